This design comes from an exercise in tuning for small area, a short achievable clock period and few clock cycles on the open sky130 flow, not from production work. Only simulation tests tie the RTL to the original design; equivalence was not proved. Order is by start time. A run may have started before the one above it ended, and the first run may already hold edits. Not every run is shown, and edits may drop behaviour that the tests do not exercise. Power figures rest on the tool's default switching activity, not on a simulated workload.

## flow/design.v

```verilog
`timescale 1ns / 1 ps
module Registers(
input clk, wr,
input [3:0] rno0, rno1, rno2,
input [31:0] din,
output [31:0] dout0, dout1, dout2);
reg [31:0] R [0:15];
assign dout0 = R[rno0];
assign dout1 = R[rno1];
assign dout2 = R[rno2];
always @ (posedge clk) begin
  if (wr) R[rno0] <= din;
end
endmodule
`timescale 1ns / 1 ps
module Multiplier(    
input clk, run, u,
output stall,
input [31:0] x, y,
output [63:0] z);
reg [5:0] S;
reg [63:0] P;
wire [31:0] w0;
wire [32:0] w1;
assign stall = (run & (S != 33));
assign z = P;
assign w0 = (P[0] ? y : 0);
assign w1 = (((S == 32) & u) ? ({P[63], P[63:32]} - {w0[31], w0}) : ({P[63], P[63:32]} + {w0[31], w0}));
always @ (posedge clk) begin S <= (run ? (S + 1) : 0);
P <= ((S == 0) ? {32'h0, x} : {w1[32:0], P[31:1]});
end
endmodule
`timescale 1ns / 1 ps
module Divider(    
input clk, run, u,
output stall,
input [31:0] x, y,
output [31:0] quot, rem);
reg [5:0] S;
reg [63:0] RQ;
wire sign;
wire [31:0] x0, w0, w1;
assign stall = (run & (S != 33));
assign quot = (~sign ? RQ[31:0] : ((RQ[63:32] == 0) ? ( - RQ[31:0]) : (( - RQ[31:0]) - 1)));
assign rem = (~sign ? RQ[63:32] : ((RQ[63:32] == 0) ? 0 : (y - RQ[63:32])));
assign sign = (x[31] & u);
assign x0 = (sign ? ( - x) : x);
assign w0 = RQ[62:31];
assign w1 = (w0 - y);
always @ (posedge clk) begin S <= (run ? (S + 1) : 0);
RQ <= ((S == 0) ? {32'h0, x0} : {(w1[31] ? w0 : w1), RQ[30:0], ~w1[31]});
end
endmodule
`timescale 1ns / 1 ps
module LeftShifter(    
input [31:0] x,
input [4:0] sc,
output [31:0] y);
wire [1:0] sc0, sc1;
wire [31:0] t1, t2;
assign y = (sc[4] ? {t2[15:0], 16'h0} : t2);
assign sc0 = sc[1:0];
assign sc1 = sc[3:2];
assign t1 = ((sc0 == 3) ? {x[28:0], 3'h0} : ((sc0 == 2) ? {x[29:0], 2'h0} : ((sc0 == 1) ? {x[30:0], 1'h0} : x)));
assign t2 = ((sc1 == 3) ? {t1[19:0], 12'h0} : ((sc1 == 2) ? {t1[23:0], 8'h0} : ((sc1 == 1) ? {t1[27:0], 4'h0} : t1)));
endmodule
`timescale 1ns / 1 ps
module RightShifter(    
input [31:0] x,
input [4:0] sc,
input md,
output [31:0] y);
wire [1:0] sc0, sc1;
wire [31:0] s1, s2;
assign y = (sc[4] ? {(md ? s2[15:0] : {16{s2[31]}}), s2[31:16]} : s2);
assign sc0 = sc[1:0];
assign sc1 = sc[3:2];
assign s1 = ((sc0 == 3) ? {(md ? x[2:0] : {3{x[31]}}), x[31:3]} : ((sc0 == 2) ? {(md ? x[1:0] : {2{x[31]}}), x[31:2]} : ((sc0 == 1) ? {(md ? x[0] : x[31]), x[31:1]} : x)));
assign s2 = ((sc1 == 3) ? {(md ? s1[11:0] : {12{x[31]}}), s1[31:12]} : ((sc1 == 2) ? {(md ? s1[7:0] : {8{x[31]}}), s1[31:8]} : ((sc1 == 1) ? {(md ? s1[3:0] : {4{x[31]}}), s1[31:4]} : s1)));
endmodule
`timescale 1ns / 1 ps
module FPAdder(    
input clk, run, u, v,
input [31:0] x, y,
output stall,
output [31:0] z);
reg [1:0] State;
reg [24:0] x3, y3, t3;
reg [26:0] Sum;
wire xs, ys, xn, yn;
wire [8:0] xe, ye;
wire [24:0] xm, ym;
wire [8:0] dx, dy, e0, e1;
wire [8:0] sx, sy;
wire [1:0] sx0, sx1, sy0, sy1;
wire sxh, syh;
wire [24:0] x0, x1, x2, y0, y1, y2;
wire [26:0] s;
wire z24, z22, z20, z18, z16, z14, z12, z10, z8, z6, z4, z2;
wire [4:0] sc;
wire [1:0] sc0, sc1;
wire [24:0] t1, t2;
assign stall = (run & (State != 3));
assign z = (v ? {{7{Sum[26]}}, Sum[25:1]} : (xn ? ((u | yn) ? 0 : y) : (yn ? x : (((t3 == 0) | e1[8]) ? 0 : {Sum[26], e1[7:0], t3[23:1]}))));
assign xs = x[31];
assign ys = y[31];
assign xn = (x[30:0] == 0);
assign yn = (y[30:0] == 0);
assign xe = (u ? 9'h96 : {1'h0, x[30:23]});
assign ye = {1'h0, y[30:23]};
assign xm = {(~u | x[23]), x[22:0], 1'h0};
assign ym = {(~u & ~v), y[22:0], 1'h0};
assign dx = (xe - ye);
assign dy = (ye - xe);
assign e0 = (dx[8] ? ye : xe);
assign e1 = ((e0 - {4'h0, sc}) + 1);
assign sx = (dy[8] ? 0 : dy);
assign sy = (dx[8] ? 0 : dx);
assign sx0 = sx[1:0];
assign sx1 = sx[3:2];
assign sy0 = sy[1:0];
assign sy1 = sy[3:2];
assign sxh = ((sx[7] | sx[6]) | sx[5]);
assign syh = ((sy[7] | sy[6]) | sy[5]);
assign x0 = ((xs & ~u) ? ( - xm) : xm);
assign x1 = ((sx0 == 3) ? {{3{xs}}, x0[24:3]} : ((sx0 == 2) ? {{2{xs}}, x0[24:2]} : ((sx0 == 1) ? {xs, x0[24:1]} : x0)));
assign x2 = ((sx1 == 3) ? {{12{xs}}, x1[24:12]} : ((sx1 == 2) ? {{8{xs}}, x1[24:8]} : ((sx1 == 1) ? {{4{xs}}, x1[24:4]} : x1)));
assign y0 = ((ys & ~u) ? ( - ym) : ym);
assign y1 = ((sy0 == 3) ? {{3{ys}}, y0[24:3]} : ((sy0 == 2) ? {{2{ys}}, y0[24:2]} : ((sy0 == 1) ? {ys, y0[24:1]} : y0)));
assign y2 = ((sy1 == 3) ? {{12{ys}}, y1[24:12]} : ((sy1 == 2) ? {{8{ys}}, y1[24:8]} : ((sy1 == 1) ? {{4{ys}}, y1[24:4]} : y1)));
assign s = ((Sum[26] ? ( - Sum) : Sum) + 1);
assign z24 = (~s[25] & ~s[24]);
assign z22 = ((z24 & ~s[23]) & ~s[22]);
assign z20 = ((z22 & ~s[21]) & ~s[20]);
assign z18 = ((z20 & ~s[19]) & ~s[18]);
assign z16 = ((z18 & ~s[17]) & ~s[16]);
assign z14 = ((z16 & ~s[15]) & ~s[14]);
assign z12 = ((z14 & ~s[13]) & ~s[12]);
assign z10 = ((z12 & ~s[11]) & ~s[10]);
assign z8 = ((z10 & ~s[9]) & ~s[8]);
assign z6 = ((z8 & ~s[7]) & ~s[6]);
assign z4 = ((z6 & ~s[5]) & ~s[4]);
assign z2 = ((z4 & ~s[3]) & ~s[2]);
assign sc = {z10, ((z18 & (((((((s[17] | s[16]) | s[15]) | s[14]) | s[13]) | s[12]) | s[11]) | s[10])) | z2), (((z22 & (((s[21] | s[20]) | s[19]) | s[18])) | (z14 & (((s[13] | s[12]) | s[11]) | s[10]))) | (z6 & (((s[5] | s[4]) | s[3]) | s[2]))), ((((((z24 & (s[23] | s[22])) | (z20 & (s[19] | s[18]))) | (z16 & (s[15] | s[14]))) | (z12 & (s[11] | s[10]))) | (z8 & (s[7] | s[6]))) | (z4 & (s[3] | s[2]))), (((((((((((((~s[25] & s[24]) | ((z24 & ~s[23]) & s[22])) | ((z24 & ~s[23]) & s[22])) | ((z22 & ~s[21]) & s[20])) | ((z20 & ~s[19]) & s[18])) | ((z18 & ~s[17]) & s[16])) | ((z16 & ~s[15]) & s[14])) | ((z14 & ~s[13]) & s[12])) | ((z12 & ~s[11]) & s[10])) | ((z10 & ~s[9]) & s[8])) | ((z8 & ~s[7]) & s[6])) | ((z6 & ~s[5]) & s[4])) | ((z4 & ~s[3]) & s[2]))};
assign sc0 = sc[1:0];
assign sc1 = sc[3:2];
assign t1 = ((sc0 == 3) ? {s[22:1], 3'h0} : ((sc0 == 2) ? {s[23:1], 2'h0} : ((sc0 == 1) ? {s[24:1], 1'h0} : s[25:1])));
assign t2 = ((sc1 == 3) ? {t1[12:0], 12'h0} : ((sc1 == 2) ? {t1[16:0], 8'h0} : ((sc1 == 1) ? {t1[20:0], 4'h0} : t1)));
always @ (posedge clk) begin State <= (run ? (State + 1) : 0);
x3 <= (sxh ? {25{xs}} : (sx[4] ? {{16{xs}}, x2[24:16]} : x2));
y3 <= (syh ? {25{ys}} : (sy[4] ? {{16{ys}}, y2[24:16]} : y2));
t3 <= (sc[4] ? {t2[8:0], 16'h0} : t2);
Sum <= ({xs, xs, x3} + {ys, ys, y3});
end
endmodule
`timescale 1ns / 1 ps
module FPMultiplier(    
input clk, run,
input [31:0] x, y,
output stall,
output [31:0] z);
reg [4:0] S;
reg [47:0] P;
wire sign;
wire [7:0] xe, ye;
wire [8:0] e0, e1;
wire [23:0] w0;
wire [24:0] w1, z0;
assign stall = (run & (S != 25));
assign z = (((xe == 0) | (ye == 0)) ? 0 : (~e1[8] ? {sign, e1[7:0], z0[23:1]} : (~e1[7] ? {sign, 8'hFF, z0[23:1]} : 0)));
assign sign = (x[31] ^ y[31]);
assign xe = x[30:23];
assign ye = y[30:23];
assign e0 = ({1'h0, xe} + {1'h0, ye});
assign e1 = ((e0 - 127) + {8'h0, P[47]});
assign w0 = (P[0] ? {1'h1, y[22:0]} : 0);
assign w1 = ({1'h0, P[47:24]} + {1'h0, w0});
assign z0 = (P[47] ? (P[47:23] + 1) : (P[46:22] + 1));
always @ (posedge clk) begin S <= (run ? (S + 1) : 0);
P <= ((S == 0) ? {24'h0, 1'h1, x[22:0]} : {w1, P[23:1]});
end
endmodule
`timescale 1ns / 1 ps
module FPDivider(    
input clk, run,
input [31:0] x, y,
output stall,
output [31:0] z);
reg [4:0] S;
reg [23:0] R;
reg [25:0] Q;
wire sign;
wire [7:0] xe, ye;
wire [8:0] e0, e1;
wire [24:0] r0, r1, d;
wire [25:0] q0;
wire [24:0] z0, z1;
assign stall = (run & (S != 26));
assign z = ((xe == 0) ? 0 : ((ye == 0) ? {sign, 8'hFF, 23'h0} : (~e1[8] ? {sign, e1[7:0], z1[23:1]} : (~e1[7] ? {sign, 8'hFF, z0[23:1]} : 0))));
assign sign = (x[31] ^ y[31]);
assign xe = x[30:23];
assign ye = y[30:23];
assign e0 = ({1'h0, xe} - {1'h0, ye});
assign e1 = ((e0 + 126) + {8'h0, Q[25]});
assign r0 = ((S == 0) ? {2'h1, x[22:0]} : {R, 1'h0});
assign r1 = (d[24] ? r0 : d);
assign d = (r0 - {2'h1, y[22:0]});
assign q0 = ((S == 0) ? 0 : Q);
assign z0 = (Q[25] ? Q[25:1] : Q[24:0]);
assign z1 = (z0 + 1);
always @ (posedge clk) begin S <= (run ? (S + 1) : 0);
R <= r1[23:0];
Q <= {q0[24:0], ~d[24]};
end
endmodule
`timescale 1ns / 1 ps
module RISC5(    
input clk, rst, irq, stallX,
input [31:0] inbus, codebus,
output [23:0] adr,
output rd, wr, ben,
output [31:0] outbus);
reg [21:0] PC;
reg [31:0] IR;
reg N, Z, C, OV, stallL1;
reg [31:0] H;
reg irq1, intEnb, intPnd, intMd;
reg [25:0] SPC;
wire [21:0] pcmux, pcmux0, nxpc;
wire cond, S, sa, sb, sc, p, q, u, v;
wire [3:0] op, ira, ira0, irb, irc;
wire [2:0] cc;
wire [15:0] imm;
wire [19:0] off;
wire [21:0] disp;
wire regwr, stall, stallL0, stallM, stallD, stallFA, stallFM, stallFD, intAck, nn, zz, cx, vv;
wire [31:0] A, B, C0, C1, aluRes, regmux, inbus1, lshout, rshout, quotient, remainder;
wire [63:0] product;
wire [31:0] fsum, fprod, fquot;
wire Add, Sub, Mul, Div, Fadd, Fsub, Fmul, Fdiv, Ldr, Str, Br, RTI;
assign adr = (stallL0 ? (B[23:0] + {{4{off[19]}}, off}) : {pcmux, 2'h0});
assign rd = ((Ldr & ~stallX) & ~stallL1);
assign wr = ((Str & ~stallX) & ~stallL1);
assign ben = ((((p & ~q) & v) & ~stallX) & ~stallL1);
assign outbus = (~ben ? A : (adr[1] ? (adr[0] ? {A[7:0], 24'h0} : {8'h0, A[7:0], 16'h0}) : (adr[0] ? {16'h0, A[7:0], 8'h0} : {24'h0, A[7:0]})));
Registers regs(.clk(clk), .wr(regwr), .rno0(ira0), .rno1(irb), .rno2(irc), .din(regmux), .dout0(A), .dout1(B), .dout2(C0));
Multiplier mulUnit(.clk(clk), .run(Mul), .u(~u), .stall(stallM), .x(B), .y(C1), .z(product));
Divider divUnit(.clk(clk), .run(Div), .u(~u), .stall(stallD), .x(B), .y(C1), .quot(quotient), .rem(remainder));
LeftShifter LshUnit(.x(B), .sc(C1[4:0]), .y(lshout));
RightShifter RshUnit(.x(B), .sc(C1[4:0]), .md(IR[16]), .y(rshout));
FPAdder faddUnit(.clk(clk), .run((Fadd | Fsub)), .u(u), .v(v), .stall(stallFA), .x(B), .y({(Fsub ^ C0[31]), C0[30:0]}), .z(fsum));
FPMultiplier fmulUnit(.clk(clk), .run(Fmul), .stall(stallFM), .x(B), .y(C0), .z(fprod));
FPDivider fdivUnit(.clk(clk), .run(Fdiv), .stall(stallFD), .x(B), .y(C0), .z(fquot));
assign pcmux = (~rst ? 22'h3FF800 : (intAck ? 1 : pcmux0));
assign pcmux0 = (stall ? PC : (RTI ? SPC[21:0] : ((Br & cond) ? (u ? (disp + nxpc) : C0[23:2]) : nxpc)));
assign nxpc = (PC + 1);
assign cond = (IR[27] ^ (((((((((cc == 0) & N) | ((cc == 1) & Z)) | ((cc == 2) & C)) | ((cc == 3) & OV)) | ((cc == 4) & (C | Z))) | ((cc == 5) & S)) | ((cc == 6) & (S | Z))) | (cc == 7)));
assign S = (N ^ OV);
assign sa = aluRes[31];
assign sb = B[31];
assign sc = C1[31];
assign p = IR[31];
assign q = IR[30];
assign u = IR[29];
assign v = IR[28];
assign op = IR[19:16];
assign ira = IR[27:24];
assign ira0 = (Br ? 4'hF : ira);
assign irb = IR[23:20];
assign irc = IR[3:0];
assign cc = IR[26:24];
assign imm = IR[15:0];
assign off = IR[19:0];
assign disp = IR[21:0];
assign regwr = (((~p & ~stall) | ((Ldr & ~stallX) & ~stallL1)) | (((Br & cond) & v) & ~stallX));
assign stall = ((((((stallL0 | stallM) | stallD) | stallFA) | stallFM) | stallFD) | stallX);
assign stallL0 = ((Ldr | Str) & ~stallL1);
assign intAck = (((intPnd & intEnb) & ~intMd) & ~stall);
assign nn = (RTI ? SPC[25] : (regwr ? regmux[31] : N));
assign zz = (RTI ? SPC[24] : (regwr ? (regmux == 0) : Z));
assign cx = (RTI ? SPC[23] : (Add ? (((sb & sc) | ((~sa & ~sb) & sc)) | (((~sa & sb) & ~sc) & sa)) : (Sub ? (((~sb & sc) | ((sa & ~sb) & ~sc)) | ((sa & sb) & sc)) : C)));
assign vv = (RTI ? SPC[22] : (Add ? (((sa & ~sb) & ~sc) | ((~sa & sb) & sc)) : (Sub ? (((sa & ~sb) & sc) | ((~sa & sb) & ~sc)) : OV)));
assign C1 = (q ? {{16{v}}, imm} : C0);
assign aluRes = (~op[3] ? (~op[2] ? (~op[1] ? (~op[0] ? (q ? (~u ? {{16{v}}, imm} : {imm, 16'h0}) : (~u ? C0 : (~v ? H : {N, Z, C, OV, 20'h0, 8'h5B}))) : lshout) : rshout) : (~op[1] ? (~op[0] ? (B & C1) : (B & ~C1)) : (~op[0] ? (B | C1) : (B ^ C1)))) : (~op[2] ? (~op[1] ? (~op[0] ? ((B + C1) + {31'h0, (u & C)}) : ((B - C1) - {31'h0, (u & C)})) : (~op[0] ? product[31:0] : quotient)) : (~op[1] ? fsum : (~op[0] ? fprod : fquot))));
assign regmux = (Ldr ? inbus1 : ((Br & v) ? {8'h0, nxpc, 2'h0} : aluRes));
assign inbus1 = (~ben ? inbus : {24'h0, (adr[1] ? (adr[0] ? inbus[31:24] : inbus[23:16]) : (adr[0] ? inbus[15:8] : inbus[7:0]))});
assign Add = (~p & (op == 8));
assign Sub = (~p & (op == 9));
assign Mul = (~p & (op == 10));
assign Div = (~p & (op == 11));
assign Fadd = (~p & (op == 12));
assign Fsub = (~p & (op == 13));
assign Fmul = (~p & (op == 14));
assign Fdiv = (~p & (op == 15));
assign Ldr = ((p & ~q) & ~u);
assign Str = ((p & ~q) & u);
assign Br = (p & q);
assign RTI = (((Br & ~u) & ~v) & IR[4]);
always @ (posedge clk) begin PC <= pcmux;
IR <= (stall ? IR : codebus);
N <= nn;
Z <= zz;
C <= (stallX ? C : cx);
OV <= (stallX ? OV : vv);
stallL1 <= (stallX ? stallL1 : stallL0);
H <= (Mul ? product[63:32] : (Div ? remainder : H));
irq1 <= irq;
intEnb <= (~rst ? 0 : ((((Br & ~u) & ~v) & IR[5]) ? IR[0] : intEnb));
intPnd <= ((rst & ~intAck) & ((~irq1 & irq) | intPnd));
intMd <= ((rst & ~RTI) & (intAck | intMd));
SPC <= (intAck ? {nn, zz, cx, vv, pcmux0} : SPC);
end
endmodule
```

## flow/run.sh

```bash
#!/bin/bash
# synth_recipe.tcl (not shown) runs the flow's synth.tcl, then flattens the netlist and writes it again
# the make line also repeats each setting of config.mk as NAME=value (left out here)
make -C /OpenROAD-flow-scripts/flow DESIGN_CONFIG=/design/flow/config.mk WORK_HOME=/design/flow/orfs CLKGATE_MAP_FILE= SYNTH_SCRIPT=/design/flow/synth_recipe.tcl finish
```

## flow/config.mk

```make
export PLATFORM = sky130hd
export DESIGN_NAME = RISC5
export DESIGN_NICKNAME = RISC5
export VERILOG_FILES = /design/flow/design.v
export SDC_FILE = /design/flow/constraint.sdc
export NUM_CORES = 4
export LEC_CHECK = 0
export CAP_MARGIN = 30
export CORE_MARGIN = 2
export CORE_UTILIZATION = 35
export PLACE_DENSITY = 0.55
export SLEW_MARGIN = 30
```

## flow/constraint.sdc

```tcl
create_clock -name core_clock -period 13.0 [get_ports {clk}]
set_input_delay 2.6000 -clock core_clock [delete_from_list [all_inputs] [get_ports {clk}]]
set_output_delay 2.6000 -clock core_clock [all_outputs]
set_load 0.01 [all_outputs]
```

==> results of run 1 <==
-- metrics by stage --
step           total power, uW  setup slack (ns)  std cells  hold slack (ns)  instance area (um2)
5_1_grt                  21100              1.56      12700            0.456                92900
6_report                 20500              1.89      12700            0.425                93000
3_5_place_dp             16300              2.76      12400            0.418                88700
2_1_floorplan            11300              3.82       9363            0.401                82000
3_3_place_gp             16400              2.80      12400            0.410                88500
4_1_cts                  20000              1.84      12700            0.420                92800
-- flip-flops by register name, summed over array words and instances (netlist names), 2 cells and up, named ones only --
signal,count
divUnit.S,6
divUnit.RQ,64
fmulUnit.S,5
mulUnit.P,64
IR,32
fmulUnit.P,48
faddUnit.Sum,27
fdivUnit.R,24
H,32
PC,22
regs.R,512
SPC,26
fdivUnit.S,5
faddUnit.x3,25
faddUnit.State,2
faddUnit.t3,25
fdivUnit.Q,26
mulUnit.S,6
faddUnit.y3,25
-- final cells by class --
cell class | count | share of cell area
diodes | 70 | 0.00188
inverters | 363 | 0.0147
multi-input cells | 7417 | 0.570
clock inverters | 87 | 0.0101
well taps | 3132 | 0.0421
repair buffers | 541 | 0.0478
flip-flops and latches | 993 | 0.279
clock buffers | 143 | 0.0344
-- final timing paths --
path	endpoint	from	slack [ns]	cells past startpoint
worst max-delay path	adr[22]	flop	1.89	24
worst min-delay path	fmulUnit.P[1]	fmulUnit.P[2]	0.42	2
worst max register to register	SPC[24]	flop	2.35	33
worst min register to register	fmulUnit.P[1]	fmulUnit.P[2]	0.42	2
-- tightest hold or removal path, stage by stage, from the launching register on --
cell	delay, ns
dfxtp_1	0.31
nand2_1	0.05
o21ai_0	0.06
-- layer usage --
layer	track usage	up-vias	part of all wire
met5	0.00674	-	0.0015
met4	0.310	50	0.086
met3	0.155	1579	0.13
met2	0.592	6772	0.41
met1	0.523	43000	0.38
li1	-	35500	-
-- power groups by stage --
stage | logic, uW | clock network [uW] | registers (uW)
floorplan | 7120 | 0 | 4130
detailed placement | 11900 | 0 | 4480
CTS | 11900 | 3650 | 4420
finish | 12500 | 3620 | 4450
global route | 12900 | 3760 | 4460
global placement | 11900 | 0 | 4480
-- Yosys cell counts (82+ instances only) --
| cell | number | share of area |
|---|---|---|
| xnor2_1 | 334 | 0.036 |
| a31oi_1 | 113 | 0.0086 |
| ha_1 | 415 | 0.063 |
| o211ai_1 | 139 | 0.013 |
| a221oi_1 | 116 | 0.012 |
| nand2_1 | 908 | 0.042 |
| xor2_1 | 143 | 0.015 |
| or3_1 | 82 | 0.0063 |
| o21ai_0 | 782 | 0.048 |
| nor2b_1 | 83 | 0.0063 |
| clkbuf_1 | 440 | 0.020 |
| a21o_1 | 91 | 0.0083 |
| o22ai_1 | 138 | 0.011 |
| a211oi_1 | 146 | 0.013 |
| nor2_1 | 916 | 0.042 |
| o31ai_1 | 82 | 0.0075 |
| nand3_1 | 226 | 0.014 |
| a21oi_1 | 684 | 0.042 |
| mux2i_1 | 241 | 0.029 |
| dfxtp_1 | 388 | 0.095 |
| mux2_2 | 144 | 0.020 |
| edfxtp_1 | 605 | 0.22 |
| inv_1 | 340 | 0.016 |
| nor3_1 | 234 | 0.014 |
| buf_1 | 108 | 0.0049 |
| mux4_2 | 294 | 0.081 |
-- kinds of logic (layout without fill, tap and decap cells) --
family / count (synthesis) / count (layout) / share of synthesized area
AOI/OAI and AO/OA: 2926 / 2926 / 0.229
xor gates and xnor gates: 477 / 477 / 0.0509
adders and majority gates: 432 / 432 / 0.0675
buffers and inverters: 953 / 1134 / 0.0447
DFF: 993 / 993 / 0.316
muxes: 679 / 679 / 0.130
other: 0 / 70 / 0
and+or+nand+nor: 2903 / 2903 / 0.161
==> impl_metrics.tcl, run 1 <==
set metrics [dict create \
    status "finished clean" \
    clk-insertion-delay-late_ns 0.88 \
    drt_wl_total_mm 518 \
    hold_viol 0 \
    syn_area_um2 82000 \
    grt_pass1_vias 79000 \
    synthDistinctLibCells 99 \
    multi_input_area_um2 53000 \
    ios 127 \
    ir_drop_uv 229 \
    hold_buffers 0 \
    grt_max_degree 83 \
    initial_core_util 0.352 \
    antenna_found_initial 92 \
    slowest_stage "inv_1" \
    tightest_slew_ns 1.26 \
    slew_viol_final 0 \
    synth_cells 9363 \
    arrival_ns 8.51 \
    cts_made_buffers 121 \
    fin_util 0.400 \
    drc 0 \
    crit_type "flop to primary output" \
    rsz0062_at_grt "no" \
    grt_pass1_wl_mm 689 \
    drt_first_pass_iters 8 \
    die_area_um2 238000 \
    max_cap_violations 0 \
    layout_common_cells "nand2_1, nor2_1, o21ai_0" \
    yosysWarningCount 7 \
    synth_edf_count 605 \
    path_common_cell "o21ai_0" \
    slowest_delay_ns 0.71 \
    ys_seq_area_frac 0.316 \
    synth_ff_type "edfxtp_1" \
    final_common_cell "nand2_1" \
    cts.sinks 993 \
    worst_hold_path_type "flop to flop" \
    power_switching_uw 10700 \
    cp_top_family "compound AO/OA/AOI/OAI gates" \
    switching_share 0.523 \
    detail-route-antenna-nets 0 \
    p_per_area_nw_per_um2 221 \
    ys_seq_elements 993 \
    core_area_um2 233000 \
    p_clk_frac 0.176 \
    clock_path_buffers 3 \
    dr_total_vias 87000 \
    path_cells "buf_6 -> mux4_2 -> a22oi_1 -> nand2_1 -> buf_4 -> inv_1 -> fa_1 -> nor2b_1 -> o21ai_0 -> a21boi_0 -> o21ai_0 -> a21boi_0 -> o21ai_0 -> a21oi_1 -> o21a_1 -> o2111a_1 -> o31a_1 -> o41ai_1 -> o21ai_0 -> nor4_1 -> nor3_1 -> xor2_1 -> mux2_2 -> clkdlybuf4s50_1" \
    grt_util_all_layers 0.421 \
    nets 9937 \
    cp-start-kind "flop" \
    grt-ovfl-total 0 \
    maxSlewHeadroom 0.152 \
    routedWlPerCell_um 40.6 \
    rows 177 \
    htreeDepth 3 \
    syn_nets 9863 \
    layout-area-overhead-vs-synth_pct 13.5 \
    first_iter_violations 13700 \
    seqCellArea_um2 26000 \
    required_ns 10.40 \
    numPortBuffers 126 \
    place_congestion 1.11 \
    path_clk_slew_ns 0.07 \
    skew_ns 0.0796 \
    p_leak_uw 0.0337 \
    avgSynthCellArea_um2 8.76 \
    setup_viol_count_final 0 \
    finalCritPeriodShare 0.854 \
    power_frac_seq 0.217 \
    cp-end-kind "primary output" \
    intPower_uw 9790 \
    setup_tns_ns 0 \
    cts_root_buffer "clkbuf_16" \
    fmax_mhz 90.0 \
    post_cts_buffers 0 \
    drive_gt1_frac 0.135 \
    cts_tree "built" \
    async_flop_share 0 \
    routed_via_density 6.82 \
    cts_resized 0 \
    fill_cells 23400 \
    crit_fanout 48 \
    die_w_um 488 \
    power_frac_comb 0.607 \
    dpl.hpwl_mm 389 \
    die_y_um 488 \
    finalCriticalPeriod_ns 11.11 \
    crit_buf_inv 4 \
]
Testbench counts, summed over its fixed seeds: cycles 180,239.
==> run 2, diff against run 1 <==
==> flow/design.v (replaced) <==
`timescale 1ns / 1 ps
module Registers(
input clk, wr,
input [3:0] wno,
input [15:0] sel1, sel2,
input [31:0] din,
output [31:0] dout1, dout2);
reg [31:0] R [0:15];
reg [31:0] d1, d2;
integer i;
always @* begin
  d1 = 32'h0; d2 = 32'h0;
  for (i = 0; i < 16; i = i + 1) begin
    d1 = d1 | (R[i] & {32{sel1[i]}});
    d2 = d2 | (R[i] & {32{sel2[i]}});
  end
end
assign dout1 = d1;
assign dout2 = d2;
always @ (posedge clk) begin
  if (wr) R[wno] <= din;
end
endmodule
`timescale 1ns / 1 ps
module MulDiv(
input clk, rst, stallX,
input mul, div, fml, fdv, u,
input [31:0] x, yi, yf,
output stall,
output [31:0] z, hz);
reg [4:0] S;
reg [63:0] P;
wire run = mul | div | fml | fdv;
wire [4:0] last = mul ? 5'd8 : (fml ? 5'd6 : (div ? 5'd17 : 5'd14));
wire done = (S == last);
assign stall = run & ~done;
wire first = (S == 0);
wire msgn = mul & ~u;                       
wire [31:0] ym = fml ? {8'h0, 1'b1, yf[22:0]} : yi;
wire [63:0] mi = first ? {32'h0, (fml ? {8'h0, 1'b1, x[22:0]} : x)} : P;
wire [3:0] nib = mi[3:0];
wire neg3 = msgn & (S == 7);
wire [36:0] Y = {{5{ym[31]}}, ym};
wire [36:0] a0 = nib[0] ? Y : 37'h0;
wire [36:0] a1 = nib[1] ? {Y[35:0], 1'b0} : 37'h0;
wire [36:0] a2 = nib[2] ? {Y[34:0], 2'b0} : 37'h0;
wire [36:0] a3 = nib[3] ? {Y[33:0], 3'b0} : 37'h0;
wire [36:0] macc = {{5{mi[63]}}, mi[63:32]} + a0 + a1 + a2 + (neg3 ? ~a3 : a3) + {36'h0, neg3};
wire [63:0] mnext = {macc[35:0], mi[31:4]};
wire dsgn = div & ~u & x[31];
wire [31:0] yd = fdv ? {8'h0, 1'b1, yf[22:0]} : yi;
wire [31:0] xneg = dsgn ? (32'h0 - x) : x;
wire [63:0] di = P;
wire [31:0] w0a = di[62:31];
wire [31:0] w1a = w0a - yd;
wire [63:0] da = {(w1a[31] ? w0a : w1a), di[30:0], ~w1a[31]};
wire [31:0] w0b = da[62:31];
wire [31:0] w1b = w0b - yd;
wire [63:0] db = {(w1b[31] ? w0b : w1b), da[30:0], ~w1b[31]};
always @ (posedge clk) begin
  S <= (~rst | ~run | (done & ~stallX)) ? 5'd0 : (done ? S : S + 5'd1);
  if (~done) P <= (mul | fml) ? mnext : (~first ? db : (fdv ? {9'h0, 1'b1, x[22:0], 31'h0} : {32'h0, xneg}));
end
wire [31:0] R = P[63:32], Q = P[31:0];
wire rz = (R == 0);
wire [31:0] quot = ~dsgn ? Q : (rz ? (32'h0 - Q) : ~Q);
wire [31:0] rem = ~dsgn ? R : (rz ? 32'h0 : (yi - R));
wire sign = x[31] ^ yf[31];
wire [7:0] xe = x[30:23], ye = yf[30:23];
wire [47:0] fp = P[55:8];
wire hb = fml ? fp[47] : P[25];
wire [8:0] e1 = fml ? ({1'b0, xe} + {1'b0, ye} - 9'd127 + {8'h0, hb})
                    : ({1'b0, xe} - {1'b0, ye} + 9'd126 + {8'h0, hb});
wire [24:0] m0 = fml ? (fp[47] ? fp[47:23] : fp[46:22]) : (P[25] ? P[25:1] : P[24:0]);
wire [24:0] m1 = m0 + 25'd1;
wire [31:0] fmz = ((xe == 0) | (ye == 0)) ? 32'h0 : (~e1[8] ? {sign, e1[7:0], m1[23:1]} : (~e1[7] ? {sign, 8'hFF, m1[23:1]} : 32'h0));
wire [31:0] fdz = (xe == 0) ? 32'h0 : ((ye == 0) ? {sign, 8'hFF, 23'h0} : (~e1[8] ? {sign, e1[7:0], m1[23:1]} : (~e1[7] ? {sign, 8'hFF, m0[23:1]} : 32'h0)));
assign z = mul ? Q : (div ? quot : (fml ? fmz : fdz));
assign hz = mul ? R : rem;
endmodule
`timescale 1ns / 1 ps
`timescale 1ns / 1 ps
module LeftShifter(
input [31:0] x,
input [4:0] sc,
input rt, ar,
output [31:0] y);
wire [4:0] n = rt ? sc : (5'd0 - sc);
wire [31:0] r0 = n[0] ? {x[0], x[31:1]} : x;
wire [31:0] r1 = n[1] ? {r0[1:0], r0[31:2]} : r0;
wire [31:0] r2 = n[2] ? {r1[3:0], r1[31:4]} : r1;
wire [31:0] r3 = n[3] ? {r2[7:0], r2[31:8]} : r2;
wire [31:0] r4 = n[4] ? {r3[15:0], r3[31:16]} : r3;
wire [31:0] lm;
genvar i;
generate for (i = 0; i < 32; i = i + 1) begin : g
  assign lm[i] = (i < sc);
  assign y[i] = rt ? (ar & lm[31 - i] ? x[31] : r4[i]) : (~lm[i] & r4[i]);
end endgenerate
endmodule
`timescale 1ns / 1 ps
`timescale 1ns / 1 ps
module FPAdder(
input clk, rst, stallX, run, u, v,
input [31:0] x, y,
output stall,
output [31:0] z);
reg [1:0] State;
reg [24:0] a3, b3;
reg as3, bs3;
reg [26:0] Sum;
wire xs = x[31], ys = y[31];
wire xn = (x[30:0] == 0), yn = (y[30:0] == 0);
wire [8:0] xe = (u ? 9'h96 : {1'h0, x[30:23]});
wire [8:0] ye = {1'h0, y[30:23]};
wire [24:0] xm = {(~u | x[23]), x[22:0], 1'h0};
wire [24:0] ym = {(~u & ~v), y[22:0], 1'h0};
wire [8:0] dx = (xe - ye);
wire [8:0] dy = (ye - xe);
wire [8:0] e0 = (dx[8] ? ye : xe);
wire [24:0] x0 = ((xs & ~u) ? ( - xm) : xm);
wire [24:0] y0 = ((ys & ~u) ? ( - ym) : ym);
wire sw = dy[8];                      
wire [24:0] h0 = sw ? y0 : x0;
wire hs = sw ? ys : xs;
wire [7:0] sa = sw ? dx[7:0] : dy[7:0];
wire [24:0] h1 = (sa[1:0] == 3) ? {{3{hs}}, h0[24:3]} : ((sa[1:0] == 2) ? {{2{hs}}, h0[24:2]} : ((sa[1:0] == 1) ? {hs, h0[24:1]} : h0));
wire [24:0] h2 = (sa[3:2] == 3) ? {{12{hs}}, h1[24:12]} : ((sa[3:2] == 2) ? {{8{hs}}, h1[24:8]} : ((sa[3:2] == 1) ? {{4{hs}}, h1[24:4]} : h1));
wire [24:0] h3 = (sa[7] | sa[6] | sa[5]) ? {25{hs}} : (sa[4] ? {{16{hs}}, h2[24:16]} : h2);
wire [26:0] s = ((Sum[26] ? ( - Sum) : Sum) + 1);
wire z24, z22, z20, z18, z16, z14, z12, z10, z8, z6, z4, z2;
wire [4:0] sc;
wire [24:0] t1, t2, t3;
wire [8:0] e1 = ((e0 - {4'h0, sc}) + 1);
assign stall = (run & (State != 2));
assign z = (v ? {{7{Sum[26]}}, Sum[25:1]} : (xn ? ((u | yn) ? 0 : y) : (yn ? x : (((t3 == 0) | e1[8]) ? 0 : {Sum[26], e1[7:0], t3[23:1]}))));
assign z24 = (~s[25] & ~s[24]);
assign z22 = ((z24 & ~s[23]) & ~s[22]);
assign z20 = ((z22 & ~s[21]) & ~s[20]);
assign z18 = ((z20 & ~s[19]) & ~s[18]);
assign z16 = ((z18 & ~s[17]) & ~s[16]);
assign z14 = ((z16 & ~s[15]) & ~s[14]);
assign z12 = ((z14 & ~s[13]) & ~s[12]);
assign z10 = ((z12 & ~s[11]) & ~s[10]);
assign z8 = ((z10 & ~s[9]) & ~s[8]);
assign z6 = ((z8 & ~s[7]) & ~s[6]);
assign z4 = ((z6 & ~s[5]) & ~s[4]);
assign z2 = ((z4 & ~s[3]) & ~s[2]);
assign sc = {z10, ((z18 & (((((((s[17] | s[16]) | s[15]) | s[14]) | s[13]) | s[12]) | s[11]) | s[10])) | z2), (((z22 & (((s[21] | s[20]) | s[19]) | s[18])) | (z14 & (((s[13] | s[12]) | s[11]) | s[10]))) | (z6 & (((s[5] | s[4]) | s[3]) | s[2]))), ((((((z24 & (s[23] | s[22])) | (z20 & (s[19] | s[18]))) | (z16 & (s[15] | s[14]))) | (z12 & (s[11] | s[10]))) | (z8 & (s[7] | s[6]))) | (z4 & (s[3] | s[2]))), (((((((((((((~s[25] & s[24]) | ((z24 & ~s[23]) & s[22])) | ((z24 & ~s[23]) & s[22])) | ((z22 & ~s[21]) & s[20])) | ((z20 & ~s[19]) & s[18])) | ((z18 & ~s[17]) & s[16])) | ((z16 & ~s[15]) & s[14])) | ((z14 & ~s[13]) & s[12])) | ((z12 & ~s[11]) & s[10])) | ((z10 & ~s[9]) & s[8])) | ((z8 & ~s[7]) & s[6])) | ((z6 & ~s[5]) & s[4])) | ((z4 & ~s[3]) & s[2]))};
assign t1 = ((sc[1:0] == 3) ? {s[22:1], 3'h0} : ((sc[1:0] == 2) ? {s[23:1], 2'h0} : ((sc[1:0] == 1) ? {s[24:1], 1'h0} : s[25:1])));
assign t2 = ((sc[3:2] == 3) ? {t1[12:0], 12'h0} : ((sc[3:2] == 2) ? {t1[16:0], 8'h0} : ((sc[3:2] == 1) ? {t1[20:0], 4'h0} : t1)));
assign t3 = (sc[4] ? {t2[8:0], 16'h0} : t2);
always @ (posedge clk) begin
  State <= (~rst | ~run | (~stall & ~stallX)) ? 2'd0 : (stall ? State + 2'd1 : State);
  a3 <= sw ? x0 : y0;
  as3 <= sw ? xs : ys;
  b3 <= h3;
  bs3 <= hs;
  Sum <= ({as3, as3, a3} + {bs3, bs3, b3});
end
endmodule
`timescale 1ns / 1 ps
`timescale 1ns / 1 ps
`timescale 1ns / 1 ps
module RISC5(    
input clk, rst, irq, stallX,
input [31:0] inbus, codebus,
output [23:0] adr,
output rd, wr, ben,
output [31:0] outbus);
reg [21:0] PC;
reg [31:0] IR;
reg N, Z, C, OV, stallL1;
reg [31:0] H;
reg irq1, intEnb, intPnd, intMd;
reg [25:0] SPC;
wire [21:0] pcmux, pcmux0, nxpc;
wire cond, S, sa, sb, sc, p, q, u, v;
wire [3:0] op, ira, ira0, irb, irc;
wire [2:0] cc;
wire [15:0] imm;
wire [19:0] off;
wire [21:0] disp;
wire regwr, stall, stallU, stallL0, stallMD, stallFA, intAck, intAckU, nn, zz, cx, vv;
wire [31:0] B, C0, C1, aluRes, regmux, inbus1, shout, mdres, mdh;
wire [31:0] fsum;
wire Add, Sub, Mul, Div, Fadd, Fsub, Fmul, Fdiv, Ldr, Str, Br, RTI;
wire ldst = stallL0 & rst;
assign adr = (ldst ? (B[23:0] + {{4{off[19]}}, off}) : {pcmux, 2'h0});
assign rd = (Ldr & ~stallL1);
assign wr = (Str & ~stallL1);
assign ben = (((p & ~q) & v) & ~stallL1);
assign outbus = (~v ? C0 : {C0[7:0], C0[7:0], C0[7:0], C0[7:0]});
reg [15:0] selB, selC;
wire [3:0] nrb = codebus[23:20];
wire [3:0] nrc = (codebus[31] & ~codebus[30]) ? codebus[27:24] : codebus[3:0];
Registers regs(.clk(clk), .wr(regwr), .wno(ira0), .sel1(selB), .sel2(selC), .din(regmux), .dout1(B), .dout2(C0));
MulDiv mdUnit(.clk(clk), .rst(rst), .stallX(stallX), .mul(Mul), .div(Div), .fml(Fmul), .fdv(Fdiv), .u(u), .x(B), .yi(C1), .yf(C0), .stall(stallMD), .z(mdres), .hz(mdh));
LeftShifter shUnit(.x(B), .sc(C1[4:0]), .rt(op[1]), .ar(~IR[16]), .y(shout));
FPAdder faddUnit(.clk(clk), .rst(rst), .stallX(stallX), .run((Fadd | Fsub)), .u(u), .v(v), .stall(stallFA), .x(B), .y({(Fsub ^ C0[31]), C0[30:0]}), .z(fsum));
assign pcmux = (~rst ? 22'h3FF800 : (intAckU ? 1 : pcmux0));
assign pcmux0 = (stallU ? PC : (RTI ? SPC[21:0] : ((Br & cond) ? (u ? (disp + nxpc) : C0[23:2]) : nxpc)));
assign nxpc = (PC + 1);
assign cond = (IR[27] ^ (((((((((cc == 0) & N) | ((cc == 1) & Z)) | ((cc == 2) & C)) | ((cc == 3) & OV)) | ((cc == 4) & (C | Z))) | ((cc == 5) & S)) | ((cc == 6) & (S | Z))) | (cc == 7)));
assign S = (N ^ OV);
assign sa = aluRes[31];
assign sb = B[31];
assign sc = C1[31];
assign p = IR[31];
assign q = IR[30];
assign u = IR[29];
assign v = IR[28];
assign op = IR[19:16];
assign ira = IR[27:24];
assign ira0 = (Br ? 4'hF : ira);
assign irb = IR[23:20];
assign irc = IR[3:0];
assign cc = IR[26:24];
assign imm = IR[15:0];
assign off = IR[19:0];
assign disp = IR[21:0];
assign regwr = (((~p & ~stall) | ((Ldr & ~stallX) & ~stallL1)) | (((Br & cond) & v) & ~stallX));
assign stallU = ((stallL0 | stallMD) | stallFA);
assign stall = stallU | stallX;
assign stallL0 = ((Ldr | Str) & ~stallL1);
assign intAckU = (((intPnd & intEnb) & ~intMd) & ~stallU);
assign intAck = intAckU & ~stallX;
assign nn = (RTI ? SPC[25] : (regwr ? regmux[31] : N));
assign zz = (RTI ? SPC[24] : (regwr ? (regmux == 0) : Z));
assign cx = (RTI ? SPC[23] : (Add ? (((sb & sc) | ((~sa & ~sb) & sc)) | (((~sa & sb) & ~sc) & sa)) : (Sub ? (((~sb & sc) | ((sa & ~sb) & ~sc)) | ((sa & sb) & sc)) : C)));
assign vv = (RTI ? SPC[22] : (Add ? (((sa & ~sb) & ~sc) | ((~sa & sb) & sc)) : (Sub ? (((sa & ~sb) & sc) | ((~sa & sb) & ~sc)) : OV)));
assign C1 = (q ? {{16{v}}, imm} : C0);
assign aluRes = (~op[3] ? (~op[2] ? (~op[1] ? (~op[0] ? (q ? (~u ? {{16{v}}, imm} : {imm, 16'h0}) : (~u ? C0 : (~v ? H : {N, Z, C, OV, 20'h0, 8'h5B}))) : shout) : shout) : (~op[1] ? (~op[0] ? (B & C1) : (B & ~C1)) : (~op[0] ? (B | C1) : (B ^ C1)))) : (~op[2] ? (~op[1] ? (~op[0] ? ((B + C1) + {31'h0, (u & C)}) : ((B - C1) - {31'h0, (u & C)})) : mdres) : (~op[1] ? fsum : mdres)));
assign regmux = (Ldr ? inbus1 : ((Br & v) ? {8'h0, nxpc, 2'h0} : aluRes));
assign inbus1 = (~v ? inbus : {24'h0, (adr[1] ? (adr[0] ? inbus[31:24] : inbus[23:16]) : (adr[0] ? inbus[15:8] : inbus[7:0]))});
assign Add = (~p & (op == 8));
assign Sub = (~p & (op == 9));
assign Mul = (~p & (op == 10));
assign Div = (~p & (op == 11));
assign Fadd = (~p & (op == 12));
assign Fsub = (~p & (op == 13));
assign Fmul = (~p & (op == 14));
assign Fdiv = (~p & (op == 15));
assign Ldr = ((p & ~q) & ~u);
assign Str = ((p & ~q) & u);
assign Br = (p & q);
assign RTI = (((Br & ~u) & ~v) & IR[4]);
always @ (posedge clk) begin
PC <= (~rst | ~stallX) ? pcmux : PC;
if (~rst | ~stall) begin
  IR <= codebus;
  selB <= 16'h1 << nrb;
  selC <= 16'h1 << nrc;
end
N <= nn;
Z <= zz;
C <= (stallX ? C : cx);
OV <= (stallX ? OV : vv);
stallL1 <= (~rst ? 1'b0 : (stallX ? stallL1 : stallL0));
H <= ((Mul | Div) & ~stallMD) ? mdh : H;
irq1 <= irq;
intEnb <= (~rst ? 0 : ((((Br & ~u) & ~v) & IR[5]) ? IR[0] : intEnb));
intPnd <= ((rst & ~intAck) & ((~irq1 & irq) | intPnd));
intMd <= ((rst & ~RTI) & (intAck | intMd));
SPC <= (intAck ? {nn, zz, cx, vv, pcmux0} : SPC);
end
endmodule
==> run 2 against run 1 <==
Global-route usage shrank 2.9 points. Critical path depth grew 20. Area after synthesis shrank 13%. Non-clock buffer count shrank 43. Clock skew shrank 0.0039 ns. Die area shrank 13%. Register-to-register slack lost 1.4 ns. Via count shrank 15%. Count of clock-buffer cells in the layout shrank 24. First-iteration DRC count shrank 16%. Cell count shrank 14%. Total power shrank 13%. Critical path type is now flop to flop.
==> impl_metrics.tcl, run 2 <==
set metrics [dict create \
    dr_total_vias 73600 \
    syn_nets 8734 \
    ys_top_cells_by_area "edfxtp_1, ha_1, nand2_1, xnor2_1, a21oi_1" \
    path_clk_slew_ns 0.06 \
    regMostFlops "regs.R" \
    whs_ns 0.338 \
    fin_area_um2 80100 \
    synth_commonest_cells "nand2_1, nor2_1, edfxtp_1" \
    hold_viol 0 \
    setup_viol_count_final 0 \
    slew_viol_final 0 \
    crit_fanout 36 \
    grt-ovfl-total 0 \
    reg2reg_setup_slack_ns 0.91 \
    drc 0 \
    cts_made_buffers 92 \
    detail-route-antenna-nets 0 \
    routedWlPerCell_um 38.0 \
    cts.sinks 812 \
    rsz0062_at_grt "no" \
    largest_register_ffs 512 \
    finalCriticalPeriod_ns 12.09 \
    cts_root_buffer "clkbuf_16" \
    required_ns 13.50 \
    reg2reg_depth 44 \
    antenna_found_initial 51 \
    finalCritPeriodShare 0.930 \
    synth_edf_count 720 \
    grt_util_all_layers 0.392 \
    ys_seq_elements 812 \
    synth_ff_type "edfxtp_1" \
    p_per_area_nw_per_um2 224 \
    top_regs "regs.R: 512 flops, mdUnit.P: 64 flops, H: 32 flops" \
    drt_wl_total_mm 418 \
    tightest_slew_ns 1.16 \
    ios 127 \
    synth_cells 8158 \
    placed_cells_incl_taps 10800 \
    hold_buffers 0 \
    layout-area-overhead-vs-synth_pct 12.8 \
    yosysWarningCount 4 \
    crit_path_end "mdUnit.P[37]" \
    clk-insertion-delay-late_ns 0.82 \
    arrival_ns 12.59 \
    yosys.area.top_type "edfxtp_1" \
    timing.rr.end "mdUnit.P[37]" \
    r2r-start "selC[14]" \
    layout_common_cells "nand2_1, nor2_1, edfxtp_1" \
    die_area_um2 206000 \
    routed_via_density 6.69 \
    async_flop_share 0 \
    crit_type "flop to flop" \
    drive_gt1_frac 0.0887 \
    status "finished clean" \
    ys_seq_area_frac 0.331 \
    crit_cells 44 \
    crit_buf_inv 3 \
    avgSynthCellArea_um2 8.70 \
    first_iter_violations 11400 \
    fin_util 0.397 \
    final_common_cell "nand2_1" \
    die_y_um 454 \
    drt_first_pass_iters 7 \
    slowest_delay_ns 0.77 \
    htreeDepth 3 \
    post_cts_buffers 0 \
    rows 165 \
    cp-start-kind "flop" \
    worst_hold_path_type "flop to flop" \
    syn_area_um2 71000 \
    max_cap_violations 0 \
    slowest_stage "edfxtp_1" \
    grt_pass1_vias 67800 \
    placed_area_um2 76900 \
    nets 8807 \
    grt_max_degree 75 \
    dpl.hpwl_mm 312 \
    cp-end-kind "flop" \
    path_common_cell "o21ai_0" \
    synthDistinctLibCells 104 \
    stdcell_count 11000 \
    cp_top_family "compound AO/OA/AOI/OAI gates" \
    place_congestion 1.12 \
    p_leak_uw 0.0301 \
    netlist.area_leader.share 0.305 \
    cts_resized 0 \
    core_area_um2 202000 \
    initial_core_util 0.352 \
    cts_tree "built" \
    skew_ns 0.0756 \
    fmax_mhz 82.7 \
    startpoint "selC[14]" \
    clock_path_buffers 3 \
    die_w_um 454 \
    setup_tns_ns 0 \
    maxSlewHeadroom 0.216 \
    yosysMostFrequentCell "nand2_1" \
    numPortBuffers 126 \
    ir_drop_uv 192 \
    grt_pass1_wl_mm 564 \
]
==> run 2: cell count changes after synthesis, sizes merged, moves of 109 or more <==
cell	delta
dfxtp	-296
o21ai	-270
edfxtp	+115
a22oi	+159
a22o	+146
mux4	-265
nor2	-157
mux2	-109
==> run 2: power breakdown <==
group / leakage [uW] / internal [uW] / switching, uW
Clock: 0.00145 / 1480 / 1210
Sequential: 0.00748 / 3320 / 400
Combinational: 0.0212 / 3960 / 7540
Total: 0.0301 / 8760 / 9150
==> run 2: final cells by class <==
type / instances / area [um2]
Timing Repair Buffer: 498 / 4100
Multi-Input combinational cell: 6401 / 44500
Fill cell: 20300 / 122000
Antenna cell: 21 / 52.6
Clock inverter: 49 / 617
Inverter: 426 / 1600
Clock buffer: 119 / 2430
Tap cell: 2672 / 3340
Sequential cell: 812 / 23500
==> run 2: through the flow <==
step                total power, uW  worst slack [ns]
floorplan                     11000              2.77
global placement              14800              1.19
detailed placement            14900              1.13
CTS                           17600              1.06
global route                  18800             0.344
finish                        17900             0.913
==> run 2: kinds of logic (layout without fill, tap and decap cells) <==
logic type	count (synthesis)	count (layout)	share of synthesized area
xor+xnor	461	461	0.0570
fa+ha+maj	509	509	0.102
flops	812	812	0.331
compound gates	2640	2640	0.252
other cells	0	21	0
mux	276	276	0.0447
buf+inv	945	1092	0.0507
simple gates	2515	2515	0.163
==> run 2: how the worst min path moves through the flow <==
stage          slack [ns]         endpoint      startpoint  cells past startpoint
3_3_place_gp         0.33  faddUnit.Sum[0]  faddUnit.b3[0]                      0
2_1_floorplan        0.31  faddUnit.Sum[0]  faddUnit.b3[0]                      0
3_5_place_dp         0.33  faddUnit.Sum[0]  faddUnit.b3[0]                      0
6_report             0.34  faddUnit.Sum[0]  faddUnit.b3[0]                      0
5_1_grt              0.34  faddUnit.Sum[0]  faddUnit.b3[0]                      0
4_1_cts              0.34  faddUnit.Sum[0]  faddUnit.b3[0]                      0
==> run 2: worst register-to-register path, delay by kind of cell (launching register included) <==
kind            cells  cell delay, ns
compound gates     24            6.51
simple gates       11            1.63
flops               1            0.77
mux                 2            0.55
xor+xnor            2            0.77
buf+inv             3            0.98
fa+ha+maj           2            0.55
==> run 2: per-layer routing <==
layer,global-route usage,vias up,wire [um],share of wire
li1,-,30700,-,-
met1,0.480,36100,156000,0.37
met2,0.579,5327,175000,0.42
met3,0.117,1393,48400,0.12
met4,0.294,34,38500,0.092
met5,0,-,216,0.00052
Testbench counts for the RTL of run 2, summed over its fixed seeds: cycles 96,917.
==> run 3, diff against run 2 <==
==> flow/design.v (replaced) <==
`timescale 1ns / 1 ps
module Registers(
input clk, wr,
input [3:0] wno,
input [15:0] sel1, sel2,
input [31:0] din,
output [31:0] dout1, dout2);
reg [31:0] R [0:15];
reg [31:0] d1, d2;
integer i;
always @* begin
  d1 = 32'h0; d2 = 32'h0;
  for (i = 0; i < 16; i = i + 1) begin
    d1 = d1 | (R[i] & {32{sel1[i]}});
    d2 = d2 | (R[i] & {32{sel2[i]}});
  end
end
assign dout1 = d1;
assign dout2 = d2;
always @ (posedge clk) begin
  if (wr) R[wno] <= din;
end
endmodule
`timescale 1ns / 1 ps
module Div2(
input [63:0] P,
input [31:0] Y, Y3,
output [63:0] Pn);
wire [31:0] w0a = P[62:31];
wire [31:0] u2 = P[61:30];
wire [31:0] t1, t2r, t2s;
PAdd #(32) sub1(.a(w0a), .b(~Y), .ci(1'b1), .s(t1));
PAdd #(32) sub2(.a(u2), .b(~Y), .ci(1'b1), .s(t2r));
PAdd #(32) sub3(.a(u2), .b(~Y3), .ci(1'b1), .s(t2s));
wire q1 = ~t1[31];
wire [31:0] w0b = q1 ? {t1[30:0], P[30]} : u2;
wire [31:0] t2 = q1 ? t2s : t2r;
wire q2 = ~t2[31];
assign Pn = {(q2 ? t2 : w0b), P[29:0], q1, q2};
endmodule
module MulDiv(
input clk, rst, stallX,
input mul, div, fml, fdv, u,
input [31:0] x, yi, yf,
output stall,
output [31:0] z, hz);
reg [3:0] S;
reg [63:0] P;
reg [31:0] Y, Y3;
reg [8:0] E;
wire run = mul | div | fml | fdv;
wire [3:0] last = mul ? 4'd5 : (fml ? 4'd4 : (div ? 4'd9 : 4'd8));
wire done = (S == last);
assign stall = run & ~done;
wire first = (S == 0);
wire dsgn = div & ~u & x[31];
wire fp = fml | fdv;
wire [31:0] yo = fp ? {8'h0, 1'b1, yf[22:0]} : yi;
wire [31:0] xneg, y3;
PAdd #(32) nadd(.a(x ^ {32{dsgn}}), .b(32'h0), .ci(dsgn), .s(xneg));
PAdd #(32) y3add(.a(yo), .b({yo[30:0], 1'b0}), .ci(1'b0), .s(y3));
wire [7:0] xe = x[30:23], ye = yf[30:23];
wire [8:0] eb = fml ? ({1'b0, xe} + {1'b0, ye} - 9'd127) : ({1'b0, xe} - {1'b0, ye} + 9'd126);
wire [63:0] P0 = fml ? {32'h0, 8'h0, 1'b1, x[22:0]} : (fdv ? {9'h0, 1'b1, x[22:0], 31'h0} : {32'h0, xneg});
wire neg = mul & ~u & (S == 4);            
wire [7:0] b = P[7:0];
wire [40:0] YM = {{9{Y[31]}}, Y};
wire [40:0] h0 = {{9{P[63]}}, P[63:32]};
wire [40:0] a0 = b[0] ? YM : 41'h0;
wire [40:0] a1 = b[1] ? {YM[39:0], 1'b0} : 41'h0;
wire [40:0] a2 = b[2] ? {YM[38:0], 2'b0} : 41'h0;
wire [40:0] a3 = b[3] ? {YM[37:0], 3'b0} : 41'h0;
wire [40:0] a4 = b[4] ? {YM[36:0], 4'b0} : 41'h0;
wire [40:0] a5 = b[5] ? {YM[35:0], 5'b0} : 41'h0;
wire [40:0] a6 = b[6] ? {YM[34:0], 6'b0} : 41'h0;
wire [40:0] a7 = (b[7] ? {YM[33:0], 7'b0} : 41'h0) ^ {41{neg}};
wire [40:0] s1 = h0 ^ a0 ^ a1, c1 = {((h0 & a0) | (h0 & a1) | (a0 & a1)), 1'b0};
wire [40:0] s2 = a2 ^ a3 ^ a4, c2 = {((a2 & a3) | (a2 & a4) | (a3 & a4)), 1'b0};
wire [40:0] s3 = a5 ^ a6 ^ a7, c3 = {((a5 & a6) | (a5 & a7) | (a6 & a7)), 1'b0};
wire [40:0] s4 = s1 ^ c1 ^ s2, c4 = {((s1 & c1) | (s1 & s2) | (c1 & s2)), 1'b0};
wire [40:0] s5 = c2 ^ s3 ^ c3, c5 = {((c2 & s3) | (c2 & c3) | (s3 & c3)), 1'b0};
wire [40:0] s6 = s4 ^ c4 ^ s5, c6 = {((s4 & c4) | (s4 & s5) | (c4 & s5)), 1'b0};
wire [40:0] s7 = s6 ^ c6 ^ c5, c7 = {((s6 & c6) | (s6 & c5) | (c6 & c5)), 1'b0};
wire [40:0] macc;
PAdd #(41) maddr(.a(s7), .b(c7), .ci(neg), .s(macc));
wire [63:0] mnext = {macc[39:0], P[31:8]};
wire [63:0] d1, d2;
Div2 dv1(.P(P), .Y(Y), .Y3(Y3), .Pn(d1));
Div2 dv2(.P(d1), .Y(Y), .Y3(Y3), .Pn(d2));
always @ (posedge clk) begin
  S <= (~rst | ~run | (done & ~stallX)) ? 4'd0 : (done ? S : S + 4'd1);
  if (first) begin
    P <= P0;
    Y <= yo;
    Y3 <= y3;
    E <= eb;
  end else if (~done)
    P <= (mul | fml) ? mnext : ((fdv & (S == 7)) ? d1 : d2);
end
wire [31:0] R = P[63:32], Q = P[31:0];
wire rz = (R == 0);
wire [31:0] qneg, rneg;
PAdd #(32) qadd(.a(~Q), .b(32'h0), .ci(rz), .s(qneg));      
PAdd #(32) radd(.a(Y), .b(~R), .ci(1'b1), .s(rneg));        
wire [31:0] quot = ~dsgn ? Q : qneg;
wire [31:0] rem = ~dsgn ? R : (rz ? 32'h0 : rneg);
wire sign = x[31] ^ yf[31];
wire [47:0] fpp = P[55:8];
wire hb = fml ? fpp[47] : P[25];
wire [8:0] e1 = E + {8'h0, hb};
wire [24:0] m0 = fml ? (fpp[47] ? fpp[47:23] : fpp[46:22]) : (P[25] ? P[25:1] : P[24:0]);
wire [24:0] m1;
PAdd #(25) madd(.a(m0), .b(25'h0), .ci(1'b1), .s(m1));
wire [31:0] fmz = ((xe == 0) | (ye == 0)) ? 32'h0 : (~e1[8] ? {sign, e1[7:0], m1[23:1]} : (~e1[7] ? {sign, 8'hFF, m1[23:1]} : 32'h0));
wire [31:0] fdz = (xe == 0) ? 32'h0 : ((ye == 0) ? {sign, 8'hFF, 23'h0} : (~e1[8] ? {sign, e1[7:0], m1[23:1]} : (~e1[7] ? {sign, 8'hFF, m0[23:1]} : 32'h0)));
assign z = mul ? Q : (div ? quot : (fml ? fmz : fdz));
assign hz = mul ? R : rem;
endmodule
`timescale 1ns / 1 ps
`timescale 1ns / 1 ps
module LeftShifter(
input [31:0] x,
input [4:0] sc,
input rt, ar,
output [31:0] y);
wire [4:0] n = rt ? sc : (5'd0 - sc);
wire [31:0] r0 = n[0] ? {x[0], x[31:1]} : x;
wire [31:0] r1 = n[1] ? {r0[1:0], r0[31:2]} : r0;
wire [31:0] r2 = n[2] ? {r1[3:0], r1[31:4]} : r1;
wire [31:0] r3 = n[3] ? {r2[7:0], r2[31:8]} : r2;
wire [31:0] r4 = n[4] ? {r3[15:0], r3[31:16]} : r3;
wire [31:0] lm;
genvar i;
generate for (i = 0; i < 32; i = i + 1) begin : g
  assign lm[i] = (i < sc);
  assign y[i] = rt ? (ar & lm[31 - i] ? x[31] : r4[i]) : (~lm[i] & r4[i]);
end endgenerate
endmodule
`timescale 1ns / 1 ps
module PAdd #(parameter N = 32) (
input [N-1:0] a, b,
input ci,
output [N-1:0] s);
localparam L = (N <= 2) ? 1 : (N <= 4) ? 2 : (N <= 8) ? 3 : (N <= 16) ? 4 : (N <= 32) ? 5 : 6;
wire [(L+1)*N-1:0] G, P;
genvar l, i;
generate
  for (i = 0; i < N; i = i + 1) begin : g0
    if (i == 0) begin : b0
      assign G[0] = (a[0] & b[0]) | ((a[0] ^ b[0]) & ci);
      assign P[0] = 1'b0;
    end else begin : bi
      assign G[i] = a[i] & b[i];
      assign P[i] = a[i] ^ b[i];
    end
  end
  for (l = 0; l < L; l = l + 1) begin : lv
    for (i = 0; i < N; i = i + 1) begin : bt
      if ((i >> l) & 1) begin : cmb
        localparam integer J = ((i >> (l + 1)) << (l + 1)) + (1 << l) - 1;
        assign G[(l+1)*N + i] = G[l*N + i] | (P[l*N + i] & G[l*N + J]);
        assign P[(l+1)*N + i] = P[l*N + i] & P[l*N + J];
      end else begin : pass
        assign G[(l+1)*N + i] = G[l*N + i];
        assign P[(l+1)*N + i] = P[l*N + i];
      end
    end
  end
  for (i = 0; i < N; i = i + 1) begin : sm
    if (i == 0) begin : s0
      assign s[0] = a[0] ^ b[0] ^ ci;
    end else begin : si
      assign s[i] = a[i] ^ b[i] ^ G[L*N + i - 1];
    end
  end
endgenerate
endmodule
`timescale 1ns / 1 ps
module FPAdder(
input clk, rst, stallX, run, u, v,
input [31:0] x, y,
output stall,
output [31:0] z);
reg [1:0] State;
reg [24:0] a3, b3;
reg as3, bs3;
reg [26:0] r;      
reg rs;            
wire xs = x[31], ys = y[31];
wire xn = (x[30:0] == 0), yn = (y[30:0] == 0);
wire [8:0] xe = (u ? 9'h96 : {1'h0, x[30:23]});
wire [8:0] ye = {1'h0, y[30:23]};
wire [24:0] xm = {(~u | x[23]), x[22:0], 1'h0};
wire [24:0] ym = {(~u & ~v), y[22:0], 1'h0};
wire [8:0] dx = (xe - ye);
wire [8:0] dy = (ye - xe);
wire [8:0] e0 = (dx[8] ? ye : xe);
wire [24:0] x0, y0;
PAdd #(25) xneg(.a(xm ^ {25{xs & ~u}}), .b(25'h0), .ci(xs & ~u), .s(x0));
PAdd #(25) yneg(.a(ym ^ {25{ys & ~u}}), .b(25'h0), .ci(ys & ~u), .s(y0));
wire sw = dy[8];                      
wire [24:0] h0 = sw ? y0 : x0;
wire hs = sw ? ys : xs;
wire [7:0] sa = sw ? dx[7:0] : dy[7:0];
wire [24:0] h1 = (sa[1:0] == 3) ? {{3{hs}}, h0[24:3]} : ((sa[1:0] == 2) ? {{2{hs}}, h0[24:2]} : ((sa[1:0] == 1) ? {hs, h0[24:1]} : h0));
wire [24:0] h2 = (sa[3:2] == 3) ? {{12{hs}}, h1[24:12]} : ((sa[3:2] == 2) ? {{8{hs}}, h1[24:8]} : ((sa[3:2] == 1) ? {{4{hs}}, h1[24:4]} : h1));
wire [24:0] h3 = (sa[7] | sa[6] | sa[5]) ? {25{hs}} : (sa[4] ? {{16{hs}}, h2[24:16]} : h2);
wire [26:0] Sum, s1;
PAdd #(27) sadd(.a({as3, as3, a3}), .b({bs3, bs3, b3}), .ci(1'b0), .s(Sum));
PAdd #(27) aadd(.a(Sum ^ {27{Sum[26]}}), .b({26'h0, Sum[26]}), .ci(1'b1), .s(s1));    
wire [26:0] s = r;
wire z24, z22, z20, z18, z16, z14, z12, z10, z8, z6, z4, z2;
wire [4:0] sc;
wire [24:0] t1, t2, t3;
wire [8:0] e1 = ((e0 - {4'h0, sc}) + 1);
assign stall = (run & (State != 2));
assign z = (v ? {{7{rs}}, r[25:1]} : (xn ? ((u | yn) ? 0 : y) : (yn ? x : (((t3 == 0) | e1[8]) ? 0 : {rs, e1[7:0], t3[23:1]}))));
assign z24 = (~s[25] & ~s[24]);
assign z22 = ((z24 & ~s[23]) & ~s[22]);
assign z20 = ((z22 & ~s[21]) & ~s[20]);
assign z18 = ((z20 & ~s[19]) & ~s[18]);
assign z16 = ((z18 & ~s[17]) & ~s[16]);
assign z14 = ((z16 & ~s[15]) & ~s[14]);
assign z12 = ((z14 & ~s[13]) & ~s[12]);
assign z10 = ((z12 & ~s[11]) & ~s[10]);
assign z8 = ((z10 & ~s[9]) & ~s[8]);
assign z6 = ((z8 & ~s[7]) & ~s[6]);
assign z4 = ((z6 & ~s[5]) & ~s[4]);
assign z2 = ((z4 & ~s[3]) & ~s[2]);
assign sc = {z10, ((z18 & (((((((s[17] | s[16]) | s[15]) | s[14]) | s[13]) | s[12]) | s[11]) | s[10])) | z2), (((z22 & (((s[21] | s[20]) | s[19]) | s[18])) | (z14 & (((s[13] | s[12]) | s[11]) | s[10]))) | (z6 & (((s[5] | s[4]) | s[3]) | s[2]))), ((((((z24 & (s[23] | s[22])) | (z20 & (s[19] | s[18]))) | (z16 & (s[15] | s[14]))) | (z12 & (s[11] | s[10]))) | (z8 & (s[7] | s[6]))) | (z4 & (s[3] | s[2]))), (((((((((((((~s[25] & s[24]) | ((z24 & ~s[23]) & s[22])) | ((z24 & ~s[23]) & s[22])) | ((z22 & ~s[21]) & s[20])) | ((z20 & ~s[19]) & s[18])) | ((z18 & ~s[17]) & s[16])) | ((z16 & ~s[15]) & s[14])) | ((z14 & ~s[13]) & s[12])) | ((z12 & ~s[11]) & s[10])) | ((z10 & ~s[9]) & s[8])) | ((z8 & ~s[7]) & s[6])) | ((z6 & ~s[5]) & s[4])) | ((z4 & ~s[3]) & s[2]))};
assign t1 = ((sc[1:0] == 3) ? {s[22:1], 3'h0} : ((sc[1:0] == 2) ? {s[23:1], 2'h0} : ((sc[1:0] == 1) ? {s[24:1], 1'h0} : s[25:1])));
assign t2 = ((sc[3:2] == 3) ? {t1[12:0], 12'h0} : ((sc[3:2] == 2) ? {t1[16:0], 8'h0} : ((sc[3:2] == 1) ? {t1[20:0], 4'h0} : t1)));
assign t3 = (sc[4] ? {t2[8:0], 16'h0} : t2);
always @ (posedge clk) begin
  State <= (~rst | ~run | (~stall & ~stallX)) ? 2'd0 : (stall ? State + 2'd1 : State);
  a3 <= sw ? x0 : y0;
  as3 <= sw ? xs : ys;
  b3 <= h3;
  bs3 <= hs;
  r <= v ? Sum : s1;
  rs <= Sum[26];
end
endmodule
`timescale 1ns / 1 ps
`timescale 1ns / 1 ps
`timescale 1ns / 1 ps
module RISC5(
input clk, rst, irq, stallX,
input [31:0] inbus, codebus,
output [23:0] adr,
output rd, wr, ben,
output [31:0] outbus);
reg [21:0] PC;          
reg [31:0] IR;
reg [15:0] selB, selC;  
reg [21:0] BT;          
reg ival;               
reg mem2;               
reg ldL, ldB;           
reg [3:0] ldR;          
reg [23:0] DA;          
reg [31:0] SD;          
reg N, Z, C, OV;
reg [31:0] H;
reg irq1, intEnb, intPnd, intMd;
reg [25:0] SPC;
wire p = IR[31], q = IR[30], u = IR[29], v = IR[28];
wire [3:0] op = IR[19:16];
wire [3:0] ira = IR[27:24];
wire [2:0] cc = IR[26:24];
wire [15:0] imm = IR[15:0];
wire [19:0] off = IR[19:0];
wire ex = ival & ~mem2;             
wire Rg = ex & ~p;
wire Add = Rg & (op == 8);
wire Sub = Rg & (op == 9);
wire Mul = Rg & (op == 10);
wire Div = Rg & (op == 11);
wire Fadd = Rg & (op == 12);
wire Fsub = Rg & (op == 13);
wire Fmul = Rg & (op == 14);
wire Fdiv = Rg & (op == 15);
wire LdSt = ex & p & ~q;
wire Br = ex & p & q;
wire RTI = Br & ~u & ~v & IR[4];
wire [31:0] B, C0, C1, aluRes, regmux, inbus1, shout, mdres, mdh, fsum, sum;
wire stallMD, stallFA;
wire busy = stallMD | stallFA;
wire S = N ^ OV;
wire cond = (IR[27] ^ (((((((((cc == 0) & N) | ((cc == 1) & Z)) | ((cc == 2) & C)) | ((cc == 3) & OV)) | ((cc == 4) & (C | Z))) | ((cc == 5) & S)) | ((cc == 6) & (S | Z))) | (cc == 7)));
wire [21:0] nxpc;
PAdd #(22) incpc(.a(PC), .b(22'h0), .ci(1'b1), .s(nxpc));
wire [21:0] pcmux0 = busy ? PC : (RTI ? SPC[21:0] : ((Br & cond) ? (u ? BT : C0[23:2]) : nxpc));
wire intAckU = intPnd & intEnb & ~intMd & ex & ~busy & ~LdSt;
wire intAck = intAckU & ~stallX;
wire [21:0] pcmux = ~ival ? PC : (intAckU ? 22'h1 : pcmux0);
wire fetch = ~mem2 & (~ival | ~busy);
wire [21:0] bt;
PAdd #(22) btadd(.a(pcmux), .b(codebus[21:0]), .ci(1'b1), .s(bt));
assign adr = mem2 ? DA : {pcmux, 2'h0};
assign rd = mem2 & ldL;
assign wr = mem2 & ~ldL;
assign ben = ldB;
assign outbus = ldB ? {SD[7:0], SD[7:0], SD[7:0], SD[7:0]} : SD;
wire regwr = (((Rg & ~busy) | (Br & cond & v)) & ~stallX) | (mem2 & ldL & ~stallX);
wire [3:0] wno = mem2 ? ldR : (Br ? 4'hF : ira);
wire [3:0] nrb = codebus[23:20];
wire [3:0] nrc = (codebus[31] & ~codebus[30]) ? codebus[27:24] : codebus[3:0];
Registers regs(.clk(clk), .wr(regwr), .wno(wno), .sel1(selB), .sel2(selC), .din(regmux), .dout1(B), .dout2(C0));
MulDiv mdUnit(.clk(clk), .rst(rst), .stallX(stallX), .mul(Mul), .div(Div), .fml(Fmul), .fdv(Fdiv), .u(u), .x(B), .yi(C1), .yf(C0), .stall(stallMD), .z(mdres), .hz(mdh));
LeftShifter shUnit(.x(B), .sc(C1[4:0]), .rt(op[1]), .ar(~IR[16]), .y(shout));
FPAdder faddUnit(.clk(clk), .rst(rst), .stallX(stallX), .run((Fadd | Fsub)), .u(u), .v(v), .stall(stallFA), .x(B), .y({(Fsub ^ C0[31]), C0[30:0]}), .z(fsum));
assign C1 = (q ? {{16{v}}, imm} : C0);
wire sb_ = op[0];
wire cin = sb_ ? ~(u & C) : (u & C);
PAdd #(32) alu(.a(B), .b(C1 ^ {32{sb_}}), .ci(cin), .s(sum));
wire sa = sum[31];
wire sb = B[31];
wire sc = C1[31];
wire o3 = op[3], o2 = op[2], o1 = op[1], o0 = op[0];
wire rMov = Rg & ~o3 & ~o2 & ~o1 & ~o0;
wire rSh = Rg & ~o3 & ~o2 & (o1 | o0);
wire rAnd = Rg & ~o3 & o2 & ~o1 & ~o0;
wire rAnn = Rg & ~o3 & o2 & ~o1 & o0;
wire rIor = Rg & ~o3 & o2 & o1 & ~o0;
wire rXor = Rg & ~o3 & o2 & o1 & o0;
wire rSum = Rg & o3 & ~o2 & ~o1;
wire rMD = Rg & o3 & o1;
wire rFA = Rg & o3 & o2 & ~o1;
wire rLink = Br & v;
assign aluRes = ({32{rMov & q & ~u}} & {{16{v}}, imm}) | ({32{rMov & q & u}} & {imm, 16'h0})
  | ({32{rMov & ~q & ~u}} & C0) | ({32{rMov & ~q & u & ~v}} & H) | ({32{rMov & ~q & u & v}} & {N, Z, C, OV, 20'h0, 8'h5B})
  | ({32{rSh}} & shout) | ({32{rAnd}} & (B & C1)) | ({32{rAnn}} & (B & ~C1)) | ({32{rIor}} & (B | C1)) | ({32{rXor}} & (B ^ C1))
  | ({32{rSum}} & sum) | ({32{rMD}} & mdres) | ({32{rFA}} & fsum);
assign regmux = ({32{mem2}} & inbus1) | ({32{rLink}} & {8'h0, nxpc, 2'h0}) | aluRes;
assign inbus1 = (~ldB ? inbus : {24'h0, (DA[1] ? (DA[0] ? inbus[31:24] : inbus[23:16]) : (DA[0] ? inbus[15:8] : inbus[7:0]))});
wire nn = (RTI ? SPC[25] : (regwr ? regmux[31] : N));
wire zz = (RTI ? SPC[24] : (regwr ? (regmux == 0) : Z));
wire cx = (RTI ? SPC[23] : (Add ? (((sb & sc) | ((~sa & ~sb) & sc)) | (((~sa & sb) & ~sc) & sa)) : (Sub ? (((~sb & sc) | ((sa & ~sb) & ~sc)) | ((sa & sb) & sc)) : C)));
wire vv = (RTI ? SPC[22] : (Add ? (((sa & ~sb) & ~sc) | ((~sa & sb) & sc)) : (Sub ? (((sa & ~sb) & sc) | ((~sa & sb) & ~sc)) : OV)));
wire [23:0] da;
PAdd #(24) dadd(.a(B[23:0]), .b({{4{off[19]}}, off}), .ci(1'b0), .s(da));
always @ (posedge clk) begin
  if (~rst) begin
    PC <= 22'h3FF800;
    ival <= 1'b0;
    mem2 <= 1'b0;
  end else if (~stallX) begin
    if (fetch) begin
      PC <= pcmux;
      IR <= codebus;
      selB <= 16'h1 << nrb;
      selC <= 16'h1 << nrc;
      BT <= bt;
      ival <= 1'b1;
    end
    mem2 <= LdSt;
  end
  if (LdSt) begin
    DA <= da;
    SD <= C0;
    ldL <= ~u;
    ldB <= v;
    ldR <= ira;
  end
  N <= nn;
  Z <= zz;
  C <= (stallX ? C : cx);
  OV <= (stallX ? OV : vv);
  H <= ((Mul | Div) & ~stallMD) ? mdh : H;
  irq1 <= irq;
  intEnb <= (~rst ? 0 : ((((Br & ~u) & ~v) & IR[5]) ? IR[0] : intEnb));
  intPnd <= ((rst & ~intAck) & ((~irq1 & irq) | intPnd));
  intMd <= ((rst & ~RTI) & (intAck | intMd));
  SPC <= (intAck ? {nn, zz, cx, vv, pcmux0} : SPC);
end
endmodule
--- a/flow/config.mk
+++ b/flow/config.mk
@@ -9,4 +9,6 @@
 export CORE_MARGIN = 2
 export CORE_UTILIZATION = 35
 export PLACE_DENSITY = 0.55
+export SETUP_SLACK_MARGIN = 5
 export SLEW_MARGIN = 30
+export TNS_END_PERCENT = 100
==> run 3 against run 2 <==
Critical path depth is 5 lower. Via count is 12% higher. Highest routed layer unchanged. Non-clock buffer count is 246 higher. Critical path type unchanged. Fmax is 43% higher. Clock skew is 0.051 ns higher. Largest cell class unchanged. Clock power is 24% higher. Register-to-register slack better by 3.6 ns. Worst hold slack better by 0.13 ns. Critical endpoint is now mdUnit.P[35]. Global-route usage is 4.4 points lower.
==> impl_metrics.tcl, run 3 <==
set metrics [dict create \
    status "finished clean" \
    die_w_um 495 \
    setup_tns_ns 0 \
    worst_hold_path_type "flop to flop" \
    cts_root_buffer "clkbuf_16" \
    cts.sinks 965 \
    synth_commonest_cells "edfxtp_1, nand2_1, inv_1" \
    initial_core_util 0.352 \
    cts_made_buffers 106 \
    ios 127 \
    hold_viol 0 \
    synth_ff_type "edfxtp_1" \
    layout-area-overhead-vs-synth_pct 17.4 \
    skew_ns 0.127 \
    p_leak_uw 0.0403 \
    largest_register_ffs 512 \
    final_common_cell "edfxtp_1" \
    htreeDepth 3 \
    core_area_um2 240000 \
    timing.rr.end "mdUnit.P[35]" \
    required_ns 13.54 \
    fin_util 0.413 \
    ys_seq_area_frac 0.329 \
    rows 180 \
    arrival_ns 9.01 \
    regMostFlops "regs.R" \
    layout_common_cells "edfxtp_1, nand2_1, inv_1" \
    ir_drop_uv 266 \
    avgSynthCellArea_um2 9.31 \
    yosysMostFrequentCell "edfxtp_1" \
    maxSlewHeadroom 0.201 \
    slowest_stage "o41a_1" \
    netlist.area_leader.share 0.303 \
    numPortBuffers 126 \
    p_per_area_nw_per_um2 173 \
    whs_path_depth 1 \
    drive_gt1_frac 0.140 \
    async_flop_share 0 \
    ys_seq_elements 965 \
    reg2reg_depth 39 \
    syn_area_um2 84500 \
    yosys.area.top_type "edfxtp_1" \
    antenna_found_initial 36 \
    grt_pass1_vias 77500 \
    nets 10400 \
    grt_util_all_layers 0.347 \
    finalCriticalPeriod_ns 8.47 \
    clk-insertion-delay-late_ns 0.88 \
    cp-start-kind "flop" \
    hold_buffers 0 \
    finalCritPeriodShare 0.651 \
    place_congestion 1.06 \
    slowest_delay_ns 0.44 \
    ys_top_cells_by_area "edfxtp_1, ha_1, fa_1, nand2_1, xnor2_1" \
    tightest_slew_ns 1.20 \
    top_regs "regs.R: 512 flops, mdUnit.P: 64 flops" \
    grt-ovfl-total 0 \
    drt_first_pass_iters 9 \
    cp-end-kind "flop" \
    yosysWarningCount 4 \
    syn_nets 10000 \
    rsz0062_at_grt "yes" \
    first_iter_violations 13000 \
    drt_wl_total_mm 442 \
    drc 0 \
    clock_path_buffers 3 \
    die_y_um 495 \
    fmax_mhz 118 \
    routedWlPerCell_um 34.8 \
    grt_max_degree 65 \
    dpl.hpwl_mm 311 \
    crit_type "flop to flop" \
    grt_pass1_wl_mm 605 \
    crit_fanout 23 \
    detail-route-antenna-nets 0 \
    synth_edf_count 852 \
    r2r-start "mdUnit.Y3[0]" \
    min-delay-start "SPC[25]" \
    path_clk_slew_ns 0.06 \
    die_area_um2 245000 \
    setup_viol_count_final 0 \
    cts_tree "built" \
    synthDistinctLibCells 111 \
    dr_total_vias 82700 \
    synth_cells 9084 \
    routed_via_density 6.51 \
    reg2reg_setup_slack_ns 4.53 \
    hold_end "N" \
    slew_viol_final 0 \
    max_cap_violations 0 \
]
==> run 3: timing repair <==
item                       4_1_cts  5_1_grt
pin swaps                      100       91
cloned                           7        6
resized for setup              283      163
setup endpoints to repair      288      110
buffers inserted               180       81
==> run 3: cell families (layout without fill, tap and decap cells) <==
kind of cell | after synthesis | in the layout | synth area share
adder cells (fa/ha/maj) | 885 | 885 | 0.158
flip-flops | 965 | 965 | 0.329
XOR/XNOR | 542 | 543 | 0.0566
buffers and inverters | 1360 | 1759 | 0.0637
AO/OA/AOI/OAI | 2582 | 2583 | 0.208
other | 0 | 33 | 0
multiplexers | 362 | 363 | 0.0539
AND/OR/NAND/NOR | 2388 | 2389 | 0.131
==> run 3: per-layer routing <==
metal | wire length, um | part of all wire | track usage
met1 | 170000 | 0.38 | 0.448
met2 | 179000 | 0.41 | 0.494
met3 | 57100 | 0.13 | 0.115
met4 | 35200 | 0.080 | 0.228
met5 | 286 | 0.00065 | 0.00568
==> run 3: report_power, final <==
group	switching, uW	internal, uW
Combinational	6250	3770
Clock	1460	1870
Sequential	244	3570
==> run 3: critical path, delay by kind of cell (launching register included) <==
family	cells	cell delay (ns)
fa+ha+maj	3	0.73
xor+xnor	1	0.16
mux	1	0.18
compound gates	18	4.08
buf+inv	10	1.38
flops	1	0.39
simple gates	6	1.22
==> run 3: worst max-delay path by stage <==
stage,start,end,slack (ns),cells after the start
final,mdUnit.Y3[0],mdUnit.P[35],4.53,39
after global routing,mdUnit.P[31],mdUnit.P[49],4.27,39
after CTS,mdUnit.P[31],mdUnit.P[62],4.36,37
after detailed placement,mdUnit.Y3[0],mdUnit.P[59],2.26,33
after global placement,mdUnit.P[30],mdUnit.P[59],2.33,36
after floorplan,mdUnit.P[31],mdUnit.P[42],4.89,34
==> run 3: layout make-up <==
type	count	area, um2
Inverter	817	3120
Sequential cell	965	27900
Fill cell	23400	141000
Antenna cell	33	82.6
Multi-Input combinational cell	6763	53500
Tap cell	3185	3990
Clock buffer	119	2720
Clock inverter	79	1040
Timing Repair Buffer	744	6890
==> run 3: per-stage QoR <==
stage	setup slack (ns)	hold slack, ns	total power [uW]	cells	area [um2]
6_report	4.53	0.467	17200	12700	99200
5_1_grt	4.27	0.485	18000	12700	99200
4_1_cts	4.36	0.471	16600	12600	97500
3_5_place_dp	2.26	0.456	12700	12200	90800
3_3_place_gp	2.33	0.447	12600	12200	90700
2_1_floorplan	4.89	0.424	9550	9084	84800
Testbench counts for the RTL of run 3, summed over its fixed seeds: cycles 78,827.
==> run 4, diff against run 3 <==
--- a/flow/design.v
+++ b/flow/design.v
@@ -40,19 +40,17 @@
 endmodule
 module MulDiv(
 input clk, rst, stallX,
-input mul, div, fml, fdv, u,
+input run, mul, div, fml, fdv, u,
 input [31:0] x, yi, yf,
 output stall,
 output [31:0] z, hz);
-reg [3:0] S;
+reg [4:0] S;
 reg [63:0] P;
 reg [31:0] Y, Y3;
 reg [8:0] E;
-wire run = mul | div | fml | fdv;
-wire [3:0] last = mul ? 4'd5 : (fml ? 4'd4 : (div ? 4'd9 : 4'd8));
-wire done = (S == last);
+reg done, first, neg;
+wire [4:0] last = mul ? 5'd5 : (fml ? 5'd4 : (div ? 5'd17 : 5'd14));
 assign stall = run & ~done;
-wire first = (S == 0);
 wire dsgn = div & ~u & x[31];
 wire fp = fml | fdv;
 wire [31:0] yo = fp ? {8'h0, 1'b1, yf[22:0]} : yi;
@@ -62,7 +60,6 @@
 wire [7:0] xe = x[30:23], ye = yf[30:23];
 wire [8:0] eb = fml ? ({1'b0, xe} + {1'b0, ye} - 9'd127) : ({1'b0, xe} - {1'b0, ye} + 9'd126);
 wire [63:0] P0 = fml ? {32'h0, 8'h0, 1'b1, x[22:0]} : (fdv ? {9'h0, 1'b1, x[22:0], 31'h0} : {32'h0, xneg});
-wire neg = mul & ~u & (S == 4);            
 wire [7:0] b = P[7:0];
 wire [40:0] YM = {{9{Y[31]}}, Y};
 wire [40:0] h0 = {{9{P[63]}}, P[63:32]};
@@ -84,18 +81,27 @@
 wire [40:0] macc;
 PAdd #(41) maddr(.a(s7), .b(c7), .ci(neg), .s(macc));
 wire [63:0] mnext = {macc[39:0], P[31:8]};
-wire [63:0] d1, d2;
+wire [63:0] d1;
 Div2 dv1(.P(P), .Y(Y), .Y3(Y3), .Pn(d1));
-Div2 dv2(.P(d1), .Y(Y), .Y3(Y3), .Pn(d2));
 always @ (posedge clk) begin
-  S <= (~rst | ~run | (done & ~stallX)) ? 4'd0 : (done ? S : S + 4'd1);
+  if (~rst | ~run | (done & ~stallX)) begin
+    S <= 5'd0;
+    done <= 1'b0;
+    first <= 1'b1;
+    neg <= 1'b0;
+  end else if (~done) begin
+    S <= S + 5'd1;
+    done <= (S + 5'd1 == last);
+    first <= 1'b0;
+    neg <= mul & ~u & (S + 5'd1 == 5'd4);     
+  end
   if (first) begin
     P <= P0;
     Y <= yo;
     Y3 <= y3;
     E <= eb;
   end else if (~done)
-    P <= (mul | fml) ? mnext : ((fdv & (S == 7)) ? d1 : d2);
+    P <= (mul | fml) ? mnext : d1;
 end
 wire [31:0] R = P[63:32], Q = P[31:0];
 wire rz = (R == 0);
@@ -252,7 +258,7 @@
 output [31:0] outbus);
 reg [21:0] PC;          
 reg [31:0] IR;
-reg [15:0] selB, selC;  
+reg [31:0] B, C0;       
 reg [21:0] BT;          
 reg ival;               
 reg mem2;               
@@ -264,6 +270,8 @@
 reg [31:0] H;
 reg irq1, intEnb, intPnd, intMd;
 reg [25:0] SPC;
+reg dRg, dAdd, dSub, dMD, dMul, dDiv, dFml, dFdv, dFA, dFsub, dLdSt, dBr, dRTI, dSTI;
+reg rMovI, rMovU, rMovC, rMovH, rMovF, rSh, rAnd, rAnn, rIor, rXor, rSum, rMD, rFA;
 wire p = IR[31], q = IR[30], u = IR[29], v = IR[28];
 wire [3:0] op = IR[19:16];
 wire [3:0] ira = IR[27:24];
@@ -271,29 +279,28 @@
 wire [15:0] imm = IR[15:0];
 wire [19:0] off = IR[19:0];
 wire ex = ival & ~mem2;             
-wire Rg = ex & ~p;
-wire Add = Rg & (op == 8);
-wire Sub = Rg & (op == 9);
-wire Mul = Rg & (op == 10);
-wire Div = Rg & (op == 11);
-wire Fadd = Rg & (op == 12);
-wire Fsub = Rg & (op == 13);
-wire Fmul = Rg & (op == 14);
-wire Fdiv = Rg & (op == 15);
-wire LdSt = ex & p & ~q;
-wire Br = ex & p & q;
-wire RTI = Br & ~u & ~v & IR[4];
-wire [31:0] B, C0, C1, aluRes, regmux, inbus1, shout, mdres, mdh, fsum, sum;
+wire Rg = ex & dRg;
+wire Add = ex & dAdd;
+wire Sub = ex & dSub;
+wire LdSt = ex & dLdSt;
+wire Br = ex & dBr;
+wire RTI = ex & dRTI;
+wire [31:0] rB, rC, C1, aluRes, regmux, inbus1, shout, mdres, mdh, fsum, sum;
 wire stallMD, stallFA;
 wire busy = stallMD | stallFA;
 wire S = N ^ OV;
 wire cond = (IR[27] ^ (((((((((cc == 0) & N) | ((cc == 1) & Z)) | ((cc == 2) & C)) | ((cc == 3) & OV)) | ((cc == 4) & (C | Z))) | ((cc == 5) & S)) | ((cc == 6) & (S | Z))) | (cc == 7)));
 wire [21:0] nxpc;
 PAdd #(22) incpc(.a(PC), .b(22'h0), .ci(1'b1), .s(nxpc));
-wire [21:0] pcmux0 = busy ? PC : (RTI ? SPC[21:0] : ((Br & cond) ? (u ? BT : C0[23:2]) : nxpc));
-wire intAckU = intPnd & intEnb & ~intMd & ex & ~busy & ~LdSt;
+wire tk = Br & cond;                
+wire [21:0] pcmux0 = busy ? PC : (RTI ? SPC[21:0] : (tk ? (u ? BT : C0[23:2]) : nxpc));
+wire intAckU = intPnd & intEnb & ~intMd & ex & ~busy & ~dLdSt;
 wire intAck = intAckU & ~stallX;
-wire [21:0] pcmux = ~ival ? PC : (intAckU ? 22'h1 : pcmux0);
+wire sPC = ~ival | busy;
+wire sI = intAckU;
+wire sT = ~sPC & ~sI & ~RTI & tk;
+wire [21:0] pcmux = ({22{sPC}} & PC) | {21'h0, sI} | ({22{~sI & RTI}} & SPC[21:0])
+  | ({22{sT & u}} & BT) | ({22{sT & ~u}} & C0[23:2]) | ({22{ival & ~busy & ~sI & ~RTI & ~tk}} & nxpc);
 wire fetch = ~mem2 & (~ival | ~busy);
 wire [21:0] bt;
 PAdd #(22) btadd(.a(pcmux), .b(codebus[21:0]), .ci(1'b1), .s(bt));
@@ -302,14 +309,17 @@
 assign wr = mem2 & ~ldL;
 assign ben = ldB;
 assign outbus = ldB ? {SD[7:0], SD[7:0], SD[7:0], SD[7:0]} : SD;
-wire regwr = (((Rg & ~busy) | (Br & cond & v)) & ~stallX) | (mem2 & ldL & ~stallX);
-wire [3:0] wno = mem2 ? ldR : (Br ? 4'hF : ira);
+wire regwr = (((Rg & ~busy) | (tk & v)) & ~stallX) | (mem2 & ldL & ~stallX);
+wire [3:0] wno = mem2 ? ldR : (dBr ? 4'hF : ira);
 wire [3:0] nrb = codebus[23:20];
 wire [3:0] nrc = (codebus[31] & ~codebus[30]) ? codebus[27:24] : codebus[3:0];
-Registers regs(.clk(clk), .wr(regwr), .wno(wno), .sel1(selB), .sel2(selC), .din(regmux), .dout1(B), .dout2(C0));
-MulDiv mdUnit(.clk(clk), .rst(rst), .stallX(stallX), .mul(Mul), .div(Div), .fml(Fmul), .fdv(Fdiv), .u(u), .x(B), .yi(C1), .yf(C0), .stall(stallMD), .z(mdres), .hz(mdh));
+wire [3:0] irc0 = (p & ~q) ? ira : IR[3:0];
+Registers regs(.clk(clk), .wr(regwr), .wno(wno), .sel1(16'h1 << nrb), .sel2(16'h1 << nrc), .din(regmux), .dout1(rB), .dout2(rC));
+wire fwdB = regwr & (wno == (mem2 ? IR[23:20] : nrb));
+wire fwdC = regwr & (wno == (mem2 ? irc0 : nrc));
+MulDiv mdUnit(.clk(clk), .rst(rst), .stallX(stallX), .run(ex & dMD), .mul(dMul), .div(dDiv), .fml(dFml), .fdv(dFdv), .u(u), .x(B), .yi(C1), .yf(C0), .stall(stallMD), .z(mdres), .hz(mdh));
 LeftShifter shUnit(.x(B), .sc(C1[4:0]), .rt(op[1]), .ar(~IR[16]), .y(shout));
-FPAdder faddUnit(.clk(clk), .rst(rst), .stallX(stallX), .run((Fadd | Fsub)), .u(u), .v(v), .stall(stallFA), .x(B), .y({(Fsub ^ C0[31]), C0[30:0]}), .z(fsum));
+FPAdder faddUnit(.clk(clk), .rst(rst), .stallX(stallX), .run(ex & dFA), .u(u), .v(v), .stall(stallFA), .x(B), .y({(dFsub ^ C0[31]), C0[30:0]}), .z(fsum));
 assign C1 = (q ? {{16{v}}, imm} : C0);
 wire sb_ = op[0];
 wire cin = sb_ ? ~(u & C) : (u & C);
@@ -317,22 +327,11 @@
 wire sa = sum[31];
 wire sb = B[31];
 wire sc = C1[31];
-wire o3 = op[3], o2 = op[2], o1 = op[1], o0 = op[0];
-wire rMov = Rg & ~o3 & ~o2 & ~o1 & ~o0;
-wire rSh = Rg & ~o3 & ~o2 & (o1 | o0);
-wire rAnd = Rg & ~o3 & o2 & ~o1 & ~o0;
-wire rAnn = Rg & ~o3 & o2 & ~o1 & o0;
-wire rIor = Rg & ~o3 & o2 & o1 & ~o0;
-wire rXor = Rg & ~o3 & o2 & o1 & o0;
-wire rSum = Rg & o3 & ~o2 & ~o1;
-wire rMD = Rg & o3 & o1;
-wire rFA = Rg & o3 & o2 & ~o1;
-wire rLink = Br & v;
-assign aluRes = ({32{rMov & q & ~u}} & {{16{v}}, imm}) | ({32{rMov & q & u}} & {imm, 16'h0})
-  | ({32{rMov & ~q & ~u}} & C0) | ({32{rMov & ~q & u & ~v}} & H) | ({32{rMov & ~q & u & v}} & {N, Z, C, OV, 20'h0, 8'h5B})
+assign aluRes = ({32{rMovI}} & {{16{v}}, imm}) | ({32{rMovU}} & {imm, 16'h0})
+  | ({32{rMovC}} & C0) | ({32{rMovH}} & H) | ({32{rMovF}} & {N, Z, C, OV, 20'h0, 8'h5B})
   | ({32{rSh}} & shout) | ({32{rAnd}} & (B & C1)) | ({32{rAnn}} & (B & ~C1)) | ({32{rIor}} & (B | C1)) | ({32{rXor}} & (B ^ C1))
   | ({32{rSum}} & sum) | ({32{rMD}} & mdres) | ({32{rFA}} & fsum);
-assign regmux = ({32{mem2}} & inbus1) | ({32{rLink}} & {8'h0, nxpc, 2'h0}) | aluRes;
+assign regmux = mem2 ? inbus1 : (dBr ? {8'h0, nxpc, 2'h0} : aluRes);
 assign inbus1 = (~ldB ? inbus : {24'h0, (DA[1] ? (DA[0] ? inbus[31:24] : inbus[23:16]) : (DA[0] ? inbus[15:8] : inbus[7:0]))});
 wire nn = (RTI ? SPC[25] : (regwr ? regmux[31] : N));
 wire zz = (RTI ? SPC[24] : (regwr ? (regmux == 0) : Z));
@@ -340,6 +339,9 @@
 wire vv = (RTI ? SPC[22] : (Add ? (((sa & ~sb) & ~sc) | ((~sa & sb) & sc)) : (Sub ? (((sa & ~sb) & sc) | ((~sa & sb) & ~sc)) : OV)));
 wire [23:0] da;
 PAdd #(24) dadd(.a(B[23:0]), .b({{4{off[19]}}, off}), .ci(1'b0), .s(da));
+wire fp = codebus[31], fq = codebus[30], fu = codebus[29], fv = codebus[28];
+wire [3:0] fo = codebus[19:16];
+wire fmov = ~fp & (fo == 0);
 always @ (posedge clk) begin
   if (~rst) begin
     PC <= 22'h3FF800;
@@ -349,10 +351,40 @@
     if (fetch) begin
       PC <= pcmux;
       IR <= codebus;
-      selB <= 16'h1 << nrb;
-      selC <= 16'h1 << nrc;
       BT <= bt;
       ival <= 1'b1;
+      B <= fwdB ? regmux : rB;
+      C0 <= fwdC ? regmux : rC;
+      dRg <= ~fp;
+      dAdd <= ~fp & (fo == 8);
+      dSub <= ~fp & (fo == 9);
+      dMD <= ~fp & fo[3] & fo[1];
+      dMul <= ~fp & (fo == 10);
+      dDiv <= ~fp & (fo == 11);
+      dFml <= ~fp & (fo == 14);
+      dFdv <= ~fp & (fo == 15);
+      dFA <= ~fp & fo[3] & fo[2] & ~fo[1];
+      dFsub <= ~fp & (fo == 13);
+      dLdSt <= fp & ~fq;
+      dBr <= fp & fq;
+      dRTI <= fp & fq & ~fu & ~fv & codebus[4];
+      dSTI <= fp & fq & ~fu & ~fv & codebus[5];
+      rMovI <= fmov & fq & ~fu;
+      rMovU <= fmov & fq & fu;
+      rMovC <= fmov & ~fq & ~fu;
+      rMovH <= fmov & ~fq & fu & ~fv;
+      rMovF <= fmov & ~fq & fu & fv;
+      rSh <= ~fp & ~fo[3] & ~fo[2] & (fo[1] | fo[0]);
+      rAnd <= ~fp & (fo == 4);
+      rAnn <= ~fp & (fo == 5);
+      rIor <= ~fp & (fo == 6);
+      rXor <= ~fp & (fo == 7);
+      rSum <= ~fp & fo[3] & ~fo[2] & ~fo[1];
+      rMD <= ~fp & fo[3] & fo[1];
+      rFA <= ~fp & fo[3] & fo[2] & ~fo[1];
+    end else if (mem2) begin
+      if (fwdB) B <= regmux;
+      if (fwdC) C0 <= regmux;
     end
     mem2 <= LdSt;
   end
@@ -367,9 +399,9 @@
   Z <= zz;
   C <= (stallX ? C : cx);
   OV <= (stallX ? OV : vv);
-  H <= ((Mul | Div) & ~stallMD) ? mdh : H;
+  H <= (ex & (dMul | dDiv) & ~stallMD) ? mdh : H;
   irq1 <= irq;
-  intEnb <= (~rst ? 0 : ((((Br & ~u) & ~v) & IR[5]) ? IR[0] : intEnb));
+  intEnb <= (~rst ? 0 : ((ex & dSTI) ? IR[0] : intEnb));
   intPnd <= ((rst & ~intAck) & ((~irq1 & irq) | intPnd));
   intMd <= ((rst & ~RTI) & (intAck | intMd));
   SPC <= (intAck ? {nn, zz, cx, vv, pcmux0} : SPC);
==> run 4 against run 3 <==
Sequential power up 16%. Largest cell class unchanged. Sequential cell count up 65. Highest routed layer unchanged. Critical path type is now flop to primary output. First-iteration DRC count down 13%. Count of clock-buffer cells in the layout up 23. Worst setup slack better by 0.44 ns. Fmax up 5.5%. Worst hold slack better by 0.0097 ns. Combinational power down 17%. Clock power up 4%.
==> impl_metrics.tcl, run 4 <==
set metrics [dict create \
    ys_seq_area_frac 0.356 \
    clk-insertion-delay-late_ns 0.86 \
    startpoint "rFA" \
    crit_fanout 25 \
    setup_tns_ns 0 \
    rsz0062_at_grt "yes" \
    timing.rr.end "SPC[24]" \
    power_frac_seq 0.272 \
    dpl.hpwl_mm 302 \
    layout-area-overhead-vs-synth_pct 12.5 \
    whs_path_depth 2 \
    stdcell_count 12200 \
    finalWorstSetupSlack_ns 4.97 \
    place_congestion 1.14 \
    fin_area_um2 93900 \
    die_w_um 492 \
    path_clk_slew_ns 0.07 \
    synth_ff_type "edfxtp_1" \
    cp_top_family "buffers and inverters" \
    power_switching_uw 7320 \
    cts_root_buffer "clkbuf_16" \
    fmax_mhz 125 \
    synth_commonest_cells "edfxtp_1, nand2_1, inv_1" \
    cts_tree "built" \
    detail-route-antenna-nets 0 \
    nets 9710 \
    routed_via_density 6.40 \
    intPower_uw 8900 \
    skew_ns 0.0815 \
    final_common_cell "edfxtp_1" \
    crit_type "flop to primary output" \
    path_common_cell "nand2_1" \
    regMostFlops "regs.R" \
    worst_hold_path_type "flop to flop" \
    ios 127 \
    syn_area_um2 83500 \
    cts.sinks 1030 \
    crit_cells 9 \
    yosysMostFrequentCell "edfxtp_1" \
    grt_max_degree 71 \
    first_iter_violations 11300 \
    crit_path_end "adr[22]" \
    die_y_um 492 \
    synth_cells 8834 \
    cp-end-kind "primary output" \
    arrival_ns 5.43 \
    layout_common_cells "edfxtp_1, nand2_1, inv_1" \
    hold_viol 0 \
    initial_core_util 0.351 \
    p_leak_uw 0.0363 \
    grt-ovfl-total 0 \
    yosysWarningCount 4 \
    maxSlewHeadroom 0.225 \
    synthDistinctLibCells 109 \
    p_clk_frac 0.213 \
    dr_total_vias 78000 \
    switching_share 0.451 \
    drive_gt1_frac 0.0975 \
    yosys.area.top_type "edfxtp_1" \
    r2r-start "IR[1]" \
    async_flop_share 0 \
    numPortBuffers 126 \
    die_area_um2 242000 \
    crit_buf_inv 3 \
    reg2reg_depth 26 \
    htreeDepth 3 \
    finalCriticalPeriod_ns 8.03 \
    antenna_found_initial 52 \
    core_area_um2 238000 \
    syn_nets 9682 \
    largest_register_ffs 512 \
    netlist.area_leader.share 0.328 \
    setup_viol_count_final 0 \
    cts_made_buffers 118 \
    drt_first_pass_iters 9 \
    grt_pass1_vias 74200 \
    power_frac_comb 0.515 \
    drc 0 \
    p_per_area_nw_per_um2 173 \
    slew_viol_final 0 \
    avgSynthCellArea_um2 9.45 \
    clock_path_buffers 3 \
    status "finished clean" \
    slowest_stage "o21ai_0" \
    ys_top_cells_by_area "edfxtp_1, ha_1, fa_1, nand2_1, xnor2_1" \
    reg2reg_setup_slack_ns 5.12 \
    tightest_slew_ns 1.16 \
    required_ns 10.40 \
    routedWlPerCell_um 35.3 \
    ys_seq_elements 1030 \
    max_cap_violations 0 \
    finalPower_uw 16200 \
    placed_area_um2 89600 \
    path_cells "inv_1 -> o22ai_1 -> nand2_1 -> buf_4 -> and3_1 -> nand2_1 -> o21ai_0 -> mux2_2 -> clkdlybuf4s50_1" \
    rows 179 \
    finalCritPeriodShare 0.617 \
    synth_edf_count 913 \
    ir_drop_uv 174 \
    slowest_delay_ns 0.90 \
    grt_pass1_wl_mm 595 \
    placed_cells_incl_taps 11900 \
    dp_slack_ns 4.48 \
    drt_wl_total_mm 430 \
    top_regs "regs.R: 512 flops, mdUnit.P: 64 flops" \
    grt_util_all_layers 0.346 \
    cp-start-kind "flop" \
]
-- run 4: cell count changes in the layout (fill, tap and decap cells not counted), moves of 57 or more --
cell      change
a22o_1      -105
nand2_1      +66
a22oi_1     +148
ha_1         -86
xor2_1       -57
edfxtp_1     +61
a221oi_1     -68
nor2_1       -76
buf_4       -190
-- run 4: power by group through the flow --
stage	combinational (uW)	clock (uW)	sequential (uW)
2_1_floorplan	5350	0	4250
5_1_grt	8980	3610	4430
4_1_cts	8060	3490	4400
3_3_place_gp	7950	0	4450
6_report	8350	3460	4410
3_5_place_dp	7980	0	4460
-- run 4: area by class of cell --
cell class                      count  area, um2
Inverter                          767       2890
Tap cell                         3167       3960
Timing Repair Buffer              450       3760
Multi-Input combinational cell   6495      49500
Antenna cell                       43        108
Clock buffer                      142       3080
Sequential cell                  1030      29800
Fill cell                       23300     144000
Clock inverter                     78        837
-- run 4: worst min-delay path by stage --
stage,from,end,slack [ns]
after CTS,intEnb,intEnb,0.48
final,intEnb,intEnb,0.48
after floorplan,C0[0],SD[0],0.42
after detailed placement,SPC[25],N,0.45
after global placement,SPC[25],N,0.45
after global routing,intEnb,intEnb,0.50
-- run 4: layer usage --
layer / track usage / up-vias / share of wire / wire length (um)
met4: 0.267 / 24 / 0.095 / 40700
met1: 0.423 / 38200 / 0.37 / 157000
met3: 0.112 / 1564 / 0.12 / 51600
li1: - / 32500 / - / -
met5: 0.00274 / - / 0.00036 / 153
met2: 0.504 / 5720 / 0.42 / 180000
-- run 4: kinds of logic after synthesis --
kind of cell,share of synthesized area
flip-flops,0.356
AO/OA/AOI/OAI,0.199
multiplexers,0.0592
AND/OR/NAND/NOR,0.131
adder cells (fa/ha/maj),0.143
XOR/XNOR,0.0516
buffers and inverters,0.0598
-- run 4: repair_timing --
item / 4_1_cts / 5_1_grt
hold buffers: 0 / 0
resized for setup: 4 / 15
setup endpoints to repair: 3 / 5
setup buffers: 0 / 12
-- run 4: through the flow --
stage / util / hold slack [ns]
finish: 0.395 / 0.476
global route: 0.395 / 0.502
CTS: 0.394 / 0.476
detailed placement: 0.377 / 0.452
global placement: 0.376 / 0.450
floorplan: - / 0.424
-- run 4: worst register-to-register path, stage by stage (launching register included) --
cell and delay, ns:
edfxtp_1 0.72, mux2_2 0.56, inv_2 0.49, xnor2_1 0.17
fa_1 0.46, a21o_1 0.19, a21oi_2 0.31, o21ai_1 0.28
a21oi_2 0.27, a31oi_2 0.23, a21oi_1 0.32, o21bai_1 0.15
fa_1 0.42, xor2_1 0.17, a221oi_1 0.27, nand3_1 0.24
a21oi_1 0.18, o41a_1 0.42, o221ai_1 0.17, a41oi_1 0.26
o31ai_2 0.12, buf_4 0.24, and3b_1 0.22, nand4_1 0.15
nor4_4 0.46, nand4_1 0.15, nand2_1 0.11
Testbench counts for the RTL of run 4, summed over its fixed seeds: cycles 90,573.
==> run 5, diff against run 4 <==
--- a/flow/design.v
+++ b/flow/design.v
@@ -49,7 +49,7 @@
 reg [31:0] Y, Y3;
 reg [8:0] E;
 reg done, first, neg;
-wire [4:0] last = mul ? 5'd5 : (fml ? 5'd4 : (div ? 5'd17 : 5'd14));
+wire [4:0] last = mul ? 5'd5 : (fml ? 5'd4 : (div ? 5'd9 : 5'd8));
 assign stall = run & ~done;
 wire dsgn = div & ~u & x[31];
 wire fp = fml | fdv;
@@ -81,19 +81,23 @@
 wire [40:0] macc;
 PAdd #(41) maddr(.a(s7), .b(c7), .ci(neg), .s(macc));
 wire [63:0] mnext = {macc[39:0], P[31:8]};
-wire [63:0] d1;
+wire [63:0] d1, d2;
 Div2 dv1(.P(P), .Y(Y), .Y3(Y3), .Pn(d1));
+Div2 dv2(.P(d1), .Y(Y), .Y3(Y3), .Pn(d2));
+reg half;
 always @ (posedge clk) begin
   if (~rst | ~run | (done & ~stallX)) begin
     S <= 5'd0;
     done <= 1'b0;
     first <= 1'b1;
     neg <= 1'b0;
+    half <= 1'b0;
   end else if (~done) begin
     S <= S + 5'd1;
     done <= (S + 5'd1 == last);
     first <= 1'b0;
     neg <= mul & ~u & (S + 5'd1 == 5'd4);     
+    half <= fdv & (S + 5'd1 == 5'd7);
   end
   if (first) begin
     P <= P0;
@@ -101,7 +105,7 @@
     Y3 <= y3;
     E <= eb;
   end else if (~done)
-    P <= (mul | fml) ? mnext : d1;
+    P <= (mul | fml) ? mnext : (half ? d1 : d2);
 end
 wire [31:0] R = P[63:32], Q = P[31:0];
 wire rz = (R == 0);
@@ -192,6 +196,8 @@
 reg as3, bs3;
 reg [26:0] r;      
 reg rs;            
+reg [8:0] e0r;     
+reg xnr, ynr;      
 wire xs = x[31], ys = y[31];
 wire xn = (x[30:0] == 0), yn = (y[30:0] == 0);
 wire [8:0] xe = (u ? 9'h96 : {1'h0, x[30:23]});
@@ -218,9 +224,9 @@
 wire z24, z22, z20, z18, z16, z14, z12, z10, z8, z6, z4, z2;
 wire [4:0] sc;
 wire [24:0] t1, t2, t3;
-wire [8:0] e1 = ((e0 - {4'h0, sc}) + 1);
+wire [8:0] e1 = ((e0r - {4'h0, sc}) + 1);
 assign stall = (run & (State != 2));
-assign z = (v ? {{7{rs}}, r[25:1]} : (xn ? ((u | yn) ? 0 : y) : (yn ? x : (((t3 == 0) | e1[8]) ? 0 : {rs, e1[7:0], t3[23:1]}))));
+assign z = (v ? {{7{rs}}, r[25:1]} : (xnr ? ((u | ynr) ? 0 : y) : (ynr ? x : (((t3 == 0) | e1[8]) ? 0 : {rs, e1[7:0], t3[23:1]}))));
 assign z24 = (~s[25] & ~s[24]);
 assign z22 = ((z24 & ~s[23]) & ~s[22]);
 assign z20 = ((z22 & ~s[21]) & ~s[20]);
@@ -242,6 +248,9 @@
   a3 <= sw ? x0 : y0;
   as3 <= sw ? xs : ys;
   b3 <= h3;
+  e0r <= e0;
+  xnr <= xn;
+  ynr <= yn;
   bs3 <= hs;
   r <= v ? Sum : s1;
   rs <= Sum[26];
@@ -258,8 +267,7 @@
 output [31:0] outbus);
 reg [21:0] PC;          
 reg [31:0] IR;
-reg [31:0] B, C0;       
-reg [21:0] BT;          
+reg [31:0] B, Cq;       
 reg ival;               
 reg mem2;               
 reg ldL, ldB;           
@@ -270,7 +278,7 @@
 reg [31:0] H;
 reg irq1, intEnb, intPnd, intMd;
 reg [25:0] SPC;
-reg dRg, dAdd, dSub, dMD, dMul, dDiv, dFml, dFdv, dFA, dFsub, dLdSt, dBr, dRTI, dSTI;
+reg dImm, dRg, dAdd, dSub, dMD, dMul, dDiv, dFml, dFdv, dFA, dFsub, dLdSt, dBr, dRTI, dSTI;
 reg rMovI, rMovU, rMovC, rMovH, rMovF, rSh, rAnd, rAnn, rIor, rXor, rSum, rMD, rFA;
 wire p = IR[31], q = IR[30], u = IR[29], v = IR[28];
 wire [3:0] op = IR[19:16];
@@ -285,13 +293,14 @@
 wire LdSt = ex & dLdSt;
 wire Br = ex & dBr;
 wire RTI = ex & dRTI;
-wire [31:0] rB, rC, C1, aluRes, regmux, inbus1, shout, mdres, mdh, fsum, sum;
+wire [31:0] rB, rC, C0, C1, aluRes, regmux, inbus1, shout, mdres, mdh, fsum, sum;
 wire stallMD, stallFA;
 wire busy = stallMD | stallFA;
 wire S = N ^ OV;
 wire cond = (IR[27] ^ (((((((((cc == 0) & N) | ((cc == 1) & Z)) | ((cc == 2) & C)) | ((cc == 3) & OV)) | ((cc == 4) & (C | Z))) | ((cc == 5) & S)) | ((cc == 6) & (S | Z))) | (cc == 7)));
-wire [21:0] nxpc;
+wire [21:0] nxpc, BT;
 PAdd #(22) incpc(.a(PC), .b(22'h0), .ci(1'b1), .s(nxpc));
+PAdd #(22) btadd(.a(PC), .b(IR[21:0]), .ci(1'b1), .s(BT));    
 wire tk = Br & cond;                
 wire [21:0] pcmux0 = busy ? PC : (RTI ? SPC[21:0] : (tk ? (u ? BT : C0[23:2]) : nxpc));
 wire intAckU = intPnd & intEnb & ~intMd & ex & ~busy & ~dLdSt;
@@ -302,8 +311,6 @@
 wire [21:0] pcmux = ({22{sPC}} & PC) | {21'h0, sI} | ({22{~sI & RTI}} & SPC[21:0])
   | ({22{sT & u}} & BT) | ({22{sT & ~u}} & C0[23:2]) | ({22{ival & ~busy & ~sI & ~RTI & ~tk}} & nxpc);
 wire fetch = ~mem2 & (~ival | ~busy);
-wire [21:0] bt;
-PAdd #(22) btadd(.a(pcmux), .b(codebus[21:0]), .ci(1'b1), .s(bt));
 assign adr = mem2 ? DA : {pcmux, 2'h0};
 assign rd = mem2 & ldL;
 assign wr = mem2 & ~ldL;
@@ -316,25 +323,30 @@
 wire [3:0] irc0 = (p & ~q) ? ira : IR[3:0];
 Registers regs(.clk(clk), .wr(regwr), .wno(wno), .sel1(16'h1 << nrb), .sel2(16'h1 << nrc), .din(regmux), .dout1(rB), .dout2(rC));
 wire fwdB = regwr & (wno == (mem2 ? IR[23:20] : nrb));
-wire fwdC = regwr & (wno == (mem2 ? irc0 : nrc));
+wire fwdC = regwr & (wno == (mem2 ? irc0 : nrc)) & ~(mem2 & dImm);
 MulDiv mdUnit(.clk(clk), .rst(rst), .stallX(stallX), .run(ex & dMD), .mul(dMul), .div(dDiv), .fml(dFml), .fdv(dFdv), .u(u), .x(B), .yi(C1), .yf(C0), .stall(stallMD), .z(mdres), .hz(mdh));
 LeftShifter shUnit(.x(B), .sc(C1[4:0]), .rt(op[1]), .ar(~IR[16]), .y(shout));
 FPAdder faddUnit(.clk(clk), .rst(rst), .stallX(stallX), .run(ex & dFA), .u(u), .v(v), .stall(stallFA), .x(B), .y({(dFsub ^ C0[31]), C0[30:0]}), .z(fsum));
-assign C1 = (q ? {{16{v}}, imm} : C0);
-wire sb_ = op[0];
-wire cin = sb_ ? ~(u & C) : (u & C);
-PAdd #(32) alu(.a(B), .b(C1 ^ {32{sb_}}), .ci(cin), .s(sum));
+assign C0 = Cq;
+assign C1 = Cq;
+wire cin = dSub ? ~(u & C) : (u & C);
+PAdd #(32) alu(.a(B), .b(Cq), .ci(cin), .s(sum));
+wire [31:0] ht = B ^ Cq;
+wire [31:0] ho = B | Cq;
+wire zs = (ht[0] == cin) & (ht[31:1] == ho[30:0]);
 wire sa = sum[31];
 wire sb = B[31];
-wire sc = C1[31];
-assign aluRes = ({32{rMovI}} & {{16{v}}, imm}) | ({32{rMovU}} & {imm, 16'h0})
-  | ({32{rMovC}} & C0) | ({32{rMovH}} & H) | ({32{rMovF}} & {N, Z, C, OV, 20'h0, 8'h5B})
-  | ({32{rSh}} & shout) | ({32{rAnd}} & (B & C1)) | ({32{rAnn}} & (B & ~C1)) | ({32{rIor}} & (B | C1)) | ({32{rXor}} & (B ^ C1))
-  | ({32{rSum}} & sum) | ({32{rMD}} & mdres) | ({32{rFA}} & fsum);
-assign regmux = mem2 ? inbus1 : (dBr ? {8'h0, nxpc, 2'h0} : aluRes);
+wire sc = Cq[31] ^ dSub;
+wire [31:0] other = ({32{rMovI & ~mem2}} & {{16{v}}, imm}) | ({32{rMovU & ~mem2}} & {imm, 16'h0})
+  | ({32{rMovC & ~mem2}} & C0) | ({32{rMovH & ~mem2}} & H) | ({32{rMovF & ~mem2}} & {N, Z, C, OV, 20'h0, 8'h5B})
+  | ({32{rSh & ~mem2}} & shout) | ({32{rAnd & ~mem2}} & (B & C1)) | ({32{rAnn & ~mem2}} & (B & ~C1)) | ({32{rIor & ~mem2}} & (B | C1)) | ({32{rXor & ~mem2}} & (B ^ C1))
+  | ({32{rMD & ~mem2}} & mdres) | ({32{rFA & ~mem2}} & fsum)
+  | ({32{dBr & ~mem2}} & {8'h0, nxpc, 2'h0}) | ({32{mem2}} & inbus1);
+assign regmux = other | ({32{rSum & ~mem2}} & sum);
+wire zres = (rSum & ~mem2) ? zs : (other == 0);
 assign inbus1 = (~ldB ? inbus : {24'h0, (DA[1] ? (DA[0] ? inbus[31:24] : inbus[23:16]) : (DA[0] ? inbus[15:8] : inbus[7:0]))});
 wire nn = (RTI ? SPC[25] : (regwr ? regmux[31] : N));
-wire zz = (RTI ? SPC[24] : (regwr ? (regmux == 0) : Z));
+wire zz = (RTI ? SPC[24] : (regwr ? zres : Z));
 wire cx = (RTI ? SPC[23] : (Add ? (((sb & sc) | ((~sa & ~sb) & sc)) | (((~sa & sb) & ~sc) & sa)) : (Sub ? (((~sb & sc) | ((sa & ~sb) & ~sc)) | ((sa & sb) & sc)) : C)));
 wire vv = (RTI ? SPC[22] : (Add ? (((sa & ~sb) & ~sc) | ((~sa & sb) & sc)) : (Sub ? (((sa & ~sb) & sc) | ((~sa & sb) & ~sc)) : OV)));
 wire [23:0] da;
@@ -342,6 +354,8 @@
 wire fp = codebus[31], fq = codebus[30], fu = codebus[29], fv = codebus[28];
 wire [3:0] fo = codebus[19:16];
 wire fmov = ~fp & (fo == 0);
+wire fsub = ~fp & (fo == 9);
+wire fimm = ~fp & fq & ~(fo[3] & fo[2]);    
 always @ (posedge clk) begin
   if (~rst) begin
     PC <= 22'h3FF800;
@@ -351,13 +365,13 @@
     if (fetch) begin
       PC <= pcmux;
       IR <= codebus;
-      BT <= bt;
       ival <= 1'b1;
       B <= fwdB ? regmux : rB;
-      C0 <= fwdC ? regmux : rC;
+      Cq <= (fimm ? {{16{fv}}, codebus[15:0]} : (fwdC ? regmux : rC)) ^ {32{fsub}};
+      dImm <= fimm;
       dRg <= ~fp;
       dAdd <= ~fp & (fo == 8);
-      dSub <= ~fp & (fo == 9);
+      dSub <= fsub;
       dMD <= ~fp & fo[3] & fo[1];
       dMul <= ~fp & (fo == 10);
       dDiv <= ~fp & (fo == 11);
@@ -384,7 +398,7 @@
       rFA <= ~fp & fo[3] & fo[2] & ~fo[1];
     end else if (mem2) begin
       if (fwdB) B <= regmux;
-      if (fwdC) C0 <= regmux;
+      if (fwdC) Cq <= regmux ^ {32{dSub}};
     end
     mem2 <= LdSt;
   end
==> run 5 against run 4 <==
Via count up 7.6%. Fmax down 11%. Clock power rose by 9.0%. Global-route usage up 1.8 points. Die area rose by 4.1%. Sequential cell count is 10 lower. Clock skew decreased by 0.0077 ns. Worst setup slack got worse by 1.0 ns. First-iteration DRC count increased by 12%. Utilization up 1.3 points. Total power increased by 70%. Critical endpoint is now mdUnit.P[55].
==> impl_metrics.tcl, run 5 <==
set metrics [dict create \
    cts_root_buffer "clkbuf_16" \
    place_congestion 1.06 \
    yosysMostFrequentCell "edfxtp_1" \
    rows 182 \
    drc 0 \
    finalWorstSetupSlack_ns 3.96 \
    antenna_found_initial 44 \
    routed_via_density 6.45 \
    dr_total_vias 83900 \
    regMostFlops "regs.R" \
    whs_ns 0.469 \
    finalCriticalPeriod_ns 9.04 \
    top_regs "regs.R: 512 flops, mdUnit.P: 64 flops" \
    slowest_stage "edfxtp_1" \
    p_per_area_nw_per_um2 274 \
    setup_tns_ns 0 \
    worst_hold_path_type "flop to flop" \
    detail-route-antenna-nets 0 \
    synth_cells 9375 \
    cts_made_buffers 130 \
    synth_top_family_by_area "compound AO/OA/AOI/OAI gates" \
    setup_viol_count_final 0 \
    grt_pass1_vias 79700 \
    syn_nets 10300 \
    tightest_slew_ns 1.15 \
    grt_max_degree 63 \
    ys_top_cells_by_area "edfxtp_1, ha_1, fa_1, xnor2_1, mux2i_1" \
    cp-end-kind "flop" \
    ys_seq_elements 1020 \
    finalCritPeriodShare 0.695 \
    async_flop_share 0 \
    synthDistinctLibCells 106 \
    hold_viol 0 \
    largest_register_ffs 512 \
    core_area_um2 246000 \
    fmax_mhz 111 \
    clk-insertion-delay-late_ns 0.87 \
    slowest_delay_ns 0.72 \
    p_leak_uw 0.0389 \
    dpl.hpwl_mm 336 \
    layout-area-overhead-vs-synth_pct 15.8 \
    cts_tree "built" \
    synth_fa_ha_area_frac 0.151 \
    drive_gt1_frac 0.115 \
    grt_pass1_wl_mm 644 \
    status "finished clean" \
    cts.sinks 1020 \
    yosys.area.top_type "edfxtp_1" \
    drt_first_pass_iters 7 \
    synth-xor-area-share 0.0597 \
    synth_compound_area_frac 0.210 \
    synthMuxAreaShare 0.0486 \
    numPortBuffers 126 \
    max_cap_violations 0 \
    routedWlPerCell_um 36.4 \
    syn_area_um2 86900 \
    slew_viol_final 0 \
    yosysWarningCount 4 \
    yosys.area_share.simple 0.134 \
    clock_path_buffers 3 \
    cp-start-kind "flop" \
    crit_type "flop to flop" \
    arrival_ns 9.72 \
    ir_drop_uv 347 \
    maxSlewHeadroom 0.229 \
    crit_fanout 10 \
    dp_slack_ns 1.63 \
    final_common_cell "edfxtp_1" \
    netlist.area_leader.share 0.308 \
    first_iter_violations 12600 \
    synth_ff_type "edfxtp_1" \
    required_ns 13.68 \
    rsz0062_at_grt "yes" \
    grt_util_all_layers 0.364 \
    synth_edf_count 892 \
    grt-ovfl-total 0 \
    layout_common_cells "edfxtp_1, inv_1, nand2_1" \
    drt_wl_total_mm 474 \
    avgSynthCellArea_um2 9.27 \
    initial_core_util 0.353 \
    synth_commonest_cells "edfxtp_1, inv_1, nand2_1" \
    fin_util 0.408 \
    nets 10500 \
    path_common_cell "buf_12" \
    htreeDepth 4 \
    path_clk_slew_ns 0.06 \
    die_y_um 502 \
    ys_seq_area_frac 0.338 \
    skew_ns 0.0739 \
    ios 127 \
    die_area_um2 252000 \
    finalPower_uw 27600 \
    die_w_um 502 \
]
==> run 5: cell count changes in the layout (fill, tap and decap cells not counted), sizes merged, moves of 66 or more <==
cell	delta
buf	+168
nand2	-134
nor2	+117
xnor2	+66
mux2i	+83
a22o	+72
ha	+68
==> run 5: power breakdown <==
part	switching, uW	internal, uW
sequential	477	3920
clock	1690	2080
combinational	11500	7950
total	13600	13900
==> run 5: cells by family (layout without fill, tap and decap cells) <==
logic type | count (synthesis) | count (layout)
AO/OA/AOI/OAI | 2654 | 2654
AND/OR/NAND/NOR | 2512 | 2513
buffers and inverters | 1343 | 1636
flip-flops | 1020 | 1020
adder cells (fa/ha/maj) | 867 | 867
XOR/XNOR | 589 | 589
multiplexers | 390 | 390
other | 0 | 31
==> run 5: critical path, delay by kind of cell (launching register included) <==
kind / cells / cell delay (ns)
AO/OA/AOI/OAI: 17 / 4.55
XOR/XNOR: 2 / 0.32
adder cells (fa/ha/maj): 2 / 0.56
buffers and inverters: 5 / 0.70
flip-flops: 1 / 0.72
multiplexers: 2 / 0.78
AND/OR/NAND/NOR: 6 / 1.19
==> run 5: worst paths after layout <==
check	start	to	slack, ns	cells after the start
max	mdUnit.P[46]	mdUnit.P[55]	3.96	34
min	intEnb	intEnb	0.47	2
max reg2reg	mdUnit.P[46]	mdUnit.P[55]	3.96	34
min reg2reg	intEnb	intEnb	0.47	2
==> run 5: final cells by class <==
type | instances | area (um2)
diodes | 31 | 77.6
inverters | 783 | 2970
clock buffers | 166 | 3510
repair buffers | 617 | 5460
well taps | 3312 | 4140
flip-flops and latches | 1020 | 29400
fillers | 24500 | 146000
clock inverters | 70 | 867
multi-input cells | 7013 | 54200
==> run 5: through the flow <==
stage	area (um2)	std cells
2_1_floorplan	87100	9375
3_3_place_gp	93500	12600
3_5_place_dp	93500	12600
4_1_cts	99800	12900
5_1_grt	101000	13000
6_report	101000	13000
==> run 5: routing by layer <==
metal	global-route usage	vias up	share of wire
met3	0.0939	1525	0.11
met1	0.463	41500	0.38
li1	-	34900	-
met4	0.247	34	0.083
met5	0	-	0.00054
met2	0.542	6014	0.42
==> run 5: timing repair <==
action / CTS / global route
gates resized for setup: 193 / 64
hold buffers: 0 / 0
setup endpoints to repair: 71 / 64
pin swaps: 81 / 51
setup buffers: 104 / 53
gates cloned: 7 / 0
Testbench counts for the RTL of run 5, summed over its fixed seeds: cycles 78,827.
==> run 6, diff against run 5 <==
--- a/flow/design.v
+++ b/flow/design.v
@@ -49,7 +49,7 @@
 reg [31:0] Y, Y3;
 reg [8:0] E;
 reg done, first, neg;
-wire [4:0] last = mul ? 5'd5 : (fml ? 5'd4 : (div ? 5'd9 : 5'd8));
+wire [4:0] last = mul ? 5'd4 : (fml ? 5'd3 : (div ? 5'd17 : 5'd14));
 assign stall = run & ~done;
 wire dsgn = div & ~u & x[31];
 wire fp = fml | fdv;
@@ -60,9 +60,11 @@
 wire [7:0] xe = x[30:23], ye = yf[30:23];
 wire [8:0] eb = fml ? ({1'b0, xe} + {1'b0, ye} - 9'd127) : ({1'b0, xe} - {1'b0, ye} + 9'd126);
 wire [63:0] P0 = fml ? {32'h0, 8'h0, 1'b1, x[22:0]} : (fdv ? {9'h0, 1'b1, x[22:0], 31'h0} : {32'h0, xneg});
-wire [7:0] b = P[7:0];
-wire [40:0] YM = {{9{Y[31]}}, Y};
-wire [40:0] h0 = {{9{P[63]}}, P[63:32]};
+wire [63:0] mi = first ? {32'h0, (fml ? {8'h0, 1'b1, x[22:0]} : x)} : P;
+wire [31:0] ym = first ? yo : Y;
+wire [7:0] b = mi[7:0];
+wire [40:0] YM = {{9{ym[31]}}, ym};
+wire [40:0] h0 = {{9{mi[63]}}, mi[63:32]};
 wire [40:0] a0 = b[0] ? YM : 41'h0;
 wire [40:0] a1 = b[1] ? {YM[39:0], 1'b0} : 41'h0;
 wire [40:0] a2 = b[2] ? {YM[38:0], 2'b0} : 41'h0;
@@ -80,32 +82,28 @@
 wire [40:0] s7 = s6 ^ c6 ^ c5, c7 = {((s6 & c6) | (s6 & c5) | (c6 & c5)), 1'b0};
 wire [40:0] macc;
 PAdd #(41) maddr(.a(s7), .b(c7), .ci(neg), .s(macc));
-wire [63:0] mnext = {macc[39:0], P[31:8]};
-wire [63:0] d1, d2;
+wire [63:0] mnext = {macc[39:0], mi[31:8]};
+wire [63:0] d1;
 Div2 dv1(.P(P), .Y(Y), .Y3(Y3), .Pn(d1));
-Div2 dv2(.P(d1), .Y(Y), .Y3(Y3), .Pn(d2));
-reg half;
 always @ (posedge clk) begin
   if (~rst | ~run | (done & ~stallX)) begin
     S <= 5'd0;
     done <= 1'b0;
     first <= 1'b1;
     neg <= 1'b0;
-    half <= 1'b0;
   end else if (~done) begin
     S <= S + 5'd1;
     done <= (S + 5'd1 == last);
     first <= 1'b0;
-    neg <= mul & ~u & (S + 5'd1 == 5'd4);     
-    half <= fdv & (S + 5'd1 == 5'd7);
+    neg <= mul & ~u & (S + 5'd1 == 5'd3);     
   end
   if (first) begin
-    P <= P0;
+    P <= (mul | fml) ? mnext : P0;
     Y <= yo;
     Y3 <= y3;
     E <= eb;
   end else if (~done)
-    P <= (mul | fml) ? mnext : (half ? d1 : d2);
+    P <= (mul | fml) ? mnext : d1;
 end
 wire [31:0] R = P[63:32], Q = P[31:0];
 wire rz = (R == 0);
@@ -268,6 +266,7 @@
 reg [21:0] PC;          
 reg [31:0] IR;
 reg [31:0] B, Cq;       
+reg [21:0] BT, nxpc;    
 reg ival;               
 reg mem2;               
 reg ldL, ldB;           
@@ -298,9 +297,6 @@
 wire busy = stallMD | stallFA;
 wire S = N ^ OV;
 wire cond = (IR[27] ^ (((((((((cc == 0) & N) | ((cc == 1) & Z)) | ((cc == 2) & C)) | ((cc == 3) & OV)) | ((cc == 4) & (C | Z))) | ((cc == 5) & S)) | ((cc == 6) & (S | Z))) | (cc == 7)));
-wire [21:0] nxpc, BT;
-PAdd #(22) incpc(.a(PC), .b(22'h0), .ci(1'b1), .s(nxpc));
-PAdd #(22) btadd(.a(PC), .b(IR[21:0]), .ci(1'b1), .s(BT));    
 wire tk = Br & cond;                
 wire [21:0] pcmux0 = busy ? PC : (RTI ? SPC[21:0] : (tk ? (u ? BT : C0[23:2]) : nxpc));
 wire intAckU = intPnd & intEnb & ~intMd & ex & ~busy & ~dLdSt;
@@ -311,6 +307,9 @@
 wire [21:0] pcmux = ({22{sPC}} & PC) | {21'h0, sI} | ({22{~sI & RTI}} & SPC[21:0])
   | ({22{sT & u}} & BT) | ({22{sT & ~u}} & C0[23:2]) | ({22{ival & ~busy & ~sI & ~RTI & ~tk}} & nxpc);
 wire fetch = ~mem2 & (~ival | ~busy);
+wire [21:0] bt, nx;
+PAdd #(22) btadd(.a(pcmux), .b(codebus[21:0]), .ci(1'b1), .s(bt));
+PAdd #(22) incpc(.a(pcmux), .b(22'h0), .ci(1'b1), .s(nx));
 assign adr = mem2 ? DA : {pcmux, 2'h0};
 assign rd = mem2 & ldL;
 assign wr = mem2 & ~ldL;
@@ -364,6 +363,8 @@
   end else if (~stallX) begin
     if (fetch) begin
       PC <= pcmux;
+      BT <= bt;
+      nxpc <= nx;
       IR <= codebus;
       ival <= 1'b1;
       B <= fwdB ? regmux : rB;
==> flow/flow/run.sh (new file) <==
#!/bin/bash
set -o pipefail
sed 's/SETUP_SLACK_MARGIN=[0-9.]*/SETUP_SLACK_MARGIN=7/' standard.sh > standard_m.sh
bash standard_m.sh > standard.log 2>&1
==> flow/standard.sh (new file) <==
#!/bin/bash
# synth_recipe.tcl (not shown) runs the flow's synth.tcl, then flattens the netlist and writes it again
# the make line also repeats each setting of config.mk as NAME=value (left out here)
make -C /OpenROAD-flow-scripts/flow DESIGN_CONFIG=/design/flow/config.mk WORK_HOME=/design/flow/orfs CLKGATE_MAP_FILE= SYNTH_SCRIPT=/design/flow/synth_recipe.tcl "${@:-finish}"
removed: flow/run.sh
==> run 6 against run 5 <==
Still clean. Worst setup slack improved by 2.1 ns. Sequential power increased by 7.5%. Largest cell class unchanged. Sequential share of layout area increased by 1.3 points. Fmax increased by 30%. Wire length decreased by 6.0%. Clock skew increased by 0.083 ns. First-iteration DRC count increased by 0.17%.
==> impl_metrics.tcl, run 6 <==
set metrics [dict create \
    largest_register_ffs 512 \
    fin_area_um2 99700 \
    dr_total_vias 80400 \
    synthDistinctLibCells 118 \
    antenna_found_initial 55 \
    r2r-start "IR[24]" \
    grt_pass1_vias 76600 \
    placed_area_um2 89800 \
    reg2reg_depth 44 \
    synth_cells 8681 \
    top_regs "regs.R: 512 flops, mdUnit.P: 64 flops" \
    setup_viol_count_final 0 \
    finalCriticalPeriod_ns 6.93 \
    grt_pass1_wl_mm 609 \
    async_flop_share 0 \
    p_leak_uw 0.0387 \
    drt_wl_total_mm 445 \
    drt_first_pass_iters 10 \
    rows 179 \
    regMostFlops "regs.R" \
    layout_common_cells "edfxtp_1, nand2_1, inv_1" \
    whs_ns 0.477 \
    die_y_um 493 \
    timing.rr.end "BT[19]" \
    synth_compound_area_frac 0.204 \
    initial_core_util 0.352 \
    crit_type "flop to flop" \
    dpl.hpwl_mm 302 \
    syn_nets 9511 \
    htreeDepth 3 \
    syn_area_um2 83700 \
    core_area_um2 238000 \
    finalCritPeriodShare 0.533 \
    ys_seq_area_frac 0.363 \
    arrival_ns 7.57 \
    slew_viol_final 0 \
    avgSynthCellArea_um2 9.64 \
    whs_path_depth 0 \
    grt_util_all_layers 0.354 \
    setup_tns_ns 0 \
    synth_edf_count 905 \
    netlist.area_leader.share 0.325 \
    nets 9878 \
    yosys.area_share.simple 0.128 \
    reg2reg_setup_slack_ns 6.07 \
    synth_top_family_by_area "compound AO/OA/AOI/OAI gates" \
    slowest_stage "a222oi_1" \
    slowest_delay_ns 0.51 \
    final_common_cell "edfxtp_1" \
    p_per_area_nw_per_um2 194 \
    hold_viol 0 \
    synth_fa_ha_area_frac 0.140 \
    cts_made_buffers 118 \
    tightest_slew_ns 1.15 \
    numPortBuffers 126 \
    yosysWarningCount 4 \
    first_iter_violations 12700 \
    fin_util 0.419 \
    cts.sinks 1064 \
    cp-end-kind "flop" \
    status "finished clean" \
    yosysMostFrequentCell "edfxtp_1" \
    detail-route-antenna-nets 0 \
    routed_via_density 6.50 \
    synthMuxAreaShare 0.0474 \
    place_congestion 1.12 \
    layout-area-overhead-vs-synth_pct 19.1 \
    yosys.area.top_type "edfxtp_1" \
    cp-start-kind "flop" \
    placed_cells_incl_taps 11700 \
    stdcell_count 12400 \
    path_clk_slew_ns 0.07 \
    path_common_cell "buf_6" \
    drc 0 \
    cts_tree "built" \
    fmax_mhz 144 \
    drive_gt1_frac 0.166 \
    synth_ff_type "edfxtp_1" \
    ios 127 \
    ys_top_cells_by_area "edfxtp_1, ha_1, fa_1, xnor2_1, dfxtp_1" \
    max_cap_violations 0 \
    worst_hold_path_type "flop to flop" \
    die_w_um 493 \
    rsz0062_at_grt "yes" \
    synth_commonest_cells "edfxtp_1, nand2_1, inv_1" \
    maxSlewHeadroom 0.232 \
    cts_root_buffer "clkbuf_16" \
    synth-xor-area-share 0.0573 \
    grt_max_degree 59 \
    clock_path_buffers 3 \
    ys_seq_elements 1064 \
    required_ns 13.63 \
    min-delay-start "IR[28]" \
    crit_fanout 5 \
    hold_end "ldB" \
    ir_drop_uv 218 \
    grt-ovfl-total 0 \
    clk-insertion-delay-late_ns 0.91 \
    skew_ns 0.157 \
    die_area_um2 243000 \
    routedWlPerCell_um 36.0 \
]
==> run 6: cell count changes in the layout (fill, tap and decap cells not counted), moves of 44 or more <==
cell / previous run / this run
nor2_1: 670 / 473
a21oi_1: 564 / 412
mux2i_1: 287 / 158
o21ai_0: 443 / 341
ha_1: 551 / 459
buf_6: 26 / 103
nor3_1: 188 / 122
xnor2_1: 406 / 340
buf_4: 433 / 481
a211oi_1: 88 / 44
==> run 6: how the worst max path moves through the flow <==
stage            startpoint           end  slack (ns)
5_1_grt              IR[24]        BT[19]        5.97
6_report             IR[24]        BT[19]        6.07
3_5_place_dp   mdUnit.first  mdUnit.P[63]        4.32
4_1_cts        mdUnit.first  mdUnit.P[57]        6.17
2_1_floorplan  mdUnit.first  mdUnit.P[57]        6.27
3_3_place_gp   mdUnit.first  mdUnit.P[63]        4.32
==> run 6: power by group <==
| group | internal, uW | switching [uW] | total, uW | leakage [uW] |
|---|---|---|---|---|
| logic | 4290 | 6810 | 11100 | 0.0269 |
| registers | 4200 | 531 | 4730 | 0.00981 |
| clock network | 1910 | 1590 | 3510 | 0.00190 |
==> run 6: layout make-up <==
| type | instances | area, um2 |
|---|---|---|
| Fill cell | 23000 | 138000 |
| Multi-Input combinational cell | 6311 | 51000 |
| Sequential cell | 1064 | 30400 |
| Timing Repair Buffer | 757 | 7190 |
| Tap cell | 3167 | 3960 |
| Clock buffer | 150 | 3110 |
| Inverter | 795 | 3030 |
| Clock inverter | 73 | 847 |
| Antenna cell | 47 | 118 |
| Timing Repair inverter | 1 | 8.76 |
==> run 6: cell families after synthesis <==
group                    Yosys count
buffers and inverters           1312
multiplexers                     315
adder cells (fa/ha/maj)          763
XOR/XNOR                         547
AND/OR/NAND/NOR                 2269
flip-flops                      1064
AO/OA/AOI/OAI                   2411
==> run 6: layer usage <==
layer / wire (um) / global-route usage / vias to the layer above
met5: 256 / 0 / -
met4: 42000 / 0.278 / 30
met3: 53700 / 0.114 / 1740
met2: 189000 / 0.519 / 6278
met1: 160000 / 0.428 / 39500
li1: - / - / 32800
==> run 6: timing repair <==
item,in CTS,in global routing
setup endpoints to repair,654,271
gates cloned,20,1
gates resized for setup,502,244
hold buffers,0,0
buffers inserted,215,110
pin swaps,121,100
==> run 6: through the flow <==
step / worst slack (ns) / total power (uW)
floorplan: 6.27 / 11000
global placement: 4.32 / 14200
detailed placement: 4.32 / 14300
CTS: 6.17 / 18500
global route: 5.97 / 20200
finish: 6.07 / 19300
==> run 6: critical path, delay by kind of cell (launching register included) <==
kind            cells  cell delay [ns]
compound gates      8             1.57
xor+xnor            2             0.48
fa+ha+maj           1             0.30
simple gates        4             0.70
buf+inv            29             3.17
flops               1             0.47
Testbench counts for the RTL of run 6, summed over its fixed seeds: cycles 88,139.
==> run 7, diff against run 6 <==
--- a/flow/design.v
+++ b/flow/design.v
@@ -49,7 +49,7 @@
 reg [31:0] Y, Y3;
 reg [8:0] E;
 reg done, first, neg;
-wire [4:0] last = mul ? 5'd4 : (fml ? 5'd3 : (div ? 5'd17 : 5'd14));
+wire [4:0] last = mul ? 5'd5 : (fml ? 5'd4 : (div ? 5'd17 : 5'd14));
 assign stall = run & ~done;
 wire dsgn = div & ~u & x[31];
 wire fp = fml | fdv;
@@ -60,11 +60,9 @@
 wire [7:0] xe = x[30:23], ye = yf[30:23];
 wire [8:0] eb = fml ? ({1'b0, xe} + {1'b0, ye} - 9'd127) : ({1'b0, xe} - {1'b0, ye} + 9'd126);
 wire [63:0] P0 = fml ? {32'h0, 8'h0, 1'b1, x[22:0]} : (fdv ? {9'h0, 1'b1, x[22:0], 31'h0} : {32'h0, xneg});
-wire [63:0] mi = first ? {32'h0, (fml ? {8'h0, 1'b1, x[22:0]} : x)} : P;
-wire [31:0] ym = first ? yo : Y;
-wire [7:0] b = mi[7:0];
-wire [40:0] YM = {{9{ym[31]}}, ym};
-wire [40:0] h0 = {{9{mi[63]}}, mi[63:32]};
+wire [7:0] b = P[7:0];
+wire [40:0] YM = {{9{Y[31]}}, Y};
+wire [40:0] h0 = {{9{P[63]}}, P[63:32]};
 wire [40:0] a0 = b[0] ? YM : 41'h0;
 wire [40:0] a1 = b[1] ? {YM[39:0], 1'b0} : 41'h0;
 wire [40:0] a2 = b[2] ? {YM[38:0], 2'b0} : 41'h0;
@@ -82,7 +80,7 @@
 wire [40:0] s7 = s6 ^ c6 ^ c5, c7 = {((s6 & c6) | (s6 & c5) | (c6 & c5)), 1'b0};
 wire [40:0] macc;
 PAdd #(41) maddr(.a(s7), .b(c7), .ci(neg), .s(macc));
-wire [63:0] mnext = {macc[39:0], mi[31:8]};
+wire [63:0] mnext = {macc[39:0], P[31:8]};
 wire [63:0] d1;
 Div2 dv1(.P(P), .Y(Y), .Y3(Y3), .Pn(d1));
 always @ (posedge clk) begin
@@ -95,10 +93,10 @@
     S <= S + 5'd1;
     done <= (S + 5'd1 == last);
     first <= 1'b0;
-    neg <= mul & ~u & (S + 5'd1 == 5'd3);     
+    neg <= mul & ~u & (S + 5'd1 == 5'd4);     
   end
   if (first) begin
-    P <= (mul | fml) ? mnext : P0;
+    P <= P0;
     Y <= yo;
     Y3 <= y3;
     E <= eb;
==> flow/flow/run.sh (replaced) <==
#!/bin/bash
set -o pipefail
sed 's/SETUP_SLACK_MARGIN=[0-9.]*/SETUP_SLACK_MARGIN=8.5/' standard.sh > standard_m.sh
bash standard_m.sh > standard.log 2>&1
==> run 7 against run 6 <==
Area after synthesis fell by 0.37%. Via count up 3.6%. Global-route usage rose by 0.73 points. Critical path depth shrank 31. Clock power is 1% higher. Cell count increased by 2.6%. Synthesized cell count is 0.92% lower. Non-clock buffer count up 406. Worst setup slack improved by 0.61 ns. Critical path type is now flop to primary output. Critical endpoint is now adr[13]. Highest routed layer unchanged.
==> impl_metrics.tcl, run 7 <==
set metrics [dict create \
    regMostFlops "regs.R" \
    first_iter_violations 13200 \
    yosys.area.top_type "edfxtp_1" \
    whs_ns 0.476 \
    final_common_cell "edfxtp_1" \
    rsz0062_at_grt "yes" \
    drt_first_pass_iters 7 \
    slowest_stage "edfxtp_1" \
    detail-route-antenna-nets 0 \
    grt_max_degree 72 \
    cp-start-kind "flop" \
    avgSynthCellArea_um2 9.70 \
    yosysMostFrequentCell "edfxtp_1" \
    hold_viol 0 \
    routed_via_density 6.56 \
    p_leak_uw 0.0417 \
    fmax_mhz 158 \
    numPortBuffers 126 \
    grt_util_all_layers 0.361 \
    ys_seq_area_frac 0.367 \
    drive_gt1_frac 0.258 \
    intPower_uw 10900 \
    layout_common_cells "edfxtp_1, nand2_1, inv_1" \
    synth_edf_count 936 \
    grt-ovfl-total 0 \
    cts_made_buffers 119 \
    core_area_um2 237000 \
    netlist.area_leader.share 0.337 \
    switching_share 0.451 \
    worst_hold_path_type "flop to flop" \
    dpl.hpwl_mm 298 \
    top_regs "regs.R: 512 flops, mdUnit.P: 64 flops" \
    path_cells "buf_6 -> xor2_1 -> a21oi_2 -> o22ai_4 -> xor2_2 -> buf_12 -> nand2_8 -> nand2_2 -> o21ai_1 -> a222oi_1 -> buf_4 -> a21oi_1 -> buf_2" \
    routedWlPerCell_um 36.1 \
    crit_buf_inv 4 \
    clock_path_buffers 3 \
    syn_nets 9430 \
    antenna_found_initial 38 \
    grt_pass1_vias 78900 \
    status "finished clean" \
    ios 127 \
    initial_core_util 0.351 \
    htreeDepth 3 \
    grt_pass1_wl_mm 623 \
    maxSlewHeadroom 0.202 \
    cts_root_buffer "clkbuf_16" \
    synth_ff_type "edfxtp_1" \
    drt_wl_total_mm 458 \
    synthDistinctLibCells 103 \
    setup_viol_count_final 0 \
    dr_total_vias 83300 \
    place_congestion 1.09 \
    syn_area_um2 83400 \
    rows 179 \
    slew_viol_final 0 \
    power_frac_comb 0.594 \
    crit_fanout 6 \
    min-delay-start "intEnb" \
    tightest_slew_ns 1.18 \
    finalWorstSetupSlack_ns 6.67 \
    cp_top_family "compound AO/OA/AOI/OAI gates" \
    startpoint "OV" \
    cp-end-kind "primary output" \
    drc 0 \
    path_clk_slew_ns 0.07 \
    yosysWarningCount 4 \
    ys_seq_elements 1063 \
    p_per_area_nw_per_um2 182 \
    power_frac_seq 0.227 \
    ir_drop_uv 227 \
    power_switching_uw 8950 \
    clk-insertion-delay-late_ns 0.88 \
    nets 10200 \
    ys_top_cells_by_area "edfxtp_1, ha_1, fa_1, xnor2_1, nand2_1" \
    async_flop_share 0 \
    cts.sinks 1063 \
    finalCritPeriodShare 0.487 \
    required_ns 10.40 \
    setup_tns_ns 0 \
    synth_commonest_cells "edfxtp_1, nand2_1, inv_1" \
    largest_register_ffs 512 \
    skew_ns 0.107 \
    slowest_delay_ns 0.57 \
    synth_cells 8601 \
    r2r-start "mdUnit.P[7]" \
    arrival_ns 3.73 \
    p_clk_frac 0.179 \
    finalCriticalPeriod_ns 6.33 \
    max_cap_violations 0 \
    dp_slack_ns 6.01 \
    die_area_um2 242000 \
    die_w_um 492 \
    die_y_um 492 \
    cts_tree "built" \
    crit_type "flop to primary output" \
    layout-area-overhead-vs-synth_pct 30.8 \
]
[run 7: changes by cell type after synthesis, moves of 44 or more]
cell	before	now
a211oi_1	51	95
a22oi_1	288	340
inv_1	775	718
mux2i_1	165	241
nand3_1	226	163
nor2_1	541	599
xor2_1	182	133
[run 7: stage by stage]
| step | instances | util | total power (uW) | cell area (um2) |
|---|---|---|---|---|
| 2_1_floorplan | 8601 | - | 10200 | 86100 |
| 3_3_place_gp | 11600 | 0.383 | 13000 | 90800 |
| 3_5_place_dp | 11700 | 0.383 | 13100 | 91000 |
| 4_1_cts | 12500 | 0.442 | 18500 | 105000 |
| 5_1_grt | 12700 | 0.459 | 20600 | 109000 |
| 6_report | 12700 | 0.460 | 19800 | 109000 |
[run 7: area by class of cell]
class | instances | area (um2)
fill | 21900 | 128000
multi-input combinational | 6300 | 54900
sequential | 1063 | 30700
timing repair buffer | 1163 | 12400
antenna | 34 | 85.1
tap | 3167 | 3960
timing repair inverter | 4 | 32.5
inverter | 732 | 2970
clock buffer | 143 | 3170
clock inverter | 83 | 847
[run 7: final timing paths]
check,endpoint,slack [ns],cells after the start
setup / recovery,adr[13],6.67,13
hold / removal,intEnb,0.48,2
setup reg to reg,mdUnit.P[62],7.02,26
hold reg to reg,intEnb,0.48,2
[run 7: power by group through the flow]
stage / clock network [uW] / registers, uW / logic [uW]
finish: 3550 / 4500 / 11800
global route: 3680 / 4500 / 12400
CTS: 3550 / 4460 / 10500
detailed placement: 0 / 4600 / 8500
global placement: 0 / 4600 / 8450
floorplan: 0 / 4350 / 5800
[run 7: worst reg2reg max path: cells and delay by family, from the launching register on]
family                   cells  cell delay, ns
AO/OA/AOI/OAI               11            2.15
flip-flops                   1            0.44
buffers and inverters        6            0.62
XOR/XNOR                     2            0.14
AND/OR/NAND/NOR              2            0.21
adder cells (fa/ha/maj)      5            2.18
[run 7: cell families after synthesis]
| kind of cell | count (synthesis) | share of synthesized area |
|---|---|---|
| adder cells (fa/ha/maj) | 762 | 0.140 |
| XOR/XNOR | 514 | 0.0540 |
| multiplexers | 355 | 0.0522 |
| buffers and inverters | 1250 | 0.0570 |
| flip-flops | 1063 | 0.367 |
| AO/OA/AOI/OAI | 2365 | 0.200 |
| AND/OR/NAND/NOR | 2292 | 0.129 |
[run 7: routing by layer]
| metal | share of wire | track usage | vias to the layer above |
|---|---|---|---|
| met5 | 0.00035 | 0 | - |
| met4 | 0.093 | 0.269 | 26 |
| met3 | 0.13 | 0.112 | 1863 |
| met2 | 0.41 | 0.515 | 6837 |
| met1 | 0.37 | 0.457 | 41100 |
| li1 | - | - | 33500 |
[run 7: timing repair]
action,4_1_cts,5_1_grt
resized for setup,1258,584
pin swaps,307,246
buffers inserted,522,186
gates cloned,52,14
setup endpoints to repair,1329,1072
hold buffers,0,0
Testbench counts for the RTL of run 7, summed over its fixed seeds: cycles 90,573.
==> run 8, diff against run 7 <==
--- a/flow/design.v
+++ b/flow/design.v
@@ -95,13 +95,13 @@
     first <= 1'b0;
     neg <= mul & ~u & (S + 5'd1 == 5'd4);     
   end
+  if (first | ~done)
+    P <= ({64{first}} & P0) | ({64{~first & (mul | fml)}} & mnext) | ({64{~first & ~(mul | fml)}} & d1);
   if (first) begin
-    P <= P0;
     Y <= yo;
     Y3 <= y3;
     E <= eb;
-  end else if (~done)
-    P <= (mul | fml) ? mnext : d1;
+  end
 end
 wire [31:0] R = P[63:32], Q = P[31:0];
 wire rz = (R == 0);
@@ -275,6 +275,7 @@
 reg [31:0] H;
 reg irq1, intEnb, intPnd, intMd;
 reg [25:0] SPC;
+reg [7:0] dcc;          
 reg dImm, dRg, dAdd, dSub, dMD, dMul, dDiv, dFml, dFdv, dFA, dFsub, dLdSt, dBr, dRTI, dSTI;
 reg rMovI, rMovU, rMovC, rMovH, rMovF, rSh, rAnd, rAnn, rIor, rXor, rSum, rMD, rFA;
 wire p = IR[31], q = IR[30], u = IR[29], v = IR[28];
@@ -294,21 +295,23 @@
 wire stallMD, stallFA;
 wire busy = stallMD | stallFA;
 wire S = N ^ OV;
-wire cond = (IR[27] ^ (((((((((cc == 0) & N) | ((cc == 1) & Z)) | ((cc == 2) & C)) | ((cc == 3) & OV)) | ((cc == 4) & (C | Z))) | ((cc == 5) & S)) | ((cc == 6) & (S | Z))) | (cc == 7)));
+wire cond = IR[27] ^ ((dcc[0] & N) | (dcc[1] & Z) | (dcc[2] & C) | (dcc[3] & OV) | (dcc[4] & (C | Z)) | (dcc[5] & S) | (dcc[6] & (S | Z)) | dcc[7]);
 wire tk = Br & cond;                
 wire [21:0] pcmux0 = busy ? PC : (RTI ? SPC[21:0] : (tk ? (u ? BT : C0[23:2]) : nxpc));
 wire intAckU = intPnd & intEnb & ~intMd & ex & ~busy & ~dLdSt;
 wire intAck = intAckU & ~stallX;
 wire sPC = ~ival | busy;
 wire sI = intAckU;
-wire sT = ~sPC & ~sI & ~RTI & tk;
-wire [21:0] pcmux = ({22{sPC}} & PC) | {21'h0, sI} | ({22{~sI & RTI}} & SPC[21:0])
-  | ({22{sT & u}} & BT) | ({22{sT & ~u}} & C0[23:2]) | ({22{ival & ~busy & ~sI & ~RTI & ~tk}} & nxpc);
+wire sN = ~sPC & ~sI & ~RTI;           
+wire [21:0] npc = ({22{sPC}} & PC) | {21'h0, sI} | ({22{~sI & RTI}} & SPC[21:0]) | ({22{sN}} & nxpc);
+wire [21:0] tgt = u ? BT : C0[23:2];
+wire tkF = sN & tk;
+wire [21:0] pcmux = tkF ? tgt : npc;
 wire fetch = ~mem2 & (~ival | ~busy);
 wire [21:0] bt, nx;
 PAdd #(22) btadd(.a(pcmux), .b(codebus[21:0]), .ci(1'b1), .s(bt));
 PAdd #(22) incpc(.a(pcmux), .b(22'h0), .ci(1'b1), .s(nx));
-assign adr = mem2 ? DA : {pcmux, 2'h0};
+assign adr = (tkF & ~mem2) ? {tgt, 2'h0} : (mem2 ? DA : {npc, 2'h0});
 assign rd = mem2 & ldL;
 assign wr = mem2 & ~ldL;
 assign ben = ldB;
@@ -368,6 +371,7 @@
       B <= fwdB ? regmux : rB;
       Cq <= (fimm ? {{16{fv}}, codebus[15:0]} : (fwdC ? regmux : rC)) ^ {32{fsub}};
       dImm <= fimm;
+      dcc <= 8'h1 << codebus[26:24];
       dRg <= ~fp;
       dAdd <= ~fp & (fo == 8);
       dSub <= fsub;
==> flow/flow/run.sh (replaced) <==
#!/bin/bash
set -o pipefail
sed 's/SETUP_SLACK_MARGIN=[0-9.]*/SETUP_SLACK_MARGIN=7/' standard.sh > standard_m.sh
bash standard_m.sh > standard.log 2>&1
==> run 8 against run 7 <==
Combinational power is 21% lower. Global-route usage is 0.34 points lower. Area after synthesis is 0.46% higher. Wire length is 1.6% lower. Still clean on timing, DRC and antenna. Total power is 13% lower.
==> impl_metrics.tcl, run 8 <==
set metrics [dict create \
    status "finished clean" \
    path_common_cell "buf_4" \
    rows 179 \
    required_ns 13.63 \
    die_y_um 493 \
    placed_cells_incl_taps 11700 \
    timing.rr.end "B[6]" \
    grt_util_all_layers 0.358 \
    cp-end-kind "flop" \
    cp-start-kind "flop" \
    grt_pass1_wl_mm 612 \
    drc 0 \
    worst_hold_path_type "flop to flop" \
    ios 127 \
    place_congestion 1.09 \
    die_area_um2 243000 \
    top_regs "regs.R: 512 flops, mdUnit.P: 64 flops" \
    first_iter_violations 11200 \
    synth_commonest_cells "edfxtp_1, nand2_1, inv_1" \
    drt_first_pass_iters 7 \
    met3_length_mm 46.4 \
    slowest_delay_ns 0.72 \
    drt_wl_total_mm 450 \
    path_cells "inv_1 -> buf_4 -> ha_1 -> mux2i_4 -> buf_4 -> mux2i_1 -> mux2i_1 -> mux4_2 -> o2111ai_1 -> o2111ai_1 -> a221oi_1 -> buf_4 -> inv_1 -> mux2_2" \
    crit_type "flop to flop" \
    grt_pass1_vias 75400 \
    ys_top_cells_by_area "edfxtp_1, ha_1, fa_1, xnor2_1, nand2_1" \
    die_w_um 493 \
    hold_end "SD[16]" \
    avgSynthCellArea_um2 9.69 \
    grt_max_degree 74 \
    r2r-start "Cq[1]" \
    final_common_cell "edfxtp_1" \
    finalWorstSetupSlack_ns 6.89 \
    layout_common_cells "edfxtp_1, nand2_1, inv_1" \
    min-delay-start "Cq[16]" \
    fin_util 0.411 \
    layout-area-overhead-vs-synth_pct 16.7 \
    largest_register_ffs 512 \
    setup_tns_ns 0 \
    detail-route-antenna-nets 0 \
    tightest_slew_ns 1.17 \
    finalCriticalPeriod_ns 6.11 \
    fill_cells 23200 \
    ys_seq_area_frac 0.369 \
    netlist.area_leader.share 0.338 \
    yosysWarningCount 4 \
    drive_gt1_frac 0.136 \
    syn_area_um2 83800 \
    core_area_um2 238000 \
    placed_area_um2 89900 \
    stdcell_count 12200 \
    rsz0062_at_grt "yes" \
    cts_root_buffer "clkbuf_16" \
    synth_edf_count 944 \
    grt-ovfl-total 0 \
    yosys.area.top_type "edfxtp_1" \
    fmax_mhz 164 \
    whs_path_depth 0 \
    routed_via_density 6.43 \
    skew_ns 0.139 \
    cts_tree "built" \
    fin_area_um2 97800 \
    routedLengthMet1_mm 168 \
    ir_drop_uv 155 \
    slowest_stage "o2111ai_1" \
    clock_path_buffers 3 \
    htreeDepth 3 \
    p_per_area_nw_per_um2 177 \
    yosysMostFrequentCell "edfxtp_1" \
    finalCritPeriodShare 0.470 \
    synthDistinctLibCells 116 \
    cts.sinks 1071 \
    path_clk_slew_ns 0.07 \
    syn_nets 9479 \
    dpl.hpwl_mm 313 \
    dr_total_vias 78500 \
    synth_cells 8650 \
    clk-insertion-delay-late_ns 0.88 \
    antenna_found_initial 34 \
    setup_viol_count_final 0 \
    arrival_ns 6.74 \
    synth_ff_type "edfxtp_1" \
    numPortBuffers 126 \
    slew_viol_final 0 \
    hold_viol 0 \
    crit_fanout 32 \
    routedWlPerCell_um 36.9 \
    nets 9744 \
    reg2reg_setup_slack_ns 6.89 \
    p_leak_uw 0.0377 \
    initial_core_util 0.352 \
    hold_buffers 0 \
    topRoutingLayerUsed "met5" \
    dp_slack_ns 5.38 \
    max_cap_violations 0 \
    cts_made_buffers 120 \
    ys_seq_elements 1071 \
    wl_met2_mm 197 \
    regMostFlops "regs.R" \
    reg2reg_depth 14 \
    maxSlewHeadroom 0.211 \
    async_flop_share 0 \
]
-- run 8: report_power, final --
part	internal [uW]	switching, uW
clock network	1980	1580
registers	4090	326
logic	3390	5930
total	9460	7840
-- run 8: area by class of cell --
class	count	area, um2	area share
multi-input combinational	6314	49800	0.510
sequential	1071	30900	0.316
inverter	732	2810	0.0287
tap	3167	3960	0.0405
clock buffer	154	3210	0.0328
clock inverter	72	838	0.00858
timing repair buffer	676	6150	0.0629
antenna	14	35.0	0.000358
-- run 8: timing repair --
| action | 4_1_cts | 5_1_grt |
|---|---|---|
| resized for setup | 272 | 134 |
| pin swaps | 65 | 53 |
| buffers inserted | 139 | 87 |
| setup endpoints to repair | 637 | 205 |
| hold endpoints to repair | 0 | 0 |
| cloned | 13 | 1 |
-- run 8: cell families (layout without fill, tap and decap cells) --
kind of cell    Yosys count  count (layout)  synth area share
other cells               0              14                 0
compound gates         2406            2406             0.201
simple gates           2247            2247             0.124
buf+inv                1265            1634            0.0589
mux                     355             355            0.0499
xor+xnor                544             544            0.0572
flops                  1071            1071             0.369
fa+ha+maj               762             762             0.140
-- run 8: worst max-delay path by stage --
stage,from,endpoint,slack (ns),cells after the start
global route,mdUnit.P[7],mdUnit.P[63],6.76,25
global placement,mdUnit.P[46],B[27],5.32,20
floorplan,faddUnit.r[20],Cq[9],7.01,24
CTS,OV,adr[14],6.78,10
finish,Cq[1],B[6],6.89,14
detailed placement,mdUnit.P[46],B[27],5.38,20
-- run 8: through the flow --
stage                     hold WS, ns  total power [uW]
after CTS                       0.475             16800
final                           0.471             17300
after detailed placement        0.460             12700
after global placement          0.448             12700
after global routing            0.490             18000
after floorplan                 0.443              9620
-- run 8: per-layer routing --
| metal | vias up | track usage |
|---|---|---|
| met1 | 39100 | 0.442 |
| met4 | 26 | 0.250 |
| met2 | 5461 | 0.554 |
| met3 | 1477 | 0.0799 |
| li1 | 32400 | - |
| met5 | - | 0 |
-- run 8: worst max-delay path: cells and delay by family, from the launching register on --
kind	cells	cell delay (ns)
DFF	1	0.41
muxes	5	1.78
adders and majority gates	1	0.29
buffers and inverters	5	1.36
AOI/OAI and AO/OA	3	2.07
Testbench counts for the RTL of run 8, summed over its fixed seeds: cycles 90,573.
==> run 9, diff against run 8 <==
--- a/flow/design.v
+++ b/flow/design.v
@@ -299,7 +299,8 @@
 wire tk = Br & cond;                
 wire [21:0] pcmux0 = busy ? PC : (RTI ? SPC[21:0] : (tk ? (u ? BT : C0[23:2]) : nxpc));
 wire intAckU = intPnd & intEnb & ~intMd & ex & ~busy & ~dLdSt;
-wire intAck = intAckU & ~stallX;
+wire intAckM = intPnd & intEnb & ~intMd & mem2;
+wire intAck = (intAckU | intAckM) & ~stallX;
 wire sPC = ~ival | busy;
 wire sI = intAckU;
 wire sN = ~sPC & ~sI & ~RTI;           
@@ -402,6 +403,10 @@
     end else if (mem2) begin
       if (fwdB) B <= regmux;
       if (fwdC) Cq <= regmux ^ {32{dSub}};
+      if (intAckM) begin
+        PC <= 22'h1;
+        ival <= 1'b0;
+      end
     end
     mem2 <= LdSt;
   end
@@ -421,6 +426,6 @@
   intEnb <= (~rst ? 0 : ((ex & dSTI) ? IR[0] : intEnb));
   intPnd <= ((rst & ~intAck) & ((~irq1 & irq) | intPnd));
   intMd <= ((rst & ~RTI) & (intAck | intMd));
-  SPC <= (intAck ? {nn, zz, cx, vv, pcmux0} : SPC);
+  SPC <= (intAck ? {nn, zz, cx, vv, (mem2 ? PC : pcmux0)} : SPC);
 end
 endmodule
==> run 9 against run 8 <==
First-iteration DRC count rose by 16%. Largest cell class unchanged. Critical path type unchanged. Register-to-register slack worse by 0.32 ns. Largest power group unchanged. Highest routed layer unchanged. Sequential cell count unchanged. Critical endpoint is now mdUnit.P[63]. Synthesized cell count is 2.4% higher. Wire length down 1.2%.
==> impl_metrics.tcl, run 9 <==
set metrics [dict create \
    antenna_found_initial 40 \
    cp-end-kind "flop" \
    finalCriticalPeriod_ns 6.43 \
    power_frac_comb 0.523 \
    syn_area_um2 85100 \
    maxSlewHeadroom 0.156 \
    layout_common_cells "edfxtp_1, nand2_1, inv_1" \
    drt_first_pass_iters 10 \
    max_cap_violations 0 \
    die_w_um 497 \
    stdcell_count 12400 \
    syn_nets 9686 \
    synthDistinctLibCells 118 \
    synth_commonest_cells "edfxtp_1, nand2_1, inv_1" \
    setup_viol_count_final 0 \
    routed_via_density 6.52 \
    synth_edf_count 944 \
    grt_pass1_wl_mm 609 \
    final_common_cell "edfxtp_1" \
    ir_drop_uv 177 \
    intPower_uw 9410 \
    fmax_mhz 155 \
    die_area_um2 247000 \
    ios 127 \
    nets 9946 \
    p_per_area_nw_per_um2 171 \
    regMostFlops "regs.R" \
    synth_ff_type "edfxtp_1" \
    seqCellArea_um2 30900 \
    ys_seq_area_frac 0.363 \
    fill_cells 23500 \
    ys_top_cells_by_area "edfxtp_1, ha_1, fa_1, xnor2_1, nand2_1" \
    drc 0 \
    place_congestion 1.12 \
    path_clk_slew_ns 0.06 \
    placed_cells_incl_taps 11900 \
    crit_type "flop to flop" \
    cp-start-kind "flop" \
    p_leak_uw 0.0384 \
    async_flop_share 0 \
    drive_gt1_frac 0.151 \
    ys_seq_elements 1071 \
    grt_max_degree 70 \
    required_ns 13.58 \
    core_area_um2 243000 \
    detail-route-antenna-nets 0 \
    first_iter_violations 13000 \
    arrival_ns 7.01 \
    cts_made_buffers 130 \
    largest_register_ffs 512 \
    dpl.hpwl_mm 297 \
    power_switching_uw 7710 \
    netlist.area_leader.share 0.333 \
    clk-insertion-delay-late_ns 0.86 \
    tightest_slew_ns 1.26 \
    power_frac_seq 0.261 \
    hold_viol 0 \
    top_regs "regs.R: 512 flops, mdUnit.P: 64 flops" \
    cts_root_buffer "clkbuf_16" \
    worst_hold_path_type "flop to flop" \
    routedWlPerCell_um 35.8 \
    drt_wl_total_mm 445 \
    status "finished clean" \
    switching_share 0.450 \
    htreeDepth 4 \
    placed_area_um2 90800 \
    finalCritPeriodShare 0.495 \
    synth_cells 8857 \
    crit_fanout 7 \
    yosysWarningCount 4 \
    clock_path_buffers 3 \
    multi_input_area_um2 51800 \
    avgSynthCellArea_um2 9.61 \
    skew_ns 0.0731 \
    setup_tns_ns 0 \
    initial_core_util 0.351 \
    die_y_um 497 \
    yosys.area.top_type "edfxtp_1" \
    rsz0062_at_grt "yes" \
    rows 181 \
    cts_tree "built" \
    grt_pass1_vias 77200 \
    fin_area_um2 100000 \
    layout-area-overhead-vs-synth_pct 17.8 \
    cts.sinks 1071 \
    grt-ovfl-total 0 \
    finalPower_uw 17100 \
    fin_util 0.413 \
    dr_total_vias 81100 \
    grt_util_all_layers 0.346 \
    slew_viol_final 0 \
    yosysMostFrequentCell "edfxtp_1" \
    numPortBuffers 126 \
    p_clk_frac 0.216 \
]
## run 9: repair_timing
action / CTS / global route
gates cloned: 13 / 4
endpoints found under the setup margin: 660 / 268
gates resized for setup: 368 / 272
pin swaps: 81 / 129
buffers inserted: 151 / 113
hold buffers: 0 / 0
## run 9: metrics by stage
step	hold slack, ns	setup slack, ns
floorplan	0.424	6.98
global placement	0.452	5.47
detailed placement	0.477	5.47
CTS	0.484	6.60
global route	0.501	6.48
finish	0.487	6.57
## run 9: cells by family (layout without fill, tap and decap cells)
kind of cell / count (synthesis) / count (layout) / share of synthesized area
and+or+nand+nor: 2340 / 2343 / 0.129
other: 0 / 19 / 0
xor gates and xnor gates: 511 / 511 / 0.0529
muxes: 361 / 361 / 0.0510
DFF: 1071 / 1071 / 0.363
adders and majority gates: 761 / 761 / 0.138
AOI/OAI and AO/OA: 2495 / 2497 / 0.206
buffers and inverters: 1318 / 1675 / 0.0600
## run 9: worst max-delay path, cell delays in order (launching register included)
cell and delay [ns]:
edfxtp_1 0.47, inv_4 0.11, buf_12 0.14, nor2_2 0.05
fa_1 0.47, fa_1 0.51, inv_1 0.06, fa_2 0.55
inv_1 0.05, ha_1 0.27, ha_1 0.31, a31oi_4 0.18
o21ba_4 0.19, o21bai_1 0.08, a21oi_2 0.28, o21ai_2 0.13
a2111o_1 0.53, a31oi_4 0.35, o21a_4 0.21, o211ai_1 0.12
a31oi_1 0.22, nor2b_1 0.09, or4_1 0.51, o211ai_1 0.27
## run 9: path summary, 6_finish.rpt
path / cells past startpoint / to / start / slack (ns)
max reg2reg: 23 / mdUnit.P[63] / mdUnit.P[0] / 6.57
max: 23 / mdUnit.P[63] / mdUnit.P[0] / 6.57
min: 0 / ldR[0] / IR[24] / 0.49
min reg2reg: 0 / ldR[0] / IR[24] / 0.49
## run 9: layout make-up
class | instances | area share
Antenna cell | 19 | 0.000474
Clock buffer | 164 | 0.0351
Clock inverter | 70 | 0.00703
Inverter | 753 | 0.0288
Multi-Input combinational cell | 6473 | 0.517
Sequential cell | 1071 | 0.309
Tap cell | 3202 | 0.0400
Timing Repair Buffer | 687 | 0.0632
Timing Repair inverter | 1 | 0.0000874
## run 9: power groups by stage
stage | combinational (uW) | clock [uW] | sequential, uW
global route | 9460 | 3850 | 4470
global placement | 7580 | 0 | 4510
floorplan | 5020 | 0 | 4310
finish | 8950 | 3700 | 4470
CTS | 8200 | 3710 | 4440
detailed placement | 7620 | 0 | 4520
## run 9: layer usage
metal,GRT usage,share of wire
met5,0,0.00048
met3,0.120,0.13
met1,0.418,0.36
met4,0.259,0.092
met2,0.508,0.42
Testbench counts for the RTL of run 9, summed over its fixed seeds: cycles 90,573.
==> run 10, diff against run 9 <==
--- a/flow/config.mk
+++ b/flow/config.mk
@@ -7,8 +7,8 @@
 export LEC_CHECK = 0
 export CAP_MARGIN = 30
 export CORE_MARGIN = 2
-export CORE_UTILIZATION = 35
-export PLACE_DENSITY = 0.55
+export CORE_UTILIZATION = 50
+export PLACE_DENSITY = 0.68
 export SETUP_SLACK_MARGIN = 5
 export SLEW_MARGIN = 30
 export TNS_END_PERCENT = 100
==> run 10 against run 9 <==
Largest cell class unchanged. Via count up 1.0%. Non-clock buffer count fell by 67. Area after synthesis stayed put. Clock skew barely moved.
==> impl_metrics.tcl, run 10 <==
set metrics [dict create \
    p_clk_frac 0.215 \
    die_w_um 417 \
    async_flop_share 0 \
    worst_hold_path_type "flop to flop" \
    synth_cells 8857 \
    rsz0062_at_grt "yes" \
    regMostFlops "regs.R" \
    ir_drop_uv 136 \
    ys_top_cells_by_area "edfxtp_1, ha_1, fa_1, xnor2_1, nand2_1" \
    power_frac_comb 0.521 \
    synth_commonest_cells "edfxtp_1, nand2_1, inv_1" \
    setup_tns_ns 0 \
    status "finished clean" \
    dpl.hpwl_mm 307 \
    rows 151 \
    cp_top_family "buffers and inverters" \
    yosysMostFrequentCell "edfxtp_1" \
    slowest_stage "edfxtp_1" \
    synthDistinctLibCells 118 \
    grt_util_all_layers 0.496 \
    cp-end-kind "primary output" \
    netlist.area_leader.share 0.333 \
    drc 0 \
    drt_first_pass_iters 14 \
    grt_pass1_vias 77700 \
    skew_ns 0.0734 \
    drive_gt1_frac 0.140 \
    place_congestion 1.12 \
    path_cells "buf_6 -> a22oi_2 -> nand2_2 -> o31a_1 -> nor3_4 -> buf_12 -> nand2_8 -> nand2_1 -> o21ai_2 -> o21ai_2 -> clkdlybuf4s50_1" \
    p_per_area_nw_per_um2 172 \
    first_iter_violations 12900 \
    power_frac_seq 0.264 \
    yosysWarningCount 4 \
    tightest_slew_ns 1.44 \
    hold_viol 0 \
    clk-insertion-delay-late_ns 0.83 \
    slowest_delay_ns 0.57 \
    grt_pass1_wl_mm 605 \
    detail-route-antenna-nets 0 \
    arrival_ns 3.72 \
    core_area_um2 169000 \
    intPower_uw 9320 \
    path_clk_slew_ns 0.06 \
    htreeDepth 3 \
    initial_core_util 0.503 \
    switching_share 0.449 \
    startpoint "OV" \
    finalCriticalPeriod_ns 6.32 \
    hold_buffers 0 \
    cts_tree "built" \
    ios 127 \
    finalCritPeriodShare 0.486 \
    timing.rr.end "mdUnit.P[63]" \
    crit_path_end "adr[23]" \
    dr_total_vias 82000 \
    slew_viol_final 0 \
    routed_via_density 7.20 \
    setup_viol_count_final 0 \
    nets 9863 \
    cts.sinks 1071 \
    p_leak_uw 0.0379 \
    layout_common_cells "edfxtp_1, nand2_1, inv_1" \
    top_regs "regs.R: 512 flops, mdUnit.P: 64 flops" \
    syn_nets 9686 \
    clock_path_buffers 3 \
    reg2reg_depth 25 \
    crit_buf_inv 3 \
    crit_type "flop to primary output" \
    path_common_cell "o21ai_2" \
    routedWlPerCell_um 38.8 \
    crit_cells 11 \
    power_switching_uw 7600 \
    reg2reg_setup_slack_ns 6.71 \
    antenna_found_initial 32 \
    fmax_mhz 158 \
    yosys.area.top_type "edfxtp_1" \
    cts_made_buffers 116 \
    die_y_um 417 \
    synth_ff_type "edfxtp_1" \
    crit_fanout 12 \
    r2r-start "mdUnit.P[1]" \
    grt-ovfl-total 0 \
    maxSlewHeadroom 0.0299 \
    largest_register_ffs 512 \
    required_ns 10.40 \
    die_area_um2 173000 \
    synth_edf_count 944 \
    numPortBuffers 126 \
    grt_max_degree 96 \
    syn_area_um2 85100 \
    fill_cells 14400 \
    final_common_cell "edfxtp_1" \
    drt_wl_total_mm 442 \
    finalPower_uw 16900 \
    cp-start-kind "flop" \
    avgSynthCellArea_um2 9.61 \
    cts_root_buffer "clkbuf_16" \
    ys_seq_elements 1071 \
    layout-area-overhead-vs-synth_pct 15.3 \
    ys_seq_area_frac 0.363 \
    max_cap_violations 0 \
]
==> run 10: cell counts after synthesis <==
No cell type changed its count.
==> run 10: cell families after synthesis <==
| logic type | count (synthesis) | synth area share |
|---|---|---|
| mux | 361 | 0.0510 |
| compound gates | 2495 | 0.206 |
| buf+inv | 1318 | 0.0600 |
| flops | 1071 | 0.363 |
| xor+xnor | 511 | 0.0529 |
| fa+ha+maj | 761 | 0.138 |
| simple gates | 2340 | 0.129 |
==> run 10: worst min-delay path by stage <==
stage | startpoint | end | slack, ns | depth (start not counted)
5_1_grt | SPC[25] | N | 0.51 | 2
3_3_place_gp | SPC[25] | N | 0.45 | 2
2_1_floorplan | IR[28] | ldB | 0.42 | 0
6_report | intEnb | intEnb | 0.49 | 2
4_1_cts | PC[3] | PC[3] | 0.48 | 2
3_5_place_dp | intEnb | intEnb | 0.47 | 2
==> run 10: cell type report <==
type	instances	area, um2	share of cell area
repair buffers	620	5720	0.0584
clock inverters	83	1070	0.0110
inverters	753	2850	0.0291
clock buffers	136	3050	0.0311
multi-input cells	6472	51600	0.526
flip-flops and latches	1071	30900	0.315
diodes	29	72.6	0.000740
well taps	2218	2780	0.0283
==> run 10: layer usage <==
| metal | wire, um | up-vias | track usage |
|---|---|---|---|
| met1 | 151000 | 39900 | 0.577 |
| li1 | - | 33100 | - |
| met4 | 49600 | 22 | 0.449 |
| met3 | 53800 | 2134 | 0.147 |
| met5 | 156 | - | 0.00139 |
| met2 | 188000 | 6828 | 0.740 |
==> run 10: metrics by stage <==
stage | instance area (um2) | cells | hold WS, ns | worst slack, ns | utilization
2_1_floorplan | 85200 | 8857 | 0.424 | 6.98 | -
3_3_place_gp | 89600 | 10900 | 0.450 | 5.43 | 0.529
3_5_place_dp | 89700 | 10900 | 0.473 | 5.43 | 0.530
4_1_cts | 96600 | 11300 | 0.482 | 6.78 | 0.570
5_1_grt | 98000 | 11400 | 0.513 | 6.60 | 0.579
6_report | 98100 | 11400 | 0.489 | 6.68 | 0.579
==> run 10: power by group through the flow <==
stage               Clock, uW  Combinational, uW  Sequential (uW)
detailed placement          0               7630             4530
finish                   3640               8810             4470
global route             3760               9250             4470
global placement            0               7560             4520
floorplan                   0               5020             4310
CTS                      3630               8210             4440
==> run 10: worst register-to-register path, cell delays in order, from the launching register on <==
cell,delay (ns)
edfxtp_1,0.51
inv_4,0.14
buf_12,0.16
nor2_4,0.05
fa_1,0.50
inv_2,0.05
fa_1,0.49
inv_2,0.04
fa_1,0.55
inv_2,0.05
fa_1,0.53
inv_2,0.05
ha_4,0.21
a21o_1,0.21
a21oi_4,0.21
o21bai_4,0.10
a2111oi_4,0.47
o31ai_1,0.15
a21o_1,0.20
a21oi_2,0.14
o21a_4,0.17
o211ai_1,0.14
a31oi_1,0.27
nor2b_1,0.09
or4_1,0.51
o211ai_1,0.13
==> run 10: what timing repair did <==
action                     in CTS  in global routing
setup buffers                 138                 66
setup endpoints to repair     659                257
resized for setup             350                189
cloned                         12                  2
pin swaps                      90                 75

==> what the ideal ports hide <==
The results above use ideal ports. As a check the final layouts listed here were re-extracted and re-timed, cells and wires unchanged.
Step 1 assumes that a clkbuf_16 drives the clock port and a buf_2 every other input.
Step 2 moves the port delays by t, midway between the first and last clock arrival at a register: inputs arrive t later, outputs are due t later. That takes back most of the time a late clock gives input paths.
a / b / c = ideal / step 1 / step 2; a / b = the first two.
| run | shift t [ns] | setup slack, ns | worst register clock-pin slew, ns | worst data-port slew with drivers (ns) |
|---|---|---|---|---|
| run 1 | 0.943 | 1.893 / 1.789 / 2.353 | 0.10 / 0.10 | 0.12 |
| run 2 | 0.877 | 0.913 / 0.913 / 0.913 | 0.07 / 0.07 | 0.06 |
| run 3 | 0.911 | 4.534 / 4.534 / 4.534 | 0.09 / 0.09 | 0.06 |
| run 4 | 0.919 | 4.974 / 4.874 / 4.540 | 0.07 / 0.07 | 0.09 |
| run 5 | 0.934 | 3.960 / 3.960 / 3.960 | 0.08 / 0.08 | 0.13 |
| run 6 | 0.934 | 6.067 / 6.059 / 5.807 | 0.07 / 0.07 | 0.11 |
| run 7 | 0.918 | 6.672 / 6.582 / 6.733 | 0.08 / 0.08 | 0.24 |
| run 8 | 0.904 | 6.892 / 6.892 / 6.397 | 0.07 / 0.07 | 0.08 |
| run 9 | 0.918 | 6.568 / 6.568 / 5.962 | 0.08 / 0.08 | 0.11 |
| run 10 | 0.873 | 6.676 / 6.592 / 6.181 | 0.08 / 0.08 | 0.09 |
After both steps every run listed still meets setup and hold. For run 9, which loses most, drivers alone change the setup slack by 0.000 ns; drivers and shift together by -0.606 ns.
